This design comes from an exercise in tuning for small area, a short achievable clock period and few clock cycles per item on the open sky130 flow, not from production work. Where RTL was checked, it was by simulation tests only, not by an equivalence proof against the original. Runs are listed by start time; runs that overlapped did not see each other's results, and the first one shown may already differ from the original design. Some runs may be left out. An edit can pass the tests and still lose a function that they never use. Only the layout flow was run in runs 2 to 7, 9 to 13 and 25; the RTL was not checked for function there. No activity file was given, so power comes from the tool's default toggle rates.

==> flow/design.v <==
module sha1_block (
    input wire clk,
    input wire rst,
    input wire start,
    input wire [159:0] context_in,
    input wire [511:0] block,
    output wire done,
    output wire [159:0] context_out);
reg [6:0] round;
reg [159:0] ctx;
wire [159:0] context_next;
assign done = round == 80;
wire [31:0] h0 = context_in[159:128];
wire [31:0] h1 = context_in[127:96];
wire [31:0] h2 = context_in[95:64];
wire [31:0] h3 = context_in[63:32];
wire [31:0] h4 = context_in[31:0];
wire [31:0] a = ctx[159:128];
wire [31:0] b = ctx[127:96];
wire [31:0] c = ctx[95:64];
wire [31:0] d = ctx[63:32];
wire [31:0] e = ctx[31:0];
wire [31:0] w;
wire [31:0] k = (round <= 19) ? 32'h5A827999 :
                (round <= 39) ? 32'h6ED9EBA1 :
                (round <= 59) ? 32'h8F1BBCDC :
                                32'hCA62C1D6;
reg [31:0] f;
wire [31:0] f_zero = ((h1 & h2) | (~h1 & h3));  
wire [31:0] f_next_20;
wire [31:0] f_next_40;
wire [31:0] f_next_60;
wire [31:0] f_next_80;
assign context_out = {h0+a, h1+b, h2+c, h3+d, h4+e};
w_machine w_machine (.clk(clk), .load(start), .block(block), .w(w));
sha1_round sha1_round (
    .context_in(ctx),
    .w(w), .k(k), .f(f),
    .context_out(context_next),
    .f_next_20(f_next_20),
    .f_next_40(f_next_40),
    .f_next_60(f_next_60),
    .f_next_80(f_next_80));
always @(posedge clk)
begin
    if (rst) begin
        round <= 81;  
    end else if (start) begin
        round <= 0;
        ctx <= context_in;
        f <= f_zero;
    end else begin
        if (round != 81)  
            round <= (round + 1) % 128;
        ctx <= context_next;
        if (round+1 <= 19)  
            f <= f_next_20;
        else if (round+1 <= 39)
            f <= f_next_40;
        else if (round+1 <= 59)
            f <= f_next_60;
        else
            f <= f_next_80;
    end
end
endmodule
module w_machine (
    input wire clk,
    input wire load,
    input wire [511:0] block,
    output wire [31:0] w);
reg [511:0] state;
assign w = state[511:480];
wire [31:0] w_im3 = state[95:64];
wire [31:0] w_im8 = state[255:224];
wire [31:0] w_im14 = state[447:416];
wire [31:0] w_im16 = state[511:480];
wire [31:0] w_temp = w_im3 ^ w_im8 ^ w_im14 ^ w_im16;
wire [31:0] w_next = {w_temp[30:0], w_temp[31]};
always @(posedge clk)
begin
    if (load)
        state <= block;
    else begin
        state <= {state[479:0], w_next};
    end
end
endmodule
module sha1_round (
    input wire [159:0] context_in,
    input wire [31:0] w,
    input wire [31:0] k,
    input wire [31:0] f,
    output wire [159:0] context_out,
    output wire [31:0] f_next_20,
    output wire [31:0] f_next_40,
    output wire [31:0] f_next_60,
    output wire [31:0] f_next_80);
wire [31:0] a_in = context_in[159:128];
wire [31:0] b_in = context_in[127:96];
wire [31:0] c_in = context_in[95:64];
wire [31:0] d_in = context_in[63:32];
wire [31:0] e_in = context_in[31:0];
wire [31:0] a_out = {a_in[26:0], a_in[31:27]} + f + e_in + k + w;
wire [31:0] b_out = a_in;
wire [31:0] c_out = {b_in[1:0],b_in[31:2]};
wire [31:0] d_out = c_in;
wire [31:0] e_out = d_in;
assign f_next_20 = ((b_out & c_out) | (~b_out & d_out));
assign f_next_40 = (b_out ^ c_out ^ d_out);
assign f_next_60 = ((b_out & c_out) | (b_out & d_out) | (c_out & d_out));
assign f_next_80 = (b_out ^ c_out ^ d_out);
assign context_out = {a_out, b_out, c_out, d_out, e_out};
endmodule
==> flow/run.sh <==
#!/bin/bash
# synth_recipe.tcl (not shown) runs the flow's synth.tcl, then flattens the netlist and writes it again
# the make line also repeats each setting of config.mk as NAME=value (left out here)
make -C /OpenROAD-flow-scripts/flow DESIGN_CONFIG=/design/flow/config.mk WORK_HOME=/design/flow/orfs CLKGATE_MAP_FILE= SYNTH_SCRIPT=/design/flow/synth_recipe.tcl finish
==> flow/config.mk <==
export PLATFORM = sky130hd
export DESIGN_NAME = sha1_block
export DESIGN_NICKNAME = sha1_block
export VERILOG_FILES = /design/flow/design.v
export SDC_FILE = /design/flow/constraint.sdc
export NUM_CORES = 4
export LEC_CHECK = 0
export CAP_MARGIN = 20
export CORE_MARGIN = 2
export CORE_UTILIZATION = 40
export PLACE_DENSITY = 0.6
export SLEW_MARGIN = 20
==> flow/constraint.sdc <==
create_clock -name core_clock -period 6.0 [get_ports {clk}]
set_input_delay 1.2000 -clock core_clock [delete_from_list [all_inputs] [get_ports {clk}]]
set_output_delay 1.2000 -clock core_clock [all_outputs]
set_load 0.01 [all_outputs]
==> results.sh, run 1 <==
export IMPL_status="complete, no violations"
export IMPL_report_final_setup_viol=0
export IMPL_max_cap_viol_count=0
export IMPL_worst_setup_sp_type="input pin"
export IMPL_worstPathMaxFanout=4
export IMPL_total_power_uw=24080
export IMPL_grt_setup_unrepaired="yes"
export IMPL_postSynthNetCount=4638
export IMPL_crit_required_ps=4800
export IMPL_area_of_the_multi_input_gates_mm2=0.02193
export IMPL_fillerInstances=8896
export IMPL_pin_count=836
export IMPL_worst_slew_pin_slew_ps=1062
export IMPL_hold_path_class="reg -> reg"
export IMPL_route_antenna_remaining_nets=0
export IMPL_register_bit_count_reported_by_yosys=711
export IMPL_fp_dieW_um=318.7
export IMPL_pwr_density_cell_mw_per_mm2=455.8
export IMPL_fin_hold_ws_ps=432.3
export IMPL_internal_power_uw=14620
export IMPL_number_of_search_and_repair_iterations_in_the_first_detailed_routing_pass=6
export IMPL_crit_start="context_in[70]"
export IMPL_worst_setup_path_endpoint="context_out[85]"
export IMPL_antenna_found_initial=63
export IMPL_post_route_util_pct=53.75
export IMPL_via_count_of_the_first_global_routing_pass=31210
export IMPL_mostFrequentLayoutCells="sky130_fd_sc_hd__clkdlybuf4s50_1 (831), sky130_fd_sc_hd__mux2_2 (582), sky130_fd_sc_hd__dfxtp_1 (519)"
export IMPL_cts_tree="built"
export IMPL_synth_area_mm2=0.03960
export IMPL_final_hold_violation_count=0
export IMPL_route_detailed_vias_per_inst=5.215
export IMPL_switching_share_pct=39.29
export IMPL_combPwrFrac_pct=52.5
export IMPL_placeableCoreArea_mm2=0.09828
export IMPL_portBuffers=835
export IMPL_numClockSinks=711
export IMPL_syn_area_per_cell_um2=10.87
export IMPL_std_cell_rows=115
export IMPL_die_h_um=318.7
export IMPL_die_area_mm2=0.1015
export IMPL_groute_usage_overall_pct=26.29
export IMPL_cts_buffer_depth=3
export IMPL_timing_critical_path_to_type="output port"
export IMPL_hold_buffers=0
export IMPL_final_sum_of_negative_setup_slack_ps=0
export IMPL_synth_yosys_seq_area_share_pct=40.79
export IMPL_synth_async_reset_ratio_pct=0
export IMPL_worst_r2r_path_depth=16
export IMPL_initial_core_util_pct=40.30
export IMPL_timing_worst_setup_path_type="in -> out"
export IMPL_wl_per_cell_um=23.18
export IMPL_post_route_fraction_of_the_period_consumed_by_the_critical_path_pct=98.70
export IMPL_reg2reg_slack_ps=540
export IMPL_dp_cells=5739
export IMPL_cts_max_level=3
export IMPL_time_the_worst_path_needs_with_i_o_delays_and_setup_ps=5922
export IMPL_synthesis_instances=3644
export IMPL_groute_layer_met1_usage_pct=31.75
export IMPL_drc=0
export IMPL_drt_iter0_drc=2223
export IMPL_met3_usage_in_global_routing_pct=7.218
export IMPL_arrival_time_of_the_worst_setup_path_ps=4720
export IMPL_regArea_mm2=0.01616
export IMPL_synth_edf_count=192
export IMPL_sequential_power_share_pct=26.5
export IMPL_gp_congestion=0.9554
export IMPL_final_setup_skew_ps=42.78
export IMPL_num_nets_final=5534
export IMPL_netlist_cell_type_count=73
export IMPL_crit_reg2reg_capture="ctx[156]"
export IMPL_area_growth_pct=33.37
export IMPL_wire_length_of_the_first_global_routing_pass_um=199400
export IMPL_largest_net_degree_at_the_start_of_global_routing=194
export IMPL_detailed_place_hpwl_um=110900
export IMPL_timing_max_slew_rel_slack_pct=29.20
export IMPL_worstReg2RegStart="round[0]"
export IMPL_commonest_non_fill_non_tap_cell_in_the_layout="sky130_fd_sc_hd__clkdlybuf4s50_1"
export IMPL_post_route_cells_drive_above_1_share_pct=18.78
export IMPL_path_clk_slew_ps=60
export IMPL_most_frequently_used_flop_master_after_synthesis="sky130_fd_sc_hd__dfxtp_1"
export IMPL_ir_worst_vdd_mv=0.3327
export IMPL_grt_met2_usage_pct=45.15
export IMPL_clock_fmax_ghz=0.1689
export IMPL_globalRouteOverflowTotal=0
export IMPL_cts_buffers=82
export IMPL_drv_slew=0
export IMPL_grt_busiest_layer="met2"
export IMPL_clock_root_buffer="sky130_fd_sc_hd__clkbuf_16"
export IMPL_worstSkewPairLatency_ps=660
export IMPL_instances_no_fill=5917
export IMPL_switchingPower_uw=9459
export IMPL_power_frac_clock_pct=21.0
export IMPL_wirelength_um=137200
export IMPL_leakage_power_figure_uw=0.02158
export IMPL_ys_warn_count=2
export IMPL_total_vias_in_the_final_route=30860
## per-layer routing
| metal | routed length [µm] | part of all wire (%) |
|---|---|---|
| met5 | 312 | 0.23 |
| met4 | 4550 | 3.3 |
| met3 | 10140 | 7.4 |
| met2 | 66140 | 48 |
| met1 | 56030 | 41 |
## sequential cells by signal (all words and copies together), names as in the netlist
register,flops
f,32
ctx,160
w_machine.state,512
round,7
## cells in the mapped netlist (all sizes together), types with 11 or more instances
master	n	area, µm²
nand2	201	757.0
a211oi	50	375.4
mux2	582	6554
fa	123	2462
ha	196	2452
mux2i	66	660.6
a31oi	18	112.6
buf	11	65.07
clkbuf	125	479.2
a21o	89	670.7
a21oi	187	935.9
o21bai	18	135.1
and2	28	177.7
edfxtp	192	5766
o31ai	17	141.4
o21a	36	270.3
nand3	41	205.2
nand4	17	106.4
a221oi	11	121.4
and3	19	118.9
nand2b	31	193.9
nor3	24	120.1
dfxtp	519	10390
nor2	106	397.9
inv	277	1040
o21ai	199	996.0
xor2	37	324.1
a211o	41	361.6
nor2b	24	150.1
xnor2	229	2006
or3	14	87.58
o211ai	28	210.2
## metrics by stage
stage | worst slack (ps) | cell area (µm²)
6_report | 78.25 | 52820
5_1_grt | -22.18 | 52800
4_1_cts | 18.87 | 52680
3_5_place_dp | -62.95 | 49930
3_3_place_gp | -51.51 | 49930
2_1_floorplan | 299.3 | 39600
## critical path, cell delays in order
cell	delay (ps)
sky130_fd_sc_hd__clkdlybuf4s50_1	580
sky130_fd_sc_hd__ha_1	320
sky130_fd_sc_hd__and4_1	230
sky130_fd_sc_hd__and3_1	200
sky130_fd_sc_hd__a221oi_2	410
sky130_fd_sc_hd__o21ai_1	180
sky130_fd_sc_hd__or3_1	450
sky130_fd_sc_hd__a31o_1	230
sky130_fd_sc_hd__a21oi_1	180
sky130_fd_sc_hd__xnor2_1	140
sky130_fd_sc_hd__clkdlybuf4s50_1	600
## final cells by class
type | instances | area share, %
flip-flops and latches | 711 | 30.59
multi-input cells | 2519 | 41.51
inverters | 277 | 1.978
repair buffers | 949 | 17.59
clock inverters | 29 | 0.6277
well taps | 1287 | 3.049
clock buffers | 121 | 4.548
diodes | 24 | 0.1137
## kinds of logic after synthesis
group / after synthesis / synth area share [%]
AO/OA/AOI/OAI: 748 / 12.15
XOR/XNOR: 266 / 5.883
adder cells (fa/ha/maj): 319 / 12.41
buffers and inverters: 414 / 4.025
flip-flops: 711 / 40.79
multiplexers: 648 / 18.22
AND/OR/NAND/NOR: 538 / 6.518
## how the worst min path moves through the flow
| stage | from | cells past startpoint | to | slack [ps] |
|---|---|---|---|---|
| floorplan | w_machine.state[479] | 1 | w_machine.state[511] | 430 |
| global placement | w_machine.state[317] | 1 | w_machine.state[349] | 440 |
| detailed placement | w_machine.state[343] | 1 | w_machine.state[375] | 440 |
| CTS | w_machine.state[300] | 1 | w_machine.state[332] | 430 |
| global route | w_machine.state[395] | 1 | w_machine.state[427] | 440 |
| finish | w_machine.state[300] | 1 | w_machine.state[332] | 430 |
## power by group through the flow
stage	Clock (µW)	Combinational, µW	Sequential [µW]
floorplan	0	8310	6220
global placement	0	12500	6450
detailed placement	0	12500	6470
CTS	5180	12600	6380
global route	5370	14000	6450
finish	5070	12600	6370
## what timing repair did
action	CTS	global route
endpoints found under the setup margin	2	20
setup buffers	1	3
pin swaps	1	7
gates resized for setup	1	15
Testbench counts, summed over its fixed seeds: cycles 41,984, blocks 512.
==> run 2: changes to the inputs <==
==> flow/design.v (replaced) <==
module sha1_block (
    input wire clk,
    input wire rst,
    input wire start,
    input wire [159:0] context_in,
    input wire [511:0] block,
    output wire done,
    output wire [159:0] context_out);
reg [31:0] a, b, c, d, e;
reg [511:0] win;         
reg [31:0] p;            
reg [31:0] q;            
reg [5:0] cnt;           
reg [1:0] ph;            
reg busy;
reg done_r;
assign done = done_r;
assign context_out = {a, b, c, d, e};
wire [31:0] h0 = context_in[159:128];
wire [31:0] h1 = context_in[127:96];
wire [31:0] h2 = context_in[95:64];
wire [31:0] h3 = context_in[63:32];
wire [31:0] h4 = context_in[31:0];
function [31:0] rotl5(input [31:0] x); rotl5 = {x[26:0], x[31:27]}; endfunction
function [31:0] rotr2(input [31:0] x); rotr2 = {x[1:0], x[31:2]}; endfunction
function [31:0] rotl1(input [31:0] x); rotl1 = {x[30:0], x[31]}; endfunction
function [31:0] kconst(input [1:0] g);
    case (g)
        2'd0: kconst = 32'h5A827999;
        2'd1: kconst = 32'h6ED9EBA1;
        2'd2: kconst = 32'h8F1BBCDC;
        default: kconst = 32'hCA62C1D6;
    endcase
endfunction
function [31:0] ffun(input [1:0] g, input [31:0] x, input [31:0] y, input [31:0] z);
    case (g)
        2'd0: ffun = (x & y) | (~x & z);
        2'd2: ffun = (x & y) | (x & z) | (y & z);
        default: ffun = x ^ y ^ z;
    endcase
endfunction
wire last = busy && (cnt == 6'd40);
wire pre_last = busy && (cnt == 6'd39);
wire [1:0] ph_n = start ? 2'd0 :
                  (cnt == 6'd10) ? 2'd1 :
                  (cnt == 6'd20) ? 2'd2 :
                  (cnt == 6'd30) ? 2'd3 : ph;
wire [31:0] x13 = win[95:64];
wire [31:0] x8  = win[255:224];
wire [31:0] x2  = win[447:416];
wire [31:0] x0  = win[511:480];
wire [31:0] x14 = win[63:32];
wire [31:0] x9  = win[223:192];
wire [31:0] x3  = win[415:384];
wire [31:0] x1  = win[479:448];
wire [31:0] ws0 = rotl1(x13 ^ x8 ^ x2 ^ x0);
wire [31:0] ws1 = rotl1(x14 ^ x9 ^ x3 ^ x1);
wire [2:0] bsel = start ? 3'd0 : cnt[2:0];
wire [63:0] bpair = block[511 - 64*bsel -: 64];
wire from_block = start || (cnt < 6'd8);
wire [31:0] wn0 = from_block ? bpair[63:32] : ws0;
wire [31:0] wn1 = from_block ? bpair[31:0] : ws1;
wire [31:0] fa = ffun(ph, b, c, d);
wire [31:0] a1 = rotl5(a) + fa + p;
wire [31:0] fb = ffun(ph, a, rotr2(b), c);
wire [31:0] s2 = fb + q;
wire [31:0] a2 = rotl5(a1) + s2;
wire [31:0] k_n = last ? 32'd0 : kconst(ph_n);
wire [31:0] p_n = (start ? h4 : c) + k_n + (last ? h4 : wn0);
wire [31:0] q_n = (start ? h3 : rotr2(b)) + k_n + (last ? h3 : wn1) +
                  (pre_last ? h0 : 32'd0);
always @(posedge clk) begin
    if (rst) begin
        busy <= 1'b0;
        done_r <= 1'b0;
    end else begin
        done_r <= last;
        if (start) busy <= 1'b1;
        else if (last) busy <= 1'b0;
    end
    if (start) cnt <= 6'd1;
    else cnt <= cnt + 6'd1;
    ph <= ph_n;
    win <= {win[447:0], wn0, wn1};
    p <= p_n;
    q <= q_n;
    if (start) begin
        a <= h0; b <= h1; c <= h2; d <= h3; e <= h4;
    end else begin
        a <= a2;
        b <= a1 + (last ? h1 : 32'd0);
        c <= rotr2(a) + (last ? h2 : 32'd0);
        d <= last ? q_n : rotr2(b);
        e <= last ? p_n : c;
    end
end
endmodule
==> results.sh, run 2 <==
export IMPL_status="finished with violations"
export IMPL_violatedChecks="negative setup slack"
export IMPL_critical_path_slowest_cell="sky130_fd_sc_hd__fa_2"
export IMPL_synthesis_instances=4752
export IMPL_critical_path_top_delay_family="compound AO/OA/AOI/OAI gates"
export IMPL_die_h_um=331.5
export IMPL_drv_slew=0
export IMPL_std_cell_rows=120
export IMPL_synth_area_mm2=0.04289
export IMPL_path_clk_slew_ps=70
export IMPL_area_growth_pct=51.40
export IMPL_placeableCoreArea_mm2=0.1068
export IMPL_numClockSinks=746
export IMPL_groute_layer_met1_usage_pct=44.23
export IMPL_syn_area_per_cell_um2=9.026
export IMPL_synth_async_reset_ratio_pct=0
export IMPL_critical_path_most_common_cell="sky130_fd_sc_hd__a21o_1"
export IMPL_most_frequently_used_flop_master_after_synthesis="sky130_fd_sc_hd__dfxtp_1"
export IMPL_timing_max_slew_rel_slack_pct=34.69
export IMPL_yosys_top_cells_area="sky130_fd_sc_hd__dfxtp_1 (35%), sky130_fd_sc_hd__fa_1 (10%), sky130_fd_sc_hd__xnor2_1 (6.0%)"
export IMPL_largest_net_degree_at_the_start_of_global_routing=93
export IMPL_final_sum_of_negative_setup_slack_ps=-9890
export IMPL_synth_compound_area_share_pct=15.57
export IMPL_synth_yosys_seq_area_share_pct=34.82
export IMPL_groute_usage_overall_pct=35.64
export IMPL_initial_core_util_pct=40.18
export IMPL_die_area_mm2=0.1099
export IMPL_simple_gate_fraction_of_synth_area_pct=13.24
export IMPL_route_detailed_vias_per_inst=5.265
export IMPL_fp_dieW_um=331.5
export IMPL_cts_max_level=3
export IMPL_timing_worst_setup_path_type="reg -> reg"
export IMPL_cts_buffer_depth=3
export IMPL_clock_fmax_ghz=0.1475
export IMPL_route_antenna_remaining_nets=0
export IMPL_synth_common_cells="sky130_fd_sc_hd__dfxtp_1 (746), sky130_fd_sc_hd__nand2_1 (652), sky130_fd_sc_hd__inv_1 (428)"
export IMPL_total_vias_in_the_final_route=41510
export IMPL_reg2reg_slack_ps=-780
export IMPL_synth_edf_count=0
export IMPL_largest_reg_flops=512
export IMPL_register_bit_count_reported_by_yosys=746
export IMPL_pin_count=836
export IMPL_time_the_worst_path_needs_with_i_o_delays_and_setup_ps=6780
export IMPL_mostFrequentLayoutCells="sky130_fd_sc_hd__buf_4 (844), sky130_fd_sc_hd__clkdlybuf4s50_1 (834), sky130_fd_sc_hd__dfxtp_1 (703)"
export IMPL_dominant_combinational_cell_family_by_area_after_synthesis="adder cells"
export IMPL_timing_critical_path_to_type="flop"
export IMPL_worstSkewPairLatency_ps=650
export IMPL_portBuffers=835
export IMPL_wirelength_um=203000
export IMPL_drc=0
export IMPL_worst_setup_sp_type="flop"
export IMPL_cts_buffers=79
export IMPL_fillerInstances=9231
export IMPL_post_route_fraction_of_the_period_consumed_by_the_critical_path_pct=113.0
export IMPL_commonest_non_fill_non_tap_cell_in_the_layout="sky130_fd_sc_hd__buf_4"
export IMPL_synth_most_common_cell="sky130_fd_sc_hd__dfxtp_1"
export IMPL_detailed_place_hpwl_um=168200
export IMPL_synth_top_area_share_pct=34.82
export IMPL_post_synth_top_area_cell="sky130_fd_sc_hd__dfxtp_1"
export IMPL_met3_usage_in_global_routing_pct=6.337
export IMPL_post_route_util_pct=60.83
export IMPL_crit_required_ps=6520
export IMPL_synthMuxAreaShare_pct=7.217
export IMPL_worstPathMaxFanout=4
export IMPL_ys_warn_count=1
export IMPL_crit_buf_inv=3
export IMPL_report_final_setup_viol=30
export IMPL_hold_buffers=0
export IMPL_grt_busiest_layer="met2"
export IMPL_via_count_of_the_first_global_routing_pass=41590
export IMPL_grt_met2_usage_pct=59.56
export IMPL_worst_slew_pin_slew_ps=969.4
export IMPL_gp_congestion=1.000
export IMPL_postSynthNetCount=5845
export IMPL_detailedPlace_worstSlack_ps=-1103
export IMPL_final_hold_violation_count=0
export IMPL_post_route_cells_drive_above_1_share_pct=24.66
export IMPL_layout_setup_ws_ps=-780.3
export IMPL_arrival_time_of_the_worst_setup_path_ps=7300
export IMPL_synth_xor_xnor_area_share_pct=7.412
export IMPL_max_cap_viol_count=0
export IMPL_max_flop_register="win"
export IMPL_drt_iter0_drc=3262
export IMPL_grt_setup_unrepaired="yes"
export IMPL_num_nets_final=7485
export IMPL_number_of_search_and_repair_iterations_in_the_first_detailed_routing_pass=6
export IMPL_hold_path_class="reg -> reg"
export IMPL_crit_path_max_incr_delay_ps=510
export IMPL_final_setup_skew_ps=43.76
export IMPL_globalRouteOverflowTotal=0
export IMPL_wl_per_cell_um=25.75
export IMPL_clock_root_buffer="sky130_fd_sc_hd__clkbuf_16"
export IMPL_wire_length_of_the_first_global_routing_pass_um=283500
export IMPL_antenna_found_initial=41
export IMPL_netlist_cell_type_count=100
export IMPL_fin_hold_ws_ps=290.4
export IMPL_adder_cell_fraction_of_synth_area_pct=16.08
export IMPL_cts_tree="built"
==> run 2: cell count changes after synthesis, moves of 36 or more <==
cell                       delta
sky130_fd_sc_hd__mux2i_1     +70
sky130_fd_sc_hd__edfxtp_1   -192
sky130_fd_sc_hd__mux2_2     -558
sky130_fd_sc_hd__nor2_1     +170
sky130_fd_sc_hd__dfxtp_1    +227
sky130_fd_sc_hd__o21ai_0    +190
sky130_fd_sc_hd__a21oi_1    +102
sky130_fd_sc_hd__xnor2_1     +65
sky130_fd_sc_hd__a21boi_0    +36
sky130_fd_sc_hd__fa_1        +99
sky130_fd_sc_hd__and3_1      +61
sky130_fd_sc_hd__inv_1      +151
sky130_fd_sc_hd__mux4_2      +64
sky130_fd_sc_hd__nand2_1    +452
==> run 2: logic make-up (layout without fill, tap and decap cells) <==
logic type,count (synthesis),after routing
AND/OR/NAND/NOR,1279,1279
AO/OA/AOI/OAI,1093,1093
flip-flops,746,746
buffers and inverters,631,2334
adder cells (fa/ha/maj),418,418
XOR/XNOR,359,359
multiplexers,226,226
other,0,26
==> run 2: final timing paths <==
kind,start,end,cells after the start
worst min-delay path,win[278],win[342],0
worst min register to register,win[278],win[342],0
worst max-delay path,d[6],a[24],30
worst max register to register,d[6],a[24],30
==> run 2: area by class of cell <==
class / count / area [µm²] / area share (%)
flip-flops and latches: 746 / 15050 / 23.18
clock inverters: 40 / 579.3 / 0.8921
multi-input cells: 3375 / 27620 / 42.53
diodes: 26 / 65.06 / 0.1002
repair buffers: 1760 / 16030 / 24.68
clock buffers: 104 / 2202 / 3.391
inverters: 430 / 1639 / 2.524
well taps: 1403 / 1755 / 2.703
==> run 2: repair_timing <==
item                                    CTS  global route
resized for setup                       179           305
hold endpoints to repair                  0             0
endpoints found under the setup margin   78            91
setup buffers                            31            71
pin swaps                               103           162
gates cloned                              2             3
==> run 2: stage by stage <==
stage | cells | instance area (µm²)
after CTS | 7790 | 63140
after global placement | 7619 | 59400
after global routing | 7878 | 64920
final | 7884 | 64940
after detailed placement | 7619 | 59400
after floorplan | 4752 | 43750
==> run 2: metal layers <==
layer	up-vias	wire (µm)
met5	-	101
met4	18	11480
met3	396	14100
met2	1723	95250
met1	20060	82070
li1	19310	-
Power of run 2 is left out: the tool's default activity adds up to more than one toggle a clock period on the data nets, which glitch-free logic cannot reach.
==> run 3: changes to the inputs <==
--- a/flow/config.mk
+++ b/flow/config.mk
@@ -7,6 +7,7 @@
 export LEC_CHECK = 0
 export CAP_MARGIN = 20
 export CORE_MARGIN = 2
-export CORE_UTILIZATION = 40
-export PLACE_DENSITY = 0.6
+export CORE_UTILIZATION = 50
+export PLACE_DENSITY = 0.65
+export SETUP_SLACK_MARGIN = 2.5
 export SLEW_MARGIN = 20
==> results.sh, run 3 <==
export IMPL_status="finished with violations"
export IMPL_violatedChecks="negative setup slack"
export IMPL_crit_path_max_incr_delay_ps=550
export IMPL_netlist_cell_type_count=100
export IMPL_hold_path_class="reg -> reg"
export IMPL_synth_most_common_cell="sky130_fd_sc_hd__dfxtp_1"
export IMPL_largest_net_degree_at_the_start_of_global_routing=143
export IMPL_synth_top_area_share_pct=34.82
export IMPL_layout_setup_ws_ps=-764.3
export IMPL_drv_slew=0
export IMPL_drc=0
export IMPL_pin_count=836
export IMPL_synthMuxAreaShare_pct=7.217
export IMPL_fp_dieW_um=296.9
export IMPL_commonest_non_fill_non_tap_cell_in_the_layout="sky130_fd_sc_hd__clkdlybuf4s50_1"
export IMPL_synth_xor_xnor_area_share_pct=7.412
export IMPL_detailed_place_hpwl_um=164000
export IMPL_synthesis_instances=4752
export IMPL_adder_cell_fraction_of_synth_area_pct=16.08
export IMPL_final_hold_violation_count=0
export IMPL_register_bit_count_reported_by_yosys=746
export IMPL_synth_common_cells="sky130_fd_sc_hd__dfxtp_1 (746), sky130_fd_sc_hd__nand2_1 (652), sky130_fd_sc_hd__inv_1 (428)"
export IMPL_clock_root_buffer="sky130_fd_sc_hd__clkbuf_16"
export IMPL_via_count_of_the_first_global_routing_pass=43360
export IMPL_initial_core_util_pct=50.38
export IMPL_largest_reg_flops=512
export IMPL_holdPathStages=0
export IMPL_portBuffers=835
export IMPL_timing_critical_path_to_type="flop"
export IMPL_synth_yosys_seq_area_share_pct=34.82
export IMPL_final_setup_skew_ps=25.99
export IMPL_source_of_the_worst_hold_timing_path="win[114]"
export IMPL_holdPathEnd="win[178]"
export IMPL_area_growth_pct=54.57
export IMPL_post_synth_top_area_cell="sky130_fd_sc_hd__dfxtp_1"
export IMPL_cts_buffer_depth=3
export IMPL_cts_buffers=76
export IMPL_route_antenna_remaining_nets=0
export IMPL_antenna_found_initial=57
export IMPL_clock_fmax_ghz=0.1478
export IMPL_timing_worst_setup_path_type="reg -> reg"
export IMPL_wl_per_cell_um=28.24
export IMPL_route_detailed_vias_per_inst=5.798
export IMPL_groute_usage_overall_pct=45.09
export IMPL_gp_congestion=1.070
export IMPL_synth_edf_count=0
export IMPL_max_flop_register="win"
export IMPL_post_route_fraction_of_the_period_consumed_by_the_critical_path_pct=112.7
export IMPL_critical_path_most_common_cell="sky130_fd_sc_hd__o21ai_2"
export IMPL_simple_gate_fraction_of_synth_area_pct=13.24
export IMPL_number_of_search_and_repair_iterations_in_the_first_detailed_routing_pass=8
export IMPL_total_vias_in_the_final_route=44390
export IMPL_num_nets_final=7494
export IMPL_hold_buffers=0
export IMPL_report_final_setup_viol=62
export IMPL_postSynthNetCount=5845
export IMPL_numClockSinks=746
export IMPL_max_cap_viol_count=0
export IMPL_syn_area_per_cell_um2=9.026
export IMPL_worst_r2r_path_depth=33
export IMPL_most_frequently_used_flop_master_after_synthesis="sky130_fd_sc_hd__dfxtp_1"
export IMPL_worstPathMaxFanout=2
export IMPL_crit_required_ps=6570
export IMPL_crit_buf_inv=6
export IMPL_critical_path_slowest_cell="sky130_fd_sc_hd__fa_2"
export IMPL_timing_max_slew_rel_slack_pct=35.35
export IMPL_synth_area_mm2=0.04289
export IMPL_critical_path_top_delay_family="compound AO/OA/AOI/OAI gates"
export IMPL_worstSkewPairLatency_ps=650
export IMPL_std_cell_rows=107
export IMPL_post_route_cells_drive_above_1_share_pct=27.30
export IMPL_die_area_mm2=0.08815
export IMPL_worst_setup_sp_type="flop"
export IMPL_die_h_um=296.9
export IMPL_synth_compound_area_share_pct=15.57
export IMPL_fin_hold_ws_ps=322.3
export IMPL_time_the_worst_path_needs_with_i_o_delays_and_setup_ps=6764
export IMPL_wirelength_um=216200
export IMPL_reg2reg_slack_ps=-760
export IMPL_grt_setup_unrepaired="yes"
export IMPL_mostFrequentLayoutCells="sky130_fd_sc_hd__clkdlybuf4s50_1 (834), sky130_fd_sc_hd__buf_4 (766), sky130_fd_sc_hd__dfxtp_1 (702)"
export IMPL_worstReg2RegStart="d[4]"
export IMPL_drt_iter0_drc=4576
export IMPL_crit_reg2reg_capture="a[31]"
export IMPL_synth_async_reset_ratio_pct=0
export IMPL_ys_warn_count=1
export IMPL_cts_tree="built"
export IMPL_path_clk_slew_ps=70
export IMPL_dominant_combinational_cell_family_by_area_after_synthesis="adder cells"
export IMPL_fillerInstances=5699
export IMPL_globalRouteOverflowTotal=0
export IMPL_arrival_time_of_the_worst_setup_path_ps=7330
export IMPL_wire_length_of_the_first_global_routing_pass_um=291000
export IMPL_yosys_top_cells_area="sky130_fd_sc_hd__dfxtp_1 (35%), sky130_fd_sc_hd__fa_1 (10%), sky130_fd_sc_hd__xnor2_1 (6.0%)"
export IMPL_worst_slew_pin_slew_ps=961.1
export IMPL_cts_max_level=3
export IMPL_placeableCoreArea_mm2=0.08515
[run 3: cell counts after synthesis]
Identical to the previous run, type by type.
[run 3: routing by layer]
| metal | vias up | wire length [µm] | share of wire, % | global-route usage, % |
|---|---|---|---|---|
| met5 | - | 131 | 0.061 | 0 |
| met4 | 18 | 20950 | 9.7 | 35.26 |
| met3 | 792 | 20460 | 9.5 | 8.887 |
| met2 | 2770 | 98340 | 45 | 72.40 |
| met1 | 21480 | 76320 | 35 | 53.04 |
| li1 | 19330 | - | - | - |
[run 3: final cells by class]
class / instances / area [µm²] / share of cell area (%)
Timing Repair Buffer: 1772 / 16430 / 24.78
Sequential cell: 746 / 15050 / 22.71
Clock buffer: 104 / 2181 / 3.289
Multi-Input combinational cell: 3375 / 28980 / 43.70
Antenna cell: 50 / 125.1 / 0.1887
Clock inverter: 35 / 464.2 / 0.7001
Inverter: 430 / 1644 / 2.480
Tap cell: 1144 / 1431 / 2.159
[run 3: what timing repair did]
action                                  4_1_cts  5_1_grt
gates resized for setup                     387      379
setup buffers                                78       88
gates cloned                                  4        3
endpoints found under the setup margin      217      219
pin swaps                                   177      225
[run 3: worst max path at each step]
stage | from | to | cells after the start
3_3_place_gp | start | p[31] | 26
3_5_place_dp | start | p[31] | 26
4_1_cts | d[5] | a[31] | 33
2_1_floorplan | start | q[31] | 27
6_report | d[4] | a[31] | 33
5_1_grt | d[4] | a[27] | 34
[run 3: cells by family (layout without fill, tap and decap cells)]
logic type | Yosys count | in the layout
AND/OR/NAND/NOR | 1279 | 1279
AO/OA/AOI/OAI | 1093 | 1093
flip-flops | 746 | 746
buffers and inverters | 631 | 2341
adder cells (fa/ha/maj) | 418 | 418
XOR/XNOR | 359 | 359
multiplexers | 226 | 226
other | 0 | 50
[run 3: stage by stage]
step / std cells / setup WS [ps] / area (µm²) / utilization (%) / setup TNS [ps]
floorplan: 4752 / -457.6 / 43910 / - / -3156
global placement: 7294 / -1010 / 58740 / 68.98 / -58620
detailed placement: 7294 / -1107 / 58740 / 68.98 / -67360
CTS: 7515 / -648.4 / 63790 / 74.92 / -7869
global route: 7649 / -1003 / 66280 / 77.85 / -25070
finish: 7656 / -764.3 / 66300 / 77.87 / -14310
[run 3: worst register-to-register path: cells and delay by family, from the launching register on]
| kind | cells | cell delay (ps) |
|---|---|---|
| muxes | 1 | 270 |
| AOI/OAI and AO/OA | 15 | 2600 |
| DFF | 1 | 330 |
| and+or+nand+nor | 3 | 330 |
| xor gates and xnor gates | 2 | 370 |
| adders and majority gates | 6 | 2200 |
| buffers and inverters | 6 | 560 |
Power of run 3 is left out for the same reason.
==> run 4: changes to the inputs <==
==> flow/design.v (replaced) <==
module sha1_block (
    input wire clk,
    input wire rst,
    input wire start,
    input wire [159:0] context_in,
    input wire [511:0] block,
    output wire done,
    output wire [159:0] context_out);
reg [31:0] a, b, c, d, e;
reg [511:0] win;         
reg [31:0] s;            
reg [31:0] pw;           
reg [6:0] cnt;           
reg [1:0] gk;            
reg [1:0] gf;            
reg busy;
reg pre_last;            
reg done_r;
assign done = done_r;
assign context_out = {a, b, c, d, e};
wire [31:0] h0 = context_in[159:128];
wire [31:0] h1 = context_in[127:96];
wire [31:0] h2 = context_in[95:64];
wire [31:0] h3 = context_in[63:32];
wire [31:0] h4 = context_in[31:0];
function [31:0] rotl5(input [31:0] x); rotl5 = {x[26:0], x[31:27]}; endfunction
function [31:0] rotr2(input [31:0] x); rotr2 = {x[1:0], x[31:2]}; endfunction
function [31:0] rotl2(input [31:0] x); rotl2 = {x[29:0], x[31:30]}; endfunction
function [31:0] rotl1(input [31:0] x); rotl1 = {x[30:0], x[31]}; endfunction
function [31:0] kconst(input [1:0] g);
    case (g)
        2'd0: kconst = 32'h5A827999;
        2'd1: kconst = 32'h6ED9EBA1;
        2'd2: kconst = 32'h8F1BBCDC;
        default: kconst = 32'hCA62C1D6;
    endcase
endfunction
function [31:0] ffun(input [1:0] g, input [31:0] x, input [31:0] y, input [31:0] z);
    case (g)
        2'd0: ffun = (x & y) | (~x & z);
        2'd2: ffun = (x & y) | (x & z) | (y & z);
        default: ffun = x ^ y ^ z;
    endcase
endfunction
wire q1 = busy && (cnt == 7'd1);
wire q2 = busy && (cnt == 7'd2);
wire last = busy && (cnt == 7'd82);        
wire [31:0] wx = rotl1(win[95:64] ^ win[255:224] ^ win[447:416] ^ win[511:480]);
wire [31:0] wb = block[511 - 32*cnt[3:0] -: 32];
wire [31:0] wn = start ? block[511:480] : (cnt < 7'd16) ? wb : wx;
wire [31:0] wq1 = win[31:0];                
wire [31:0] a_n = rotl5(a) + s;
wire [31:0] s_n = ffun(gf, a, rotr2(b), c) + pw;
wire [31:0] pw_n = c + kconst(gk) + wq1 + (pre_last ? h0 : 32'd0);
always @(posedge clk) begin
    if (rst) begin
        busy <= 1'b0;
        done_r <= 1'b0;
    end else begin
        done_r <= last;
        if (start) busy <= 1'b1;
        else if (last) busy <= 1'b0;
    end
    pre_last <= busy && !start && (cnt == 7'd79);
    if (start) cnt <= 7'd1;
    else cnt <= cnt + 7'd1;
    gf <= gk;
    if (start || cnt < 7'd20) gk <= 2'd0;
    else if (cnt < 7'd40) gk <= 2'd1;
    else if (cnt < 7'd60) gk <= 2'd2;
    else gk <= 2'd3;
    win <= {win[479:0], wn};
    s <= s_n;
    pw <= pw_n;
    if (start) begin
        a <= rotl2(h2);
        b <= rotl2(h3);
        c <= h4;
    end else begin
        a <= q1 ? h1 : q2 ? h0 : a_n;
        b <= last ? a + h1 : a;
        c <= last ? rotr2(b) + h2 : rotr2(b);
    end
    d <= last ? c + h3 : c;
    e <= last ? d + h4 : d;
end
endmodule
--- a/flow/config.mk
+++ b/flow/config.mk
@@ -9,5 +9,5 @@
 export CORE_MARGIN = 2
 export CORE_UTILIZATION = 50
 export PLACE_DENSITY = 0.65
-export SETUP_SLACK_MARGIN = 2.5
+export SETUP_SLACK_MARGIN = 3.0
 export SLEW_MARGIN = 20
==> results.sh, run 4 <==
export IMPL_status="complete, no violations"
export IMPL_wirelength_um=163200
export IMPL_wire_length_of_the_first_global_routing_pass_um=225500
export IMPL_worstSkewPairLatency_ps=660
export IMPL_ir_worst_vdd_mv=0.3661
export IMPL_groute_usage_overall_pct=40.46
export IMPL_leakage_power_figure_uw=0.02210
export IMPL_max_cap_viol_count=0
export IMPL_die_h_um=276.6
export IMPL_largest_reg_flops=512
export IMPL_report_final_setup_viol=0
export IMPL_clock_root_buffer="sky130_fd_sc_hd__clkbuf_16"
export IMPL_worst_slew_pin_slew_ps=1161
export IMPL_syn_area_per_cell_um2=9.997
export IMPL_commonest_non_fill_non_tap_cell_in_the_layout="sky130_fd_sc_hd__clkdlybuf4s50_1"
export IMPL_wl_met1_um=59030
export IMPL_clock_fmax_ghz=0.2391
export IMPL_pwr_density_cell_mw_per_mm2=468.0
export IMPL_final_sum_of_negative_setup_slack_ps=0
export IMPL_hold_path_class="reg -> reg"
export IMPL_synth_yosys_seq_area_share_pct=40.40
export IMPL_post_synth_top_area_cell="sky130_fd_sc_hd__dfxtp_1"
export IMPL_grt_setup_unrepaired="yes"
export IMPL_wl_per_cell_um=28.43
export IMPL_timing_critical_path_to_type="flop"
export IMPL_post_route_fraction_of_the_period_consumed_by_the_critical_path_pct=69.70
export IMPL_antenna_found_initial=52
export IMPL_number_of_search_and_repair_iterations_in_the_first_detailed_routing_pass=6
export IMPL_cts_tree="built"
export IMPL_synth_edf_count=0
export IMPL_worst_setup_sp_type="flop"
export IMPL_final_setup_skew_ps=32.26
export IMPL_area_growth_pct=43.78
export IMPL_ys_warn_count=1
export IMPL_post_route_cells_drive_above_1_share_pct=21.10
export IMPL_yosys_top_cells_area="sky130_fd_sc_hd__dfxtp_1 (40%), sky130_fd_sc_hd__ha_1 (8.0%), sky130_fd_sc_hd__mux4_2 (7.8%)"
export IMPL_timing_max_slew_rel_slack_pct=22.60
export IMPL_mostFrequentLayoutCells="sky130_fd_sc_hd__clkdlybuf4s50_1 (733), sky130_fd_sc_hd__dfxtp_1 (658), sky130_fd_sc_hd__nand2_1 (374)"
export IMPL_crit_start="gk[1]"
export IMPL_register_bit_count_reported_by_yosys=750
export IMPL_source_of_the_worst_hold_timing_path="win[270]"
export IMPL_netlist_cell_type_count=88
export IMPL_arrival_time_of_the_worst_setup_path_ps=4710
export IMPL_largest_net_degree_at_the_start_of_global_routing=103
export IMPL_time_the_worst_path_needs_with_i_o_delays_and_setup_ps=4182
export IMPL_max_flop_register="win"
export IMPL_initial_core_util_pct=50.69
export IMPL_route_detailed_vias_per_inst=5.910
export IMPL_globalRouteOverflowTotal=0
export IMPL_synth_top_area_share_pct=40.40
export IMPL_portBuffers=835
export IMPL_placeableCoreArea_mm2=0.07333
export IMPL_drv_slew=0
export IMPL_postSynthNetCount=4722
export IMPL_hold_buffers=0
export IMPL_synth_common_cells="sky130_fd_sc_hd__dfxtp_1 (750), sky130_fd_sc_hd__nand2_1 (387), sky130_fd_sc_hd__o21ai_0 (322)"
export IMPL_numClockSinks=750
export IMPL_crit_required_ps=6530
export IMPL_synth_most_common_cell="sky130_fd_sc_hd__dfxtp_1"
export IMPL_post_route_util_pct=72.88
export IMPL_fp_dieW_um=276.6
export IMPL_dr_wl_met2_um=74910
export IMPL_route_antenna_remaining_nets=0
export IMPL_timing_worst_setup_path_type="reg -> reg"
export IMPL_final_hold_violation_count=0
export IMPL_gp_congestion=1.016
export IMPL_pin_count=836
export IMPL_met3_length_um=14650
export IMPL_die_area_mm2=0.07653
export IMPL_cts_max_level=3
export IMPL_cts_buffers=77
export IMPL_synthesis_instances=3718
export IMPL_top_signal_layer_used="met5"
export IMPL_via_count_of_the_first_global_routing_pass=33270
export IMPL_worstPathMaxFanout=5
export IMPL_worstReg2RegStart="gk[1]"
export IMPL_most_frequently_used_flop_master_after_synthesis="sky130_fd_sc_hd__dfxtp_1"
export IMPL_detailed_place_hpwl_um=124700
export IMPL_total_vias_in_the_final_route=33930
export IMPL_synth_async_reset_ratio_pct=0
export IMPL_num_nets_final=5690
export IMPL_path_clk_slew_ps=70
export IMPL_fillerInstances=5385
export IMPL_drt_iter0_drc=2829
export IMPL_synth_area_mm2=0.03717
export IMPL_std_cell_rows=99
export IMPL_cts_buffer_depth=3
export IMPL_drc=0
==> run 4: path summary, 6_finish.rpt <==
| path | endpoint | slack [ps] | cells after the start |
|---|---|---|---|
| max | pw[28] | 1820 | 17 |
| min | win[302] | 310 | 0 |
| max reg2reg | pw[28] | 1820 | 17 |
| min reg2reg | win[302] | 310 | 0 |
==> run 4: worst max-delay path, stage by stage, from the launching register on <==
cell	delay, ps
sky130_fd_sc_hd__dfxtp_4	380
sky130_fd_sc_hd__buf_12	130
sky130_fd_sc_hd__ha_4	170
sky130_fd_sc_hd__nor2_4	130
sky130_fd_sc_hd__fa_1	460
sky130_fd_sc_hd__fa_1	530
sky130_fd_sc_hd__inv_1	60
sky130_fd_sc_hd__ha_1	270
sky130_fd_sc_hd__a21o_1	170
sky130_fd_sc_hd__a21oi_2	180
sky130_fd_sc_hd__nor2b_1	70
sky130_fd_sc_hd__o21a_1	200
sky130_fd_sc_hd__o2111ai_2	240
sky130_fd_sc_hd__a41oi_4	180
sky130_fd_sc_hd__o2111ai_4	360
sky130_fd_sc_hd__a21oi_4	120
sky130_fd_sc_hd__a221oi_2	270
sky130_fd_sc_hd__xnor2_1	100
==> run 4: cell families (layout without fill, tap and decap cells) <==
kind of cell	Yosys count	after routing	share of synthesized area (%)
AOI/OAI and AO/OA	980	981	16.47
xor gates and xnor gates	284	284	6.692
adders and majority gates	330	330	12.96
buffers and inverters	326	1351	3.346
DFF	750	750	40.40
muxes	213	213	10.06
other	0	37	0
and+or+nand+nor	835	836	10.07
==> run 4: metal layers <==
| metal | track usage (%) | up-vias |
|---|---|---|
| met5 | 0 | - |
| met1 | 46.13 | 16530 |
| met2 | 64.87 | 1655 |
| li1 | - | 15240 |
| met3 | 10.84 | 489 |
| met4 | 31.19 | 16 |
==> run 4: cell type report <==
class	count	area [µm²]	share of cell area (%)
inverter	177	674.4	1.262
tap	959	1200	2.245
clock inverter	32	364.1	0.6813
clock buffer	106	2227	4.168
antenna	37	92.59	0.1733
timing repair buffer	1036	9997	18.71
sequential	750	15220	28.48
multi-input combinational	2644	23670	44.29
==> run 4: power by group <==
| part | internal [µW] | leakage, µW | switching (µW) |
|---|---|---|---|
| Sequential | 6310 | 0.00633 | 1270 |
| Combinational | 6020 | 0.0145 | 6490 |
| Clock | 2740 | 0.00127 | 2170 |
| Total | 15100 | 0.0221 | 9940 |
==> run 4: what timing repair did <==
item / in CTS / in global routing
pin swaps: 152 / 124
gates cloned: 2 / 2
endpoints found under the setup margin: 294 / 161
setup buffers: 92 / 78
gates resized for setup: 450 / 257
==> run 4: through the flow <==
stage	cell area, µm²	setup WS (ps)	power, µW	std cells	hold WS, ps
6_report	53440	1818	25010	5741	309.2
4_1_cts	51930	1936	23920	5624	309.2
3_3_place_gp	47330	1193	17880	5392	309.8
2_1_floorplan	38080	2091	14280	3718	309.6
3_5_place_dp	47330	1154	17970	5392	312.1
5_1_grt	53430	1702	26200	5735	323.5
==> run 5: changes to the inputs <==
--- a/flow/config.mk
+++ b/flow/config.mk
@@ -9,5 +9,4 @@
 export CORE_MARGIN = 2
 export CORE_UTILIZATION = 50
 export PLACE_DENSITY = 0.65
-export SETUP_SLACK_MARGIN = 3.0
 export SLEW_MARGIN = 20
==> results.sh, run 5 <==
export IMPL_timing_worst_setup_path_type="reg -> reg"
export IMPL_largest_reg_flops=512
export IMPL_leakage_power_figure_uw=0.02062
export IMPL_hold_buffers=0
export IMPL_pin_count=836
export IMPL_cts_buffer_depth=3
export IMPL_crit_required_ps=6490
export IMPL_clock_fmax_ghz=0.1929
export IMPL_drc=0
export IMPL_layout_setup_ws_ps=814.6
export IMPL_most_frequently_used_flop_master_after_synthesis="sky130_fd_sc_hd__dfxtp_1"
export IMPL_worst_setup_sp_type="flop"
export IMPL_dp_cells=5394
export IMPL_cts_max_level=3
export IMPL_regArea_mm2=0.01502
export IMPL_num_nets_final=5517
export IMPL_placeableCoreArea_mm2=0.07333
export IMPL_arrival_time_of_the_worst_setup_path_ps=5680
export IMPL_post_route_cells_drive_above_1_share_pct=7.165
export IMPL_instances_no_fill=5541
export IMPL_synthesis_instances=3718
export IMPL_portBuffers=835
export IMPL_numClockSinks=750
export IMPL_wirelength_um=151300
export IMPL_clock_root_buffer="sky130_fd_sc_hd__clkbuf_16"
export IMPL_post_route_fraction_of_the_period_consumed_by_the_critical_path_pct=86.42
export IMPL_critical_path_slowest_cell="sky130_fd_sc_hd__o21ai_0"
export IMPL_grt_setup_unrepaired="no"
export IMPL_timing_critical_path_to_type="flop"
export IMPL_route_detailed_vias_per_inst=5.817
export IMPL_total_vias_in_the_final_route=32230
export IMPL_synth_yosys_seq_area_share_pct=40.40
export IMPL_postCtsResizedCells=0
export IMPL_cts_buffers=76
export IMPL_detailed_place_hpwl_um=123200
export IMPL_max_cap_viol_count=0
export IMPL_report_final_setup_viol=0
export IMPL_syn_area_per_cell_um2=9.997
export IMPL_ir_worst_vdd_mv=0.3255
export IMPL_globalRouteOverflowTotal=0
export IMPL_antenna_found_initial=37
export IMPL_final_hold_violation_count=0
export IMPL_final_setup_skew_ps=23.27
export IMPL_drt_iter0_drc=2950
export IMPL_post_route_util_pct=66.92
export IMPL_synth_async_reset_ratio_pct=0
export IMPL_number_of_search_and_repair_iterations_in_the_first_detailed_routing_pass=5
export IMPL_cts_post_setup_buffers_inserted=0
export IMPL_worstPathMaxFanout=6
export IMPL_worst_slew_pin_slew_ps=1046
export IMPL_via_count_of_the_first_global_routing_pass=31360
export IMPL_stdcell_area_mm2=0.04907
export IMPL_post_place_cell_area_mm2=0.04648
export IMPL_netlist_cell_type_count=88
export IMPL_std_cell_rows=99
export IMPL_wl_per_cell_um=27.31
export IMPL_crit_path_max_incr_delay_ps=650
export IMPL_worstSkewPairLatency_ps=620
export IMPL_synth_edf_count=0
export IMPL_drv_slew=0
export IMPL_commonest_non_fill_non_tap_cell_in_the_layout="sky130_fd_sc_hd__clkdlybuf4s50_1"
export IMPL_fp_dieW_um=276.6
export IMPL_gp_congestion=1.058
export IMPL_yosys_top_cells_area="sky130_fd_sc_hd__dfxtp_1 (40%), sky130_fd_sc_hd__ha_1 (8.0%), sky130_fd_sc_hd__mux4_2 (7.8%)"
export IMPL_cts_tree="built"
export IMPL_timing_max_slew_rel_slack_pct=29.51
export IMPL_fillerInstances=5902
export IMPL_crit_buf_inv=2
export IMPL_critical_path_cell_by_cell="inv_1 -> ha_1 -> o21ai_0 -> fa_1 -> inv_1 -> fa_1 -> ha_1 -> nor2b_1 -> o21a_1 -> o211ai_1 -> a21boi_0 -> o311ai_2 -> nor3_1 -> a21oi_1 -> o21bai_1 -> a21o_1 -> xor2_1"
export IMPL_final_sum_of_negative_setup_slack_ps=0
export IMPL_die_area_mm2=0.07653
export IMPL_die_h_um=276.6
export IMPL_wire_length_of_the_first_global_routing_pass_um=212900
export IMPL_max_flop_register="win"
export IMPL_critical_path_top_delay_family="compound AO/OA/AOI/OAI gates"
export IMPL_area_of_the_multi_input_gates_mm2=0.02098
export IMPL_detailedPlace_worstSlack_ps=871.2
export IMPL_synth_top_area_share_pct=40.40
export IMPL_postSynthNetCount=4722
export IMPL_pwr_density_cell_mw_per_mm2=460.0
export IMPL_post_synth_top_area_cell="sky130_fd_sc_hd__dfxtp_1"
export IMPL_synth_most_common_cell="sky130_fd_sc_hd__dfxtp_1"
export IMPL_path_clk_slew_ps=70
export IMPL_route_antenna_remaining_nets=0
export IMPL_time_the_worst_path_needs_with_i_o_delays_and_setup_ps=5185
export IMPL_synth_area_mm2=0.03717
export IMPL_register_bit_count_reported_by_yosys=750
export IMPL_initial_core_util_pct=50.69
export IMPL_synth_common_cells="sky130_fd_sc_hd__dfxtp_1 (750), sky130_fd_sc_hd__nand2_1 (387), sky130_fd_sc_hd__o21ai_0 (322)"
export IMPL_area_growth_pct=32.02
export IMPL_status="complete, no violations"
export IMPL_largest_net_degree_at_the_start_of_global_routing=100
export IMPL_mostFrequentLayoutCells="sky130_fd_sc_hd__clkdlybuf4s50_1 (834), sky130_fd_sc_hd__dfxtp_1 (747), sky130_fd_sc_hd__nand2_1 (386)"
export IMPL_ys_warn_count=1
export IMPL_groute_usage_overall_pct=38.29
export IMPL_hold_path_class="reg -> reg"
[run 5: cell counts after synthesis]
No cell type changed its count.
[run 5: kinds of logic (layout without fill, tap and decap cells)]
| group | after synthesis | count (layout) | share of synthesized area [%] |
|---|---|---|---|
| other | 0 | 18 | 0 |
| XOR/XNOR | 284 | 284 | 6.692 |
| buffers and inverters | 326 | 1172 | 3.346 |
| multiplexers | 213 | 213 | 10.06 |
| flip-flops | 750 | 750 | 40.40 |
| adder cells (fa/ha/maj) | 330 | 330 | 12.96 |
| AO/OA/AOI/OAI | 980 | 980 | 16.47 |
| AND/OR/NAND/NOR | 835 | 835 | 10.07 |
[run 5: layer usage]
metal	track usage, %	up-vias	wire (µm)
met2	61.10	1528	68950
met4	22.51	22	9633
met1	46.76	15470	58840
met3	10.07	376	13740
li1	-	14840	-
met5	0	-	147
[run 5: final cells by class]
type / count / area share (%)
clock buffer: 100 / 4.327
timing repair buffer: 866 / 17.56
tap: 959 / 2.445
clock inverter: 29 / 0.8567
sequential: 750 / 30.61
antenna: 18 / 0.09179
multi-input combinational: 2642 / 42.75
inverter: 177 / 1.354
[run 5: final timing paths]
path              slack, ps        to  cells past startpoint     start
setup / recovery        810    pw[29]                     17     gk[0]
hold / removal          320  win[179]                      0  win[147]
setup reg to reg        810    pw[29]                     17     gk[0]
hold reg to reg         320  win[179]                      0  win[147]
[run 5: through the flow]
step | hold WS, ps | power (µW)
2_1_floorplan | 309.6 | 13890
3_3_place_gp | 309.9 | 17340
5_1_grt | 324.3 | 23800
6_report | 321.6 | 22570
4_1_cts | 323.3 | 22420
3_5_place_dp | 312.1 | 17440
[run 5: report_power, final]
group / leakage, µW / internal, µW / switching [µW] / total, µW
Clock: 0.00124 / 2860 / 2070 / 4920
Combinational: 0.0131 / 4790 / 5400 / 10200
Sequential: 0.00631 / 6240 / 1220 / 7460
==> run 6: changes to the inputs <==
==> flow/design.v (replaced) <==
module sha1_block (
    input wire clk,
    input wire rst,
    input wire start,
    input wire [159:0] context_in,
    input wire [511:0] block,
    output wire done,
    output wire [159:0] context_out);
reg [31:0] a, b, c, d, e;
reg [511:0] win;         
reg [31:0] s;            
reg [31:0] pw;           
reg [6:0] cnt;           
reg [1:0] gk;            
reg [2:0] gf;            
reg busy;
reg f1, f2, f80, f81, f82;   
reg done_r;
assign done = done_r;
assign context_out = {a, b, c, pw, s};
wire [31:0] h0 = context_in[159:128];
wire [31:0] h1 = context_in[127:96];
wire [31:0] h2 = context_in[95:64];
wire [31:0] h3 = context_in[63:32];
wire [31:0] h4 = context_in[31:0];
function [31:0] rotl5(input [31:0] x); rotl5 = {x[26:0], x[31:27]}; endfunction
function [31:0] rotr2(input [31:0] x); rotr2 = {x[1:0], x[31:2]}; endfunction
function [31:0] rotl2(input [31:0] x); rotl2 = {x[29:0], x[31:30]}; endfunction
function [31:0] rotl1(input [31:0] x); rotl1 = {x[30:0], x[31]}; endfunction
function [31:0] kconst(input [1:0] g);
    case (g)
        2'd0: kconst = 32'h5A827999;
        2'd1: kconst = 32'h6ED9EBA1;
        2'd2: kconst = 32'h8F1BBCDC;
        default: kconst = 32'hCA62C1D6;
    endcase
endfunction
wire [31:0] wx = rotl1(win[95:64] ^ win[255:224] ^ win[447:416] ^ win[511:480]);
wire [31:0] wb = block[511 - 32*cnt[3:0] -: 32];
wire [31:0] wn = start ? block[511:480] : (cnt < 7'd16) ? wb : wx;
wire [31:0] wq1 = win[31:0];                
wire [31:0] x = a, y = rotr2(b), z = c;
wire [31:0] f = ({32{gf[0]}} & ((x & y) | (~x & z))) |
                ({32{gf[1]}} & (x ^ y ^ z)) |
                ({32{gf[2]}} & ((x & y) | (x & z) | (y & z)));
wire [31:0] a_n = rotl5(a) + s;
wire [31:0] s_n = f + pw;
wire [31:0] pw_w = f81 ? h4 : f82 ? h3 : wq1;
wire [31:0] pw_k = (f81 || f82) ? 32'd0 : kconst(gk);
wire [31:0] pw_n = c + pw_k + pw_w + (f80 ? h0 : 32'd0);
always @(posedge clk) begin
    if (rst) begin
        busy <= 1'b0;
        done_r <= 1'b0;
    end else begin
        done_r <= busy && f82;
        if (start) busy <= 1'b1;
        else if (f82) busy <= 1'b0;
    end
    if (start) cnt <= 7'd1;
    else cnt <= cnt + 7'd1;
    f1 <= start;
    f2 <= f1;
    f80 <= busy && !start && (cnt == 7'd79);
    f81 <= busy && !start && (cnt == 7'd80);
    f82 <= busy && !start && (cnt == 7'd81);
    if (start || cnt < 7'd20) gk <= 2'd0;
    else if (cnt < 7'd40) gk <= 2'd1;
    else if (cnt < 7'd60) gk <= 2'd2;
    else gk <= 2'd3;
    gf <= f81 ? 3'b000 :
          (gk == 2'd0) ? 3'b001 :
          (gk == 2'd2) ? 3'b100 : 3'b010;
    win <= {win[479:0], wn};
    s <= s_n;
    pw <= pw_n;
    if (start) begin
        a <= rotl2(h2);
        b <= rotl2(h3);
        c <= h4;
    end else begin
        a <= f1 ? h1 : f2 ? h0 : a_n;
        b <= f82 ? a + h1 : a;
        c <= f82 ? rotr2(b) + h2 : rotr2(b);
    end
    d <= c;
    e <= d;
end
endmodule
==> flow/flow/run.sh (new file) <==
#!/bin/bash
# The standard ORFS layout (standard.sh), except that the buffers ORFS puts on
# every input and output port are the smallest buffer cell instead of the
# resizer's default choice.
set -euo pipefail
bash standard.sh BUFFER_PORTS_ARGS="-buffer_cell sky130_fd_sc_hd__buf_1" finish > flow_make.log 2>&1
==> flow/standard.sh (new file) <==
#!/bin/bash
# synth_recipe.tcl (not shown) runs the flow's synth.tcl, then flattens the netlist and writes it again
# the make line also repeats each setting of config.mk as NAME=value (left out here)
make -C /OpenROAD-flow-scripts/flow DESIGN_CONFIG=/design/flow/config.mk WORK_HOME=/design/flow/orfs CLKGATE_MAP_FILE= SYNTH_SCRIPT=/design/flow/synth_recipe.tcl "${@:-finish}"
--- a/flow/config.mk
+++ b/flow/config.mk
@@ -9,4 +9,5 @@
 export CORE_MARGIN = 2
 export CORE_UTILIZATION = 50
 export PLACE_DENSITY = 0.65
+export SETUP_SLACK_MARGIN = 2.7
 export SLEW_MARGIN = 20
removed: flow/run.sh
==> results.sh, run 6 <==
export IMPL_status="complete, no violations"
export IMPL_synth_edf_count=0
export IMPL_arrival_time_of_the_worst_setup_path_ps=5070
export IMPL_ir_worst_vdd_mv=0.4065
export IMPL_wire_length_of_the_first_global_routing_pass_um=194900
export IMPL_yosys_top_cells_area="sky130_fd_sc_hd__dfxtp_1 (42%), sky130_fd_sc_hd__mux4_2 (8.8%), sky130_fd_sc_hd__ha_1 (6.4%)"
export IMPL_crit_required_ps=6500
export IMPL_route_detailed_vias_per_inst=5.957
export IMPL_pwr_density_cell_mw_per_mm2=473.6
export IMPL_max_cap_viol_count=0
export IMPL_cts_buffers=74
export IMPL_final_sum_of_negative_setup_slack_ps=0
export IMPL_antenna_found_initial=50
export IMPL_drv_slew=0
export IMPL_holdPathEnd="win[340]"
export IMPL_largest_reg_flops=512
export IMPL_mostFrequentLayoutCells="sky130_fd_sc_hd__buf_1 (827), sky130_fd_sc_hd__dfxtp_1 (640), sky130_fd_sc_hd__nand2_1 (283)"
export IMPL_std_cell_rows=93
export IMPL_gp_congestion=1.027
export IMPL_reg2reg_slack_ps=1470
export IMPL_groute_layer_met1_usage_pct=50.49
export IMPL_max_flop_register="win"
export IMPL_leakage_power_figure_uw=0.01712
export IMPL_largest_net_degree_at_the_start_of_global_routing=81
export IMPL_cts_buffer_depth=3
export IMPL_wl_per_cell_um=28.53
export IMPL_area_growth_pct=28.78
export IMPL_critical_path_slowest_cell="sky130_fd_sc_hd__fa_1"
export IMPL_portBuffers=835
export IMPL_internal_power_uw=12480
export IMPL_ys_warn_count=1
export IMPL_switchingPower_uw=7501
export IMPL_power_frac_clock_pct=25.3
export IMPL_cts_max_level=3
export IMPL_synthesis_instances=3123
export IMPL_grt_busiest_layer="met2"
export IMPL_crit_path_max_incr_delay_ps=490
export IMPL_wirelength_um=142500
export IMPL_combPwrFrac_pct=41.8
export IMPL_netlist_cell_type_count=76
export IMPL_critical_path_most_common_cell="sky130_fd_sc_hd__a21oi_2"
export IMPL_worstPathMaxFanout=3
export IMPL_grt_setup_unrepaired="yes"
export IMPL_drc=0
export IMPL_crit_buf_inv=2
export IMPL_globalRouteOverflowTotal=0
export IMPL_worstSkewPairLatency_ps=630
export IMPL_syn_area_per_cell_um2=10.49
export IMPL_timing_critical_path_to_type="flop"
export IMPL_timing_worst_setup_path_type="in -> reg"
export IMPL_clock_fmax_ghz=0.2189
export IMPL_worstReg2RegStart="gk[1]"
export IMPL_grt_met2_usage_pct=63.00
export IMPL_via_count_of_the_first_global_routing_pass=28610
export IMPL_cts_tree="built"
export IMPL_most_frequently_used_flop_master_after_synthesis="sky130_fd_sc_hd__dfxtp_1"
export IMPL_report_final_setup_viol=0
export IMPL_worst_slew_pin_slew_ps=1137
export IMPL_post_route_fraction_of_the_period_consumed_by_the_critical_path_pct=76.14
export IMPL_total_power_uw=19980
export IMPL_drt_iter0_drc=3413
export IMPL_synth_area_mm2=0.03276
export IMPL_hold_path_class="reg -> reg"
export IMPL_post_route_cells_drive_above_1_share_pct=16.44
export IMPL_num_nets_final=4991
export IMPL_timing_max_slew_rel_slack_pct=24.22
export IMPL_route_antenna_remaining_nets=0
export IMPL_time_the_worst_path_needs_with_i_o_delays_and_setup_ps=4569
export IMPL_clock_root_buffer="sky130_fd_sc_hd__clkbuf_16"
export IMPL_die_h_um=260.0
export IMPL_register_bit_count_reported_by_yosys=691
export IMPL_numClockSinks=691
export IMPL_switching_share_pct=37.54
export IMPL_critical_path_top_delay_family="compound AO/OA/AOI/OAI gates"
export IMPL_crit_reg2reg_capture="pw[19]"
export IMPL_total_vias_in_the_final_route=29740
export IMPL_initial_core_util_pct=50.73
export IMPL_synth_common_cells="sky130_fd_sc_hd__dfxtp_1 (691), sky130_fd_sc_hd__nand2_1 (287), sky130_fd_sc_hd__o21ai_0 (251)"
export IMPL_synth_most_common_cell="sky130_fd_sc_hd__dfxtp_1"
export IMPL_holdPathStages=0
export IMPL_synth_yosys_seq_area_share_pct=42.23
export IMPL_met3_usage_in_global_routing_pct=11.52
export IMPL_pin_count=836
export IMPL_fp_dieW_um=260.0
export IMPL_final_setup_skew_ps=37.47
export IMPL_placeableCoreArea_mm2=0.06458
export IMPL_sequential_power_share_pct=32.9
export IMPL_synth_async_reset_ratio_pct=0
export IMPL_worst_r2r_path_depth=18
export IMPL_critical_path_cell_by_cell="buf_1 -> mux2i_1 -> nor2_1 -> a21oi_2 -> fa_1 -> inv_1 -> fa_1 -> ha_4 -> fa_2 -> a21o_1 -> a21oi_2 -> o21bai_2 -> a2111oi_4 -> o21bai_2 -> a21o_1 -> a21oi_2 -> nor2b_2 -> o41ai_2 -> xnor2_1"
export IMPL_die_area_mm2=0.06758
export IMPL_hold_buffers=0
export IMPL_groute_usage_overall_pct=40.49
export IMPL_postSynthNetCount=4061
export IMPL_number_of_search_and_repair_iterations_in_the_first_detailed_routing_pass=6
export IMPL_path_clk_slew_ps=60
export IMPL_post_synth_top_area_cell="sky130_fd_sc_hd__dfxtp_1"
export IMPL_commonest_non_fill_non_tap_cell_in_the_layout="sky130_fd_sc_hd__buf_1"
export IMPL_worst_setup_sp_type="input pin"
export IMPL_final_hold_violation_count=0
export IMPL_source_of_the_worst_hold_timing_path="win[308]"
export IMPL_synth_top_area_share_pct=42.23
export IMPL_detailed_place_hpwl_um=108600
run 6: cell count changes in the layout (fill, tap and decap cells not counted), moves of 31 or more:
cell                              change
sky130_fd_sc_hd__a21oi_1             -85
sky130_fd_sc_hd__a21oi_2             +36
sky130_fd_sc_hd__a222oi_1            +32
sky130_fd_sc_hd__buf_1              +827
sky130_fd_sc_hd__buf_4               +70
sky130_fd_sc_hd__buf_6               +41
sky130_fd_sc_hd__clkdlybuf4s50_1    -834
sky130_fd_sc_hd__dfxtp_1            -107
sky130_fd_sc_hd__ha_1               -101
sky130_fd_sc_hd__nand2_1            -103
sky130_fd_sc_hd__nand3_1             -31
sky130_fd_sc_hd__nor2_1              -46
sky130_fd_sc_hd__o21ai_0             -93
sky130_fd_sc_hd__xor2_1              -35
run 6: repair_timing:
item / CTS / global route
pin swaps: 78 / 74
setup endpoints to repair: 107 / 83
hold endpoints to repair: 0 / 0
buffers inserted: 82 / 38
cloned: 3 / 0
gates resized for setup: 208 / 108
run 6: layer usage:
metal / routed length, µm / vias up / part of all wire [%]
met5: 138 / - / 0.097
met4: 9189 / 20 / 6.5
met3: 15670 / 443 / 11
met2: 63400 / 1925 / 45
met1: 54060 / 14320 / 38
li1: - / 13040 / -
run 6: kinds of logic (layout without fill, tap and decap cells):
family                     after synthesis  count (layout)  share of synthesized area [%]
AOI/OAI and AO/OA                      784             784                          15.15
DFF                                    691             691                          42.23
and+or+nand+nor                        606             606                          8.185
buffers and inverters                  293            1283                          3.369
adders and majority gates              264             264                          12.25
xor gates and xnor gates               243             243                          6.497
muxes                                  242             242                          12.32
other                                    0              25                              0
run 6: final cells by class:
cell class	count	area (µm²)
Clock inverter	41	645.6
Inverter	160	604.3
Antenna cell	25	62.56
Tap cell	855	1070
Multi-Input combinational cell	2139	19130
Clock buffer	95	2083
Sequential cell	691	13960
Timing Repair Buffer	987	4638
Fill cell	5388	22390
run 6: power by group through the flow:
stage | Combinational, µW | Clock [µW] | Sequential (µW)
floorplan | 4610 | 0 | 6300
global placement | 6640 | 0 | 6590
detailed placement | 6660 | 0 | 6590
CTS | 7610 | 5080 | 6510
global route | 8920 | 5280 | 6620
finish | 8360 | 5050 | 6580
run 6: through the flow:
step                instance area (µm²)  hold slack, ps  worst slack, ps  utilization (%)  std cells
floorplan                         33010           309.6             1272                -       3123
global placement                  37020           309.9            773.7            57.32       4709
detailed placement                37020           312.1            708.1            57.32       4709
CTS                               41350           304.6             1551            64.03       4930
global route                      42180           307.0             1327            65.32       4991
finish                            42190           296.4             1432            65.33       4993
run 6: worst max-delay path by stage:
| stage | start | end | slack [ps] | cells after the start |
|---|---|---|---|---|
| floorplan | context_in[33] | pw[31] | 1270 | 18 |
| global placement | context_in[33] | pw[31] | 770 | 19 |
| detailed placement | gk[0] | pw[31] | 710 | 18 |
| CTS | context_in[33] | pw[19] | 1550 | 19 |
| global route | context_in[33] | pw[19] | 1330 | 19 |
| finish | context_in[33] | pw[19] | 1430 | 19 |
run 6: worst register-to-register path, cell delays in order, from the launching register on:
cell                        delay (ps)
sky130_fd_sc_hd__dfxtp_2           350
sky130_fd_sc_hd__inv_1              90
sky130_fd_sc_hd__ha_1              250
sky130_fd_sc_hd__o21ai_4           230
sky130_fd_sc_hd__inv_1             100
sky130_fd_sc_hd__fa_1              420
sky130_fd_sc_hd__fa_1              510
sky130_fd_sc_hd__ha_4              190
sky130_fd_sc_hd__fa_2              390
sky130_fd_sc_hd__a21o_1            180
sky130_fd_sc_hd__a21oi_2           170
sky130_fd_sc_hd__o21bai_2          100
sky130_fd_sc_hd__a2111oi_4         350
sky130_fd_sc_hd__o21bai_2          140
sky130_fd_sc_hd__a21o_1            280
sky130_fd_sc_hd__a21oi_2           170
sky130_fd_sc_hd__nor2b_2            60
sky130_fd_sc_hd__o41ai_2           310
sky130_fd_sc_hd__xnor2_1           110
==> run 7: changes to the inputs <==
==> flow/design.v (replaced) <==
module sha1_block (
    input wire clk,
    input wire rst,
    input wire start,
    input wire [159:0] context_in,
    input wire [511:0] block,
    output wire done,
    output wire [159:0] context_out);
reg [31:0] a, b, c;
reg [31:0] s, u;
reg [511:0] win;         
reg [5:0] cnt;           
reg [2:0] gc;            
reg [2:0] gn;            
reg busy;
reg f39, f40;            
reg done_r;
assign done = done_r;
assign context_out = {a, b, c, u, s};
wire [31:0] h0 = context_in[159:128];
wire [31:0] h1 = context_in[127:96];
wire [31:0] h2 = context_in[95:64];
wire [31:0] h3 = context_in[63:32];
wire [31:0] h4 = context_in[31:0];
function [31:0] rotl5(input [31:0] x); rotl5 = {x[26:0], x[31:27]}; endfunction
function [31:0] rotr2(input [31:0] x); rotr2 = {x[1:0], x[31:2]}; endfunction
function [31:0] rotl1(input [31:0] x); rotl1 = {x[30:0], x[31]}; endfunction
function [31:0] kconst(input [2:0] g);
    case (g)
        3'd0: kconst = 32'h5A827999;
        3'd1: kconst = 32'h6ED9EBA1;
        3'd2: kconst = 32'h8F1BBCDC;
        3'd3: kconst = 32'hCA62C1D6;
        default: kconst = 32'd0;
    endcase
endfunction
function [31:0] ffun(input [2:0] g, input [31:0] x, input [31:0] y, input [31:0] z);
    case (g)
        3'd0: ffun = (x & y) | (~x & z);
        3'd1, 3'd3: ffun = x ^ y ^ z;
        3'd2: ffun = (x & y) | (x & z) | (y & z);
        default: ffun = 32'd0;
    endcase
endfunction
function [2:0] group(input [5:0] q);    
    group = (q <= 6'd10) ? 3'd0 : (q <= 6'd20) ? 3'd1 : (q <= 6'd30) ? 3'd2 :
            (q <= 6'd40) ? 3'd3 : 3'd4;
endfunction
wire [31:0] x0 = rotl1(win[95:64] ^ win[255:224] ^ win[447:416] ^ win[511:480]);
wire [31:0] x1 = rotl1(win[63:32] ^ win[223:192] ^ win[415:384] ^ win[479:448]);
wire [63:0] bp = block[511 - 64*cnt[2:0] -: 64];
wire [63:0] wnn = start ? block[511:448] : (cnt < 6'd8) ? bp : {x0, x1};
wire [31:0] w2 = wnn[63:32];
wire [31:0] w3 = wnn[31:0];
wire [31:0] a1 = rotl5(a) + s;
wire [31:0] s1 = ffun(gc, a, rotr2(b), c) + u;
wire [31:0] a2 = rotl5(a1) + s1;
wire [31:0] fx = start ? h1 : a1;
wire [31:0] fy = start ? h2 : rotr2(a);
wire [31:0] fz = start ? h3 : rotr2(b);
wire [31:0] kn = kconst(gn);
wire [31:0] v  = (start ? h4 : c) + kn + (f40 ? h4 : w2);
wire [31:0] s2 = ffun(gn, fx, fy, fz) + v;
wire [31:0] u2 = fz + kn + (f40 ? h3 : w3) + (f39 ? h0 : 32'd0);
always @(posedge clk) begin
    if (rst) begin
        busy <= 1'b0;
        done_r <= 1'b0;
    end else begin
        done_r <= busy && f40;
        if (start) busy <= 1'b1;
        else if (f40) busy <= 1'b0;
    end
    if (start) cnt <= 6'd1;
    else cnt <= cnt + 6'd1;
    f39 <= busy && !start && (cnt == 6'd38);
    f40 <= busy && !start && (cnt == 6'd39);
    gc <= gn;
    if (rst || !busy || start) gn <= 3'd0;    
    else gn <= group(cnt + 6'd2);
    win <= {win[447:0], wnn};
    s <= s2;
    u <= u2;
    if (start) begin
        a <= h0;
        b <= h1;
        c <= h2;
    end else begin
        a <= a2;
        b <= f40 ? a1 + h1 : a1;
        c <= f40 ? rotr2(a) + h2 : rotr2(a);
    end
end
endmodule
--- a/flow/config.mk
+++ b/flow/config.mk
@@ -9,5 +9,5 @@
 export CORE_MARGIN = 2
 export CORE_UTILIZATION = 50
 export PLACE_DENSITY = 0.65
-export SETUP_SLACK_MARGIN = 2.7
+export SETUP_SLACK_MARGIN = 1.0
 export SLEW_MARGIN = 20
==> results.sh, run 7 <==
export IMPL_status="finished with violations"
export IMPL_violatedChecks="negative setup slack"
export IMPL_holdPathEnd="win[447]"
export IMPL_path_clk_slew_ps=70
export IMPL_final_sum_of_negative_setup_slack_ps=-3130
export IMPL_synth_yosys_seq_area_share_pct=34.14
export IMPL_max_flop_register="win"
export IMPL_reg2reg_slack_ps=-390
export IMPL_synth_async_reset_ratio_pct=0
export IMPL_cts_tree="built"
export IMPL_most_frequently_used_flop_master_after_synthesis="sky130_fd_sc_hd__dfxtp_1"
export IMPL_synth_most_common_cell="sky130_fd_sc_hd__dfxtp_1"
export IMPL_mostFrequentLayoutCells="sky130_fd_sc_hd__buf_1 (834), sky130_fd_sc_hd__dfxtp_1 (667), sky130_fd_sc_hd__buf_4 (579)"
export IMPL_final_setup_skew_ps=37.81
export IMPL_dp_cells=6309
export IMPL_timing_critical_path_to_type="flop"
export IMPL_route_detailed_vias_per_inst=5.846
export IMPL_drc=0
export IMPL_number_of_search_and_repair_iterations_in_the_first_detailed_routing_pass=6
export IMPL_worst_r2r_path_depth=29
export IMPL_post_route_cells_drive_above_1_share_pct=24.13
export IMPL_clock_fmax_ghz=0.1565
export IMPL_report_final_setup_viol=14
export IMPL_worst_slew_pin_slew_ps=1340
export IMPL_largest_reg_flops=512
export IMPL_post_synth_top_area_cell="sky130_fd_sc_hd__dfxtp_1"
export IMPL_clock_root_buffer="sky130_fd_sc_hd__clkbuf_16"
export IMPL_portBuffers=835
export IMPL_synth_edf_count=0
export IMPL_worstReg2RegStart="s[1]"
export IMPL_crit_required_ps=6570
export IMPL_timing_max_slew_rel_slack_pct=10.45
export IMPL_arrival_time_of_the_worst_setup_path_ps=6960
export IMPL_final_hold_violation_count=0
export IMPL_register_bit_count_reported_by_yosys=688
export IMPL_syn_area_per_cell_um2=10.06
export IMPL_total_vias_in_the_final_route=38450
export IMPL_synth_common_cells="sky130_fd_sc_hd__dfxtp_1 (688), sky130_fd_sc_hd__inv_1 (290), sky130_fd_sc_hd__nor2_1 (241)"
export IMPL_pin_count=836
export IMPL_route_antenna_remaining_nets=0
export IMPL_worstPathMaxFanout=3
export IMPL_via_count_of_the_first_global_routing_pass=36990
export IMPL_crit_reg2reg_capture="s[30]"
export IMPL_die_h_um=288.0
export IMPL_initial_core_util_pct=50.32
export IMPL_holdPathStages=0
export IMPL_timing_worst_setup_path_type="reg -> reg"
export IMPL_max_cap_viol_count=0
export IMPL_groute_usage_overall_pct=43.10
export IMPL_hold_path_class="reg -> reg"
export IMPL_drt_iter0_drc=4265
export IMPL_wire_length_of_the_first_global_routing_pass_um=254300
export IMPL_yosys_top_cells_area="sky130_fd_sc_hd__dfxtp_1 (34%), sky130_fd_sc_hd__fa_1 (11%), sky130_fd_sc_hd__ha_1 (6.0%)"
export IMPL_critical_path_slowest_cell="sky130_fd_sc_hd__fa_2"
export IMPL_postSynthNetCount=5100
export IMPL_worst_setup_sp_type="flop"
export IMPL_layout_setup_ws_ps=-390.8
export IMPL_commonest_non_fill_non_tap_cell_in_the_layout="sky130_fd_sc_hd__buf_1"
export IMPL_grt_setup_unrepaired="yes"
export IMPL_netlist_cell_type_count=90
export IMPL_worstSkewPairLatency_ps=650
export IMPL_numClockSinks=688
export IMPL_cts_buffers=72
export IMPL_gp_congestion=1.061
export IMPL_crit_path_max_incr_delay_ps=540
export IMPL_die_area_mm2=0.08296
export IMPL_largest_net_degree_at_the_start_of_global_routing=65
export IMPL_synth_top_area_share_pct=34.14
export IMPL_placeableCoreArea_mm2=0.08016
export IMPL_antenna_found_initial=46
export IMPL_area_growth_pct=35.46
export IMPL_synthesis_instances=4009
export IMPL_time_the_worst_path_needs_with_i_o_delays_and_setup_ps=6391
export IMPL_wirelength_um=185200
export IMPL_std_cell_rows=104
export IMPL_fillerInstances=6594
export IMPL_detailed_place_hpwl_um=149700
export IMPL_ys_warn_count=1
export IMPL_cts_max_level=3
export IMPL_globalRouteOverflowTotal=0
export IMPL_cts_buffer_depth=3
export IMPL_synth_area_mm2=0.04034
export IMPL_critical_path_most_common_cell="sky130_fd_sc_hd__a21oi_2"
export IMPL_num_nets_final=6514
export IMPL_source_of_the_worst_hold_timing_path="win[383]"
export IMPL_wl_per_cell_um=28.16
export IMPL_fp_dieW_um=288.0
export IMPL_drv_slew=0
export IMPL_post_route_fraction_of_the_period_consumed_by_the_critical_path_pct=106.5
export IMPL_instances_no_fill=6578
==> run 7: cell types whose count changed after synthesis, moves of 63 or more <==
cell and change:
sky130_fd_sc_hd__a22o_1 +63, sky130_fd_sc_hd__fa_1 +126, sky130_fd_sc_hd__inv_1 +131, sky130_fd_sc_hd__mux2_2 +119
sky130_fd_sc_hd__mux4_2 -64, sky130_fd_sc_hd__nor2_1 +100, sky130_fd_sc_hd__o21ai_0 -96, sky130_fd_sc_hd__o32ai_1 +64
sky130_fd_sc_hd__xor2_1 +107
==> run 7: area by class of cell <==
class	instances	area [µm²]	share of cell area [%]
Antenna cell	35	87.58	0.1603
Clock buffer	87	1968	3.602
Clock inverter	47	698.2	1.278
Inverter	294	1115	2.040
Multi-Input combinational cell	2856	26760	48.98
Sequential cell	688	13820	25.29
Tap cell	1060	1326	2.427
Timing Repair Buffer	1511	8866	16.23
==> run 7: cell families (layout without fill, tap and decap cells) <==
family	Yosys count	count (layout)	synth area share (%)
compound gates	976	976	16.63
xor+xnor	372	372	8.167
fa+ha+maj	416	416	17.02
buf+inv	465	1939	4.389
flops	688	688	34.14
mux	361	361	11.35
other cells	0	35	0
simple gates	731	731	8.297
==> run 7: worst max-delay path, delay by kind of cell (launching register included) <==
kind	cells	cell delay (ps)
AO/OA/AOI/OAI	18	3020
flip-flops	1	350
XOR/XNOR	2	330
buffers and inverters	4	470
adder cells (fa/ha/maj)	5	2150
==> run 7: routing by layer <==
layer	vias to the layer above	GRT usage, %	wire length, µm
met3	523	12.68	21240
met4	26	27.25	12420
met2	2374	64.80	81080
met1	18530	54.18	70310
met5	-	0	175
li1	17010	-	-
==> run 7: repair_timing <==
action	4_1_cts	5_1_grt
hold buffers	0	0
resized for setup	240	163
setup endpoints to repair	72	85
pin swaps	120	124
gates cloned	2	0
setup buffers	52	46
==> run 7: worst max-delay path by stage <==
stage	start	endpoint	cells past startpoint
final	s[1]	s[30]	29
after global routing	a[27]	s[30]	29
after CTS	a[27]	s[31]	28
after detailed placement	start	s[31]	21
after global placement	start	s[31]	21
after floorplan	a[27]	s[31]	28
==> run 7: metrics by stage <==
stage	hold slack (ps)	setup WS, ps	instance area, µm²	utilization [%]
after floorplan	309.6	63.70	40870	-
after global placement	309.8	-515.1	49150	61.32
after detailed placement	312.1	-557.4	49150	61.32
after CTS	315.4	-315.1	53400	66.62
after global routing	317.4	-680.3	54600	68.12
final	312.5	-390.8	54640	68.17
Power of run 7 is not shown: the default activity estimate is doubtful for this run.
==> run 8: changes to the inputs <==
==> flow/design.v (replaced) <==
module sha1_block (
    input wire clk,
    input wire rst,
    input wire start,
    input wire [159:0] context_in,
    input wire [511:0] block,
    output wire done,
    output wire [159:0] context_out);
reg [31:0] a, b, c;       
reg [511:0] win;         
reg [31:0] s;            
reg [31:0] pw;           
reg [6:0] cnt;           
reg [1:0] gk;            
reg [2:0] gf;            
reg busy;
reg f1, f2, f81, f82, f83;   
reg done_r;
assign done = done_r;
assign context_out = {b, rotl2(c), pw, s, a};
wire [31:0] h0 = context_in[159:128];
wire [31:0] h1 = context_in[127:96];
wire [31:0] h2 = context_in[95:64];
wire [31:0] h3 = context_in[63:32];
wire [31:0] h4 = context_in[31:0];
function [31:0] rotl5(input [31:0] x); rotl5 = {x[26:0], x[31:27]}; endfunction
function [31:0] rotr2(input [31:0] x); rotr2 = {x[1:0], x[31:2]}; endfunction
function [31:0] rotl2(input [31:0] x); rotl2 = {x[29:0], x[31:30]}; endfunction
function [31:0] rotl1(input [31:0] x); rotl1 = {x[30:0], x[31]}; endfunction
function [31:0] kconst(input [1:0] g);
    case (g)
        2'd0: kconst = 32'h5A827999;
        2'd1: kconst = 32'h6ED9EBA1;
        2'd2: kconst = 32'h8F1BBCDC;
        default: kconst = 32'hCA62C1D6;
    endcase
endfunction
wire [31:0] wx = rotl1(win[95:64] ^ win[255:224] ^ win[447:416] ^ win[511:480]);
wire [31:0] wb = block[511 - 32*cnt[3:0] -: 32];
wire [31:0] wn = start ? block[511:480] : (cnt < 7'd16) ? wb : wx;
wire [31:0] wq1 = win[31:0];                
wire [31:0] x = a, y = rotr2(b), z = c;
wire [31:0] f = ({32{gf[0]}} & ((x & y) | (~x & z))) |
                ({32{gf[1]}} & (x ^ y ^ z)) |
                ({32{gf[2]}} & ((x & y) | (x & z) | (y & z)));
wire [31:0] a_n = rotl5(a) + s;
wire [31:0] s_n = f + pw;
wire [31:0] pw_w = (f81 || f82 || f83) ? 32'd0 : wq1;
wire [31:0] pw_k = f81 ? h4 : f82 ? h3 : f83 ? h2 : kconst(gk);
wire [31:0] pw_n = c + pw_k + pw_w;
always @(posedge clk) begin
    if (rst) begin
        busy <= 1'b0;
        done_r <= 1'b0;
    end else begin
        done_r <= busy && f83;
        if (start) busy <= 1'b1;
        else if (f83) busy <= 1'b0;
    end
    if (start) cnt <= 7'd1;
    else cnt <= cnt + 7'd1;
    f1 <= start;
    f2 <= f1;
    f81 <= busy && !start && (cnt == 7'd80);
    f82 <= busy && !start && (cnt == 7'd81);
    f83 <= busy && !start && (cnt == 7'd82);
    if (start || cnt < 7'd20) gk <= 2'd0;
    else if (cnt < 7'd40) gk <= 2'd1;
    else if (cnt < 7'd60) gk <= 2'd2;
    else gk <= 2'd3;
    gf <= (f81 || f82) ? 3'b000 :
          (gk == 2'd0) ? 3'b001 :
          (gk == 2'd2) ? 3'b100 : 3'b010;
    win <= {win[479:0], wn};
    s <= s_n;
    pw <= pw_n;
    if (start) begin
        a <= rotl2(h2);
        b <= rotl2(h3);
        c <= h4;
    end else begin
        a <= f1 ? h1 : f2 ? h0 : f83 ? s : a_n;
        b <= (f82 || f83) ? a + (f82 ? h1 : h0) : a;
        c <= rotr2(b);
    end
end
endmodule
--- a/flow/config.mk
+++ b/flow/config.mk
@@ -9,5 +9,5 @@
 export CORE_MARGIN = 2
 export CORE_UTILIZATION = 50
 export PLACE_DENSITY = 0.65
-export SETUP_SLACK_MARGIN = 1.0
+export SETUP_SLACK_MARGIN = 2.7
 export SLEW_MARGIN = 20
==> results.sh, run 8 <==
export IMPL_worst_r2r_path_depth=18
export IMPL_total_vias_in_the_final_route=28880
export IMPL_die_h_um=253.6
export IMPL_pwr_density_cell_mw_per_mm2=471.7
export IMPL_number_of_search_and_repair_iterations_in_the_first_detailed_routing_pass=9
export IMPL_synth_most_common_cell="sky130_fd_sc_hd__dfxtp_1"
export IMPL_detailed_place_hpwl_um=110800
export IMPL_post_synth_top_area_cell="sky130_fd_sc_hd__dfxtp_1"
export IMPL_leakage_power_figure_uw=0.01628
export IMPL_groute_usage_overall_pct=43.54
export IMPL_cts_max_level=3
export IMPL_cts_buffers=71
export IMPL_std_cell_rows=91
export IMPL_wl_per_cell_um=30.80
export IMPL_fin_hold_ws_ps=277.2
export IMPL_crit_required_ps=6520
export IMPL_placeableCoreArea_mm2=0.06160
export IMPL_dp_cells=4424
export IMPL_worstPathMaxFanout=3
export IMPL_initial_core_util_pct=50.57
export IMPL_route_detailed_vias_per_inst=6.093
export IMPL_synth_edf_count=0
export IMPL_syn_area_per_cell_um2=10.90
export IMPL_antenna_found_initial=51
export IMPL_synth_common_cells="sky130_fd_sc_hd__dfxtp_1 (691), sky130_fd_sc_hd__o21ai_0 (213), sky130_fd_sc_hd__nand2_1 (202)"
export IMPL_most_frequently_used_flop_master_after_synthesis="sky130_fd_sc_hd__dfxtp_1"
export IMPL_largest_reg_flops=512
export IMPL_synth_top_area_share_pct=44.41
export IMPL_wire_length_of_the_first_global_routing_pass_um=198100
export IMPL_arrival_time_of_the_worst_setup_path_ps=4770
export IMPL_time_the_worst_path_needs_with_i_o_delays_and_setup_ps=4246
export IMPL_postSynthNetCount=3733
export IMPL_synthesis_instances=2857
export IMPL_instances_no_fill=4739
export IMPL_via_count_of_the_first_global_routing_pass=28440
export IMPL_post_route_fraction_of_the_period_consumed_by_the_critical_path_pct=70.77
export IMPL_drc=0
export IMPL_path_clk_slew_ps=60
export IMPL_synth_async_reset_ratio_pct=0
export IMPL_grt_setup_unrepaired="yes"
export IMPL_timing_max_slew_rel_slack_pct=31.47
export IMPL_cts_tree="built"
export IMPL_commonest_non_fill_non_tap_cell_in_the_layout="sky130_fd_sc_hd__buf_1"
export IMPL_worst_slew_pin_slew_ps=1023
export IMPL_numClockSinks=691
export IMPL_pin_count=836
export IMPL_hold_path_class="reg -> reg"
export IMPL_clock_root_buffer="sky130_fd_sc_hd__clkbuf_16"
export IMPL_area_growth_pct=31.87
export IMPL_max_flop_register="win"
export IMPL_fp_dieW_um=253.6
export IMPL_die_area_mm2=0.06431
export IMPL_netlist_cell_type_count=78
export IMPL_clock_fmax_ghz=0.2355
export IMPL_ys_warn_count=1
export IMPL_globalRouteOverflowTotal=0
export IMPL_final_setup_skew_ps=61.13
export IMPL_route_antenna_remaining_nets=0
export IMPL_timing_worst_setup_path_type="reg -> reg"
export IMPL_status="complete, no violations"
export IMPL_wirelength_um=146000
export IMPL_portBuffers=835
export IMPL_cts_buffer_depth=3
export IMPL_synth_area_mm2=0.03115
export IMPL_synth_yosys_seq_area_share_pct=44.41
export IMPL_gp_congestion=1.108
export IMPL_hold_buffers=0
export IMPL_mostFrequentLayoutCells="sky130_fd_sc_hd__buf_1 (832), sky130_fd_sc_hd__dfxtp_1 (628), sky130_fd_sc_hd__nand2_1 (197)"
export IMPL_register_bit_count_reported_by_yosys=691
export IMPL_drt_iter0_drc=3514
export IMPL_holdPathStages=0
export IMPL_worst_setup_sp_type="flop"
export IMPL_max_cap_viol_count=0
export IMPL_final_sum_of_negative_setup_slack_ps=0
export IMPL_timing_critical_path_to_type="flop"
export IMPL_report_final_setup_viol=0
export IMPL_num_nets_final=4687
export IMPL_drv_slew=0
export IMPL_ir_worst_vdd_mv=0.2700
export IMPL_post_route_cells_drive_above_1_share_pct=22.43
export IMPL_yosys_top_cells_area="sky130_fd_sc_hd__dfxtp_1 (44%), sky130_fd_sc_hd__mux4_2 (9.3%), sky130_fd_sc_hd__ha_1 (5.4%)"
export IMPL_final_hold_violation_count=0
export IMPL_worstSkewPairLatency_ps=640
export IMPL_largest_net_degree_at_the_start_of_global_routing=74
run 8: cell types whose count changed after synthesis, moves of 52 or more:
| cell | delta |
|---|---|
| sky130_fd_sc_hd__a21oi_1 | -54 |
| sky130_fd_sc_hd__a221oi_1 | -56 |
| sky130_fd_sc_hd__a22o_1 | -64 |
| sky130_fd_sc_hd__a22oi_1 | +52 |
| sky130_fd_sc_hd__fa_1 | -154 |
| sky130_fd_sc_hd__ha_1 | -61 |
| sky130_fd_sc_hd__inv_1 | -187 |
| sky130_fd_sc_hd__mux2i_1 | -122 |
| sky130_fd_sc_hd__mux4_2 | +64 |
| sky130_fd_sc_hd__nor2_1 | -116 |
| sky130_fd_sc_hd__o21ai_0 | +58 |
| sky130_fd_sc_hd__o32ai_1 | -64 |
| sky130_fd_sc_hd__xor2_1 | -117 |
run 8: worst paths after layout:
kind,startpoint,end,slack (ps)
min,win[186],win[218],280
max,gk[0],pw[30],1750
min reg2reg,win[186],win[218],280
max reg2reg,gk[0],pw[30],1750
run 8: logic make-up (layout without fill, tap and decap cells):
logic type | Yosys count | count (layout) | share of synthesized area, %
simple gates | 499 | 499 | 7.375
flops | 691 | 691 | 44.41
compound gates | 725 | 725 | 14.89
xor+xnor | 214 | 214 | 6.017
fa+ha+maj | 202 | 202 | 9.720
buf+inv | 245 | 1254 | 2.976
mux | 281 | 281 | 14.61
other cells | 0 | 36 | 0
run 8: power breakdown:
part | switching (µW) | leakage (µW) | internal (µW) | total (µW)
combinational | 4490 | 0.00929 | 3570 | 8060
sequential | 1120 | 0.00583 | 5670 | 6790
clock | 1970 | 0.00117 | 2560 | 4540
total | 7580 | 0.0163 | 11800 | 19400
run 8: worst max-delay path, stage by stage (launching register included):
cell and delay [ps]:
sky130_fd_sc_hd__dfxtp_4 380, sky130_fd_sc_hd__inv_4 50, sky130_fd_sc_hd__ha_4 160, sky130_fd_sc_hd__nor3_4 250
sky130_fd_sc_hd__nor3_2 80, sky130_fd_sc_hd__a211oi_2 140, sky130_fd_sc_hd__a21oi_1 90, sky130_fd_sc_hd__fa_1 490
sky130_fd_sc_hd__ha_1 290, sky130_fd_sc_hd__a21o_1 160, sky130_fd_sc_hd__a21o_1 200, sky130_fd_sc_hd__a2111oi_4 400
sky130_fd_sc_hd__o211ai_1 220, sky130_fd_sc_hd__o2bb2ai_2 220, sky130_fd_sc_hd__a221oi_2 330, sky130_fd_sc_hd__o2bb2ai_2 190
sky130_fd_sc_hd__o221ai_1 160, sky130_fd_sc_hd__a21oi_1 180, sky130_fd_sc_hd__xnor2_1 130
run 8: area by class of cell:
class / count / area, µm²
well taps: 837 / 1047
multi-input cells: 1921 / 18090
clock inverters: 24 / 361.6
fillers: 4819 / 20520
inverters: 106 / 407.9
flip-flops and latches: 691 / 13990
diodes: 36 / 90.09
clock buffers: 104 / 2061
repair buffers: 1020 / 5029
run 8: what timing repair did:
action	CTS	global route
resized for setup	314	117
endpoints found under the setup margin	110	89
pin swaps	120	105
gates cloned	7	2
setup buffers	104	38
run 8: per-stage QoR:
stage                     area (µm²)  util (%)  setup slack (ps)  power, µW
after floorplan                31560         -              1875      10660
after global placement         35530     57.67              1088      13090
after detailed placement       35530     57.68              1064      13210
after CTS                      40170     65.21              1703      18610
after global routing           41050     66.65              1621      20020
final                          41080     66.69              1754      19380
run 8: metal layers:
layer / share of wire, % / up-vias / global-route usage (%)
met1: 38 / 14130 / 53.69
met3: 9.4 / 481 / 11.07
met2: 44 / 1975 / 66.94
met5: 0.16 / - / 1.236
li1: - / 12270 / -
met4: 8.2 / 24 / 29.89
Testbench counts for the RTL of run 8, summed over its fixed seeds: cycles 43,520, blocks 512.
==> run 9: changes to the inputs <==
==> flow/design.v (replaced) <==
module sha1_block (
    input wire clk,
    input wire rst,
    input wire start,
    input wire [159:0] context_in,
    input wire [511:0] block,
    output wire done,
    output wire [159:0] context_out);
reg [31:0] a, b, c;       
reg [511:0] win;         
reg [31:0] s;            
reg [31:0] pw;           
reg [31:0] yz;           
reg [6:0] cnt;           
reg [2:0] gk;            
reg [2:0] gf;            
reg busy;
reg f1, f2, f81, f82, f83;   
reg done_r;
assign done = done_r;
assign context_out = {b, rotl2(c), pw, s, a};
wire [31:0] h0 = context_in[159:128];
wire [31:0] h1 = context_in[127:96];
wire [31:0] h2 = context_in[95:64];
wire [31:0] h3 = context_in[63:32];
wire [31:0] h4 = context_in[31:0];
function [31:0] rotl5(input [31:0] x); rotl5 = {x[26:0], x[31:27]}; endfunction
function [31:0] rotr2(input [31:0] x); rotr2 = {x[1:0], x[31:2]}; endfunction
function [31:0] rotl2(input [31:0] x); rotl2 = {x[29:0], x[31:30]}; endfunction
function [31:0] rotl1(input [31:0] x); rotl1 = {x[30:0], x[31]}; endfunction
function [31:0] kconst(input [2:0] g);
    case (g)
        3'd0: kconst = 32'h5A827999;
        3'd1: kconst = 32'h6ED9EBA1;
        3'd2: kconst = 32'h8F1BBCDC;
        3'd3: kconst = 32'hCA62C1D6;
        default: kconst = 32'd0;
    endcase
endfunction
wire [31:0] wx = rotl1(win[95:64] ^ win[255:224] ^ win[447:416] ^ win[511:480]);
wire [31:0] wb = block[511 - 32*cnt[3:0] -: 32];
wire [31:0] wh = (cnt[1:0] == 2'd0) ? h4 : (cnt[1:0] == 2'd1) ? h3 : h2;
wire [31:0] wn = start ? block[511:480] : (cnt < 7'd16) ? wb : (cnt >= 7'd80) ? wh : wx;
wire [31:0] wq1 = win[31:0];                
wire [31:0] y = rotr2(b), z = c;
wire [31:0] fp = ({32{gf[0]}} & y) | ({32{gf[1]}} & ~yz) | ({32{gf[2]}} & (y | z));
wire [31:0] fq = ({32{gf[0]}} & z) | ({32{gf[1]}} & yz) | ({32{gf[2]}} & (y & z));
wire [31:0] f = (a & fp) | (~a & fq);      
wire [31:0] a_n = rotl5(a) + s;
wire [31:0] s_n = f + pw;
wire [31:0] pw_n = c + kconst(gk) + wq1;
wire [31:0] hb = ({32{f82}} & h1) | ({32{f83}} & h0);
always @(posedge clk) begin
    if (rst) begin
        busy <= 1'b0;
        done_r <= 1'b0;
    end else begin
        done_r <= busy && f83;
        if (start) busy <= 1'b1;
        else if (f83) busy <= 1'b0;
    end
    if (start) cnt <= 7'd1;
    else cnt <= cnt + 7'd1;
    f1 <= start;
    f2 <= f1;
    f81 <= busy && !start && (cnt == 7'd80);
    f82 <= busy && !start && (cnt == 7'd81);
    f83 <= busy && !start && (cnt == 7'd82);
    if (start || cnt < 7'd20) gk <= 3'd0;
    else if (cnt < 7'd40) gk <= 3'd1;
    else if (cnt < 7'd60) gk <= 3'd2;
    else if (cnt < 7'd80) gk <= 3'd3;
    else gk <= 3'd4;
    gf <= (f81 || f82) ? 3'b000 :
          (gk == 3'd0) ? 3'b001 :
          (gk == 3'd2) ? 3'b100 : 3'b010;
    win <= {win[479:0], wn};
    s <= s_n;
    pw <= pw_n;
    yz <= rotr2(a) ^ rotr2(b);
    if (start) begin
        a <= rotl2(h2);
        b <= rotl2(h3);
        c <= h4;
    end else begin
        a <= f1 ? h1 : f2 ? h0 : f83 ? s : a_n;
        b <= a + hb;
        c <= rotr2(b);
    end
end
endmodule
==> results.sh, run 9 <==
export IMPL_status="complete, no violations"
export IMPL_post_place_cell_area_mm2=0.03567
export IMPL_fillerInstances=5466
export IMPL_via_count_of_the_first_global_routing_pass=26400
export IMPL_initial_core_util_pct=50.32
export IMPL_post_route_fraction_of_the_period_consumed_by_the_critical_path_pct=61.90
export IMPL_groute_usage_overall_pct=40.94
export IMPL_timing_worst_setup_path_type="in -> reg"
export IMPL_route_detailed_vias_per_inst=5.847
export IMPL_synth_most_common_cell="sky130_fd_sc_hd__dfxtp_1"
export IMPL_numClockSinks=724
export IMPL_largest_net_degree_at_the_start_of_global_routing=73
export IMPL_yosys_top_cells_area="sky130_fd_sc_hd__dfxtp_1 (46%), sky130_fd_sc_hd__mux4_2 (6.8%), sky130_fd_sc_hd__ha_1 (5.1%)"
export IMPL_hold_buffers=0
export IMPL_post_synth_top_area_cell="sky130_fd_sc_hd__dfxtp_1"
export IMPL_std_cell_rows=92
export IMPL_ys_warn_count=1
export IMPL_grt_setup_unrepaired="yes"
export IMPL_synth_async_reset_ratio_pct=0
export IMPL_synthesis_instances=3033
export IMPL_num_nets_final=4761
export IMPL_leakage_power_figure_uw=0.01612
export IMPL_clock_fmax_ghz=0.2693
export IMPL_timing_critical_path_to_type="flop"
export IMPL_globalRouteOverflowTotal=0
export IMPL_placeableCoreArea_mm2=0.06285
export IMPL_synth_edf_count=0
export IMPL_most_frequently_used_flop_master_after_synthesis="sky130_fd_sc_hd__dfxtp_1"
export IMPL_cts_buffer_depth=3
export IMPL_gp_congestion=1.015
export IMPL_post_route_cells_drive_above_1_share_pct=14.75
export IMPL_die_area_mm2=0.06528
export IMPL_ir_worst_vdd_mv=0.3176
export IMPL_worstSkewPairLatency_ps=630
export IMPL_max_flop_register="win"
export IMPL_clock_root_buffer="sky130_fd_sc_hd__clkbuf_16"
export IMPL_worst_r2r_path_depth=18
export IMPL_wirelength_um=139500
export IMPL_worst_setup_sp_type="input pin"
export IMPL_dp_cells=4592
export IMPL_wl_per_cell_um=28.67
export IMPL_path_clk_slew_ps=60
export IMPL_synth_top_area_share_pct=45.83
export IMPL_detailedPlace_worstSlack_ps=1534
export IMPL_drv_slew=0
export IMPL_arrival_time_of_the_worst_setup_path_ps=4210
export IMPL_antenna_found_initial=60
export IMPL_largest_reg_flops=512
export IMPL_cts_max_level=3
export IMPL_report_final_setup_viol=0
export IMPL_fp_dieW_um=255.5
export IMPL_mostFrequentLayoutCells="sky130_fd_sc_hd__buf_1 (833), sky130_fd_sc_hd__dfxtp_1 (691), sky130_fd_sc_hd__nand2_1 (300)"
export IMPL_commonest_non_fill_non_tap_cell_in_the_layout="sky130_fd_sc_hd__buf_1"
export IMPL_netlist_cell_type_count=83
export IMPL_drc=0
export IMPL_die_h_um=255.5
export IMPL_route_antenna_remaining_nets=0
export IMPL_detailed_place_hpwl_um=109200
export IMPL_synth_common_cells="sky130_fd_sc_hd__dfxtp_1 (724), sky130_fd_sc_hd__nand2_1 (306), sky130_fd_sc_hd__o21ai_0 (247)"
export IMPL_worst_slew_pin_slew_ps=1138
export IMPL_synth_yosys_seq_area_share_pct=45.83
export IMPL_holdPathStages=0
export IMPL_cts_tree="built"
export IMPL_synth_area_mm2=0.03163
export IMPL_layout_setup_ws_ps=2286
export IMPL_drt_iter0_drc=2978
export IMPL_timing_max_slew_rel_slack_pct=23.84
export IMPL_register_bit_count_reported_by_yosys=724
export IMPL_time_the_worst_path_needs_with_i_o_delays_and_setup_ps=3714
export IMPL_pin_count=836
export IMPL_final_hold_violation_count=0
export IMPL_final_setup_skew_ps=17.99
export IMPL_pwr_density_cell_mw_per_mm2=452.6
export IMPL_crit_required_ps=6490
export IMPL_instances_no_fill=4867
export IMPL_stdcell_area_mm2=0.04019
export IMPL_worstPathMaxFanout=2
export IMPL_total_vias_in_the_final_route=28460
export IMPL_hold_path_class="reg -> reg"
export IMPL_cts_buffers=73
export IMPL_max_cap_viol_count=0
export IMPL_wire_length_of_the_first_global_routing_pass_um=191500
export IMPL_area_growth_pct=27.07
export IMPL_portBuffers=835
export IMPL_syn_area_per_cell_um2=10.43
export IMPL_postSynthNetCount=3870
export IMPL_number_of_search_and_repair_iterations_in_the_first_detailed_routing_pass=5
export IMPL_final_sum_of_negative_setup_slack_ps=0
==> run 9: repair_timing <==
item,in CTS,in global routing
gates resized for setup,128,132
setup endpoints to repair,95,83
gates cloned,1,0
pin swaps,58,96
setup buffers,50,52
==> run 9: through the flow <==
step / hold WS, ps / total power, µW / utilization [%]
after floorplan: 309.6 / 10550 / -
after global placement: 309.7 / 12640 / 56.74
after detailed placement: 312.1 / 12660 / 56.75
after CTS: 312.4 / 17640 / 62.15
after global routing: 326.3 / 18970 / 63.92
final: 319.9 / 18190 / 63.95
==> run 9: final cells by class <==
class,count,area [µm²],share of cell area (%)
clock inverter,24,305.3,0.7596
timing repair buffer,968,4358,10.84
multi-input combinational,2072,17300,43.03
inverter,85,329.1,0.8188
clock buffer,106,2155,5.361
sequential,724,14590,36.29
tap,846,1059,2.634
antenna,42,105.1,0.2615
==> run 9: routing by layer <==
layer	up-vias	share of wire (%)	global-route usage [%]
met5	-	0.098	0
met2	1580	43	60.67
met1	13760	39	52.51
met3	375	10	11.95
li1	12720	-	-
met4	22	7.4	25.73
==> run 9: cell families (layout without fill, tap and decap cells) <==
| kind of cell | count (synthesis) | count (layout) | synth area share (%) |
|---|---|---|---|
| AO/OA/AOI/OAI | 844 | 844 | 17.56 |
| other | 0 | 42 | 0 |
| multiplexers | 233 | 233 | 11.31 |
| AND/OR/NAND/NOR | 563 | 564 | 7.758 |
| flip-flops | 724 | 724 | 45.83 |
| buffers and inverters | 238 | 1183 | 2.880 |
| XOR/XNOR | 268 | 268 | 7.421 |
| adder cells (fa/ha/maj) | 163 | 163 | 7.247 |
==> run 9: critical path: stages <==
cell                       delay [ps]
sky130_fd_sc_hd__buf_6             90
sky130_fd_sc_hd__a22o_4           250
sky130_fd_sc_hd__ha_4             170
sky130_fd_sc_hd__fa_2             400
sky130_fd_sc_hd__a211oi_4         240
sky130_fd_sc_hd__o21bai_2         110
sky130_fd_sc_hd__a2111o_1         470
sky130_fd_sc_hd__a31o_1           240
sky130_fd_sc_hd__a21o_1           230
sky130_fd_sc_hd__a221oi_4         290
sky130_fd_sc_hd__o21bai_1         110
sky130_fd_sc_hd__a21oi_2          130
sky130_fd_sc_hd__xor2_1           180
sky130_fd_sc_hd__o21ai_1           80
==> run 9: power breakdown <==
part	switching (µW)	internal, µW
clock network	1950	2730
registers	1000	5900
logic	3690	2910
==> run 9: final timing paths <==
path | from | end | slack (ps)
worst min register to register | win[273] | win[305] | 320
worst max register to register | gk[2] | pw[17] | 2370
worst min-delay path | win[273] | win[305] | 320
worst max-delay path | context_in[128] | b[20] | 2290
==> run 10: changes to the inputs <==
--- a/flow/config.mk
+++ b/flow/config.mk
@@ -9,5 +9,5 @@
 export CORE_MARGIN = 2
 export CORE_UTILIZATION = 50
 export PLACE_DENSITY = 0.65
-export SETUP_SLACK_MARGIN = 2.7
+export SETUP_SLACK_MARGIN = 2.3
 export SLEW_MARGIN = 20
==> results.sh, run 10 <==
export IMPL_status="complete, no violations"
export IMPL_final_setup_skew_ps=23.00
export IMPL_gp_congestion=1.088
export IMPL_time_the_worst_path_needs_with_i_o_delays_and_setup_ps=3742
export IMPL_globalRouteOverflowTotal=0
export IMPL_critical_path_slowest_cell="sky130_fd_sc_hd__a2111o_1"
export IMPL_worstSkewPairLatency_ps=630
export IMPL_pwr_density_cell_mw_per_mm2=459.5
export IMPL_commonest_non_fill_non_tap_cell_in_the_layout="sky130_fd_sc_hd__buf_1"
export IMPL_largest_reg_flops=512
export IMPL_hold_path_class="reg -> reg"
export IMPL_groute_usage_overall_pct=40.93
export IMPL_syn_area_per_cell_um2=10.43
export IMPL_placeableCoreArea_mm2=0.06285
export IMPL_crit_path_max_incr_delay_ps=500
export IMPL_register_bit_count_reported_by_yosys=724
export IMPL_timing_max_slew_rel_slack_pct=21.18
export IMPL_via_count_of_the_first_global_routing_pass=26340
export IMPL_portBuffers=835
export IMPL_postSynthNetCount=3870
export IMPL_worst_slew_pin_slew_ps=1175
export IMPL_worstPathMaxFanout=3
export IMPL_die_h_um=255.5
export IMPL_synth_most_common_cell="sky130_fd_sc_hd__dfxtp_1"
export IMPL_die_area_mm2=0.06528
export IMPL_cts_tree="built"
export IMPL_reg2reg_slack_ps=2280
export IMPL_crit_required_ps=6500
export IMPL_route_detailed_vias_per_inst=5.897
export IMPL_largest_net_degree_at_the_start_of_global_routing=161
export IMPL_report_final_setup_viol=0
export IMPL_hold_buffers=0
export IMPL_clock_root_buffer="sky130_fd_sc_hd__clkbuf_16"
export IMPL_source_of_the_worst_hold_timing_path="win[189]"
export IMPL_max_cap_viol_count=0
export IMPL_area_growth_pct=22.63
export IMPL_antenna_found_initial=37
export IMPL_pin_count=836
export IMPL_ys_warn_count=1
export IMPL_post_route_fraction_of_the_period_consumed_by_the_critical_path_pct=62.37
export IMPL_synth_async_reset_ratio_pct=0
export IMPL_worstReg2RegStart="gk[2]"
export IMPL_synth_top_area_share_pct=45.83
export IMPL_grt_setup_unrepaired="yes"
export IMPL_total_vias_in_the_final_route=28180
export IMPL_crit_buf_inv=1
export IMPL_cts_max_level=3
export IMPL_drc=0
export IMPL_mostFrequentLayoutCells="sky130_fd_sc_hd__buf_1 (834), sky130_fd_sc_hd__dfxtp_1 (696), sky130_fd_sc_hd__nand2_1 (303)"
export IMPL_yosys_top_cells_area="sky130_fd_sc_hd__dfxtp_1 (46%), sky130_fd_sc_hd__mux4_2 (6.8%), sky130_fd_sc_hd__ha_1 (5.1%)"
export IMPL_detailed_place_hpwl_um=110300
export IMPL_synth_yosys_seq_area_share_pct=45.83
export IMPL_drt_iter0_drc=3236
export IMPL_initial_core_util_pct=50.32
export IMPL_route_antenna_remaining_nets=0
export IMPL_std_cell_rows=92
export IMPL_cts_buffer_depth=3
export IMPL_crit_cells=14
export IMPL_fillerInstances=5474
export IMPL_max_flop_register="win"
export IMPL_wirelength_um=139600
export IMPL_post_route_util_pct=61.71
export IMPL_wl_per_cell_um=29.22
export IMPL_timing_worst_setup_path_type="in -> reg"
export IMPL_crit_start="context_in[128]"
export IMPL_worst_r2r_path_depth=17
export IMPL_numClockSinks=724
export IMPL_netlist_cell_type_count=83
export IMPL_worst_setup_sp_type="input pin"
export IMPL_number_of_search_and_repair_iterations_in_the_first_detailed_routing_pass=6
export IMPL_synth_area_mm2=0.03163
export IMPL_leakage_power_figure_uw=0.01561
export IMPL_synth_common_cells="sky130_fd_sc_hd__dfxtp_1 (724), sky130_fd_sc_hd__nand2_1 (306), sky130_fd_sc_hd__o21ai_0 (247)"
export IMPL_most_frequently_used_flop_master_after_synthesis="sky130_fd_sc_hd__dfxtp_1"
export IMPL_worst_setup_path_endpoint="b[20]"
export IMPL_ir_worst_vdd_mv=0.3265
export IMPL_critical_path_top_delay_family="compound AO/OA/AOI/OAI gates"
export IMPL_synthesis_instances=3033
export IMPL_final_sum_of_negative_setup_slack_ps=0
export IMPL_crit_reg2reg_capture="pw[31]"
export IMPL_path_clk_slew_ps=60
export IMPL_synth_edf_count=0
export IMPL_fp_dieW_um=255.5
export IMPL_critical_path_cell_by_cell="buf_1 -> a22o_1 -> ha_2 -> fa_2 -> a211oi_4 -> o21bai_2 -> a2111o_1 -> a31o_1 -> a21o_4 -> a221oi_4 -> o21bai_1 -> a21oi_2 -> xor2_1 -> o21ai_1"
export IMPL_post_synth_top_area_cell="sky130_fd_sc_hd__dfxtp_1"
export IMPL_num_nets_final=4687
export IMPL_timing_critical_path_to_type="flop"
export IMPL_cts_buffers=72
export IMPL_wire_length_of_the_first_global_routing_pass_um=190800
export IMPL_final_hold_violation_count=0
export IMPL_drv_slew=0
export IMPL_post_route_cells_drive_above_1_share_pct=10.93
export IMPL_clock_fmax_ghz=0.2672
export IMPL_arrival_time_of_the_worst_setup_path_ps=4240
run 10: changes by cell type in the layout (fill, tap and decap cells not counted), moves of 7 or more:
cell                       before  now
sky130_fd_sc_hd__buf_6         18    2
sky130_fd_sc_hd__o21ai_1       21    5
sky130_fd_sc_hd__ha_1         105  122
sky130_fd_sc_hd__ha_4          20    4
sky130_fd_sc_hd__buf_4        105   54
sky130_fd_sc_hd__o21ai_0      222  243
sky130_fd_sc_hd__a21oi_2       22    7
sky130_fd_sc_hd__diode_2       42   25
sky130_fd_sc_hd__a211oi_1      42   49
sky130_fd_sc_hd__dfxtp_4       20   11
sky130_fd_sc_hd__a21oi_1      142  161
run 10: routing by layer:
metal  vias to the layer above  GRT usage, %  part of all wire (%)
met1                     13500         53.34                    40
met5                         -             0                 0.054
met2                      1764         59.28                    42
met3                       368         11.97                    11
li1                      12540             -                     -
met4                        12         26.43                   7.2
run 10: power by group:
part | switching [µW] | leakage, µW | internal (µW)
clock | 1950 | 0.00125 | 2860
combinational | 3470 | 0.00826 | 2570
sequential | 1070 | 0.00610 | 5900
run 10: what timing repair did:
item | 4_1_cts | 5_1_grt
pin swaps | 8 | 31
setup endpoints to repair | 47 | 38
gates resized for setup | 45 | 62
buffers inserted | 5 | 26
gates cloned | 0 | 1
run 10: cell families after synthesis:
group / Yosys count / synth area share, %
flip-flops: 724 / 45.83
multiplexers: 233 / 11.31
AND/OR/NAND/NOR: 563 / 7.758
adder cells (fa/ha/maj): 163 / 7.247
buffers and inverters: 238 / 2.880
XOR/XNOR: 268 / 7.421
AO/OA/AOI/OAI: 844 / 17.56
run 10: area by class of cell:
class	instances	area, µm²	area share, %
antenna	25	62.56	0.1613
clock buffer	99	2056	5.300
clock inverter	33	488.0	1.258
inverter	85	329.1	0.8484
multi-input combinational	2072	16590	42.79
sequential	724	14560	37.53
tap	846	1059	2.729
timing repair buffer	895	3641	9.387
run 10: worst min-delay path by stage:
stage | slack [ps] | end | cells after the start
after floorplan | 310 | win[128] | 0
after global placement | 310 | win[156] | 0
after detailed placement | 310 | win[153] | 0
after CTS | 310 | win[385] | 0
after global routing | 320 | win[161] | 0
final | 310 | win[221] | 0
run 10: stage by stage:
stage	power, µW	hold slack [ps]	area [µm²]	setup slack (ps)	std cells
2_1_floorplan	10520	309.6	31630	2088	3033
3_3_place_gp	12650	309.7	35550	1482	4589
3_5_place_dp	12680	312.1	35550	1473	4589
4_1_cts	17540	313.4	38260	2155	4726
5_1_grt	18560	322.3	38780	2118	4775
6_report	17820	312.9	38790	2258	4779
==> run 11: changes to the inputs <==
--- a/flow/config.mk
+++ b/flow/config.mk
@@ -9,5 +9,5 @@
 export CORE_MARGIN = 2
 export CORE_UTILIZATION = 50
 export PLACE_DENSITY = 0.65
-export SETUP_SLACK_MARGIN = 2.3
+export SETUP_SLACK_MARGIN = 3.1
 export SLEW_MARGIN = 20
==> results.sh, run 11 <==
export IMPL_status="complete, no violations"
export IMPL_initial_core_util_pct=50.32
export IMPL_total_vias_in_the_final_route=28890
export IMPL_std_cell_rows=92
export IMPL_cts_tree="built"
export IMPL_wirelength_um=142900
export IMPL_cts_buffers=73
export IMPL_worstPathMaxFanout=2
export IMPL_yosys_top_cells_area="sky130_fd_sc_hd__dfxtp_1 (46%), sky130_fd_sc_hd__mux4_2 (6.8%), sky130_fd_sc_hd__ha_1 (5.1%)"
export IMPL_synth_area_mm2=0.03163
export IMPL_detailed_place_hpwl_um=109400
export IMPL_wire_length_of_the_first_global_routing_pass_um=195800
export IMPL_regArea_mm2=0.01460
export IMPL_synth_top_area_share_pct=45.83
export IMPL_route_detailed_vias_per_inst=5.909
export IMPL_numClockSinks=724
export IMPL_wl_per_cell_um=29.23
export IMPL_drv_slew=0
export IMPL_mostFrequentLayoutCells="sky130_fd_sc_hd__buf_1 (832), sky130_fd_sc_hd__dfxtp_1 (685), sky130_fd_sc_hd__nand2_1 (297)"
export IMPL_commonest_non_fill_non_tap_cell_in_the_layout="sky130_fd_sc_hd__buf_1"
export IMPL_worst_slew_pin_slew_ps=1232
export IMPL_crit_required_ps=6500
export IMPL_area_growth_pct=29.59
export IMPL_via_count_of_the_first_global_routing_pass=27000
export IMPL_fp_dieW_um=255.5
export IMPL_drt_iter0_drc=3325
export IMPL_portBuffers=835
export IMPL_path_clk_slew_ps=60
export IMPL_max_flop_register="win"
export IMPL_largest_net_degree_at_the_start_of_global_routing=74
export IMPL_post_synth_top_area_cell="sky130_fd_sc_hd__dfxtp_1"
export IMPL_ir_worst_vdd_mv=0.3060
export IMPL_report_final_setup_viol=0
export IMPL_timing_critical_path_to_type="flop"
export IMPL_arrival_time_of_the_worst_setup_path_ps=4220
export IMPL_synth_edf_count=0
export IMPL_time_the_worst_path_needs_with_i_o_delays_and_setup_ps=3722
export IMPL_max_cap_viol_count=0
export IMPL_post_route_fraction_of_the_period_consumed_by_the_critical_path_pct=62.03
export IMPL_pwr_density_cell_mw_per_mm2=453.9
export IMPL_route_antenna_remaining_nets=0
export IMPL_die_h_um=255.5
export IMPL_groute_usage_overall_pct=41.96
export IMPL_postSynthNetCount=3870
export IMPL_post_route_util_pct=65.21
export IMPL_final_hold_violation_count=0
export IMPL_final_setup_skew_ps=26.76
export IMPL_placeableCoreArea_mm2=0.06285
export IMPL_hold_path_class="reg -> reg"
export IMPL_num_nets_final=4785
export IMPL_die_area_mm2=0.06528
export IMPL_final_sum_of_negative_setup_slack_ps=0
export IMPL_instances_no_fill=4889
export IMPL_register_bit_count_reported_by_yosys=724
export IMPL_drc=0
export IMPL_hold_buffers=0
export IMPL_synth_most_common_cell="sky130_fd_sc_hd__dfxtp_1"
export IMPL_timing_max_slew_rel_slack_pct=17.60
export IMPL_largest_reg_flops=512
export IMPL_worst_setup_sp_type="input pin"
export IMPL_globalRouteOverflowTotal=0
export IMPL_gp_congestion=1.049
export IMPL_netlist_cell_type_count=83
export IMPL_worstSkewPairLatency_ps=620
export IMPL_antenna_found_initial=53
export IMPL_area_of_the_multi_input_gates_mm2=0.01769
export IMPL_clock_fmax_ghz=0.2687
export IMPL_fillerInstances=5201
export IMPL_leakage_power_figure_uw=0.01634
export IMPL_number_of_search_and_repair_iterations_in_the_first_detailed_routing_pass=6
export IMPL_syn_area_per_cell_um2=10.43
export IMPL_cts_max_level=3
export IMPL_synth_common_cells="sky130_fd_sc_hd__dfxtp_1 (724), sky130_fd_sc_hd__nand2_1 (306), sky130_fd_sc_hd__o21ai_0 (247)"
export IMPL_fin_hold_ws_ps=311.8
export IMPL_timing_worst_setup_path_type="in -> reg"
export IMPL_ys_warn_count=1
export IMPL_post_route_cells_drive_above_1_share_pct=17.02
export IMPL_clock_root_buffer="sky130_fd_sc_hd__clkbuf_16"
export IMPL_most_frequently_used_flop_master_after_synthesis="sky130_fd_sc_hd__dfxtp_1"
export IMPL_dp_cells=4591
export IMPL_cts_buffer_depth=3
export IMPL_synth_async_reset_ratio_pct=0
export IMPL_synthesis_instances=3033
export IMPL_synth_yosys_seq_area_share_pct=45.83
export IMPL_pin_count=836
export IMPL_grt_setup_unrepaired="yes"
==> run 11: cell counts after synthesis <==
Identical to the previous run, type by type.
==> run 11: timing repair <==
item,CTS,global route
pin swaps,81,98
setup endpoints to repair,116,110
setup buffers,64,59
resized for setup,193,149
cloned,4,1
==> run 11: path summary, 6_finish.rpt <==
check             end  cells past startpoint  slack (ps)       startpoint
max reg2reg    pw[30]                     18        2420            gk[2]
max             b[20]                     14        2280  context_in[128]
min          win[428]                      0         310         win[396]
min reg2reg  win[428]                      0         310         win[396]
==> run 11: metrics by stage <==
step	cell area (µm²)	setup slack, ps	total power [µW]
2_1_floorplan	31930	2089	10620
3_3_place_gp	35780	1571	12660
3_5_place_dp	35780	1566	12700
4_1_cts	39820	2332	17960
5_1_grt	40960	2180	19390
6_report	40990	2278	18600
==> run 11: final cells by class <==
cell class | instances | area share [%]
antenna | 37 | 0.2259
multi-input combinational | 2074 | 43.17
tap | 846 | 2.583
inverter | 85 | 0.8029
clock inverter | 37 | 1.096
sequential | 724 | 35.62
clock buffer | 96 | 5.116
timing repair buffer | 990 | 11.39
==> run 11: power by group <==
part	internal (µW)	switching, µW	leakage, µW
Clock	2800	2000	0.00123
Sequential	5900	1030	0.00610
Combinational	3080	3790	0.00900
Total	11800	6820	0.0163
==> run 11: critical path, cell delays in order <==
cell	delay [ps]
sky130_fd_sc_hd__buf_6	90
sky130_fd_sc_hd__a22o_1	210
sky130_fd_sc_hd__ha_2	190
sky130_fd_sc_hd__fa_2	360
sky130_fd_sc_hd__a211oi_2	290
sky130_fd_sc_hd__o21bai_2	90
sky130_fd_sc_hd__a2111o_1	450
sky130_fd_sc_hd__a31o_1	250
sky130_fd_sc_hd__a21o_1	220
sky130_fd_sc_hd__a221oi_4	310
sky130_fd_sc_hd__o21bai_1	130
sky130_fd_sc_hd__a21oi_2	140
sky130_fd_sc_hd__xor2_1	200
sky130_fd_sc_hd__o21ai_1	70
==> run 11: kinds of logic (layout without fill, tap and decap cells) <==
group	after synthesis	in the layout	synth area share (%)
XOR/XNOR	268	270	7.421
flip-flops	724	724	45.83
multiplexers	233	233	11.31
adder cells (fa/ha/maj)	163	163	7.247
buffers and inverters	238	1208	2.880
AO/OA/AOI/OAI	844	844	17.56
AND/OR/NAND/NOR	563	564	7.758
other	0	37	0
==> run 11: per-layer routing <==
metal  global-route usage (%)  wire [µm]  share of wire [%]
met2                    60.75      60000                 42
met1                    54.11      55700                 39
met3                    13.57      16350                 11
met4                    26.48      10660                7.5
met5                        0        170               0.12
==> run 12: changes to the inputs <==
--- a/flow/config.mk
+++ b/flow/config.mk
@@ -8,6 +8,8 @@
 export CAP_MARGIN = 20
 export CORE_MARGIN = 2
 export CORE_UTILIZATION = 50
+export CTS_BUF_LIST = sky130_fd_sc_hd__clkbuf_4 sky130_fd_sc_hd__clkbuf_8
+export CTS_CLUSTER_SIZE = 30
 export PLACE_DENSITY = 0.65
-export SETUP_SLACK_MARGIN = 3.1
+export SETUP_SLACK_MARGIN = 2.3
 export SLEW_MARGIN = 20
==> results.sh, run 12 <==
export IMPL_netlist_cell_type_count=83
export IMPL_post_synth_top_area_cell="sky130_fd_sc_hd__dfxtp_1"
export IMPL_worst_slew_pin_slew_ps=1204
export IMPL_drt_iter0_drc=3194
export IMPL_placeableCoreArea_mm2=0.06285
export IMPL_synth_most_common_cell="sky130_fd_sc_hd__dfxtp_1"
export IMPL_std_cell_rows=92
export IMPL_synth_yosys_seq_area_share_pct=45.83
export IMPL_route_detailed_vias_per_inst=5.842
export IMPL_synth_area_mm2=0.03163
export IMPL_number_of_search_and_repair_iterations_in_the_first_detailed_routing_pass=5
export IMPL_die_h_um=255.5
export IMPL_portBuffers=835
export IMPL_globalRouteOverflowTotal=0
export IMPL_cts_buffer_depth=3
export IMPL_synth_common_cells="sky130_fd_sc_hd__dfxtp_1 (724), sky130_fd_sc_hd__nand2_1 (306), sky130_fd_sc_hd__o21ai_0 (247)"
export IMPL_critical_path_slowest_cell="sky130_fd_sc_hd__dfxtp_1"
export IMPL_worst_setup_sp_type="flop"
export IMPL_via_count_of_the_first_global_routing_pass=26560
export IMPL_cts_max_level=3
export IMPL_final_hold_violation_count=0
export IMPL_num_nets_final=4718
export IMPL_ir_worst_vdd_mv=0.2417
export IMPL_final_setup_skew_ps=41.53
export IMPL_initial_core_util_pct=50.32
export IMPL_critical_path_top_delay_family="compound AO/OA/AOI/OAI gates"
export IMPL_wl_per_cell_um=28.85
export IMPL_report_final_setup_viol=0
export IMPL_total_vias_in_the_final_route=28280
export IMPL_critical_path_most_common_cell="sky130_fd_sc_hd__nand2_1"
export IMPL_crit_buf_inv=1
export IMPL_leakage_power_figure_uw=0.01561
export IMPL_arrival_time_of_the_worst_setup_path_ps=4350
export IMPL_time_the_worst_path_needs_with_i_o_delays_and_setup_ps=3746
export IMPL_postSynthNetCount=3870
export IMPL_largest_net_degree_at_the_start_of_global_routing=161
export IMPL_register_bit_count_reported_by_yosys=724
export IMPL_gp_congestion=1.088
export IMPL_synthesis_instances=3033
export IMPL_crit_path_max_incr_delay_ps=710
export IMPL_wirelength_um=139700
export IMPL_grt_setup_unrepaired="yes"
export IMPL_cts_buffers=108
export IMPL_numClockSinks=724
export IMPL_syn_area_per_cell_um2=10.43
export IMPL_hold_buffers=0
export IMPL_mostFrequentLayoutCells="sky130_fd_sc_hd__buf_1 (834), sky130_fd_sc_hd__dfxtp_1 (699), sky130_fd_sc_hd__nand2_1 (303)"
export IMPL_largest_reg_flops=512
export IMPL_timing_worst_setup_path_type="reg -> reg"
export IMPL_clock_root_buffer="sky130_fd_sc_hd__clkbuf_8"
export IMPL_route_antenna_remaining_nets=0
export IMPL_antenna_found_initial=43
export IMPL_final_sum_of_negative_setup_slack_ps=0
export IMPL_pin_count=836
export IMPL_hold_path_class="reg -> reg"
export IMPL_groute_usage_overall_pct=40.92
export IMPL_drv_slew=0
export IMPL_area_growth_pct=22.07
export IMPL_fillerInstances=5542
export IMPL_pwr_density_cell_mw_per_mm2=449.3
export IMPL_worstPathMaxFanout=8
export IMPL_clock_fmax_ghz=0.2670
export IMPL_synth_async_reset_ratio_pct=0
export IMPL_commonest_non_fill_non_tap_cell_in_the_layout="sky130_fd_sc_hd__buf_1"
export IMPL_total_power_uw=17350
export IMPL_yosys_top_cells_area="sky130_fd_sc_hd__dfxtp_1 (46%), sky130_fd_sc_hd__mux4_2 (6.8%), sky130_fd_sc_hd__ha_1 (5.1%)"
export IMPL_max_flop_register="win"
export IMPL_status="complete, no violations"
export IMPL_die_area_mm2=0.06528
export IMPL_timing_max_slew_rel_slack_pct=19.28
export IMPL_wire_length_of_the_first_global_routing_pass_um=191200
export IMPL_most_frequently_used_flop_master_after_synthesis="sky130_fd_sc_hd__dfxtp_1"
export IMPL_synth_top_area_share_pct=45.83
export IMPL_post_route_cells_drive_above_1_share_pct=12.54
export IMPL_timing_critical_path_to_type="flop"
export IMPL_critical_path_cell_by_cell="inv_1 -> o21ai_0 -> nand2_1 -> o21ai_0 -> nand2_1 -> ha_1 -> nand2_1 -> o21bai_1 -> o41ai_4 -> o21ai_2 -> o31ai_2 -> o21a_1 -> a21oi_1 -> a41oi_1 -> and2b_1 -> xnor2_1"
export IMPL_fp_dieW_um=255.5
export IMPL_detailed_place_hpwl_um=110300
export IMPL_crit_required_ps=6610
export IMPL_max_cap_viol_count=0
export IMPL_synth_edf_count=0
export IMPL_cts_tree="built"
export IMPL_post_route_fraction_of_the_period_consumed_by_the_critical_path_pct=62.43
export IMPL_worstSkewPairLatency_ps=740
export IMPL_path_clk_slew_ps=70
export IMPL_ys_warn_count=1
export IMPL_drc=0
run 12: cell types whose count changed in the layout (fill, tap and decap cells not counted), sizes merged:
cell,delta
diode,-6
xor2,-2
nor2b,-1
buf,-99
clkbuf,+73
bufinv,-4
inv,-1
clkinvlp,-7
clkinv,-1
run 12: cell families after synthesis:
family,Yosys count,synth area share [%]
AO/OA/AOI/OAI,844,17.56
flip-flops,724,45.83
AND/OR/NAND/NOR,563,7.758
XOR/XNOR,268,7.421
buffers and inverters,238,2.880
multiplexers,233,11.31
adder cells (fa/ha/maj),163,7.247
run 12: worst reg2reg max path: cells and delay by family, from the launching register on:
family / cells / cell delay [ps]
DFF: 1 / 710
adders and majority gates: 1 / 380
and+or+nand+nor: 4 / 460
buffers and inverters: 1 / 80
AOI/OAI and AO/OA: 9 / 1890
xor gates and xnor gates: 1 / 110
run 12: power by group:
group	switching, µW	internal, µW
clock network	1940	2410
logic	3460	2570
registers	1070	5900
run 12: final timing paths:
path / from / end / slack [ps] / cells past startpoint
max reg2reg: a[5] / s[29] / 2250 / 16
max: a[5] / s[29] / 2250 / 16
min reg2reg: win[464] / win[496] / 300 / 0
min: win[464] / win[496] / 300 / 0
run 12: area by class of cell:
| class | instances | area (µm²) | area share (%) |
|---|---|---|---|
| diodes | 31 | 77.57 | 0.2009 |
| clock buffers | 169 | 2151 | 5.571 |
| clock inverters | 24 | 235.2 | 0.6093 |
| inverters | 85 | 329.1 | 0.8523 |
| multi-input cells | 2071 | 16580 | 42.94 |
| flip-flops and latches | 724 | 14560 | 37.70 |
| well taps | 846 | 1059 | 2.742 |
| repair buffers | 891 | 3625 | 9.388 |
run 12: repair_timing:
| action | 4_1_cts | 5_1_grt |
|---|---|---|
| pin swaps | 9 | 38 |
| resized for setup | 48 | 58 |
| setup endpoints to repair | 44 | 38 |
| buffers inserted | 3 | 24 |
run 12: per-stage QoR:
stage | cells | hold WS [ps] | instance area, µm² | utilization (%) | worst slack (ps)
final | 4841 | 303.6 | 38610 | 61.43 | 2254
after global placement | 4589 | 309.7 | 35550 | 56.57 | 1482
after CTS | 4785 | 312.2 | 38110 | 60.63 | 2188
after detailed placement | 4589 | 312.1 | 35550 | 56.57 | 1473
after global routing | 4836 | 319.0 | 38600 | 61.41 | 2098
after floorplan | 3033 | 309.6 | 31630 | - | 2088
run 12: metal layers:
metal / vias up / share of wire [%] / track usage [%]
li1: 12620 / - / -
met3: 358 / 11 / 12.00
met5: - / 0.064 / 0
met4: 14 / 7.8 / 27.58
met1: 13520 / 40 / 53.66
met2: 1772 / 41 / 58.33
==> run 13: changes to the inputs <==
==> flow/config.mk (replaced) <==
export PLATFORM = sky130hd
export DESIGN_NAME = sha1_block
export DESIGN_NICKNAME = sha1_block
export VERILOG_FILES = /design/flow/design.v
export SDC_FILE = /design/flow/constraint.sdc
export NUM_CORES = 4
export LEC_CHECK = 0
export CAP_MARGIN = 20
export CORE_MARGIN = 2
export CORE_UTILIZATION = 65
export PLACE_DENSITY = 0.75
export SETUP_SLACK_MARGIN = 2.3
export SLEW_MARGIN = 20
==> results.sh, run 13 <==
export IMPL_ys_warn_count=1
export IMPL_die_h_um=224.6
export IMPL_synth_top_area_share_pct=45.83
export IMPL_failed_stage="I/O pin placement"
export IMPL_status="did not finish"
export IMPL_register_bit_count_reported_by_yosys=724
export IMPL_synth_area_mm2=0.03163
export IMPL_synth_most_common_cell="sky130_fd_sc_hd__dfxtp_1"
export IMPL_syn_area_per_cell_um2=10.43
export IMPL_postSynthNetCount=3870
export IMPL_yosys_top_cells_area="sky130_fd_sc_hd__dfxtp_1 (46%), sky130_fd_sc_hd__mux4_2 (6.8%), sky130_fd_sc_hd__ha_1 (5.1%)"
export IMPL_synth_yosys_seq_area_share_pct=45.83
export IMPL_synth_async_reset_ratio_pct=0
export IMPL_tool_error="[ERROR PPL-0024] Number of IO pins (836) exceeds maximum number of available positions (806). Increase the die perimeter from 898.34um to 1136.96um."
export IMPL_fp_dieW_um=224.6
export IMPL_synth_common_cells="sky130_fd_sc_hd__dfxtp_1 (724), sky130_fd_sc_hd__nand2_1 (306), sky130_fd_sc_hd__o21ai_0 (247)"
export IMPL_synthesis_instances=3033
export IMPL_most_frequently_used_flop_master_after_synthesis="sky130_fd_sc_hd__dfxtp_1"
export IMPL_initial_core_util_pct=66.10
export IMPL_post_synth_top_area_cell="sky130_fd_sc_hd__dfxtp_1"
export IMPL_std_cell_rows=80
export IMPL_synth_edf_count=0
export IMPL_netlist_cell_type_count=83
## run 13: cell counts after synthesis
No cell type changed its count.
## run 13: cell families after synthesis
family                   Yosys count  synth area share (%)
flip-flops                       724                 45.83
AO/OA/AOI/OAI                    844                 17.56
XOR/XNOR                         268                 7.421
adder cells (fa/ha/maj)          163                 7.247
AND/OR/NAND/NOR                  563                 7.758
multiplexers                     233                 11.31
buffers and inverters            238                 2.880
==> run 14: changes to the inputs <==
--- a/flow/design.v
+++ b/flow/design.v
@@ -12,7 +12,7 @@
 reg [31:0] pw;           
 reg [31:0] yz;           
 reg [6:0] cnt;           
-reg [2:0] gk;            
+reg [3:0] gk;            
 reg [2:0] gf;            
 reg busy;
 reg f1, f2, f81, f82, f83;   
@@ -28,14 +28,9 @@
 function [31:0] rotr2(input [31:0] x); rotr2 = {x[1:0], x[31:2]}; endfunction
 function [31:0] rotl2(input [31:0] x); rotl2 = {x[29:0], x[31:30]}; endfunction
 function [31:0] rotl1(input [31:0] x); rotl1 = {x[30:0], x[31]}; endfunction
-function [31:0] kconst(input [2:0] g);
-    case (g)
-        3'd0: kconst = 32'h5A827999;
-        3'd1: kconst = 32'h6ED9EBA1;
-        3'd2: kconst = 32'h8F1BBCDC;
-        3'd3: kconst = 32'hCA62C1D6;
-        default: kconst = 32'd0;
-    endcase
+function [31:0] kconst(input [3:0] g);
+    kconst = ({32{g[0]}} & 32'h5A827999) | ({32{g[1]}} & 32'h6ED9EBA1) |
+             ({32{g[2]}} & 32'h8F1BBCDC) | ({32{g[3]}} & 32'hCA62C1D6);
 endfunction
 wire [31:0] wx = rotl1(win[95:64] ^ win[255:224] ^ win[447:416] ^ win[511:480]);
 wire [31:0] wb = block[511 - 32*cnt[3:0] -: 32];
@@ -49,7 +44,7 @@
 wire [31:0] a_n = rotl5(a) + s;
 wire [31:0] s_n = f + pw;
 wire [31:0] pw_n = c + kconst(gk) + wq1;
-wire [31:0] hb = ({32{f82}} & h1) | ({32{f83}} & h0);
+wire [31:0] hb = {32{f82 | f83}} & yz;
 always @(posedge clk) begin
     if (rst) begin
         busy <= 1'b0;
@@ -66,18 +61,16 @@
     f81 <= busy && !start && (cnt == 7'd80);
     f82 <= busy && !start && (cnt == 7'd81);
     f83 <= busy && !start && (cnt == 7'd82);
-    if (start || cnt < 7'd20) gk <= 3'd0;
-    else if (cnt < 7'd40) gk <= 3'd1;
-    else if (cnt < 7'd60) gk <= 3'd2;
-    else if (cnt < 7'd80) gk <= 3'd3;
-    else gk <= 3'd4;
-    gf <= (f81 || f82) ? 3'b000 :
-          (gk == 3'd0) ? 3'b001 :
-          (gk == 3'd2) ? 3'b100 : 3'b010;
+    if (start || cnt < 7'd20) gk <= 4'b0001;
+    else if (cnt < 7'd40) gk <= 4'b0010;
+    else if (cnt < 7'd60) gk <= 4'b0100;
+    else if (cnt < 7'd80) gk <= 4'b1000;
+    else gk <= 4'b0000;
+    gf <= (f81 || f82) ? 3'b000 : {gk[2], gk[1] | gk[3], gk[0]};
     win <= {win[479:0], wn};
     s <= s_n;
     pw <= pw_n;
-    yz <= rotr2(a) ^ rotr2(b);
+    yz <= f81 ? h1 : f82 ? h0 : rotr2(a) ^ rotr2(b);
     if (start) begin
         a <= rotl2(h2);
         b <= rotl2(h3);
--- a/flow/config.mk
+++ b/flow/config.mk
@@ -7,7 +7,7 @@
 export LEC_CHECK = 0
 export CAP_MARGIN = 20
 export CORE_MARGIN = 2
-export CORE_UTILIZATION = 65
-export PLACE_DENSITY = 0.75
+export CORE_UTILIZATION = 50
+export PLACE_DENSITY = 0.65
 export SETUP_SLACK_MARGIN = 2.3
 export SLEW_MARGIN = 20
==> results.sh, run 14 <==
export IMPL_status="complete, no violations"
export IMPL_wirelength_um=140400
export IMPL_hold_path_class="reg -> reg"
export IMPL_cts_buffer_depth=3
export IMPL_route_antenna_remaining_nets=0
export IMPL_synth_async_reset_ratio_pct=0
export IMPL_path_clk_slew_ps=60
export IMPL_initial_core_util_pct=50.67
export IMPL_synth_top_area_share_pct=45.24
export IMPL_crit_path_max_incr_delay_ps=640
export IMPL_synth_yosys_seq_area_share_pct=45.24
export IMPL_max_cap_viol_count=0
export IMPL_synthesis_instances=3168
export IMPL_pwr_density_cell_mw_per_mm2=459.7
export IMPL_number_of_search_and_repair_iterations_in_the_first_detailed_routing_pass=6
export IMPL_globalRouteOverflowTotal=0
export IMPL_leakage_power_figure_uw=0.01559
export IMPL_synth_common_cells="sky130_fd_sc_hd__dfxtp_1 (725), sky130_fd_sc_hd__nand2_1 (336), sky130_fd_sc_hd__o21ai_0 (279)"
export IMPL_worstPathMaxFanout=8
export IMPL_critical_path_cell_by_cell="ha_2 -> a211oi_2 -> nor2_1 -> o41ai_4 -> buf_4 -> or4_1 -> o211ai_4 -> o21a_1 -> a221o_2 -> a21o_1 -> a211o_1 -> a22o_1"
export IMPL_post_route_fraction_of_the_period_consumed_by_the_critical_path_pct=60.31
export IMPL_cts_tree="built"
export IMPL_worstSkewPairLatency_ps=640
export IMPL_synth_edf_count=0
export IMPL_postSynthNetCount=4005
export IMPL_drc=0
export IMPL_numClockSinks=725
export IMPL_largest_reg_flops=512
export IMPL_critical_path_slowest_cell="sky130_fd_sc_hd__dfxtp_1"
export IMPL_worst_setup_sp_type="flop"
export IMPL_pin_count=836
export IMPL_total_vias_in_the_final_route=28610
export IMPL_antenna_found_initial=32
export IMPL_largest_net_degree_at_the_start_of_global_routing=69
export IMPL_wire_length_of_the_first_global_routing_pass_um=194000
export IMPL_timing_critical_path_to_type="flop"
export IMPL_std_cell_rows=92
export IMPL_detailed_place_hpwl_um=111700
export IMPL_most_frequently_used_flop_master_after_synthesis="sky130_fd_sc_hd__dfxtp_1"
export IMPL_gp_congestion=1.022
export IMPL_die_area_mm2=0.06621
export IMPL_synth_most_common_cell="sky130_fd_sc_hd__dfxtp_1"
export IMPL_yosys_top_cells_area="sky130_fd_sc_hd__dfxtp_1 (45%), sky130_fd_sc_hd__mux4_2 (6.7%), sky130_fd_sc_hd__xnor2_1 (5.4%)"
export IMPL_post_synth_top_area_cell="sky130_fd_sc_hd__dfxtp_1"
export IMPL_route_detailed_vias_per_inst=5.844
export IMPL_register_bit_count_reported_by_yosys=725
export IMPL_grt_setup_unrepaired="no"
export IMPL_max_flop_register="win"
export IMPL_clock_fmax_ghz=0.2764
export IMPL_fin_hold_ws_ps=307.1
export IMPL_final_setup_skew_ps=43.62
export IMPL_wl_per_cell_um=28.69
export IMPL_final_hold_violation_count=0
export IMPL_die_h_um=257.3
export IMPL_final_sum_of_negative_setup_slack_ps=0
export IMPL_timing_worst_setup_path_type="reg -> reg"
export IMPL_synth_area_mm2=0.03208
export IMPL_ir_worst_vdd_mv=0.2831
export IMPL_drv_slew=0
export IMPL_post_route_cells_drive_above_1_share_pct=9.362
export IMPL_report_final_setup_viol=0
export IMPL_layout_setup_ws_ps=2381
export IMPL_num_nets_final=4810
export IMPL_fp_dieW_um=257.3
export IMPL_groute_usage_overall_pct=41.00
export IMPL_cts_max_level=3
export IMPL_detailedPlace_worstSlack_ps=1764
export IMPL_ys_warn_count=1
export IMPL_area_growth_pct=21.59
export IMPL_worst_slew_pin_slew_ps=1154
export IMPL_timing_max_slew_rel_slack_pct=22.91
export IMPL_placeableCoreArea_mm2=0.06331
export IMPL_mostFrequentLayoutCells="sky130_fd_sc_hd__buf_1 (834), sky130_fd_sc_hd__dfxtp_1 (704), sky130_fd_sc_hd__nand2_1 (336)"
export IMPL_time_the_worst_path_needs_with_i_o_delays_and_setup_ps=3619
export IMPL_portBuffers=835
export IMPL_crit_required_ps=6520
export IMPL_syn_area_per_cell_um2=10.13
export IMPL_hold_buffers=0
export IMPL_arrival_time_of_the_worst_setup_path_ps=4130
export IMPL_clock_root_buffer="sky130_fd_sc_hd__clkbuf_16"
export IMPL_cts_buffers=72
export IMPL_netlist_cell_type_count=75
export IMPL_drt_iter0_drc=3071
export IMPL_commonest_non_fill_non_tap_cell_in_the_layout="sky130_fd_sc_hd__buf_1"
export IMPL_via_count_of_the_first_global_routing_pass=27120
==> run 14: cell count changes after synthesis, sizes merged, moves of 19 or more <==
| cell | delta |
|---|---|
| nand2 | +30 |
| nor2 | +43 |
| xnor2 | +33 |
| xor2 | -31 |
| a22o | -29 |
| nor2b | +33 |
| o21ai | +27 |
| a21oi | +19 |
==> run 14: layer usage <==
metal | wire length, µm | global-route usage (%)
met1 | 54670 | 51.50
met2 | 59940 | 61.39
met4 | 11350 | 26.41
met5 | 28 | 0
met3 | 14450 | 12.25
==> run 14: final timing paths <==
path                            startpoint  endpoint  slack, ps  depth (start not counted)
worst max-delay path                  a[7]     b[29]       2380                         12
worst min-delay path               win[32]   win[64]        310                          0
worst max register to register        a[7]     b[29]       2380                         12
worst min register to register     win[32]   win[64]        310                          0
==> run 14: stage by stage <==
stage | utilization (%) | instances | instance area, µm² | power [µW]
floorplan | - | 3168 | 32080 | 10700
global placement | 56.96 | 4729 | 36060 | 12930
detailed placement | 56.96 | 4729 | 36060 | 12930
CTS | 61.09 | 4862 | 38680 | 17730
global route | 61.61 | 4894 | 39010 | 18730
finish | 61.61 | 4895 | 39010 | 17930
==> run 14: logic make-up after synthesis <==
group	Yosys count	synth area share, %
AOI/OAI and AO/OA	857	16.84
xor gates and xnor gates	270	7.371
adders and majority gates	162	7.114
buffers and inverters	233	2.730
DFF	725	45.24
muxes	237	11.29
and+or+nand+nor	684	9.422
==> run 14: power by group <==
part	internal [µW]	switching [µW]
clock network	2750	1990
logic	2650	3500
registers	5910	1140
==> run 14: area by class of cell <==
type / count / area (µm²)
Fill cell: 5663 / 24300
Clock inverter: 32 / 447.9
Antenna cell: 22 / 55.05
Sequential cell: 725 / 14550
Tap cell: 846 / 1059
Timing Repair Buffer: 884 / 3613
Multi-Input combinational cell: 2212 / 16970
Clock buffer: 96 / 2023
Inverter: 78 / 292.8
==> run 14: critical path, delay by kind of cell, from the launching register on <==
family | cells | cell delay, ps
and+or+nand+nor | 2 | 290
buffers and inverters | 1 | 200
adders and majority gates | 1 | 420
DFF | 1 | 640
AOI/OAI and AO/OA | 8 | 1960
==> run 14: timing repair <==
action	CTS	global route
gates resized for setup	22	51
pin swaps	7	17
buffers inserted	3	9
endpoints found under the setup margin	38	44
gates cloned	2	1
Testbench counts for the RTL of run 14, summed over its fixed seeds: cycles 43,520, blocks 512.
==> run 15: changes to the inputs <==
--- a/flow/config.mk
+++ b/flow/config.mk
@@ -9,5 +9,5 @@
 export CORE_MARGIN = 2
 export CORE_UTILIZATION = 50
 export PLACE_DENSITY = 0.65
-export SETUP_SLACK_MARGIN = 2.3
+export SETUP_SLACK_MARGIN = 2.6
 export SLEW_MARGIN = 20
==> results.sh, run 15 <==
export IMPL_reg2reg_slack_ps=2460
export IMPL_synth_edf_count=0
export IMPL_synth_most_common_cell="sky130_fd_sc_hd__dfxtp_1"
export IMPL_layout_setup_ws_ps=2463
export IMPL_register_bit_count_reported_by_yosys=725
export IMPL_path_clk_slew_ps=60
export IMPL_wirelength_um=143000
export IMPL_gp_congestion=1.034
export IMPL_drv_slew=0
export IMPL_num_nets_final=4870
export IMPL_sequential_power_share_pct=38.7
export IMPL_initial_core_util_pct=50.67
export IMPL_largest_net_degree_at_the_start_of_global_routing=73
export IMPL_synth_top_area_share_pct=45.24
export IMPL_fillerInstances=5516
export IMPL_die_h_um=257.3
export IMPL_number_of_search_and_repair_iterations_in_the_first_detailed_routing_pass=5
export IMPL_grt_setup_unrepaired="yes"
export IMPL_final_sum_of_negative_setup_slack_ps=0
export IMPL_status="complete, no violations"
export IMPL_worst_slew_pin_slew_ps=1180
export IMPL_route_detailed_vias_per_inst=5.894
export IMPL_report_final_setup_viol=0
export IMPL_portBuffers=835
export IMPL_arrival_time_of_the_worst_setup_path_ps=4060
export IMPL_drc=0
export IMPL_pwr_density_cell_mw_per_mm2=453.2
export IMPL_final_hold_violation_count=0
export IMPL_cts_max_level=3
export IMPL_pin_count=836
export IMPL_synthesis_instances=3168
export IMPL_synth_async_reset_ratio_pct=0
export IMPL_numClockSinks=725
export IMPL_groute_usage_overall_pct=41.31
export IMPL_post_synth_top_area_cell="sky130_fd_sc_hd__dfxtp_1"
export IMPL_hold_buffers=0
export IMPL_final_setup_skew_ps=19.16
export IMPL_cts_buffer_depth=3
export IMPL_postSynthNetCount=4005
export IMPL_cts_tree="built"
export IMPL_synth_common_cells="sky130_fd_sc_hd__dfxtp_1 (725), sky130_fd_sc_hd__nand2_1 (336), sky130_fd_sc_hd__o21ai_0 (279)"
export IMPL_die_area_mm2=0.06621
export IMPL_max_flop_register="win"
export IMPL_power_frac_clock_pct=25.9
export IMPL_crit_start="f82"
export IMPL_hold_path_class="reg -> reg"
export IMPL_commonest_non_fill_non_tap_cell_in_the_layout="sky130_fd_sc_hd__buf_1"
export IMPL_drt_iter0_drc=3190
export IMPL_switching_share_pct=37.17
export IMPL_largest_reg_flops=512
export IMPL_synth_area_mm2=0.03208
export IMPL_timing_max_slew_rel_slack_pct=20.85
export IMPL_clock_root_buffer="sky130_fd_sc_hd__clkbuf_16"
export IMPL_post_route_fraction_of_the_period_consumed_by_the_critical_path_pct=58.95
export IMPL_via_count_of_the_first_global_routing_pass=27370
export IMPL_wire_length_of_the_first_global_routing_pass_um=195000
export IMPL_yosys_top_cells_area="sky130_fd_sc_hd__dfxtp_1 (45%), sky130_fd_sc_hd__mux4_2 (6.7%), sky130_fd_sc_hd__xnor2_1 (5.4%)"
export IMPL_route_antenna_remaining_nets=0
export IMPL_syn_area_per_cell_um2=10.13
export IMPL_crit_required_ps=6520
export IMPL_globalRouteOverflowTotal=0
export IMPL_combPwrFrac_pct=35.4
export IMPL_placeableCoreArea_mm2=0.06331
export IMPL_worst_setup_path_endpoint="b[29]"
export IMPL_internal_power_uw=11400
export IMPL_detailedPlace_worstSlack_ps=1924
export IMPL_most_frequently_used_flop_master_after_synthesis="sky130_fd_sc_hd__dfxtp_1"
export IMPL_total_vias_in_the_final_route=29180
export IMPL_detailed_place_hpwl_um=112000
export IMPL_ir_worst_vdd_mv=0.2581
export IMPL_netlist_cell_type_count=75
export IMPL_ys_warn_count=1
export IMPL_worst_r2r_path_depth=17
export IMPL_clock_fmax_ghz=0.2827
export IMPL_leakage_power_figure_uw=0.01597
export IMPL_std_cell_rows=92
export IMPL_timing_critical_path_to_type="flop"
export IMPL_crit_reg2reg_capture="b[29]"
export IMPL_time_the_worst_path_needs_with_i_o_delays_and_setup_ps=3537
export IMPL_worstSkewPairLatency_ps=630
export IMPL_post_route_util_pct=63.22
export IMPL_synth_yosys_seq_area_share_pct=45.24
export IMPL_mostFrequentLayoutCells="sky130_fd_sc_hd__buf_1 (834), sky130_fd_sc_hd__dfxtp_1 (694), sky130_fd_sc_hd__nand2_1 (334)"
export IMPL_switchingPower_uw=6742
export IMPL_worstReg2RegStart="f82"
export IMPL_worst_setup_sp_type="flop"
export IMPL_wl_per_cell_um=28.89
export IMPL_fp_dieW_um=257.3
export IMPL_post_route_cells_drive_above_1_share_pct=12.41
export IMPL_max_cap_viol_count=0
export IMPL_worstPathMaxFanout=4
export IMPL_area_growth_pct=24.75
export IMPL_antenna_found_initial=33
export IMPL_timing_worst_setup_path_type="reg -> reg"
export IMPL_cts_buffers=73
## run 15: changes by cell type in the layout (fill, tap and decap cells not counted), moves of 6 or more
| cell | delta |
|---|---|
| sky130_fd_sc_hd__a211oi_1 | -6 |
| sky130_fd_sc_hd__ha_4 | +9 |
| sky130_fd_sc_hd__a21oi_2 | +7 |
| sky130_fd_sc_hd__a211oi_2 | +6 |
| sky130_fd_sc_hd__buf_4 | +45 |
| sky130_fd_sc_hd__dfxtp_2 | +6 |
| sky130_fd_sc_hd__a21oi_1 | -8 |
| sky130_fd_sc_hd__o21ai_1 | +7 |
| sky130_fd_sc_hd__ha_2 | +6 |
| sky130_fd_sc_hd__ha_1 | -15 |
| sky130_fd_sc_hd__o21ai_0 | -11 |
| sky130_fd_sc_hd__dfxtp_1 | -10 |
## run 15: logic make-up (layout without fill, tap and decap cells)
kind of cell	Yosys count	after routing	share of synthesized area (%)
XOR/XNOR	270	271	7.371
multiplexers	237	237	11.29
flip-flops	725	725	45.24
other	0	19	0
AO/OA/AOI/OAI	857	857	16.84
buffers and inverters	233	1150	2.730
adder cells (fa/ha/maj)	162	162	7.114
AND/OR/NAND/NOR	684	684	9.422
## run 15: layout make-up
cell class	count	area (µm²)	share of cell area [%]
Multi-Input combinational cell	2211	17350	43.36
Timing Repair Buffer	944	4272	10.67
Clock buffer	95	1979	4.946
Inverter	78	292.8	0.7315
Antenna cell	19	47.55	0.1188
Sequential cell	725	14580	36.42
Tap cell	846	1059	2.645
Clock inverter	33	444.2	1.110
## run 15: what timing repair did
| action | 4_1_cts | 5_1_grt |
|---|---|---|
| pin swaps | 53 | 56 |
| endpoints found under the hold margin | 0 | 0 |
| buffers inserted | 38 | 27 |
| gates cloned | 7 | 0 |
| gates resized for setup | 67 | 102 |
| setup endpoints to repair | 47 | 60 |
## run 15: through the flow
step           area [µm²]  std cells  power [µW]  hold WS (ps)
2_1_floorplan       32150       3168       10720         309.6
3_3_place_gp        36120       4732       12940         309.8
3_5_place_dp        36120       4732       12950         312.1
4_1_cts             39350       4905       17750         321.1
5_1_grt             40020       4948       18910         327.1
6_report            40020       4951       18140         317.8
## run 15: worst min path at each step
stage	startpoint	end	slack, ps	cells after the start
final	win[282]	win[314]	320	0
after CTS	win[303]	win[335]	320	0
after detailed placement	win[115]	win[147]	310	0
after global routing	win[282]	win[314]	330	0
after floorplan	win[96]	win[128]	310	0
after global placement	win[298]	win[330]	310	0
## run 15: power by group through the flow
stage | clock network (µW) | logic (µW) | registers, µW
2_1_floorplan | 0 | 4090 | 6630
3_3_place_gp | 0 | 5910 | 7040
3_5_place_dp | 0 | 5920 | 7040
4_1_cts | 4720 | 6070 | 6950
5_1_grt | 4940 | 6920 | 7050
6_report | 4700 | 6410 | 7020
## run 15: critical path: stages (launching register included)
cell                       delay [ps]
sky130_fd_sc_hd__dfxtp_4          360
sky130_fd_sc_hd__nor2_4           130
sky130_fd_sc_hd__buf_6            130
sky130_fd_sc_hd__buf_12           110
sky130_fd_sc_hd__buf_16           110
sky130_fd_sc_hd__nor2b_1           50
sky130_fd_sc_hd__ha_1             370
sky130_fd_sc_hd__o21ai_2          100
sky130_fd_sc_hd__nor2_1            70
sky130_fd_sc_hd__o41ai_2          320
sky130_fd_sc_hd__buf_4            200
sky130_fd_sc_hd__or4_4            130
sky130_fd_sc_hd__o211ai_4         120
sky130_fd_sc_hd__o21a_1           260
sky130_fd_sc_hd__a221o_2          380
sky130_fd_sc_hd__a21o_1           170
sky130_fd_sc_hd__a211o_1          250
sky130_fd_sc_hd__a22o_1           180
## run 15: routing by layer
layer	up-vias	wire [µm]	global-route usage, %	share of wire (%)
li1	13020	-	-	-
met1	14020	54870	51.73	38
met3	351	15130	11.92	11
met2	1768	62840	62.77	44
met4	14	10010	25.53	7.0
met5	-	178	1.096	0.12
==> run 16: changes to the inputs <==
--- a/flow/config.mk
+++ b/flow/config.mk
@@ -8,6 +8,7 @@
 export CAP_MARGIN = 20
 export CORE_MARGIN = 2
 export CORE_UTILIZATION = 50
+export CTS_BUF_LIST = sky130_fd_sc_hd__clkbuf_8
 export PLACE_DENSITY = 0.65
-export SETUP_SLACK_MARGIN = 2.6
+export SETUP_SLACK_MARGIN = 2.3
 export SLEW_MARGIN = 20
==> results.sh, run 16 <==
export IMPL_pin_count=836
export IMPL_globalRouteOverflowTotal=0
export IMPL_dp_cells=4729
export IMPL_numClockSinks=725
export IMPL_arrival_time_of_the_worst_setup_path_ps=4310
export IMPL_antenna_found_initial=30
export IMPL_die_h_um=257.3
export IMPL_synth_compound_area_share_pct=16.84
export IMPL_ir_worst_vdd_mv=0.2833
export IMPL_wl_per_cell_um=28.30
export IMPL_crit_required_ps=6620
export IMPL_largest_net_degree_at_the_start_of_global_routing=69
export IMPL_die_area_mm2=0.06621
export IMPL_instances_no_fill=4957
export IMPL_final_setup_skew_ps=43.29
export IMPL_ys_warn_count=1
export IMPL_gp_congestion=1.022
export IMPL_netlist_cell_type_count=75
export IMPL_most_frequently_used_flop_master_after_synthesis="sky130_fd_sc_hd__dfxtp_1"
export IMPL_worstSkewPairLatency_ps=750
export IMPL_via_count_of_the_first_global_routing_pass=27220
export IMPL_drt_iter0_drc=3100
export IMPL_worst_setup_sp_type="flop"
export IMPL_largest_reg_flops=512
export IMPL_wirelength_um=140300
export IMPL_synth_edf_count=0
export IMPL_report_final_setup_viol=0
export IMPL_crit_buf_inv=1
export IMPL_groute_usage_overall_pct=40.94
export IMPL_post_synth_top_area_cell="sky130_fd_sc_hd__dfxtp_1"
export IMPL_path_clk_slew_ps=60
export IMPL_time_the_worst_path_needs_with_i_o_delays_and_setup_ps=3698
export IMPL_initial_core_util_pct=50.67
export IMPL_dominant_combinational_cell_family_by_area_after_synthesis="compound AO/OA/AOI/OAI gates"
export IMPL_cts_max_level=3
export IMPL_max_cap_viol_count=0
export IMPL_critical_path_cell_by_cell="ha_2 -> a211oi_2 -> nor2_1 -> o41ai_4 -> buf_4 -> or4_1 -> o211ai_2 -> o21a_1 -> a221o_2 -> a21o_1 -> a211o_1 -> a22o_1"
export IMPL_synth_async_reset_ratio_pct=0
export IMPL_total_vias_in_the_final_route=28900
export IMPL_status="complete, no violations"
export IMPL_final_hold_violation_count=0
export IMPL_worstReg2RegStart="a[7]"
export IMPL_timing_worst_setup_path_type="reg -> reg"
export IMPL_placeableCoreArea_mm2=0.06331
export IMPL_synth_common_cells="sky130_fd_sc_hd__dfxtp_1 (725), sky130_fd_sc_hd__nand2_1 (336), sky130_fd_sc_hd__o21ai_0 (279)"
export IMPL_worst_slew_pin_slew_ps=1215
export IMPL_clock_fmax_ghz=0.2704
export IMPL_pwr_density_cell_mw_per_mm2=452.6
export IMPL_synth_xor_xnor_area_share_pct=7.371
export IMPL_post_route_cells_drive_above_1_share_pct=10.24
export IMPL_synth_yosys_seq_area_share_pct=45.24
export IMPL_fillerInstances=5728
export IMPL_yosys_top_cells_area="sky130_fd_sc_hd__dfxtp_1 (45%), sky130_fd_sc_hd__mux4_2 (6.7%), sky130_fd_sc_hd__xnor2_1 (5.4%)"
export IMPL_cts_buffers=110
export IMPL_synth_area_mm2=0.03208
export IMPL_wire_length_of_the_first_global_routing_pass_um=193800
export IMPL_area_growth_pct=21.17
export IMPL_adder_cell_fraction_of_synth_area_pct=7.114
export IMPL_syn_area_per_cell_um2=10.13
export IMPL_clock_root_buffer="sky130_fd_sc_hd__clkbuf_8"
export IMPL_route_detailed_vias_per_inst=5.829
export IMPL_leakage_power_figure_uw=0.01573
export IMPL_number_of_search_and_repair_iterations_in_the_first_detailed_routing_pass=5
export IMPL_postSynthNetCount=4005
export IMPL_crit_path_max_incr_delay_ps=660
export IMPL_critical_path_top_delay_family="compound AO/OA/AOI/OAI gates"
export IMPL_synthMuxAreaShare_pct=11.29
export IMPL_std_cell_rows=92
export IMPL_cts_buffer_depth=3
export IMPL_crit_start="a[7]"
export IMPL_synth_most_common_cell="sky130_fd_sc_hd__dfxtp_1"
export IMPL_register_bit_count_reported_by_yosys=725
export IMPL_stdcell_area_mm2=0.03887
export IMPL_timing_critical_path_to_type="flop"
export IMPL_synthesis_instances=3168
export IMPL_post_route_fraction_of_the_period_consumed_by_the_critical_path_pct=61.63
export IMPL_detailed_place_hpwl_um=111700
export IMPL_synth_top_area_share_pct=45.24
export IMPL_drc=0
export IMPL_detailedPlace_worstSlack_ps=1764
export IMPL_final_sum_of_negative_setup_slack_ps=0
export IMPL_route_antenna_remaining_nets=0
export IMPL_critical_path_slowest_cell="sky130_fd_sc_hd__dfxtp_1"
export IMPL_grt_setup_unrepaired="yes"
export IMPL_layout_setup_ws_ps=2302
export IMPL_source_of_the_worst_hold_timing_path="win[156]"
export IMPL_max_flop_register="win"
export IMPL_mostFrequentLayoutCells="sky130_fd_sc_hd__buf_1 (834), sky130_fd_sc_hd__dfxtp_1 (703), sky130_fd_sc_hd__nand2_1 (336)"
export IMPL_worstPathMaxFanout=8
export IMPL_post_place_cell_area_mm2=0.03606
export IMPL_cts_tree="built"
export IMPL_portBuffers=835
export IMPL_simple_gate_fraction_of_synth_area_pct=9.422
export IMPL_hold_path_class="reg -> reg"
export IMPL_drv_slew=0
export IMPL_fp_dieW_um=257.3
export IMPL_timing_max_slew_rel_slack_pct=18.51
export IMPL_commonest_non_fill_non_tap_cell_in_the_layout="sky130_fd_sc_hd__buf_1"
export IMPL_num_nets_final=4848
## run 16: changes by cell type in the layout (fill, tap and decap cells not counted), sizes merged
cell / previous run / this run
diode: 19 / 20
clkinv: 11 / 19
nor2b: 49 / 50
clkinvlp: 6 / 0
clkbuf: 96 / 134
bufbuf: 4 / 0
inv: 86 / 109
buf: 939 / 882
bufinv: 8 / 10
## run 16: worst reg2reg max path: stages, from the launching register on
cell	delay [ps]
sky130_fd_sc_hd__dfxtp_1	660
sky130_fd_sc_hd__ha_2	430
sky130_fd_sc_hd__a211oi_2	260
sky130_fd_sc_hd__nor2_1	120
sky130_fd_sc_hd__o41ai_4	280
sky130_fd_sc_hd__buf_4	200
sky130_fd_sc_hd__or4_1	150
sky130_fd_sc_hd__o211ai_2	170
sky130_fd_sc_hd__o21a_1	270
sky130_fd_sc_hd__a221o_2	400
sky130_fd_sc_hd__a21o_1	200
sky130_fd_sc_hd__a211o_1	280
sky130_fd_sc_hd__a22o_1	170
## run 16: final timing paths
| check | endpoint | slack [ps] | cells past startpoint |
|---|---|---|---|
| worst min-delay path | win[188] | 290 | 0 |
| worst max-delay path | b[29] | 2300 | 12 |
| worst max register to register | b[29] | 2300 | 12 |
| worst min register to register | win[188] | 290 | 0 |
## run 16: timing repair
action / 4_1_cts / 5_1_grt
cloned: 2 / 1
pin swaps: 6 / 15
setup endpoints to repair: 35 / 41
hold buffers: 0 / 0
buffers inserted: 3 / 10
resized for setup: 24 / 39
## run 16: logic make-up after synthesis
kind of cell	Yosys count
adder cells (fa/ha/maj)	162
multiplexers	237
buffers and inverters	233
AND/OR/NAND/NOR	684
XOR/XNOR	270
flip-flops	725
AO/OA/AOI/OAI	857
## run 16: metal layers
layer,global-route usage [%],wire (µm)
met4,24.81,9931
met1,52.01,54570
met5,0,54
met2,62.09,61120
met3,11.25,14580
## run 16: where the power goes
| group | switching (µW) | total [µW] | internal, µW |
|---|---|---|---|
| Clock | 1980 | 4410 | 2430 |
| Sequential | 1140 | 7050 | 5910 |
| Combinational | 3490 | 6140 | 2650 |
| Total | 6600 | 17600 | 11000 |
## run 16: area by class of cell
class	count	area [µm²]	area share, %
Multi-Input combinational cell	2212	16930	43.55
Tap cell	846	1059	2.723
Timing Repair Buffer	884	3613	9.295
Clock buffer	132	1817	4.673
Sequential cell	725	14550	37.42
Antenna cell	20	50.05	0.1287
Clock inverter	60	564.3	1.452
Inverter	78	292.8	0.7532
## run 16: stage by stage
step / power, µW / utilization (%) / hold WS, ps
5_1_grt: 18410 / 61.39 / 315.1
3_3_place_gp: 12930 / 56.96 / 309.5
3_5_place_dp: 12930 / 56.96 / 312.1
2_1_floorplan: 10700 / - / 309.6
4_1_cts: 17400 / 60.96 / 294.5
6_report: 17590 / 61.40 / 294.4
==> run 17: changes to the inputs <==
--- a/flow/design.v
+++ b/flow/design.v
@@ -33,9 +33,14 @@
              ({32{g[2]}} & 32'h8F1BBCDC) | ({32{g[3]}} & 32'hCA62C1D6);
 endfunction
 wire [31:0] wx = rotl1(win[95:64] ^ win[255:224] ^ win[447:416] ^ win[511:480]);
-wire [31:0] wb = block[511 - 32*cnt[3:0] -: 32];
-wire [31:0] wh = (cnt[1:0] == 2'd0) ? h4 : (cnt[1:0] == 2'd1) ? h3 : h2;
-wire [31:0] wn = start ? block[511:480] : (cnt < 7'd16) ? wb : (cnt >= 7'd80) ? wh : wx;
+reg [31:0] wn;
+integer i;
+always @* begin
+    wn = {32{cnt >= 7'd16 && cnt < 7'd80}} & wx;
+    for (i = 0; i < 16; i = i + 1)
+        wn = wn | ({32{cnt == i}} & block[511 - 32*i -: 32]);
+    wn = wn | ({32{cnt == 7'd80}} & h4) | ({32{cnt == 7'd81}} & h3) | ({32{cnt == 7'd82}} & h2);
+end
 wire [31:0] wq1 = win[31:0];                
 wire [31:0] y = rotr2(b), z = c;
 wire [31:0] fp = ({32{gf[0]}} & y) | ({32{gf[1]}} & ~yz) | ({32{gf[2]}} & (y | z));
@@ -54,14 +59,14 @@
         if (start) busy <= 1'b1;
         else if (f83) busy <= 1'b0;
     end
-    if (start) cnt <= 7'd1;
+    if (rst || !(busy || start)) cnt <= 7'd0;
     else cnt <= cnt + 7'd1;
     f1 <= start;
     f2 <= f1;
-    f81 <= busy && !start && (cnt == 7'd80);
-    f82 <= busy && !start && (cnt == 7'd81);
-    f83 <= busy && !start && (cnt == 7'd82);
-    if (start || cnt < 7'd20) gk <= 4'b0001;
+    f81 <= busy && (cnt == 7'd80);
+    f82 <= busy && (cnt == 7'd81);
+    f83 <= busy && (cnt == 7'd82);
+    if (cnt < 7'd20) gk <= 4'b0001;
     else if (cnt < 7'd40) gk <= 4'b0010;
     else if (cnt < 7'd60) gk <= 4'b0100;
     else if (cnt < 7'd80) gk <= 4'b1000;
@@ -76,7 +81,8 @@
         b <= rotl2(h3);
         c <= h4;
     end else begin
-        a <= f1 ? h1 : f2 ? h0 : f83 ? s : a_n;
+        a <= ({32{f1}} & h1) | ({32{f2}} & h0) | ({32{f83}} & s) |
+             ({32{!(f1 | f2 | f83)}} & a_n);
         b <= a + hb;
         c <= rotr2(b);
     end
--- a/flow/config.mk
+++ b/flow/config.mk
@@ -8,7 +8,6 @@
 export CAP_MARGIN = 20
 export CORE_MARGIN = 2
 export CORE_UTILIZATION = 50
-export CTS_BUF_LIST = sky130_fd_sc_hd__clkbuf_8
 export PLACE_DENSITY = 0.65
 export SETUP_SLACK_MARGIN = 2.3
 export SLEW_MARGIN = 20
==> results.sh, run 17 <==
export IMPL_status="complete, no violations"
export IMPL_fp_dieW_um=250.8
export IMPL_portBuffers=835
export IMPL_wl_per_cell_um=29.27
export IMPL_largest_net_degree_at_the_start_of_global_routing=80
export IMPL_number_of_search_and_repair_iterations_in_the_first_detailed_routing_pass=8
export IMPL_worstSkewPairLatency_ps=630
export IMPL_layout_setup_ws_ps=2396
export IMPL_netlist_cell_type_count=78
export IMPL_pwr_density_cell_mw_per_mm2=450.0
export IMPL_clock_fmax_ghz=0.2775
export IMPL_crit_required_ps=6540
export IMPL_worstPathMaxFanout=5
export IMPL_synthesis_instances=3054
export IMPL_report_final_setup_viol=0
export IMPL_die_h_um=250.8
export IMPL_fillerInstances=5427
export IMPL_worst_setup_sp_type="flop"
export IMPL_cts_max_level=3
export IMPL_commonest_non_fill_non_tap_cell_in_the_layout="sky130_fd_sc_hd__buf_1"
export IMPL_timing_worst_setup_path_type="reg -> reg"
export IMPL_timing_critical_path_to_type="flop"
export IMPL_cts_tree="built"
export IMPL_total_power_uw=16730
export IMPL_worst_slew_pin_slew_ps=1072
export IMPL_synth_yosys_seq_area_share_pct=47.65
export IMPL_antenna_found_initial=36
export IMPL_globalRouteOverflowTotal=0
export IMPL_max_flop_register="win"
export IMPL_drc=0
export IMPL_final_setup_skew_ps=39.83
export IMPL_total_vias_in_the_final_route=29120
export IMPL_drt_iter0_drc=4033
export IMPL_post_synth_top_area_cell="sky130_fd_sc_hd__dfxtp_1"
export IMPL_mostFrequentLayoutCells="sky130_fd_sc_hd__buf_1 (834), sky130_fd_sc_hd__dfxtp_1 (713), sky130_fd_sc_hd__nand2_1 (223)"
export IMPL_largest_reg_flops=512
export IMPL_crit_path_max_incr_delay_ps=580
export IMPL_std_cell_rows=90
export IMPL_cts_buffers=72
export IMPL_register_bit_count_reported_by_yosys=725
export IMPL_critical_path_slowest_cell="sky130_fd_sc_hd__fa_1"
export IMPL_grt_setup_unrepaired="yes"
export IMPL_synth_common_cells="sky130_fd_sc_hd__dfxtp_1 (725), sky130_fd_sc_hd__nand2_1 (223), sky130_fd_sc_hd__xnor2_1 (194)"
export IMPL_drv_slew=0
export IMPL_time_the_worst_path_needs_with_i_o_delays_and_setup_ps=3604
export IMPL_hold_path_class="reg -> reg"
export IMPL_postSynthNetCount=3891
export IMPL_final_hold_violation_count=0
export IMPL_wire_length_of_the_first_global_routing_pass_um=188600
export IMPL_stdcell_area_mm2=0.03717
export IMPL_leakage_power_figure_uw=0.01463
export IMPL_ys_warn_count=1
export IMPL_post_route_fraction_of_the_period_consumed_by_the_critical_path_pct=60.06
export IMPL_syn_area_per_cell_um2=9.974
export IMPL_via_count_of_the_first_global_routing_pass=26870
export IMPL_final_sum_of_negative_setup_slack_ps=0
export IMPL_synth_most_common_cell="sky130_fd_sc_hd__dfxtp_1"
export IMPL_synth_top_area_share_pct=47.65
export IMPL_path_clk_slew_ps=70
export IMPL_num_nets_final=4712
export IMPL_max_cap_viol_count=0
export IMPL_wirelength_um=138500
export IMPL_synth_area_mm2=0.03046
export IMPL_groute_usage_overall_pct=42.08
export IMPL_placeableCoreArea_mm2=0.06025
export IMPL_critical_path_cell_by_cell="inv_1 -> fa_1 -> inv_1 -> ha_1 -> a21o_1 -> a21oi_2 -> o21bai_1 -> a2111o_1 -> and2_1 -> a21o_1 -> o21a_1 -> o21a_1 -> o311ai_1"
export IMPL_post_route_cells_drive_above_1_share_pct=6.867
export IMPL_route_antenna_remaining_nets=0
export IMPL_dp_cells=4576
export IMPL_cts_buffer_depth=3
export IMPL_initial_core_util_pct=50.56
export IMPL_yosys_top_cells_area="sky130_fd_sc_hd__dfxtp_1 (48%), sky130_fd_sc_hd__xnor2_1 (5.6%), sky130_fd_sc_hd__ha_1 (5.3%)"
export IMPL_clock_root_buffer="sky130_fd_sc_hd__clkbuf_16"
export IMPL_pin_count=836
export IMPL_die_area_mm2=0.06291
export IMPL_detailed_place_hpwl_um=108400
export IMPL_most_frequently_used_flop_master_after_synthesis="sky130_fd_sc_hd__dfxtp_1"
export IMPL_synth_edf_count=0
export IMPL_arrival_time_of_the_worst_setup_path_ps=4140
export IMPL_synth_async_reset_ratio_pct=0
export IMPL_ir_worst_vdd_mv=0.2668
export IMPL_timing_max_slew_rel_slack_pct=28.56
export IMPL_gp_congestion=1.020
export IMPL_instances_no_fill=4733
export IMPL_numClockSinks=725
export IMPL_post_place_cell_area_mm2=0.03451
export IMPL_area_growth_pct=22.04
export IMPL_detailedPlace_worstSlack_ps=1964
export IMPL_route_detailed_vias_per_inst=6.152
==> run 17: cell types whose count changed in the layout (fill, tap and decap cells not counted), sizes merged, moves of 37 or more <==
cell	before	now
a221oi	3	134
o21ai	283	169
nand2	336	223
mux2i	103	3
mux4	96	0
a22o	2	97
o211ai	85	19
nand4	7	44
==> run 17: layout make-up <==
type	count	area, µm²	area share, %
clock inverter	29	362.8	0.9761
inverter	137	514.2	1.383
clock buffer	102	2095	5.634
sequential	725	14540	39.12
tap	782	978.4	2.632
multi-input combinational	2058	15130	40.70
antenna	19	47.55	0.1279
timing repair buffer	881	3505	9.428
==> run 17: final timing paths <==
| kind | start | end | slack [ps] | depth (start not counted) |
|---|---|---|---|---|
| worst max register to register | c[2] | pw[28] | 2400 | 13 |
| worst max-delay path | c[2] | pw[28] | 2400 | 13 |
| worst min-delay path | win[478] | win[510] | 300 | 0 |
| worst min register to register | win[478] | win[510] | 300 | 0 |
==> run 17: repair_timing <==
action | in CTS | in global routing
endpoints found under the hold margin | 0 | 0
setup endpoints to repair | 14 | 30
resized for setup | 8 | 24
pin swaps | 1 | 6
hold buffers | 0 | 0
buffers inserted | 2 | 5
==> run 17: critical path: cells and delay by family (launching register included) <==
family | cells | cell delay, ps
fa+ha+maj | 2 | 850
flops | 1 | 430
compound gates | 8 | 1870
buf+inv | 2 | 160
simple gates | 1 | 180
==> run 17: cells by family (layout without fill, tap and decap cells) <==
logic type / after synthesis / after routing / synth area share (%)
XOR/XNOR: 262 / 262 / 7.534
buffers and inverters: 271 / 1149 / 3.426
AO/OA/AOI/OAI: 923 / 923 / 21.70
flip-flops: 725 / 725 / 47.65
multiplexers: 45 / 45 / 1.651
other: 0 / 19 / 0
AND/OR/NAND/NOR: 666 / 666 / 10.54
adder cells (fa/ha/maj): 162 / 162 / 7.493
==> run 17: per-layer routing <==
metal  global-route usage, %  vias to the layer above  wire, µm
li1                        -                    12770         -
met1                   57.76                    13910     57230
met2                   60.60                     2066     57170
met3                   13.38                      359     17710
met4                   18.34                       20      6256
met5                  0.7722                        -       175
==> run 17: through the flow <==
| stage | util, % | hold WS [ps] |
|---|---|---|
| final | 61.70 | 301.2 |
| after global routing | 61.67 | 310.1 |
| after CTS | 61.41 | 300.4 |
| after detailed placement | 57.28 | 312.1 |
| after global placement | 57.28 | 309.5 |
| after floorplan | - | 309.6 |
==> run 17: power by group <==
part           switching [µW]  total, µW  internal (µW)
clock network            1980       4630           2650
registers                1110       6930           5820
logic                    2980       5170           2190
total                    6070      16700          10700
Testbench counts for the RTL of run 17, summed over its fixed seeds: cycles 43,520, blocks 512.
==> run 18: changes to the inputs <==
--- a/flow/config.mk
+++ b/flow/config.mk
@@ -9,5 +9,5 @@
 export CORE_MARGIN = 2
 export CORE_UTILIZATION = 50
 export PLACE_DENSITY = 0.65
-export SETUP_SLACK_MARGIN = 2.3
+export SETUP_SLACK_MARGIN = 1.9
 export SLEW_MARGIN = 20
==> results.sh, run 18 <==
export IMPL_synth_async_reset_ratio_pct=0
export IMPL_worstReg2RegStart="gk[2]"
export IMPL_pwr_density_cell_mw_per_mm2=450.8
export IMPL_synthesis_instances=3054
export IMPL_synth_area_mm2=0.03046
export IMPL_largest_net_degree_at_the_start_of_global_routing=80
export IMPL_detailed_place_hpwl_um=108400
export IMPL_status="complete, no violations"
export IMPL_ir_worst_vdd_mv=0.2673
export IMPL_clock_fmax_ghz=0.2577
export IMPL_synth_common_cells="sky130_fd_sc_hd__dfxtp_1 (725), sky130_fd_sc_hd__nand2_1 (223), sky130_fd_sc_hd__xnor2_1 (194)"
export IMPL_grt_busiest_layer="met2"
export IMPL_final_setup_skew_ps=40.92
export IMPL_crit_start="gk[2]"
export IMPL_clock_root_buffer="sky130_fd_sc_hd__clkbuf_16"
export IMPL_crit_reg2reg_capture="pw[28]"
export IMPL_wl_per_cell_um=29.19
export IMPL_wire_length_of_the_first_global_routing_pass_um=188500
export IMPL_route_detailed_vias_per_inst=6.179
export IMPL_report_final_setup_viol=0
export IMPL_postSynthNetCount=3891
export IMPL_combPwrFrac_pct=30.8
export IMPL_switchingPower_uw=6046
export IMPL_switching_share_pct=36.24
export IMPL_worstSkewPairLatency_ps=640
export IMPL_worstPathMaxFanout=10
export IMPL_wirelength_um=137900
export IMPL_cts_post_setup_buffers_inserted=0
export IMPL_post_synth_top_area_cell="sky130_fd_sc_hd__dfxtp_1"
export IMPL_cts_buffer_depth=3
export IMPL_total_vias_in_the_final_route=29180
export IMPL_worst_setup_sp_type="flop"
export IMPL_post_route_cells_drive_above_1_share_pct=6.293
export IMPL_num_nets_final=4705
export IMPL_cts_max_level=3
export IMPL_drc=0
export IMPL_netlist_cell_type_count=78
export IMPL_pin_count=836
export IMPL_met3_usage_in_global_routing_pct=13.13
export IMPL_die_area_mm2=0.06291
export IMPL_crit_required_ps=6530
export IMPL_portBuffers=835
export IMPL_commonest_non_fill_non_tap_cell_in_the_layout="sky130_fd_sc_hd__buf_1"
export IMPL_fp_dieW_um=250.8
export IMPL_worst_setup_path_endpoint="pw[28]"
export IMPL_final_hold_violation_count=0
export IMPL_numClockSinks=725
export IMPL_time_the_worst_path_needs_with_i_o_delays_and_setup_ps=3881
export IMPL_globalRouteOverflowTotal=0
export IMPL_largest_reg_flops=512
export IMPL_final_sum_of_negative_setup_slack_ps=0
export IMPL_synth_top_area_share_pct=47.65
export IMPL_placeableCoreArea_mm2=0.06025
export IMPL_std_cell_rows=90
export IMPL_hold_path_class="reg -> reg"
export IMPL_groute_layer_met1_usage_pct=57.91
export IMPL_grt_met2_usage_pct=60.49
export IMPL_max_cap_viol_count=0
export IMPL_sequential_power_share_pct=41.5
export IMPL_antenna_found_initial=35
export IMPL_initial_core_util_pct=50.56
export IMPL_cts_buffers=72
export IMPL_area_growth_pct=21.51
export IMPL_most_frequently_used_flop_master_after_synthesis="sky130_fd_sc_hd__dfxtp_1"
export IMPL_grt_setup_unrepaired="no"
export IMPL_timing_max_slew_rel_slack_pct=30.66
export IMPL_ys_warn_count=1
export IMPL_worst_r2r_path_depth=13
export IMPL_internal_power_uw=10640
export IMPL_max_flop_register="win"
export IMPL_gp_congestion=1.020
export IMPL_path_clk_slew_ps=60
export IMPL_timing_critical_path_to_type="flop"
export IMPL_syn_area_per_cell_um2=9.974
export IMPL_timing_worst_setup_path_type="reg -> reg"
export IMPL_drt_iter0_drc=4050
export IMPL_register_bit_count_reported_by_yosys=725
export IMPL_cts_tree="built"
export IMPL_leakage_power_figure_uw=0.01457
export IMPL_post_route_fraction_of_the_period_consumed_by_the_critical_path_pct=64.68
export IMPL_drv_slew=0
export IMPL_route_antenna_remaining_nets=0
export IMPL_die_h_um=250.8
export IMPL_yosys_top_cells_area="sky130_fd_sc_hd__dfxtp_1 (48%), sky130_fd_sc_hd__xnor2_1 (5.6%), sky130_fd_sc_hd__ha_1 (5.3%)"
export IMPL_synth_most_common_cell="sky130_fd_sc_hd__dfxtp_1"
export IMPL_groute_usage_overall_pct=42.06
export IMPL_number_of_search_and_repair_iterations_in_the_first_detailed_routing_pass=9
export IMPL_worst_slew_pin_slew_ps=1040
export IMPL_arrival_time_of_the_worst_setup_path_ps=4410
export IMPL_synth_yosys_seq_area_share_pct=47.65
export IMPL_power_frac_clock_pct=27.7
export IMPL_mostFrequentLayoutCells="sky130_fd_sc_hd__buf_1 (834), sky130_fd_sc_hd__dfxtp_1 (721), sky130_fd_sc_hd__nand2_1 (223)"
export IMPL_via_count_of_the_first_global_routing_pass=26850
export IMPL_reg2reg_slack_ps=2120
export IMPL_synth_edf_count=0
export IMPL_post_route_util_pct=61.43
==> run 18: layer usage <==
layer,share of wire (%),up-vias
li1,-,12750
met1,41,13980
met2,41,2104
met3,13,327
met4,4.5,20
met5,0.13,-
==> run 18: stage by stage <==
| stage | hold slack, ps | worst slack (ps) | instance area [µm²] | cells | power, µW |
|---|---|---|---|---|---|
| 2_1_floorplan | 309.6 | 2551 | 30460 | 3054 | 9946 |
| 4_1_cts | 300.4 | 1975 | 36960 | 4707 | 16530 |
| 5_1_grt | 310.1 | 1904 | 37000 | 4718 | 17370 |
| 3_5_place_dp | 312.1 | 1964 | 34510 | 4576 | 11890 |
| 3_3_place_gp | 309.5 | 1987 | 34510 | 4576 | 11930 |
| 6_report | 302.2 | 2119 | 37010 | 4723 | 16680 |
==> run 18: worst min path at each step <==
| stage | startpoint | to | slack (ps) | cells after the start |
|---|---|---|---|---|
| 2_1_floorplan | win[96] | win[128] | 310 | 0 |
| 3_3_place_gp | win[449] | win[481] | 310 | 0 |
| 3_5_place_dp | win[148] | win[180] | 310 | 0 |
| 4_1_cts | win[478] | win[510] | 300 | 0 |
| 5_1_grt | win[130] | win[162] | 310 | 0 |
| 6_report | win[382] | win[414] | 300 | 0 |
==> run 18: layout make-up <==
type                       count  area [µm²]
antenna                       16       40.04
clock buffer                 102        2095
clock inverter                29       362.8
fill                        5441       23230
inverter                     137       514.2
multi-input combinational   2058       15070
sequential                   725       14520
tap                          782       978.4
timing repair buffer         874        3431
==> run 18: worst max-delay path, stage by stage, from the launching register on <==
cell,delay (ps)
sky130_fd_sc_hd__dfxtp_1,640
sky130_fd_sc_hd__nor2_1,200
sky130_fd_sc_hd__fa_1,560
sky130_fd_sc_hd__inv_1,60
sky130_fd_sc_hd__ha_1,270
sky130_fd_sc_hd__a21o_1,170
sky130_fd_sc_hd__a21oi_1,240
sky130_fd_sc_hd__o21bai_1,160
sky130_fd_sc_hd__a2111o_1,440
sky130_fd_sc_hd__and2_1,180
sky130_fd_sc_hd__a21o_1,240
sky130_fd_sc_hd__o21a_1,230
sky130_fd_sc_hd__o21a_1,190
sky130_fd_sc_hd__o311ai_1,240
==> run 18: power by group through the flow <==
stage | combinational [µW] | sequential [µW] | clock [µW]
3_5_place_dp | 4970 | 6930 | 0
2_1_floorplan | 3430 | 6510 | 0
5_1_grt | 5590 | 6940 | 4840
3_3_place_gp | 4990 | 6940 | 0
4_1_cts | 5030 | 6850 | 4650
6_report | 5140 | 6930 | 4620
==> run 18: repair_timing <==
action,CTS,global route
hold buffers,0,0
hold endpoints to repair,0,0
resized for setup,0,2
endpoints found under the setup margin,0,5
==> run 18: cells by family (layout without fill, tap and decap cells) <==
kind of cell               after synthesis  count (layout)  share of synthesized area [%]
buffers and inverters                  271            1142                          3.426
muxes                                   45              45                          1.651
other                                    0              16                              0
adders and majority gates              162             162                          7.493
and+or+nand+nor                        666             666                          10.54
AOI/OAI and AO/OA                      923             923                          21.70
xor gates and xnor gates               262             262                          7.534
DFF                                    725             725                          47.65
==> run 19: changes to the inputs <==
--- a/flow/config.mk
+++ b/flow/config.mk
@@ -9,5 +9,5 @@
 export CORE_MARGIN = 2
 export CORE_UTILIZATION = 50
 export PLACE_DENSITY = 0.65
-export SETUP_SLACK_MARGIN = 1.9
+export SETUP_SLACK_MARGIN = 2.6
 export SLEW_MARGIN = 20
==> results.sh, run 19 <==
export IMPL_status="complete, no violations"
export IMPL_synth_area_mm2=0.03046
export IMPL_timing_max_slew_rel_slack_pct=13.22
export IMPL_register_bit_count_reported_by_yosys=725
export IMPL_wirelength_um=140100
export IMPL_synth_yosys_seq_area_share_pct=47.65
export IMPL_final_hold_violation_count=0
export IMPL_globalRouteOverflowTotal=0
export IMPL_dp_cells=4572
export IMPL_met3_usage_in_global_routing_pct=12.89
export IMPL_post_route_fraction_of_the_period_consumed_by_the_critical_path_pct=56.54
export IMPL_std_cell_rows=90
export IMPL_cts_buffer_depth=3
export IMPL_instances_no_fill=4785
export IMPL_fin_hold_ws_ps=310.3
export IMPL_crit_path_max_incr_delay_ps=630
export IMPL_netlist_cell_type_count=78
export IMPL_route_antenna_remaining_nets=0
export IMPL_synth_common_cells="sky130_fd_sc_hd__dfxtp_1 (725), sky130_fd_sc_hd__nand2_1 (223), sky130_fd_sc_hd__xnor2_1 (194)"
export IMPL_numClockSinks=725
export IMPL_worstPathMaxFanout=8
export IMPL_ys_warn_count=1
export IMPL_largest_net_degree_at_the_start_of_global_routing=75
export IMPL_postSynthNetCount=3891
export IMPL_antenna_found_initial=31
export IMPL_drv_slew=0
export IMPL_die_area_mm2=0.06291
export IMPL_pin_count=836
export IMPL_max_flop_register="win"
export IMPL_worst_setup_sp_type="flop"
export IMPL_groute_layer_met1_usage_pct=57.89
export IMPL_grt_setup_unrepaired="yes"
export IMPL_crit_required_ps=6470
export IMPL_yosys_top_cells_area="sky130_fd_sc_hd__dfxtp_1 (48%), sky130_fd_sc_hd__xnor2_1 (5.6%), sky130_fd_sc_hd__ha_1 (5.3%)"
export IMPL_mostFrequentLayoutCells="sky130_fd_sc_hd__buf_1 (834), sky130_fd_sc_hd__dfxtp_1 (698), sky130_fd_sc_hd__nand2_1 (223)"
export IMPL_synth_async_reset_ratio_pct=0
export IMPL_via_count_of_the_first_global_routing_pass=27010
export IMPL_largest_reg_flops=512
export IMPL_cts_max_level=3
export IMPL_worstSkewPairLatency_ps=630
export IMPL_hold_path_class="reg -> reg"
export IMPL_switchingPower_uw=6157
export IMPL_grt_busiest_layer="met2"
export IMPL_final_sum_of_negative_setup_slack_ps=0
export IMPL_max_cap_viol_count=0
export IMPL_gp_congestion=1.046
export IMPL_wl_per_cell_um=29.27
export IMPL_synth_most_common_cell="sky130_fd_sc_hd__dfxtp_1"
export IMPL_path_clk_slew_ps=70
export IMPL_critical_path_slowest_cell="sky130_fd_sc_hd__dfxtp_1"
export IMPL_leakage_power_figure_uw=0.01500
export IMPL_ir_worst_vdd_mv=0.2899
export IMPL_cts_tree="built"
export IMPL_total_power_uw=17050
export IMPL_pwr_density_cell_mw_per_mm2=447.7
export IMPL_timing_worst_setup_path_type="reg -> reg"
export IMPL_drt_iter0_drc=4174
export IMPL_wire_length_of_the_first_global_routing_pass_um=189600
export IMPL_worst_slew_pin_slew_ps=1300
export IMPL_hold_buffers=0
export IMPL_time_the_worst_path_needs_with_i_o_delays_and_setup_ps=3392
export IMPL_post_route_util_pct=63.21
export IMPL_groute_usage_overall_pct=42.19
export IMPL_area_growth_pct=25.02
export IMPL_arrival_time_of_the_worst_setup_path_ps=3860
export IMPL_switching_share_pct=36.12
export IMPL_post_route_cells_drive_above_1_share_pct=9.674
export IMPL_final_setup_skew_ps=25.02
export IMPL_power_frac_clock_pct=27.9
export IMPL_commonest_non_fill_non_tap_cell_in_the_layout="sky130_fd_sc_hd__buf_1"
export IMPL_sequential_power_share_pct=40.6
export IMPL_detailed_place_hpwl_um=106700
export IMPL_combPwrFrac_pct=31.5
export IMPL_initial_core_util_pct=50.56
export IMPL_clock_fmax_ghz=0.2948
export IMPL_internal_power_uw=10890
export IMPL_critical_path_cell_by_cell="a21oi_1 -> o31ai_1 -> ha_1 -> o21ai_0 -> o21ai_1 -> a211o_1 -> a211o_1 -> a41o_1 -> o21ai_4 -> o21ai_4 -> nand4_1 -> o211ai_1"
export IMPL_clock_root_buffer="sky130_fd_sc_hd__clkbuf_16"
export IMPL_most_frequently_used_flop_master_after_synthesis="sky130_fd_sc_hd__dfxtp_1"
export IMPL_die_h_um=250.8
export IMPL_fp_dieW_um=250.8
export IMPL_synthesis_instances=3054
export IMPL_num_nets_final=4770
export IMPL_placeableCoreArea_mm2=0.06025
export IMPL_grt_met2_usage_pct=60.83
export IMPL_drc=0
export IMPL_total_vias_in_the_final_route=29670
export IMPL_number_of_search_and_repair_iterations_in_the_first_detailed_routing_pass=9
export IMPL_report_final_setup_viol=0
export IMPL_syn_area_per_cell_um2=9.974
export IMPL_cts_buffers=72
export IMPL_portBuffers=835
export IMPL_timing_critical_path_to_type="flop"
export IMPL_post_synth_top_area_cell="sky130_fd_sc_hd__dfxtp_1"
export IMPL_synth_top_area_share_pct=47.65
export IMPL_route_detailed_vias_per_inst=6.200
export IMPL_synth_edf_count=0
-- run 19: path summary, 6_finish.rpt --
path                               start       end  slack (ps)  depth (start not counted)
worst max-delay path                a[3]     s[30]        2610                         12
worst max register to register      a[3]     s[30]        2610                         12
worst min-delay path            win[136]  win[168]         310                          0
worst min register to register  win[136]  win[168]         310                          0
-- run 19: critical path: cells and delay by family, from the launching register on --
| kind | cells | cell delay [ps] |
|---|---|---|
| adders and majority gates | 1 | 320 |
| and+or+nand+nor | 1 | 90 |
| DFF | 1 | 630 |
| AOI/OAI and AO/OA | 10 | 2190 |
-- run 19: area by class of cell --
type | instances | area (µm²)
well taps | 782 | 978.4
repair buffers | 937 | 4068
fillers | 5293 | 22160
clock buffers | 98 | 2073
flip-flops and latches | 725 | 14580
multi-input cells | 2060 | 15400
clock inverters | 33 | 435.4
inverters | 137 | 514.2
diodes | 13 | 32.53
-- run 19: per-layer routing --
metal / wire length [µm] / vias to the layer above
li1: - / 12890
met1: 56920 / 14110
met2: 57630 / 2224
met3: 18050 / 426
met4: 7324 / 20
met5: 130 / -
-- run 19: per-stage QoR --
step | setup slack (ps) | area (µm²)
2_1_floorplan | 2633 | 30470
3_3_place_gp | 2098 | 34480
3_5_place_dp | 2038 | 34480
4_1_cts | 2552 | 37460
5_1_grt | 2464 | 38080
6_report | 2608 | 38080
-- run 19: cells by family (layout without fill, tap and decap cells) --
group / after synthesis / in the layout / share of synthesized area, %
flops: 725 / 725 / 47.65
buf+inv: 271 / 1205 / 3.426
simple gates: 666 / 668 / 10.54
other cells: 0 / 13 / 0
compound gates: 923 / 923 / 21.70
xor+xnor: 262 / 262 / 7.534
fa+ha+maj: 162 / 162 / 7.493
mux: 45 / 45 / 1.651
-- run 19: power groups by stage --
stage / sequential [µW] / combinational, µW / clock [µW]
final: 6920 / 5370 / 4750
after global routing: 6940 / 5810 / 4970
after CTS: 6840 / 5100 / 4770
after detailed placement: 6920 / 4970 / 0
after global placement: 6940 / 4980 / 0
after floorplan: 6510 / 3440 / 0
-- run 19: timing repair --
action / 4_1_cts / 5_1_grt
pin swaps: 21 / 51
setup buffers: 28 / 36
cloned: 1 / 4
gates resized for setup: 62 / 56
setup endpoints to repair: 60 / 43
==> run 20: changes to the inputs <==
--- a/flow/config.mk
+++ b/flow/config.mk
@@ -9,5 +9,5 @@
 export CORE_MARGIN = 2
 export CORE_UTILIZATION = 50
 export PLACE_DENSITY = 0.65
-export SETUP_SLACK_MARGIN = 2.6
+export SETUP_SLACK_MARGIN = 2.9
 export SLEW_MARGIN = 20
==> results.sh, run 20 <==
export IMPL_status="complete, no violations"
export IMPL_max_cap_viol_count=0
export IMPL_synth_area_mm2=0.03046
export IMPL_dp_cells=4575
export IMPL_reg2reg_slack_ps=2650
export IMPL_globalRouteOverflowTotal=0
export IMPL_worst_setup_sp_type="flop"
export IMPL_num_nets_final=4864
export IMPL_synth_edf_count=0
export IMPL_portBuffers=835
export IMPL_hold_buffers=0
export IMPL_ys_warn_count=1
export IMPL_fp_dieW_um=250.8
export IMPL_antenna_found_initial=35
export IMPL_worstReg2RegStart="gk[3]"
export IMPL_cts_max_level=3
export IMPL_fillerInstances=5076
export IMPL_power_frac_clock_pct=26.7
export IMPL_post_route_fraction_of_the_period_consumed_by_the_critical_path_pct=55.80
export IMPL_number_of_search_and_repair_iterations_in_the_first_detailed_routing_pass=8
export IMPL_pin_count=836
export IMPL_cts_buffers=75
export IMPL_detailed_place_hpwl_um=108900
export IMPL_clock_fmax_ghz=0.2987
export IMPL_synth_top_area_share_pct=47.65
export IMPL_combPwrFrac_pct=33.3
export IMPL_wirelength_um=144700
export IMPL_switching_share_pct=36.50
export IMPL_final_setup_skew_ps=28.18
export IMPL_instances_no_fill=4884
export IMPL_final_sum_of_negative_setup_slack_ps=0
export IMPL_arrival_time_of_the_worst_setup_path_ps=3890
export IMPL_drt_iter0_drc=4350
export IMPL_crit_reg2reg_capture="pw[28]"
export IMPL_timing_critical_path_to_type="flop"
export IMPL_route_detailed_vias_per_inst=6.199
export IMPL_die_area_mm2=0.06291
export IMPL_worst_setup_path_endpoint="pw[28]"
export IMPL_synth_common_cells="sky130_fd_sc_hd__dfxtp_1 (725), sky130_fd_sc_hd__nand2_1 (223), sky130_fd_sc_hd__xnor2_1 (194)"
export IMPL_cts_tree="built"
export IMPL_most_frequently_used_flop_master_after_synthesis="sky130_fd_sc_hd__dfxtp_1"
export IMPL_worstSkewPairLatency_ps=640
export IMPL_timing_worst_setup_path_type="reg -> reg"
export IMPL_route_antenna_remaining_nets=0
export IMPL_die_h_um=250.8
export IMPL_syn_area_per_cell_um2=9.974
export IMPL_total_vias_in_the_final_route=30280
export IMPL_via_count_of_the_first_global_routing_pass=27900
export IMPL_gp_congestion=1.047
export IMPL_path_clk_slew_ps=70
export IMPL_wire_length_of_the_first_global_routing_pass_um=195300
export IMPL_internal_power_uw=11050
export IMPL_switchingPower_uw=6352
export IMPL_crit_start="gk[3]"
export IMPL_crit_required_ps=6540
export IMPL_report_final_setup_viol=0
export IMPL_clock_root_buffer="sky130_fd_sc_hd__clkbuf_16"
export IMPL_numClockSinks=725
export IMPL_cts_buffer_depth=3
export IMPL_time_the_worst_path_needs_with_i_o_delays_and_setup_ps=3348
export IMPL_grt_setup_unrepaired="yes"
export IMPL_ir_worst_vdd_mv=0.2906
export IMPL_placeableCoreArea_mm2=0.06025
export IMPL_drc=0
export IMPL_hold_path_class="reg -> reg"
export IMPL_timing_max_slew_rel_slack_pct=28.38
export IMPL_pwr_density_cell_mw_per_mm2=440.8
export IMPL_netlist_cell_type_count=78
export IMPL_mostFrequentLayoutCells="sky130_fd_sc_hd__buf_1 (834), sky130_fd_sc_hd__dfxtp_1 (690), sky130_fd_sc_hd__nand2_1 (218)"
export IMPL_commonest_non_fill_non_tap_cell_in_the_layout="sky130_fd_sc_hd__buf_1"
export IMPL_area_growth_pct=29.61
export IMPL_register_bit_count_reported_by_yosys=725
export IMPL_leakage_power_figure_uw=0.01556
export IMPL_post_route_cells_drive_above_1_share_pct=14.21
export IMPL_groute_usage_overall_pct=43.60
export IMPL_drv_slew=0
export IMPL_max_flop_register="win"
export IMPL_synth_yosys_seq_area_share_pct=47.65
export IMPL_sequential_power_share_pct=39.9
export IMPL_worst_r2r_path_depth=13
export IMPL_wl_per_cell_um=29.63
export IMPL_worst_slew_pin_slew_ps=1074
export IMPL_postSynthNetCount=3891
export IMPL_synth_most_common_cell="sky130_fd_sc_hd__dfxtp_1"
export IMPL_worstPathMaxFanout=6
export IMPL_post_synth_top_area_cell="sky130_fd_sc_hd__dfxtp_1"
export IMPL_synth_async_reset_ratio_pct=0
export IMPL_initial_core_util_pct=50.56
export IMPL_std_cell_rows=90
export IMPL_largest_net_degree_at_the_start_of_global_routing=70
export IMPL_synthesis_instances=3054
export IMPL_yosys_top_cells_area="sky130_fd_sc_hd__dfxtp_1 (48%), sky130_fd_sc_hd__xnor2_1 (5.6%), sky130_fd_sc_hd__ha_1 (5.3%)"
export IMPL_largest_reg_flops=512
export IMPL_final_hold_violation_count=0
run 20: stage by stage:
step                utilization, %  worst slack, ps  hold slack (ps)  power (µW)  instance area (µm²)
finish                       65.53             2652            313.3       17400                39480
global placement             57.44             2200            309.7       11930                34610
detailed placement           57.44             2141            312.1       11890                34610
floorplan                        -             2828            309.6        9966                30630
global route                 65.49             2479            312.6       18090                39450
CTS                          63.75             2674            313.5       16870                38410
run 20: routing by layer:
| layer | wire length, µm | vias to the layer above | GRT usage, % | share of wire (%) |
|---|---|---|---|---|
| met5 | 101 | - | 0.7722 | 0.070 |
| met4 | 8316 | 16 | 19.88 | 5.7 |
| met3 | 19970 | 480 | 15.26 | 14 |
| met2 | 59310 | 2257 | 63.01 | 41 |
| met1 | 56990 | 14450 | 58.38 | 39 |
| li1 | - | 13070 | - | - |
run 20: area by class of cell:
class | instances | area [µm²] | share of cell area [%]
diodes | 20 | 50.05 | 0.1268
inverters | 137 | 514.2 | 1.303
repair buffers | 1025 | 4780 | 12.11
multi-input cells | 2063 | 16090 | 40.76
clock buffers | 105 | 2130 | 5.394
clock inverters | 27 | 350.3 | 0.8874
well taps | 782 | 978.4 | 2.478
flip-flops and latches | 725 | 14590 | 36.94
run 20: how the worst min path moves through the flow:
| stage | from | to | depth (start not counted) |
|---|---|---|---|
| after global routing | win[46] | win[78] | 0 |
| after CTS | win[344] | win[376] | 0 |
| after global placement | win[373] | win[405] | 0 |
| after detailed placement | win[103] | win[135] | 0 |
| after floorplan | win[96] | win[128] | 0 |
| final | win[46] | win[78] | 0 |
run 20: power groups by stage:
stage,Sequential (µW),Combinational (µW),Clock (µW)
6_report,6950,5800,4650
3_3_place_gp,6930,4990,0
5_1_grt,6960,6260,4880
3_5_place_dp,6920,4970,0
2_1_floorplan,6510,3450,0
4_1_cts,6860,5340,4670
run 20: logic make-up after synthesis:
kind of cell | after synthesis | share of synthesized area (%)
DFF | 725 | 47.65
buffers and inverters | 271 | 3.426
AOI/OAI and AO/OA | 923 | 21.70
muxes | 45 | 1.651
and+or+nand+nor | 666 | 10.54
xor gates and xnor gates | 262 | 7.534
adders and majority gates | 162 | 7.493
run 20: critical path, cell delays in order (launching register included):
cell and delay (ps):
sky130_fd_sc_hd__dfxtp_4 430, sky130_fd_sc_hd__nor2_4 60, sky130_fd_sc_hd__fa_1 510, sky130_fd_sc_hd__inv_1 50
sky130_fd_sc_hd__ha_1 260, sky130_fd_sc_hd__a21o_1 170, sky130_fd_sc_hd__a21oi_2 190, sky130_fd_sc_hd__o21bai_2 110
sky130_fd_sc_hd__a2111o_1 390, sky130_fd_sc_hd__and2_4 170, sky130_fd_sc_hd__a21o_4 240, sky130_fd_sc_hd__o21a_1 230
sky130_fd_sc_hd__o21a_1 200, sky130_fd_sc_hd__o311ai_1 220
run 20: timing repair:
item                       4_1_cts  5_1_grt
buffers inserted                97       51
setup endpoints to repair       82       80
gates cloned                     6        3
gates resized for setup        118      124
pin swaps                       84       90
==> run 21: changes to the inputs <==
--- a/flow/config.mk
+++ b/flow/config.mk
@@ -7,7 +7,9 @@
 export LEC_CHECK = 0
 export CAP_MARGIN = 20
 export CORE_MARGIN = 2
-export CORE_UTILIZATION = 50
-export PLACE_DENSITY = 0.65
-export SETUP_SLACK_MARGIN = 2.9
+export CORE_UTILIZATION = 55
+export CTS_CLUSTER_DIAMETER = 80
+export CTS_CLUSTER_SIZE = 30
+export PLACE_DENSITY = 0.7
+export SETUP_SLACK_MARGIN = 2.6
 export SLEW_MARGIN = 20
==> results.sh, run 21 <==
export IMPL_status="complete, no violations"
export IMPL_yosys_top_cells_area="sky130_fd_sc_hd__dfxtp_1 (48%), sky130_fd_sc_hd__xnor2_1 (5.6%), sky130_fd_sc_hd__ha_1 (5.3%)"
export IMPL_pin_count=836
export IMPL_antenna_found_initial=42
export IMPL_instances_no_fill=4651
export IMPL_wire_length_of_the_first_global_routing_pass_um=198400
export IMPL_report_final_setup_viol=0
export IMPL_ir_worst_vdd_mv=0.2628
export IMPL_cts_buffer_depth=3
export IMPL_timing_worst_setup_path_type="reg -> reg"
export IMPL_register_bit_count_reported_by_yosys=725
export IMPL_cts_max_level=2
export IMPL_synthesis_instances=3054
export IMPL_final_sum_of_negative_setup_slack_ps=0
export IMPL_regArea_mm2=0.01459
export IMPL_cts_tree="built"
export IMPL_grt_setup_unrepaired="yes"
export IMPL_worstPathMaxFanout=14
export IMPL_wirelength_um=147400
export IMPL_most_frequently_used_flop_master_after_synthesis="sky130_fd_sc_hd__dfxtp_1"
export IMPL_detailed_place_hpwl_um=112100
export IMPL_final_hold_violation_count=0
export IMPL_die_area_mm2=0.05728
export IMPL_total_power_uw=15500
export IMPL_largest_net_degree_at_the_start_of_global_routing=77
export IMPL_critical_path_cell_by_cell="o21ai_1 -> nand2_1 -> o21ai_0 -> nand2_1 -> ha_1 -> fa_2 -> a211oi_2 -> o21ai_1 -> a211o_1 -> a211o_1 -> a41o_1 -> o21ai_4 -> o21ai_4 -> o311ai_2"
export IMPL_netlist_cell_type_count=78
export IMPL_drc=0
export IMPL_via_count_of_the_first_global_routing_pass=28570
export IMPL_crit_path_max_incr_delay_ps=420
export IMPL_numClockSinks=725
export IMPL_route_antenna_remaining_nets=0
export IMPL_post_route_util_pct=67.09
export IMPL_arrival_time_of_the_worst_setup_path_ps=3970
export IMPL_largest_reg_flops=512
export IMPL_gp_congestion=1.129
export IMPL_time_the_worst_path_needs_with_i_o_delays_and_setup_ps=3495
export IMPL_synth_common_cells="sky130_fd_sc_hd__dfxtp_1 (725), sky130_fd_sc_hd__nand2_1 (223), sky130_fd_sc_hd__xnor2_1 (194)"
export IMPL_clock_fmax_ghz=0.2861
export IMPL_worstSkewPairLatency_ps=600
export IMPL_max_cap_viol_count=0
export IMPL_num_nets_final=4746
export IMPL_die_h_um=239.3
export IMPL_std_cell_rows=86
export IMPL_fillerInstances=4327
export IMPL_portBuffers=835
export IMPL_dp_cells=4497
export IMPL_critical_path_slowest_cell="sky130_fd_sc_hd__dfxtp_4"
export IMPL_hold_path_class="reg -> reg"
export IMPL_route_detailed_vias_per_inst=6.598
export IMPL_cts_buffers=35
export IMPL_synth_most_common_cell="sky130_fd_sc_hd__dfxtp_1"
export IMPL_synth_top_area_share_pct=47.65
export IMPL_post_route_fraction_of_the_period_consumed_by_the_critical_path_pct=58.25
export IMPL_clock_root_buffer="sky130_fd_sc_hd__clkbuf_16"
export IMPL_worst_slew_pin_slew_ps=1127
export IMPL_groute_usage_overall_pct=48.82
export IMPL_total_vias_in_the_final_route=30690
export IMPL_synth_yosys_seq_area_share_pct=47.65
export IMPL_commonest_non_fill_non_tap_cell_in_the_layout="sky130_fd_sc_hd__buf_1"
export IMPL_mostFrequentLayoutCells="sky130_fd_sc_hd__buf_1 (834), sky130_fd_sc_hd__dfxtp_1 (689), sky130_fd_sc_hd__nand2_1 (222)"
export IMPL_globalRouteOverflowTotal=0
export IMPL_postSynthNetCount=3891
export IMPL_ys_warn_count=1
export IMPL_post_route_cells_drive_above_1_share_pct=8.926
export IMPL_synth_async_reset_ratio_pct=0
export IMPL_fp_dieW_um=239.3
export IMPL_post_synth_top_area_cell="sky130_fd_sc_hd__dfxtp_1"
export IMPL_path_clk_slew_ps=100
export IMPL_area_growth_pct=20.87
export IMPL_placeableCoreArea_mm2=0.05488
export IMPL_wl_per_cell_um=31.69
export IMPL_synth_edf_count=0
export IMPL_drt_iter0_drc=4351
export IMPL_initial_core_util_pct=55.50
export IMPL_final_setup_skew_ps=21.43
export IMPL_area_of_the_multi_input_gates_mm2=0.01551
export IMPL_synth_area_mm2=0.03046
export IMPL_timing_max_slew_rel_slack_pct=24.86
export IMPL_number_of_search_and_repair_iterations_in_the_first_detailed_routing_pass=14
export IMPL_syn_area_per_cell_um2=9.974
export IMPL_worst_setup_sp_type="flop"
export IMPL_pwr_density_cell_mw_per_mm2=421.1
export IMPL_max_flop_register="win"
export IMPL_timing_critical_path_to_type="flop"
export IMPL_fin_hold_ws_ps=322.4
export IMPL_crit_required_ps=6470
export IMPL_drv_slew=0
export IMPL_leakage_power_figure_uw=0.01437
run 21: logic make-up after synthesis:
group / after synthesis / share of synthesized area, %
flip-flops: 725 / 47.65
XOR/XNOR: 262 / 7.534
AND/OR/NAND/NOR: 666 / 10.54
multiplexers: 45 / 1.651
AO/OA/AOI/OAI: 923 / 21.70
adder cells (fa/ha/maj): 162 / 7.493
buffers and inverters: 271 / 3.426
run 21: worst max-delay path: cells and delay by family (launching register included):
family | cells | cell delay (ps)
compound gates | 10 | 2190
fa+ha+maj | 2 | 620
flops | 1 | 420
simple gates | 2 | 140
run 21: report_power, final:
part	internal, µW	total, µW	switching (µW)
clock	1180	2850	1670
sequential	5820	7000	1190
combinational	2390	5650	3260
run 21: path summary, 6_finish.rpt:
check	from	end	slack, ps	cells after the start
hold / removal	win[54]	win[86]	320	0
hold reg to reg	win[54]	win[86]	320	0
setup / recovery	gf[2]	s[28]	2500	14
setup reg to reg	gf[2]	s[28]	2500	14
run 21: final cells by class:
class | instances | share of cell area [%]
clock inverter | 13 | 0.5132
clock buffer | 36 | 2.416
tap | 704 | 2.393
timing repair buffer | 951 | 11.35
sequential | 725 | 39.63
inverter | 137 | 1.397
multi-input combinational | 2059 | 42.13
antenna | 26 | 0.1767
run 21: through the flow:
stage               instance area (µm²)  setup slack [ps]
floorplan                         30470              2633
global placement                  34400              2159
detailed placement                34400              2065
CTS                               35860              2520
global route                      36790              2383
finish                            36820              2505
run 21: repair_timing:
item                                    4_1_cts  5_1_grt
buffers inserted                             24       51
pin swaps                                    18       56
hold buffers                                  0        0
resized for setup                            52       99
gates cloned                                  1        3
endpoints found under the setup margin       50       54
run 21: routing by layer:
metal / part of all wire [%] / track usage (%) / routed length [µm] / up-vias
li1: - / - / - / 12790
met2: 40 / 68.38 / 59000 / 2770
met4: 7.3 / 28.05 / 10700 / 40
met3: 16 / 23.41 / 23940 / 686
met5: 0.22 / 1.212 / 323 / -
met1: 36 / 60.87 / 53430 / 14410
==> run 22: changes to the inputs <==
--- a/flow/config.mk
+++ b/flow/config.mk
@@ -7,9 +7,9 @@
 export LEC_CHECK = 0
 export CAP_MARGIN = 20
 export CORE_MARGIN = 2
-export CORE_UTILIZATION = 55
+export CORE_UTILIZATION = 50
 export CTS_CLUSTER_DIAMETER = 80
 export CTS_CLUSTER_SIZE = 30
-export PLACE_DENSITY = 0.7
-export SETUP_SLACK_MARGIN = 2.6
+export PLACE_DENSITY = 0.65
+export SETUP_SLACK_MARGIN = 2.75
 export SLEW_MARGIN = 20
==> results.sh, run 22 <==
export IMPL_largest_reg_flops=512
export IMPL_cts_buffers=37
export IMPL_fp_dieW_um=250.8
export IMPL_grt_met2_usage_pct=60.49
export IMPL_synth_top_area_share_pct=47.65
export IMPL_commonest_non_fill_non_tap_cell_in_the_layout="sky130_fd_sc_hd__buf_1"
export IMPL_wire_length_of_the_first_global_routing_pass_um=191300
export IMPL_portBuffers=835
export IMPL_time_the_worst_path_needs_with_i_o_delays_and_setup_ps=3401
export IMPL_drt_iter0_drc=4237
export IMPL_clock_fmax_ghz=0.2940
export IMPL_leakage_power_figure_uw=0.01455
export IMPL_std_cell_rows=90
export IMPL_route_antenna_remaining_nets=0
export IMPL_grt_busiest_layer="met2"
export IMPL_worstSkewPairLatency_ps=610
export IMPL_timing_worst_setup_path_type="reg -> reg"
export IMPL_status="complete, no violations"
export IMPL_synthesis_instances=3054
export IMPL_met3_usage_in_global_routing_pct=12.33
export IMPL_ys_warn_count=1
export IMPL_detailed_place_hpwl_um=108600
export IMPL_post_route_cells_drive_above_1_share_pct=10.45
export IMPL_area_growth_pct=22.91
export IMPL_synth_area_mm2=0.03046
export IMPL_numClockSinks=725
export IMPL_synth_yosys_seq_area_share_pct=47.65
export IMPL_groute_usage_overall_pct=42.31
export IMPL_worstPathMaxFanout=6
export IMPL_mostFrequentLayoutCells="sky130_fd_sc_hd__buf_1 (834), sky130_fd_sc_hd__dfxtp_1 (690), sky130_fd_sc_hd__nand2_1 (222)"
export IMPL_path_clk_slew_ps=110
export IMPL_globalRouteOverflowTotal=0
export IMPL_total_vias_in_the_final_route=29530
export IMPL_route_detailed_vias_per_inst=6.225
export IMPL_cts_max_level=2
export IMPL_ir_worst_vdd_mv=0.3328
export IMPL_crit_required_ps=6500
export IMPL_cts_tree="built"
export IMPL_wl_per_cell_um=29.31
export IMPL_timing_critical_path_to_type="flop"
export IMPL_synth_edf_count=0
export IMPL_drv_slew=0
export IMPL_groute_layer_met1_usage_pct=58.93
export IMPL_worst_setup_sp_type="flop"
export IMPL_drc=0
export IMPL_timing_max_slew_rel_slack_pct=13.25
export IMPL_antenna_found_initial=30
export IMPL_crit_start="gk[2]"
export IMPL_wirelength_um=139100
export IMPL_die_h_um=250.8
export IMPL_clock_root_buffer="sky130_fd_sc_hd__clkbuf_16"
export IMPL_initial_core_util_pct=50.56
export IMPL_worst_slew_pin_slew_ps=1291
export IMPL_register_bit_count_reported_by_yosys=725
export IMPL_stdcell_area_mm2=0.03744
export IMPL_most_frequently_used_flop_master_after_synthesis="sky130_fd_sc_hd__dfxtp_1"
export IMPL_cts_buffer_depth=3
export IMPL_syn_area_per_cell_um2=9.974
export IMPL_crit_reg2reg_capture="pw[28]"
export IMPL_worst_setup_path_endpoint="pw[28]"
export IMPL_netlist_cell_type_count=78
export IMPL_synth_async_reset_ratio_pct=0
export IMPL_post_route_fraction_of_the_period_consumed_by_the_critical_path_pct=56.69
export IMPL_num_nets_final=4762
export IMPL_via_count_of_the_first_global_routing_pass=27110
export IMPL_max_flop_register="win"
export IMPL_final_sum_of_negative_setup_slack_ps=0
export IMPL_hold_path_class="reg -> reg"
export IMPL_total_power_uw=15660
export IMPL_final_setup_skew_ps=36.22
export IMPL_final_hold_violation_count=0
export IMPL_largest_net_degree_at_the_start_of_global_routing=75
export IMPL_yosys_top_cells_area="sky130_fd_sc_hd__dfxtp_1 (48%), sky130_fd_sc_hd__xnor2_1 (5.6%), sky130_fd_sc_hd__ha_1 (5.3%)"
export IMPL_reg2reg_slack_ps=2600
export IMPL_max_cap_viol_count=0
export IMPL_post_synth_top_area_cell="sky130_fd_sc_hd__dfxtp_1"
export IMPL_synth_most_common_cell="sky130_fd_sc_hd__dfxtp_1"
export IMPL_report_final_setup_viol=0
export IMPL_pwr_density_cell_mw_per_mm2=418.2
export IMPL_post_place_cell_area_mm2=0.03452
export IMPL_worst_r2r_path_depth=13
export IMPL_gp_congestion=1.028
export IMPL_synth_common_cells="sky130_fd_sc_hd__dfxtp_1 (725), sky130_fd_sc_hd__nand2_1 (223), sky130_fd_sc_hd__xnor2_1 (194)"
export IMPL_pin_count=836
export IMPL_die_area_mm2=0.06291
export IMPL_number_of_search_and_repair_iterations_in_the_first_detailed_routing_pass=9
export IMPL_arrival_time_of_the_worst_setup_path_ps=3900
export IMPL_placeableCoreArea_mm2=0.06025
export IMPL_grt_setup_unrepaired="yes"
export IMPL_postSynthNetCount=3891
export IMPL_worstReg2RegStart="gk[2]"
[run 22: changes by cell type in the layout (fill, tap and decap cells not counted), sizes merged]
cell,delta
diode,-6
clkinvlp,+1
buf,+17
clkbuf,-2
clkinv,+5
[run 22: timing repair]
item / 4_1_cts / 5_1_grt
buffers inserted: 51 / 41
setup endpoints to repair: 74 / 56
gates cloned: 3 / 0
pin swaps: 44 / 83
resized for setup: 95 / 116
hold buffers: 0 / 0
[run 22: metal layers]
metal / up-vias / routed length [µm]
met5: - / 171
met4: 12 / 6773
met3: 395 / 18450
met2: 2185 / 57160
met1: 14120 / 56500
li1: 12820 / -
[run 22: worst min path at each step]
stage,startpoint,to,slack [ps],depth (start not counted)
global placement,win[459],win[491],310,0
CTS,win[118],win[150],320,0
finish,win[118],win[150],320,0
global route,win[130],win[162],330,0
detailed placement,win[148],win[180],310,0
floorplan,win[96],win[128],310,0
[run 22: stage by stage]
step | setup slack (ps) | utilization, % | std cells | hold WS, ps
after floorplan | 2723 | - | 3054 | 309.6
after global placement | 2080 | 57.29 | 4573 | 309.7
after detailed placement | 2007 | 57.29 | 4573 | 312.1
after CTS | 2578 | 60.70 | 4683 | 323.6
final | 2599 | 62.14 | 4744 | 321.1
after global routing | 2550 | 62.11 | 4736 | 330.8
[run 22: area by class of cell]
class                   count  area (µm²)
fillers                  5338       22810
diodes                     20       50.05
clock inverters            19       335.3
repair buffers            965        4299
multi-input cells        2059       15750
inverters                 137       514.2
flip-flops and latches    725       14590
clock buffers              37       925.9
well taps                 782       978.4
[run 22: power by group]
part / total [µW] / switching (µW) / leakage (µW) / internal [µW]
Clock: 3020 / 1740 / 0.000598 / 1280
Combinational: 5720 / 3190 / 0.00783 / 2530
Sequential: 6920 / 1110 / 0.00611 / 5810
Total: 15700 / 6040 / 0.0145 / 9620
[run 22: worst max-delay path, stage by stage (launching register included)]
cell,delay [ps]
sky130_fd_sc_hd__dfxtp_4,430
sky130_fd_sc_hd__nor2_4,70
sky130_fd_sc_hd__fa_1,590
sky130_fd_sc_hd__inv_1,60
sky130_fd_sc_hd__ha_1,260
sky130_fd_sc_hd__a21o_1,170
sky130_fd_sc_hd__a21oi_2,170
sky130_fd_sc_hd__o21bai_2,100
sky130_fd_sc_hd__a2111o_1,380
sky130_fd_sc_hd__and2_4,160
sky130_fd_sc_hd__a21o_4,220
sky130_fd_sc_hd__o21a_1,200
sky130_fd_sc_hd__o21a_1,200
sky130_fd_sc_hd__o311ai_1,290
[run 22: kinds of logic (layout without fill, tap and decap cells)]
kind of cell               Yosys count  in the layout  share of synthesized area, %
AOI/OAI and AO/OA                  923            923                         21.70
xor gates and xnor gates           262            262                         7.534
adders and majority gates          162            162                         7.493
buffers and inverters              271           1158                         3.426
DFF                                725            725                         47.65
muxes                               45             45                         1.651
other                                0             20                             0
and+or+nand+nor                    666            667                         10.54
==> run 23: changes to the inputs <==
--- a/flow/config.mk
+++ b/flow/config.mk
@@ -11,5 +11,5 @@
 export CTS_CLUSTER_DIAMETER = 80
 export CTS_CLUSTER_SIZE = 30
 export PLACE_DENSITY = 0.65
-export SETUP_SLACK_MARGIN = 2.75
+export SETUP_SLACK_MARGIN = 2.6
 export SLEW_MARGIN = 20
==> results.sh, run 23 <==
export IMPL_globalRouteOverflowTotal=0
export IMPL_sequential_power_share_pct=45.7
export IMPL_largest_reg_flops=512
export IMPL_crit_reg2reg_capture="a[31]"
export IMPL_switchingPower_uw=5810
export IMPL_die_area_mm2=0.06291
export IMPL_worstReg2RegStart="a[28]"
export IMPL_timing_worst_setup_path_type="reg -> reg"
export IMPL_worst_slew_pin_slew_ps=1071
export IMPL_placeableCoreArea_mm2=0.06025
export IMPL_hold_path_class="reg -> reg"
export IMPL_commonest_non_fill_non_tap_cell_in_the_layout="sky130_fd_sc_hd__buf_1"
export IMPL_clock_root_buffer="sky130_fd_sc_hd__clkbuf_16"
export IMPL_register_bit_count_reported_by_yosys=725
export IMPL_stdcell_area_mm2=0.03667
export IMPL_syn_area_per_cell_um2=9.974
export IMPL_timing_max_slew_rel_slack_pct=28.41
export IMPL_source_of_the_worst_hold_timing_path="win[58]"
export IMPL_synth_yosys_seq_area_share_pct=47.65
export IMPL_pin_count=836
export IMPL_drc=0
export IMPL_die_h_um=250.8
export IMPL_crit_required_ps=6530
export IMPL_post_place_cell_area_mm2=0.03448
export IMPL_synth_common_cells="sky130_fd_sc_hd__dfxtp_1 (725), sky130_fd_sc_hd__nand2_1 (223), sky130_fd_sc_hd__xnor2_1 (194)"
export IMPL_switching_share_pct=38.37
export IMPL_critical_path_cell_by_cell="ha_1 -> a211oi_1 -> o21a_1 -> o21ai_1 -> o21ai_1 -> o21ai_1 -> a221o_1 -> a21oi_1 -> a31oi_1 -> a21oi_1"
export IMPL_clock_fmax_ghz=0.2934
export IMPL_drv_slew=0
export IMPL_synth_most_common_cell="sky130_fd_sc_hd__dfxtp_1"
export IMPL_synthesis_instances=3054
export IMPL_antenna_found_initial=31
export IMPL_area_growth_pct=20.38
export IMPL_leakage_power_figure_uw=0.01429
export IMPL_wl_per_cell_um=29.30
export IMPL_wirelength_um=137700
export IMPL_groute_usage_overall_pct=41.60
export IMPL_worstPathMaxFanout=9
export IMPL_postSynthNetCount=3891
export IMPL_largest_net_degree_at_the_start_of_global_routing=75
export IMPL_arrival_time_of_the_worst_setup_path_ps=3940
export IMPL_via_count_of_the_first_global_routing_pass=26380
export IMPL_fin_hold_ws_ps=322.3
export IMPL_dp_cells=4572
export IMPL_initial_core_util_pct=50.56
export IMPL_std_cell_rows=90
export IMPL_final_setup_skew_ps=22.09
export IMPL_total_vias_in_the_final_route=29290
export IMPL_cts_tree="built"
export IMPL_time_the_worst_path_needs_with_i_o_delays_and_setup_ps=3408
export IMPL_report_final_setup_viol=0
export IMPL_worst_r2r_path_depth=10
export IMPL_numClockSinks=725
export IMPL_netlist_cell_type_count=78
export IMPL_synth_async_reset_ratio_pct=0
export IMPL_synth_area_mm2=0.03046
export IMPL_number_of_search_and_repair_iterations_in_the_first_detailed_routing_pass=9
export IMPL_cts_max_level=2
export IMPL_drt_iter0_drc=4377
export IMPL_cts_buffers=35
export IMPL_path_clk_slew_ps=100
export IMPL_route_detailed_vias_per_inst=6.233
export IMPL_yosys_top_cells_area="sky130_fd_sc_hd__dfxtp_1 (48%), sky130_fd_sc_hd__xnor2_1 (5.6%), sky130_fd_sc_hd__ha_1 (5.3%)"
export IMPL_grt_setup_unrepaired="yes"
export IMPL_reg2reg_slack_ps=2590
export IMPL_worst_setup_sp_type="flop"
export IMPL_fp_dieW_um=250.8
export IMPL_combPwrFrac_pct=35.7
export IMPL_portBuffers=835
export IMPL_post_synth_top_area_cell="sky130_fd_sc_hd__dfxtp_1"
export IMPL_post_route_cells_drive_above_1_share_pct=8.397
export IMPL_holdPathStages=0
export IMPL_instances_no_fill=4700
export IMPL_wire_length_of_the_first_global_routing_pass_um=187000
export IMPL_status="complete, no violations"
export IMPL_worstSkewPairLatency_ps=600
export IMPL_cts_buffer_depth=3
export IMPL_timing_critical_path_to_type="flop"
export IMPL_post_route_fraction_of_the_period_consumed_by_the_critical_path_pct=56.81
export IMPL_power_frac_clock_pct=18.6
export IMPL_final_sum_of_negative_setup_slack_ps=0
export IMPL_max_cap_viol_count=0
export IMPL_most_frequently_used_flop_master_after_synthesis="sky130_fd_sc_hd__dfxtp_1"
export IMPL_crit_path_max_incr_delay_ps=630
export IMPL_ir_worst_vdd_mv=0.2520
export IMPL_internal_power_uw=9331
export IMPL_holdPathEnd="win[90]"
export IMPL_pwr_density_cell_mw_per_mm2=412.9
export IMPL_critical_path_slowest_cell="sky130_fd_sc_hd__dfxtp_2"
export IMPL_synth_top_area_share_pct=47.65
export IMPL_detailed_place_hpwl_um=106700
export IMPL_route_antenna_remaining_nets=0
export IMPL_num_nets_final=4730
export IMPL_synth_edf_count=0
export IMPL_total_power_uw=15140
export IMPL_ys_warn_count=1
export IMPL_max_flop_register="win"
export IMPL_critical_path_most_common_cell="sky130_fd_sc_hd__o21ai_1"
export IMPL_final_hold_violation_count=0
export IMPL_mostFrequentLayoutCells="sky130_fd_sc_hd__buf_1 (834), sky130_fd_sc_hd__dfxtp_1 (696), sky130_fd_sc_hd__nand2_1 (223)"
export IMPL_gp_congestion=1.046
[run 23: worst max-delay path by stage]
stage | from | to | slack [ps]
6_report | a[28] | a[31] | 2590
2_1_floorplan | gk[2] | pw[29] | 2630
3_3_place_gp | gf[2] | s[28] | 2100
5_1_grt | gf[2] | s[29] | 2490
4_1_cts | gk[1] | pw[29] | 2530
3_5_place_dp | gf[2] | s[28] | 2040
[run 23: kinds of logic after synthesis]
logic type / after synthesis / share of synthesized area (%)
buffers and inverters: 271 / 3.426
adders and majority gates: 162 / 7.493
AOI/OAI and AO/OA: 923 / 21.70
DFF: 725 / 47.65
xor gates and xnor gates: 262 / 7.534
and+or+nand+nor: 666 / 10.54
muxes: 45 / 1.651
[run 23: worst max-delay path, delay by kind of cell, from the launching register on]
family	cells	cell delay [ps]
AO/OA/AOI/OAI	9	2370
adder cells (fa/ha/maj)	1	330
flip-flops	1	630
[run 23: power groups by stage]
stage          registers [µW]  clock network, µW  logic (µW)
6_report                 6920               2820        5410
5_1_grt                  6930               3030        5840
4_1_cts                  6830               2840        5090
3_5_place_dp             6920                  0        4970
3_3_place_gp             6940                  0        4980
2_1_floorplan            6510                  0        3440
[run 23: layer usage]
metal  vias to the layer above  GRT usage, %  part of all wire (%)
li1                      12760             -                     -
met1                     14070         58.38                    41
met2                      2070         60.28                    41
met3                       376         11.71                    13
met4                        18         16.63                   4.5
met5                         -             0                 0.084
[run 23: metrics by stage]
step	setup slack (ps)	util, %
CTS	2533	59.71
floorplan	2633	-
global route	2493	60.86
finish	2592	60.86
global placement	2098	57.23
detailed placement	2038	57.24
[run 23: timing repair]
item,4_1_cts,5_1_grt
setup buffers,26,37
setup endpoints to repair,60,45
cloned,1,2
gates resized for setup,50,86
pin swaps,12,51
hold buffers,0,0
[run 23: layout make-up]
class                           count  area (µm²)
Multi-Input combinational cell   2059       15470
Fill cell                        5437       23580
Antenna cell                       12       30.03
Tap cell                          782       978.4
Inverter                          137       514.2
Sequential cell                   725       14580
Clock inverter                     14       198.9
Timing Repair Buffer              935        3995
Clock buffer                       36       900.9
==> run 24: changes to the inputs <==
--- a/flow/config.mk
+++ b/flow/config.mk
@@ -5,6 +5,7 @@
 export SDC_FILE = /design/flow/constraint.sdc
 export NUM_CORES = 4
 export LEC_CHECK = 0
+export ABC_AREA = 1
 export CAP_MARGIN = 20
 export CORE_MARGIN = 2
 export CORE_UTILIZATION = 50
==> results.sh, run 24 <==
export IMPL_timing_max_slew_rel_slack_pct=21.57
export IMPL_internal_power_uw=9137
export IMPL_synthesis_instances=4526
export IMPL_post_route_cells_drive_above_1_share_pct=3.227
export IMPL_critical_path_cell_by_cell="inv_1 -> a21oi_1 -> a31oi_1 -> ha_1 -> nand2_1 -> inv_1 -> a21oi_2 -> o21ai_0 -> nand3_1 -> nand3_1 -> nand2_1"
export IMPL_mostFrequentLayoutCells="sky130_fd_sc_hd__nand2_1 (1,372), sky130_fd_sc_hd__buf_1 (834), sky130_fd_sc_hd__dfxtp_1 (718)"
export IMPL_status="complete, no violations"
export IMPL_fillerInstances=6570
export IMPL_worstSkewPairLatency_ps=640
export IMPL_std_cell_rows=95
export IMPL_synth_common_cells="sky130_fd_sc_hd__nand2_1 (1,372), sky130_fd_sc_hd__dfxtp_1 (725), sky130_fd_sc_hd__inv_1 (491)"
export IMPL_die_area_mm2=0.06932
export IMPL_path_clk_slew_ps=100
export IMPL_synth_yosys_seq_area_share_pct=43.17
export IMPL_largest_reg_flops=512
export IMPL_num_nets_final=6146
export IMPL_syn_area_per_cell_um2=7.428
export IMPL_post_route_fraction_of_the_period_consumed_by_the_critical_path_pct=56.63
export IMPL_final_setup_skew_ps=43.66
export IMPL_pin_count=836
export IMPL_placeableCoreArea_mm2=0.06692
export IMPL_synth_async_reset_ratio_pct=0
export IMPL_pwr_density_cell_mw_per_mm2=414.2
export IMPL_synth_top_area_share_pct=43.17
export IMPL_netlist_cell_type_count=51
export IMPL_crit_buf_inv=2
export IMPL_hold_path_class="reg -> reg"
export IMPL_yosys_top_cells_area="sky130_fd_sc_hd__dfxtp_1 (43%), sky130_fd_sc_hd__nand2_1 (15%), sky130_fd_sc_hd__inv_1 (5.5%)"
export IMPL_power_frac_clock_pct=20.4
export IMPL_switchingPower_uw=7065
export IMPL_crit_cells=11
export IMPL_max_flop_register="win"
export IMPL_sequential_power_share_pct=43.3
export IMPL_cts_max_level=2
export IMPL_area_growth_pct=16.36
export IMPL_synth_edf_count=0
export IMPL_register_bit_count_reported_by_yosys=725
export IMPL_report_final_setup_viol=0
export IMPL_max_cap_viol_count=0
export IMPL_die_h_um=263.3
export IMPL_route_antenna_remaining_nets=0
export IMPL_groute_usage_overall_pct=50.72
export IMPL_commonest_non_fill_non_tap_cell_in_the_layout="sky130_fd_sc_hd__nand2_1"
export IMPL_most_frequently_used_flop_master_after_synthesis="sky130_fd_sc_hd__dfxtp_1"
export IMPL_fp_dieW_um=263.3
export IMPL_route_detailed_vias_per_inst=6.010
export IMPL_postSynthNetCount=5363
export IMPL_synth_most_common_cell="sky130_fd_sc_hd__nand2_1"
export IMPL_via_count_of_the_first_global_routing_pass=32960
export IMPL_cts_buffer_depth=3
export IMPL_wl_per_cell_um=29.40
export IMPL_critical_path_top_delay_family="compound AO/OA/AOI/OAI gates"
export IMPL_detailedPlace_worstSlack_ps=2512
export IMPL_crit_required_ps=6500
export IMPL_leakage_power_figure_uw=0.01791
export IMPL_holdPathStages=0
export IMPL_detailed_place_hpwl_um=148200
export IMPL_wire_length_of_the_first_global_routing_pass_um=246000
export IMPL_drc=0
export IMPL_crit_path_max_incr_delay_ps=830
export IMPL_final_sum_of_negative_setup_slack_ps=0
export IMPL_numClockSinks=725
export IMPL_portBuffers=835
export IMPL_arrival_time_of_the_worst_setup_path_ps=3900
export IMPL_synth_area_mm2=0.03362
export IMPL_timing_worst_setup_path_type="reg -> reg"
export IMPL_layout_setup_ws_ps=2602
export IMPL_initial_core_util_pct=50.23
export IMPL_worst_r2r_path_depth=11
export IMPL_number_of_search_and_repair_iterations_in_the_first_detailed_routing_pass=10
export IMPL_hold_buffers=0
export IMPL_clock_root_buffer="sky130_fd_sc_hd__clkbuf_16"
export IMPL_cts_buffers=42
export IMPL_globalRouteOverflowTotal=0
export IMPL_wirelength_um=183300
export IMPL_grt_setup_unrepaired="yes"
export IMPL_largest_net_degree_at_the_start_of_global_routing=86
export IMPL_worstPathMaxFanout=6
export IMPL_combPwrFrac_pct=36.3
export IMPL_total_vias_in_the_final_route=37480
export IMPL_drt_iter0_drc=5784
export IMPL_clock_fmax_ghz=0.2943
export IMPL_worst_slew_pin_slew_ps=1164
export IMPL_gp_congestion=1.164
export IMPL_timing_critical_path_to_type="flop"
export IMPL_final_hold_violation_count=0
export IMPL_worst_setup_sp_type="flop"
export IMPL_antenna_found_initial=43
export IMPL_post_synth_top_area_cell="sky130_fd_sc_hd__dfxtp_1"
export IMPL_switching_share_pct=43.60
export IMPL_time_the_worst_path_needs_with_i_o_delays_and_setup_ps=3398
export IMPL_drv_slew=0
export IMPL_ys_warn_count=1
export IMPL_cts_tree="built"
export IMPL_ir_worst_vdd_mv=0.2688
export IMPL_critical_path_slowest_cell="sky130_fd_sc_hd__dfxtp_1"
run 24: changes by cell type in the layout (fill, tap and decap cells not counted), sizes merged, moves of 81 or more:
| cell | previous run | this run |
|---|---|---|
| xnor2 | 194 | 73 |
| a221oi | 134 | 44 |
| a21oi | 155 | 314 |
| nor2 | 158 | 339 |
| nand2 | 223 | 1375 |
| a22o | 97 | 16 |
| inv | 146 | 524 |
| nand3 | 21 | 249 |
run 24: layout make-up:
| cell class | instances | area, µm² | area share, % |
|---|---|---|---|
| Tap cell | 873 | 1092 | 2.792 |
| Clock inverter | 22 | 336.6 | 0.8604 |
| Clock buffer | 43 | 1076 | 2.751 |
| Inverter | 509 | 1911 | 4.884 |
| Sequential cell | 725 | 14530 | 37.14 |
| Multi-Input combinational cell | 3163 | 16670 | 42.61 |
| Antenna cell | 33 | 82.58 | 0.2111 |
| Timing Repair Buffer | 868 | 3422 | 8.748 |
run 24: final timing paths:
path,startpoint,to,slack [ps]
hold / removal,win[96],win[128],320
setup reg to reg,a[4],s[29],2600
setup / recovery,a[4],s[29],2600
hold reg to reg,win[96],win[128],320
run 24: timing repair:
item,4_1_cts,5_1_grt
gates resized for setup,2,18
endpoints found under the setup margin,10,28
setup buffers,0,1
run 24: power groups by stage:
stage	registers, µW	logic (µW)	clock network (µW)
2_1_floorplan	6380	3560	0
3_3_place_gp	6940	5580	0
3_5_place_dp	6930	5590	0
4_1_cts	6840	5630	3290
5_1_grt	6940	6340	3470
6_report	7010	5880	3310
run 24: cell families (layout without fill, tap and decap cells):
kind of cell | Yosys count | count (layout) | share of synthesized area, %
AO/OA/AOI/OAI | 711 | 711 | 12.41
AND/OR/NAND/NOR | 2141 | 2141 | 26.29
XOR/XNOR | 149 | 149 | 3.882
adder cells (fa/ha/maj) | 162 | 162 | 6.789
buffers and inverters | 638 | 1442 | 7.455
other | 0 | 33 | 0
flip-flops | 725 | 725 | 43.17
run 24: stage by stage:
| step | utilization, % | hold slack, ps | instance area (µm²) | cells | total power, µW |
|---|---|---|---|---|---|
| 6_report | 58.45 | 324.6 | 39120 | 6236 | 16200 |
| 5_1_grt | 58.37 | 325.7 | 39060 | 6213 | 16750 |
| 4_1_cts | 58.22 | 316.1 | 38960 | 6202 | 15770 |
| 3_5_place_dp | 56.10 | 312.1 | 37540 | 6137 | 12530 |
| 3_3_place_gp | 56.10 | 309.6 | 37540 | 6137 | 12520 |
| 2_1_floorplan | - | 309.6 | 33620 | 4526 | 9939 |
run 24: metal layers:
metal | routed length [µm] | track usage (%) | part of all wire, %
met1 | 66870 | 62.25 | 36
met2 | 69190 | 67.17 | 38
met3 | 30850 | 27.12 | 17
met4 | 15940 | 35.31 | 8.7
met5 | 494 | 1.317 | 0.27
==> run 25: changes to the inputs <==
--- a/flow/design.v
+++ b/flow/design.v
@@ -49,7 +49,8 @@
 wire [31:0] a_n = rotl5(a) + s;
 wire [31:0] s_n = f + pw;
 wire [31:0] pw_n = c + kconst(gk) + wq1;
-wire [31:0] hb = {32{f82 | f83}} & yz;
+wire [31:0] ba = {32{!start}} & a;
+wire [31:0] hb = start ? rotl2(h3) : {32{f82 | f83}} & yz;
 always @(posedge clk) begin
     if (rst) begin
         busy <= 1'b0;
@@ -76,15 +77,9 @@
     s <= s_n;
     pw <= pw_n;
     yz <= f81 ? h1 : f82 ? h0 : rotr2(a) ^ rotr2(b);
-    if (start) begin
-        a <= rotl2(h2);
-        b <= rotl2(h3);
-        c <= h4;
-    end else begin
-        a <= ({32{f1}} & h1) | ({32{f2}} & h0) | ({32{f83}} & s) |
-             ({32{!(f1 | f2 | f83)}} & a_n);
-        b <= a + hb;
-        c <= rotr2(b);
-    end
+    b <= ba + hb;
+    a <= ({32{start}} & rotl2(h2)) | ({32{f1}} & h1) | ({32{f2}} & h0) |
+         ({32{f83}} & s) | ({32{!(start | f1 | f2 | f83)}} & a_n);
+    c <= start ? h4 : rotr2(b);
 end
 endmodule
--- a/flow/config.mk
+++ b/flow/config.mk
@@ -5,7 +5,6 @@
 export SDC_FILE = /design/flow/constraint.sdc
 export NUM_CORES = 4
 export LEC_CHECK = 0
-export ABC_AREA = 1
 export CAP_MARGIN = 20
 export CORE_MARGIN = 2
 export CORE_UTILIZATION = 50
==> results.sh, run 25 <==
export IMPL_wl_per_cell_um=31.58
export IMPL_switching_share_pct=38.72
export IMPL_wire_length_of_the_first_global_routing_pass_um=194200
export IMPL_total_vias_in_the_final_route=29710
export IMPL_antenna_found_initial=38
export IMPL_internal_power_uw=9999
export IMPL_ys_warn_count=1
export IMPL_synthesis_instances=2937
export IMPL_arrival_time_of_the_worst_setup_path_ps=4480
export IMPL_mostFrequentLayoutCells="sky130_fd_sc_hd__buf_1 (834), sky130_fd_sc_hd__dfxtp_1 (704), sky130_fd_sc_hd__xnor2_1 (201)"
export IMPL_placeableCoreArea_mm2=0.05891
export IMPL_fin_hold_ws_ps=311.0
export IMPL_pin_count=836
export IMPL_final_sum_of_negative_setup_slack_ps=0
export IMPL_power_frac_clock_pct=18.2
export IMPL_drc=0
export IMPL_final_hold_violation_count=0
export IMPL_sequential_power_share_pct=43.3
export IMPL_total_power_uw=16320
export IMPL_crit_required_ps=6530
export IMPL_ir_worst_vdd_mv=0.2681
export IMPL_largest_net_degree_at_the_start_of_global_routing=63
export IMPL_worstPathMaxFanout=7
export IMPL_path_clk_slew_ps=100
export IMPL_most_frequently_used_flop_master_after_synthesis="sky130_fd_sc_hd__dfxtp_1"
export IMPL_drt_iter0_drc=3958
export IMPL_final_setup_skew_ps=30.69
export IMPL_hold_path_class="reg -> reg"
export IMPL_netlist_cell_type_count=64
export IMPL_time_the_worst_path_needs_with_i_o_delays_and_setup_ps=3946
export IMPL_cts_buffer_depth=3
export IMPL_register_bit_count_reported_by_yosys=725
export IMPL_post_route_fraction_of_the_period_consumed_by_the_critical_path_pct=65.77
export IMPL_timing_max_slew_rel_slack_pct=23.58
export IMPL_route_detailed_vias_per_inst=6.412
export IMPL_synth_area_mm2=0.02979
export IMPL_commonest_non_fill_non_tap_cell_in_the_layout="sky130_fd_sc_hd__buf_1"
export IMPL_drv_slew=0
export IMPL_post_place_cell_area_mm2=0.03409
export IMPL_portBuffers=835
export IMPL_worst_setup_sp_type="flop"
export IMPL_clock_root_buffer="sky130_fd_sc_hd__clkbuf_16"
export IMPL_wirelength_um=146300
export IMPL_synth_common_cells="sky130_fd_sc_hd__dfxtp_1 (725), sky130_fd_sc_hd__xnor2_1 (201), sky130_fd_sc_hd__a21oi_1 (186)"
export IMPL_gp_congestion=1.060
export IMPL_fp_dieW_um=248.1
export IMPL_max_cap_viol_count=0
export IMPL_globalRouteOverflowTotal=0
export IMPL_synth_edf_count=0
export IMPL_die_h_um=248.1
export IMPL_status="complete, no violations"
export IMPL_leakage_power_figure_uw=0.01432
export IMPL_area_growth_pct=24.66
export IMPL_worst_slew_pin_slew_ps=1144
export IMPL_cts_max_level=2
export IMPL_hold_buffers=0
export IMPL_initial_core_util_pct=50.56
export IMPL_max_flop_register="win"
export IMPL_yosys_top_cells_area="sky130_fd_sc_hd__dfxtp_1 (49%), sky130_fd_sc_hd__xnor2_1 (5.9%), sky130_fd_sc_hd__ha_1 (5.4%)"
export IMPL_std_cell_rows=89
export IMPL_syn_area_per_cell_um2=10.14
export IMPL_grt_setup_unrepaired="yes"
export IMPL_die_area_mm2=0.06154
export IMPL_largest_reg_flops=512
export IMPL_postSynthNetCount=3774
export IMPL_combPwrFrac_pct=38.5
export IMPL_numClockSinks=725
export IMPL_cts_buffers=38
export IMPL_synth_async_reset_ratio_pct=0
export IMPL_cts_tree="built"
export IMPL_synth_top_area_share_pct=48.73
export IMPL_groute_usage_overall_pct=44.78
export IMPL_worstSkewPairLatency_ps=610
export IMPL_synth_yosys_seq_area_share_pct=48.73
export IMPL_switchingPower_uw=6317
export IMPL_route_antenna_remaining_nets=0
export IMPL_via_count_of_the_first_global_routing_pass=27480
export IMPL_detailed_place_hpwl_um=111600
export IMPL_stdcell_area_mm2=0.03713
export IMPL_timing_worst_setup_path_type="reg -> reg"
export IMPL_post_synth_top_area_cell="sky130_fd_sc_hd__dfxtp_1"
export IMPL_timing_critical_path_to_type="flop"
export IMPL_post_route_cells_drive_above_1_share_pct=11.03
export IMPL_clock_fmax_ghz=0.2534
export IMPL_pwr_density_cell_mw_per_mm2=439.4
export IMPL_synth_most_common_cell="sky130_fd_sc_hd__dfxtp_1"
export IMPL_num_nets_final=4656
export IMPL_number_of_search_and_repair_iterations_in_the_first_detailed_routing_pass=10
export IMPL_report_final_setup_viol=0
-- run 25: what timing repair did --
item                                    CTS  global route
gates cloned                              8             4
endpoints found under the setup margin   55            40
resized for setup                        98            77
buffers inserted                         57            36
pin swaps                                46            61
-- run 25: worst max-delay path, cell delays in order, from the launching register on --
cell	delay [ps]
sky130_fd_sc_hd__dfxtp_4	410
sky130_fd_sc_hd__or2_4	260
sky130_fd_sc_hd__fa_2	360
sky130_fd_sc_hd__ha_4	170
sky130_fd_sc_hd__inv_2	50
sky130_fd_sc_hd__fa_2	240
sky130_fd_sc_hd__nor2b_4	50
sky130_fd_sc_hd__o31a_1	260
sky130_fd_sc_hd__o311a_1	330
sky130_fd_sc_hd__a2111o_1	410
sky130_fd_sc_hd__a311o_1	340
sky130_fd_sc_hd__a22o_4	300
sky130_fd_sc_hd__a21oi_4	140
sky130_fd_sc_hd__o21ai_2	100
sky130_fd_sc_hd__o41ai_2	280
sky130_fd_sc_hd__xnor2_1	160
-- run 25: worst paths after layout --
path	slack, ps	to	start	cells after the start
max reg2reg	2050	pw[31]	gk[0]	15
min	310	win[295]	win[263]	0
max	2050	pw[31]	gk[0]	15
min reg2reg	310	win[295]	win[263]	0
-- run 25: metal layers --
layer / vias to the layer above / track usage [%] / part of all wire, %
li1: 12510 / - / -
met4: 22 / 23.74 / 6.0
met1: 14300 / 57.47 / 38
met3: 551 / 18.20 / 14
met5: - / 1.510 / 0.15
met2: 2328 / 64.09 / 42
-- run 25: per-stage QoR --
stage	setup WS, ps	utilization, %	cells
5_1_grt	1987	63.00	4625
6_report	2054	63.03	4633
3_3_place_gp	1330	57.86	4447
3_5_place_dp	1258	57.86	4447
2_1_floorplan	1909	-	2937
4_1_cts	2108	61.79	4568
-- run 25: logic make-up (layout without fill, tap and decap cells) --
group	after synthesis	in the layout	share of synthesized area, %
compound gates	984	984	23.24
flops	725	725	48.73
simple gates	538	539	8.821
buf+inv	253	1150	3.188
xor+xnor	242	242	7.116
fa+ha+maj	162	162	7.662
mux	33	33	1.248
other cells	0	25	0
-- run 25: area by class of cell --
cell class / count / area (µm²)
clock inverter: 13 / 196.4
sequential: 725 / 14570
fill: 4954 / 21780
tap: 773 / 967.2
inverter: 117 / 441.7
timing repair buffer: 977 / 4563
clock buffer: 43 / 999.7
multi-input combinational: 1960 / 15330
antenna: 25 / 62.56
-- run 25: power by group through the flow --
stage          registers (µW)  logic [µW]  clock network (µW)
3_5_place_dp             7050        5360                   0
6_report                 7070        6270                2980
4_1_cts                  6970        5760                2970
3_3_place_gp             7050        5310                   0
5_1_grt                  7080        6740                3140
2_1_floorplan            6610        3610                   0
==> run 26: changes to the inputs <==
--- a/flow/design.v
+++ b/flow/design.v
@@ -28,6 +28,28 @@
 function [31:0] rotr2(input [31:0] x); rotr2 = {x[1:0], x[31:2]}; endfunction
 function [31:0] rotl2(input [31:0] x); rotl2 = {x[29:0], x[31:30]}; endfunction
 function [31:0] rotl1(input [31:0] x); rotl1 = {x[30:0], x[31]}; endfunction
+function [31:0] sk_add(input [31:0] x, input [31:0] y);
+    reg [31:0] g, p;
+    integer i, l;
+    begin
+        g = x & y;
+        p = x ^ y;
+        for (l = 0; l < 5; l = l + 1)
+            for (i = 31; i >= 0; i = i - 1)
+                if (((i >> l) & 1) == 1) begin
+                    g[i] = g[i] | (p[i] & g[((i >> l) << l) - 1]);
+                    p[i] = p[i] & p[((i >> l) << l) - 1];
+                end
+        sk_add = x ^ y ^ {g[30:0], 1'b0};
+    end
+endfunction
+function [31:0] sk_add3(input [31:0] x, input [31:0] y, input [31:0] z);
+    reg [31:0] m;
+    begin
+        m = (x & y) | (x & z) | (y & z);
+        sk_add3 = sk_add(x ^ y ^ z, {m[30:0], 1'b0});
+    end
+endfunction
 function [31:0] kconst(input [3:0] g);
     kconst = ({32{g[0]}} & 32'h5A827999) | ({32{g[1]}} & 32'h6ED9EBA1) |
              ({32{g[2]}} & 32'h8F1BBCDC) | ({32{g[3]}} & 32'hCA62C1D6);
@@ -46,11 +68,10 @@
 wire [31:0] fp = ({32{gf[0]}} & y) | ({32{gf[1]}} & ~yz) | ({32{gf[2]}} & (y | z));
 wire [31:0] fq = ({32{gf[0]}} & z) | ({32{gf[1]}} & yz) | ({32{gf[2]}} & (y & z));
 wire [31:0] f = (a & fp) | (~a & fq);      
-wire [31:0] a_n = rotl5(a) + s;
-wire [31:0] s_n = f + pw;
-wire [31:0] pw_n = c + kconst(gk) + wq1;
-wire [31:0] ba = {32{!start}} & a;
-wire [31:0] hb = start ? rotl2(h3) : {32{f82 | f83}} & yz;
+wire [31:0] a_n = sk_add(rotl5(a), s);
+wire [31:0] s_n = sk_add(f, pw);
+wire [31:0] pw_n = sk_add3(c, kconst(gk), wq1);
+wire [31:0] hb = {32{f82 | f83}} & yz;
 always @(posedge clk) begin
     if (rst) begin
         busy <= 1'b0;
@@ -77,9 +98,15 @@
     s <= s_n;
     pw <= pw_n;
     yz <= f81 ? h1 : f82 ? h0 : rotr2(a) ^ rotr2(b);
-    b <= ba + hb;
-    a <= ({32{start}} & rotl2(h2)) | ({32{f1}} & h1) | ({32{f2}} & h0) |
-         ({32{f83}} & s) | ({32{!(start | f1 | f2 | f83)}} & a_n);
-    c <= start ? h4 : rotr2(b);
+    if (start) begin
+        a <= rotl2(h2);
+        b <= rotl2(h3);
+        c <= h4;
+    end else begin
+        a <= ({32{f1}} & h1) | ({32{f2}} & h0) | ({32{f83}} & s) |
+             ({32{!(f1 | f2 | f83)}} & a_n);
+        b <= sk_add(a, hb);
+        c <= rotr2(b);
+    end
 end
 endmodule
--- a/flow/config.mk
+++ b/flow/config.mk
@@ -11,5 +11,5 @@
 export CTS_CLUSTER_DIAMETER = 80
 export CTS_CLUSTER_SIZE = 30
 export PLACE_DENSITY = 0.65
-export SETUP_SLACK_MARGIN = 2.6
+export SETUP_SLACK_MARGIN = 2.4
 export SLEW_MARGIN = 20
==> results.sh, run 26 <==
export IMPL_synth_compound_area_share_pct=19.53
export IMPL_std_cell_rows=88
export IMPL_max_cap_viol_count=0
export IMPL_portBuffers=835
export IMPL_crit_path_max_incr_delay_ps=370
export IMPL_cts_buffer_depth=3
export IMPL_synthMuxAreaShare_pct=1.654
export IMPL_worst_slew_pin_slew_ps=1052
export IMPL_pin_count=836
export IMPL_sequential_power_share_pct=48.2
export IMPL_total_vias_in_the_final_route=27860
export IMPL_numClockSinks=725
export IMPL_die_area_mm2=0.06021
export IMPL_num_nets_final=4442
export IMPL_synth_area_mm2=0.02913
export IMPL_critical_path_slowest_cell="sky130_fd_sc_hd__o21ai_1"
export IMPL_antenna_found_initial=46
export IMPL_route_antenna_remaining_nets=0
export IMPL_drc=0
export IMPL_ys_warn_count=1
export IMPL_area_growth_pct=19.11
export IMPL_gp_congestion=1.093
export IMPL_combPwrFrac_pct=31.2
export IMPL_grt_setup_unrepaired="yes"
export IMPL_post_route_fraction_of_the_period_consumed_by_the_critical_path_pct=58.82
export IMPL_arrival_time_of_the_worst_setup_path_ps=4020
export IMPL_wirelength_um=145400
export IMPL_worstPathMaxFanout=15
export IMPL_hold_buffers=0
export IMPL_drt_iter0_drc=3833
export IMPL_die_h_um=245.4
export IMPL_final_hold_violation_count=0
export IMPL_number_of_search_and_repair_iterations_in_the_first_detailed_routing_pass=10
export IMPL_initial_core_util_pct=50.49
export IMPL_post_route_util_pct=60.14
export IMPL_route_detailed_vias_per_inst=6.328
export IMPL_synth_edf_count=0
export IMPL_synth_yosys_seq_area_share_pct=49.82
export IMPL_dominant_combinational_cell_family_by_area_after_synthesis="compound AO/OA/AOI/OAI gates"
export IMPL_detailed_place_hpwl_um=114700
export IMPL_critical_path_top_delay_family="compound AO/OA/AOI/OAI gates"
export IMPL_synth_top_area_share_pct=49.82
export IMPL_via_count_of_the_first_global_routing_pass=26370
export IMPL_register_bit_count_reported_by_yosys=725
export IMPL_timing_worst_setup_path_type="reg -> reg"
export IMPL_hold_path_class="reg -> reg"
export IMPL_synth_xor_xnor_area_share_pct=7.637
export IMPL_crit_required_ps=6490
export IMPL_placeableCoreArea_mm2=0.05770
export IMPL_final_sum_of_negative_setup_slack_ps=0
export IMPL_path_clk_slew_ps=110
export IMPL_clock_root_buffer="sky130_fd_sc_hd__clkbuf_16"
export IMPL_switching_share_pct=37.28
export IMPL_max_flop_register="win"
export IMPL_largest_net_degree_at_the_start_of_global_routing=71
export IMPL_post_synth_top_area_cell="sky130_fd_sc_hd__dfxtp_1"
export IMPL_critical_path_cell_by_cell="nor2_2 -> buf_4 -> nor2b_1 -> ha_1 -> inv_1 -> fa_1 -> nor2b_1 -> o21a_1 -> o21ai_0 -> buf_4 -> a211oi_2 -> buf_4 -> o21ai_1 -> a211oi_2 -> o21a_1 -> o21a_1 -> o31ai_1"
export IMPL_commonest_non_fill_non_tap_cell_in_the_layout="sky130_fd_sc_hd__buf_1"
export IMPL_report_final_setup_viol=0
export IMPL_mostFrequentLayoutCells="sky130_fd_sc_hd__buf_1 (834), sky130_fd_sc_hd__dfxtp_1 (713), sky130_fd_sc_hd__xnor2_1 (188)"
export IMPL_power_frac_clock_pct=20.6
export IMPL_clock_fmax_ghz=0.2834
export IMPL_drv_slew=0
export IMPL_synth_async_reset_ratio_pct=0
export IMPL_synthesis_instances=2800
export IMPL_wire_length_of_the_first_global_routing_pass_um=194900
export IMPL_globalRouteOverflowTotal=0
export IMPL_crit_buf_inv=4
export IMPL_simple_gate_fraction_of_synth_area_pct=9.054
export IMPL_yosys_top_cells_area="sky130_fd_sc_hd__dfxtp_1 (50%), sky130_fd_sc_hd__xnor2_1 (5.7%), sky130_fd_sc_hd__ha_1 (5.4%)"
export IMPL_groute_usage_overall_pct=46.31
export IMPL_worstSkewPairLatency_ps=620
export IMPL_internal_power_uw=8962
export IMPL_pwr_density_cell_mw_per_mm2=411.8
export IMPL_cts_buffers=38
export IMPL_synth_common_cells="sky130_fd_sc_hd__dfxtp_1 (725), sky130_fd_sc_hd__xnor2_1 (188), sky130_fd_sc_hd__nand2_1 (163)"
export IMPL_wl_per_cell_um=33.03
export IMPL_synth_most_common_cell="sky130_fd_sc_hd__dfxtp_1"
export IMPL_postSynthNetCount=3649
export IMPL_cts_max_level=2
export IMPL_leakage_power_figure_uw=0.01360
export IMPL_final_setup_skew_ps=42.15
export IMPL_switchingPower_uw=5326
export IMPL_ir_worst_vdd_mv=0.2769
export IMPL_most_frequently_used_flop_master_after_synthesis="sky130_fd_sc_hd__dfxtp_1"
export IMPL_status="complete, no violations"
export IMPL_fp_dieW_um=245.4
export IMPL_syn_area_per_cell_um2=10.40
export IMPL_post_route_cells_drive_above_1_share_pct=6.345
export IMPL_time_the_worst_path_needs_with_i_o_delays_and_setup_ps=3529
export IMPL_timing_critical_path_to_type="flop"
export IMPL_cts_tree="built"
export IMPL_largest_reg_flops=512
export IMPL_netlist_cell_type_count=62
export IMPL_worst_setup_sp_type="flop"
export IMPL_adder_cell_fraction_of_synth_area_pct=8.736
export IMPL_timing_max_slew_rel_slack_pct=29.89
run 26: cell count changes after synthesis, moves of 15 or more:
cell,before,now
sky130_fd_sc_hd__o21ai_0,172,126
sky130_fd_sc_hd__nor2b_1,79,57
sky130_fd_sc_hd__nand2_1,120,163
sky130_fd_sc_hd__a222oi_1,0,35
sky130_fd_sc_hd__xor2_1,41,66
sky130_fd_sc_hd__fa_1,34,49
sky130_fd_sc_hd__a21oi_1,186,115
sky130_fd_sc_hd__inv_1,117,134
sky130_fd_sc_hd__a31oi_1,40,12
sky130_fd_sc_hd__a22o_1,151,97
sky130_fd_sc_hd__o31ai_1,4,27
sky130_fd_sc_hd__a221oi_1,163,131
sky130_fd_sc_hd__a22oi_1,83,65
sky130_fd_sc_hd__buf_2,0,15
run 26: metal layers:
layer	part of all wire (%)	wire length, µm	GRT usage [%]	vias up
met5	0.12	174	0	-
met4	6.0	8711	24.21	26
met3	14	20000	15.64	466
met2	43	62340	69.31	2234
met1	37	54190	59.24	13450
li1	-	-	-	11680
run 26: layout make-up:
cell class / instances / area (µm²)
diodes: 29 / 72.57
repair inverters: 1 / 7.507
inverters: 134 / 506.7
well taps: 765 / 957.2
flip-flops and latches: 725 / 14540
fillers: 5119 / 23000
multi-input cells: 1804 / 13840
repair buffers: 889 / 3588
clock buffers: 40 / 979.7
clock inverters: 16 / 205.2
run 26: worst paths after layout:
kind / from / to / slack [ps] / cells after the start
setup / recovery: f83 / b[28] / 2470 / 17
hold / removal: win[52] / win[84] / 290 / 0
setup reg to reg: f83 / b[28] / 2470 / 17
hold reg to reg: win[52] / win[84] / 290 / 0
run 26: power by group through the flow:
stage | clock network [µW] | logic [µW] | registers [µW]
after detailed placement | 0 | 4250 | 6900
after global placement | 0 | 4150 | 6890
final | 2950 | 4450 | 6890
after floorplan | 0 | 2740 | 6480
after global routing | 3120 | 4790 | 6900
after CTS | 2950 | 4300 | 6820
run 26: cell families (layout without fill, tap and decap cells):
| group | after synthesis | in the layout |
|---|---|---|
| AOI/OAI and AO/OA | 782 | 782 |
| xor gates and xnor gates | 254 | 254 |
| adders and majority gates | 174 | 174 |
| buffers and inverters | 271 | 1080 |
| DFF | 725 | 725 |
| muxes | 43 | 43 |
| other | 0 | 29 |
| and+or+nand+nor | 551 | 551 |
run 26: stage by stage:
step | setup WS (ps) | power, µW | hold slack (ps) | instances | area (µm²)
after floorplan | 2631 | 9228 | 309.6 | 2800 | 29130
after global placement | 1890 | 11040 | 309.6 | 4304 | 33150
after detailed placement | 1820 | 11150 | 312.1 | 4304 | 33150
after CTS | 2384 | 14060 | 298.5 | 4364 | 34410
after global routing | 2314 | 14800 | 300.8 | 4392 | 34670
final | 2471 | 14290 | 294.4 | 4403 | 34700
run 26: worst reg2reg max path: cells and delay by family (launching register included):
family	cells	cell delay, ps
AO/OA/AOI/OAI	8	1630
buffers and inverters	4	730
adder cells (fa/ha/maj)	2	440
flip-flops	1	340
AND/OR/NAND/NOR	3	290
run 26: what timing repair did:
| item | CTS | global route |
|---|---|---|
| setup endpoints to repair | 44 | 34 |
| gates resized for setup | 16 | 37 |
| gates cloned | 1 | 1 |
| pin swaps | 3 | 10 |
| setup buffers | 3 | 9 |
Testbench counts for the RTL of run 26, summed over its fixed seeds: cycles 43,520, blocks 512.
==> run 27: changes to the inputs <==
--- a/flow/config.mk
+++ b/flow/config.mk
@@ -11,5 +11,5 @@
 export CTS_CLUSTER_DIAMETER = 80
 export CTS_CLUSTER_SIZE = 30
 export PLACE_DENSITY = 0.65
-export SETUP_SLACK_MARGIN = 2.4
+export SETUP_SLACK_MARGIN = 2.6
 export SLEW_MARGIN = 20
==> results.sh, run 27 <==
export IMPL_wire_length_of_the_first_global_routing_pass_um=195500
export IMPL_worstPathMaxFanout=5
export IMPL_std_cell_rows=88
export IMPL_cts_tree="built"
export IMPL_postSynthNetCount=3649
export IMPL_arrival_time_of_the_worst_setup_path_ps=3940
export IMPL_crit_required_ps=6560
export IMPL_timing_critical_path_to_type="flop"
export IMPL_wl_per_cell_um=33.20
export IMPL_drc=0
export IMPL_timing_worst_setup_path_type="reg -> reg"
export IMPL_fp_dieW_um=245.4
export IMPL_number_of_search_and_repair_iterations_in_the_first_detailed_routing_pass=7
export IMPL_synthesis_instances=2800
export IMPL_largest_reg_flops=512
export IMPL_hold_path_class="reg -> reg"
export IMPL_synth_top_area_share_pct=49.82
export IMPL_fin_hold_ws_ps=295.0
export IMPL_final_setup_skew_ps=39.29
export IMPL_final_sum_of_negative_setup_slack_ps=0
export IMPL_initial_core_util_pct=50.49
export IMPL_groute_usage_overall_pct=46.47
export IMPL_synth_async_reset_ratio_pct=0
export IMPL_commonest_non_fill_non_tap_cell_in_the_layout="sky130_fd_sc_hd__buf_1"
export IMPL_detailedPlace_worstSlack_ps=1820
export IMPL_mostFrequentLayoutCells="sky130_fd_sc_hd__buf_1 (834), sky130_fd_sc_hd__dfxtp_1 (708), sky130_fd_sc_hd__xnor2_1 (188)"
export IMPL_synth_yosys_seq_area_share_pct=49.82
export IMPL_worst_setup_sp_type="flop"
export IMPL_route_detailed_vias_per_inst=6.345
export IMPL_antenna_found_initial=50
export IMPL_gp_congestion=1.093
export IMPL_max_cap_viol_count=0
export IMPL_ys_warn_count=1
export IMPL_placeableCoreArea_mm2=0.05770
export IMPL_num_nets_final=4464
export IMPL_pin_count=836
export IMPL_cts_buffer_depth=3
export IMPL_ir_worst_vdd_mv=0.2736
export IMPL_clock_root_buffer="sky130_fd_sc_hd__clkbuf_16"
export IMPL_synth_edf_count=0
export IMPL_detailed_place_hpwl_um=114700
export IMPL_largest_net_degree_at_the_start_of_global_routing=71
export IMPL_worst_slew_pin_slew_ps=1270
export IMPL_max_flop_register="win"
export IMPL_die_h_um=245.4
export IMPL_synth_common_cells="sky130_fd_sc_hd__dfxtp_1 (725), sky130_fd_sc_hd__xnor2_1 (188), sky130_fd_sc_hd__nand2_1 (163)"
export IMPL_post_synth_top_area_cell="sky130_fd_sc_hd__dfxtp_1"
export IMPL_drv_slew=0
export IMPL_netlist_cell_type_count=62
export IMPL_status="complete, no violations"
export IMPL_wirelength_um=146800
export IMPL_clock_fmax_ghz=0.2962
export IMPL_cts_max_level=2
export IMPL_globalRouteOverflowTotal=0
export IMPL_drt_iter0_drc=3684
export IMPL_final_hold_violation_count=0
export IMPL_syn_area_per_cell_um2=10.40
export IMPL_register_bit_count_reported_by_yosys=725
export IMPL_grt_setup_unrepaired="yes"
export IMPL_layout_setup_ws_ps=2624
export IMPL_path_clk_slew_ps=120
export IMPL_leakage_power_figure_uw=0.01377
export IMPL_die_area_mm2=0.06021
export IMPL_cts_buffers=38
export IMPL_post_route_cells_drive_above_1_share_pct=7.877
export IMPL_portBuffers=835
export IMPL_pwr_density_cell_mw_per_mm2=411.1
export IMPL_yosys_top_cells_area="sky130_fd_sc_hd__dfxtp_1 (50%), sky130_fd_sc_hd__xnor2_1 (5.7%), sky130_fd_sc_hd__ha_1 (5.4%)"
export IMPL_worstSkewPairLatency_ps=620
export IMPL_post_route_fraction_of_the_period_consumed_by_the_critical_path_pct=56.26
export IMPL_synth_area_mm2=0.02913
export IMPL_synth_most_common_cell="sky130_fd_sc_hd__dfxtp_1"
export IMPL_area_growth_pct=20.57
export IMPL_via_count_of_the_first_global_routing_pass=26470
export IMPL_report_final_setup_viol=0
export IMPL_route_antenna_remaining_nets=0
export IMPL_most_frequently_used_flop_master_after_synthesis="sky130_fd_sc_hd__dfxtp_1"
export IMPL_timing_max_slew_rel_slack_pct=15.35
export IMPL_time_the_worst_path_needs_with_i_o_delays_and_setup_ps=3376
export IMPL_numClockSinks=725
export IMPL_total_vias_in_the_final_route=28060
## run 27: metal layers
metal	global-route usage, %	wire length (µm)
met5	0	281
met2	69.05	63010
met3	16.11	20170
met1	59.08	54080
met4	25.61	9278
## run 27: path summary, 6_finish.rpt
check | cells past startpoint | slack, ps | start | end
worst max-delay path | 14 | 2620 | gk[0] | pw[28]
worst min-delay path | 0 | 300 | win[52] | win[84]
worst max register to register | 14 | 2620 | gk[0] | pw[28]
worst min register to register | 0 | 300 | win[52] | win[84]
## run 27: where the power goes
group,leakage [µW],internal (µW),switching (µW)
Combinational,0.00708,1970,2630
Sequential,0.00611,5790,1100
Clock,0.000580,1280,1670
## run 27: area by class of cell
cell class / instances / area (µm²)
diodes: 27 / 67.56
repair buffers: 910 / 3796
well taps: 765 / 957.2
fillers: 5074 / 22570
inverters: 134 / 506.7
clock inverters: 16 / 205.2
clock buffers: 40 / 979.7
flip-flops and latches: 725 / 14550
repair inverters: 1 / 7.507
multi-input cells: 1805 / 14050
## run 27: stage by stage
step | area [µm²] | util, % | power [µW] | cells
after floorplan | 29130 | - | 9228 | 2800
after global placement | 33150 | 57.45 | 11040 | 4304
after detailed placement | 33150 | 57.45 | 11150 | 4304
after CTS | 34650 | 60.06 | 14100 | 4377
after global routing | 35100 | 60.83 | 14950 | 4414
final | 35120 | 60.87 | 14440 | 4423
## run 27: timing repair
item                                    4_1_cts  5_1_grt
endpoints found under the setup margin       62       55
gates cloned                                  2        2
buffers inserted                             15       17
hold buffers                                  0        0
pin swaps                                    15       38
endpoints found under the hold margin         0        0
resized for setup                            51       56
## run 27: logic make-up after synthesis
logic type      Yosys count  synth area share, %
mux                      43                1.654
xor+xnor                254                7.637
fa+ha+maj               174                8.736
compound gates          782                19.53
buf+inv                 271                3.569
simple gates            551                9.054
flops                   725                49.82
## run 27: worst max-delay path, stage by stage, from the launching register on
cell and delay (ps):
sky130_fd_sc_hd__dfxtp_4 430, sky130_fd_sc_hd__buf_12 110, sky130_fd_sc_hd__nor3_4 50, sky130_fd_sc_hd__fa_1 520
sky130_fd_sc_hd__inv_2 60, sky130_fd_sc_hd__ha_4 160, sky130_fd_sc_hd__or4_4 520, sky130_fd_sc_hd__a21o_1 200
sky130_fd_sc_hd__a32o_2 290, sky130_fd_sc_hd__o41ai_4 270, sky130_fd_sc_hd__buf_4 180, sky130_fd_sc_hd__nand2_4 50
sky130_fd_sc_hd__o21a_1 230, sky130_fd_sc_hd__nor2_2 130, sky130_fd_sc_hd__xnor2_1 120
==> run 28: changes to the inputs <==
--- a/flow/config.mk
+++ b/flow/config.mk
@@ -11,5 +11,5 @@
 export CTS_CLUSTER_DIAMETER = 80
 export CTS_CLUSTER_SIZE = 30
 export PLACE_DENSITY = 0.65
-export SETUP_SLACK_MARGIN = 2.6
+export SETUP_SLACK_MARGIN = 2.8
 export SLEW_MARGIN = 20
==> results.sh, run 28 <==
export IMPL_fin_hold_ws_ps=296.6
export IMPL_cts_max_level=2
export IMPL_crit_start="gk[1]"
export IMPL_post_route_util_pct=62.28
export IMPL_drc=0
export IMPL_worstSkewPairLatency_ps=630
export IMPL_total_vias_in_the_final_route=28470
export IMPL_area_growth_pct=23.34
export IMPL_num_nets_final=4507
export IMPL_post_route_cells_drive_above_1_share_pct=10.62
export IMPL_internal_power_uw=9180
export IMPL_initial_core_util_pct=50.49
export IMPL_reg2reg_slack_ps=2650
export IMPL_arrival_time_of_the_worst_setup_path_ps=3890
export IMPL_cts_tree="built"
export IMPL_max_flop_register="win"
export IMPL_drt_iter0_drc=3957
export IMPL_worstReg2RegStart="gk[1]"
export IMPL_largest_net_degree_at_the_start_of_global_routing=78
export IMPL_report_final_setup_viol=0
export IMPL_critical_path_cell_by_cell="or2_4 -> buf_4 -> inv_1 -> fa_1 -> inv_2 -> ha_4 -> nand4_1 -> nor4_1 -> a32o_2 -> o41ai_4 -> nand3_2 -> a31o_4 -> a21oi_2 -> xnor2_1"
export IMPL_clock_fmax_ghz=0.2982
export IMPL_fillerInstances=4812
export IMPL_most_frequently_used_flop_master_after_synthesis="sky130_fd_sc_hd__dfxtp_1"
export IMPL_numClockSinks=725
export IMPL_post_route_fraction_of_the_period_consumed_by_the_critical_path_pct=55.89
export IMPL_switching_share_pct=38.15
export IMPL_crit_buf_inv=3
export IMPL_total_power_uw=14840
export IMPL_commonest_non_fill_non_tap_cell_in_the_layout="sky130_fd_sc_hd__buf_1"
export IMPL_worst_setup_path_endpoint="pw[31]"
export IMPL_cts_buffer_depth=3
export IMPL_die_area_mm2=0.06021
export IMPL_route_antenna_remaining_nets=0
export IMPL_status="complete, no violations"
export IMPL_path_clk_slew_ps=120
export IMPL_pin_count=836
export IMPL_leakage_power_figure_uw=0.01410
export IMPL_switchingPower_uw=5663
export IMPL_synthesis_instances=2800
export IMPL_register_bit_count_reported_by_yosys=725
export IMPL_netlist_cell_type_count=62
export IMPL_synth_async_reset_ratio_pct=0
export IMPL_worst_r2r_path_depth=14
export IMPL_groute_usage_overall_pct=47.75
export IMPL_fp_dieW_um=245.4
export IMPL_wirelength_um=152000
export IMPL_sequential_power_share_pct=46.7
export IMPL_final_setup_skew_ps=51.21
export IMPL_critical_path_slowest_cell="sky130_fd_sc_hd__fa_1"
export IMPL_synth_top_area_share_pct=49.82
export IMPL_crit_cells=14
export IMPL_antenna_found_initial=55
export IMPL_cts_buffers=38
export IMPL_post_synth_top_area_cell="sky130_fd_sc_hd__dfxtp_1"
export IMPL_drv_slew=0
export IMPL_synth_common_cells="sky130_fd_sc_hd__dfxtp_1 (725), sky130_fd_sc_hd__xnor2_1 (188), sky130_fd_sc_hd__nand2_1 (163)"
export IMPL_route_detailed_vias_per_inst=6.363
export IMPL_time_the_worst_path_needs_with_i_o_delays_and_setup_ps=3353
export IMPL_ir_worst_vdd_mv=0.3026
export IMPL_post_place_cell_area_mm2=0.03314
export IMPL_crit_reg2reg_capture="pw[31]"
export IMPL_worst_setup_sp_type="flop"
export IMPL_stdcell_area_mm2=0.03593
export IMPL_synth_yosys_seq_area_share_pct=49.82
export IMPL_wl_per_cell_um=33.98
export IMPL_die_h_um=245.4
export IMPL_mostFrequentLayoutCells="sky130_fd_sc_hd__buf_1 (834), sky130_fd_sc_hd__dfxtp_1 (695), sky130_fd_sc_hd__xnor2_1 (187)"
export IMPL_number_of_search_and_repair_iterations_in_the_first_detailed_routing_pass=8
export IMPL_final_sum_of_negative_setup_slack_ps=0
export IMPL_timing_critical_path_to_type="flop"
export IMPL_hold_path_class="reg -> reg"
export IMPL_pwr_density_cell_mw_per_mm2=413.1
export IMPL_via_count_of_the_first_global_routing_pass=26930
export IMPL_portBuffers=835
export IMPL_clock_root_buffer="sky130_fd_sc_hd__clkbuf_16"
export IMPL_critical_path_top_delay_family="compound AO/OA/AOI/OAI gates"
export IMPL_gp_congestion=1.069
export IMPL_max_cap_viol_count=0
export IMPL_synth_most_common_cell="sky130_fd_sc_hd__dfxtp_1"
export IMPL_timing_max_slew_rel_slack_pct=27.38
export IMPL_power_frac_clock_pct=20.3
export IMPL_globalRouteOverflowTotal=0
export IMPL_grt_setup_unrepaired="yes"
export IMPL_yosys_top_cells_area="sky130_fd_sc_hd__dfxtp_1 (50%), sky130_fd_sc_hd__xnor2_1 (5.7%), sky130_fd_sc_hd__ha_1 (5.4%)"
export IMPL_worstPathMaxFanout=7
export IMPL_crit_required_ps=6540
export IMPL_std_cell_rows=88
export IMPL_crit_path_max_incr_delay_ps=430
export IMPL_ys_warn_count=1
export IMPL_placeableCoreArea_mm2=0.05770
export IMPL_postSynthNetCount=3649
export IMPL_wire_length_of_the_first_global_routing_pass_um=200400
export IMPL_synth_edf_count=0
export IMPL_syn_area_per_cell_um2=10.40
export IMPL_synth_area_mm2=0.02913
export IMPL_detailed_place_hpwl_um=117600
export IMPL_combPwrFrac_pct=33.0
export IMPL_final_hold_violation_count=0
export IMPL_timing_worst_setup_path_type="reg -> reg"
export IMPL_largest_reg_flops=512
export IMPL_worst_slew_pin_slew_ps=1089
-- run 28: area by class of cell --
| cell class | count | area (µm²) | share of cell area [%] |
|---|---|---|---|
| tap | 765 | 957.2 | 2.664 |
| inverter | 134 | 505.5 | 1.407 |
| sequential | 725 | 14580 | 40.58 |
| timing repair buffer | 955 | 4243 | 11.81 |
| multi-input combinational | 1804 | 14340 | 39.91 |
| clock inverter | 14 | 216.5 | 0.6024 |
| antenna | 37 | 92.59 | 0.2577 |
| clock buffer | 41 | 993.5 | 2.765 |
-- run 28: routing by layer --
| layer | track usage [%] | routed length (µm) | vias up |
|---|---|---|---|
| met3 | 17.88 | 20730 | 577 |
| li1 | - | - | 11800 |
| met5 | 1.062 | 184 | - |
| met1 | 58.75 | 54950 | 13780 |
| met4 | 27.15 | 11200 | 26 |
| met2 | 71.77 | 64980 | 2284 |
-- run 28: cell families after synthesis --
family                   Yosys count  share of synthesized area (%)
multiplexers                      43                          1.654
AND/OR/NAND/NOR                  551                          9.054
AO/OA/AOI/OAI                    782                          19.53
flip-flops                       725                          49.82
XOR/XNOR                         254                          7.637
adder cells (fa/ha/maj)          174                          8.736
buffers and inverters            271                          3.569
-- run 28: per-stage QoR --
step | cells | setup WS [ps]
5_1_grt | 4465 | 2579
2_1_floorplan | 2800 | 2780
6_report | 4475 | 2647
3_3_place_gp | 4302 | 2008
3_5_place_dp | 4302 | 1950
4_1_cts | 4396 | 2599
-- run 28: how the worst min path moves through the flow --
stage / startpoint / endpoint / slack [ps] / cells past startpoint
after global routing: win[149] / win[181] / 310 / 0
after CTS: win[149] / win[181] / 300 / 0
after detailed placement: win[157] / win[189] / 310 / 0
after floorplan: win[96] / win[128] / 310 / 0
after global placement: win[35] / win[67] / 310 / 0
final: win[149] / win[181] / 300 / 0
-- run 28: timing repair --
item,in CTS,in global routing
setup buffers,37,39
pin swaps,43,62
cloned,2,3
resized for setup,94,106
setup endpoints to repair,81,73
hold buffers,0,0
-- run 28: power by group through the flow --
stage          registers (µW)  logic (µW)  clock network [µW]
6_report                 6930        4890                3020
3_5_place_dp             6900        4300                   0
2_1_floorplan            6480        2750                   0
3_3_place_gp             6890        4210                   0
5_1_grt                  6920        5220                3170
4_1_cts                  6820        4500                3000

## what the ideal ports hide
How much do the figures lean on ideal ports? The routed layouts below were timed once more, with nothing changed but the port constraints.
Step 1: set_driving_cell puts a clkbuf_16 on clk and a buf_2 on each other input, an assumption about the parent block.
Step 2 times the ports against the registers' clock, not the clock port: input delays grow and output delays shrink by t, the midpoint of the rising clock arrivals with the driver on.
Three values: ideal, step 1, step 2; two values: the first two.
run	shift t [ns]	slack for setup (ns)	hold slack, ns	worst setup path at the end
run 1	0.702	0.078 / 0.038 / 0.038	0.432 / 0.432 / 0.432	input to output
run 2	0.705	-0.780 / -0.780 / -0.780	0.290 / 0.290 / 0.290	register to register
run 3	0.689	-0.764 / -0.764 / -1.030	0.322 / 0.322 / 0.322	input to register
run 4	0.711	1.818 / 1.818 / 1.260	0.309 / 0.309 / 0.309	input to register
run 5	0.678	0.815 / 0.815 / 0.809	0.322 / 0.322 / 0.322	input to register
run 6	0.680	1.431 / 1.467 / 0.795	0.296 / 0.296 / 0.296	input to register
run 7	0.703	-0.391 / -0.391 / -0.595	0.312 / 0.312 / 0.312	input to register
run 8	0.670	1.754 / 1.754 / 1.118	0.277 / 0.277 / 0.277	input to register
run 9	0.684	2.286 / 2.315 / 1.631	0.320 / 0.320 / 0.320	input to register
run 10	0.681	2.258 / 2.276 / 1.620	0.313 / 0.313 / 0.313	input to register
run 11	0.680	2.278 / 2.318 / 1.638	0.312 / 0.312 / 0.312	input to register
run 12	0.786	2.254 / 2.254 / 1.586	0.304 / 0.304 / 0.304	input to register
run 14	0.683	2.381 / 2.381 / 2.381	0.307 / 0.307 / 0.307	register to register
run 15	0.685	2.463 / 2.463 / 2.375	0.318 / 0.318 / 0.318	input to register
run 16	0.784	2.302 / 2.302 / 2.302	0.294 / 0.294 / 0.294	register to register
run 17	0.678	2.396 / 2.396 / 2.396	0.301 / 0.301 / 0.301	register to register
run 18	0.679	2.119 / 2.119 / 2.119	0.302 / 0.302 / 0.302	register to register
run 19	0.677	2.608 / 2.608 / 2.608	0.310 / 0.310 / 0.310	register to register
run 20	0.693	2.652 / 2.652 / 2.652	0.313 / 0.313 / 0.313	register to register
run 21	0.657	2.505 / 2.505 / 2.505	0.322 / 0.322 / 0.322	register to register
run 22	0.659	2.599 / 2.599 / 2.599	0.321 / 0.321 / 0.321	register to register
run 23	0.666	2.592 / 2.592 / 2.592	0.322 / 0.322 / 0.322	register to register
run 24	0.688	2.602 / 2.602 / 2.602	0.325 / 0.325 / 0.325	register to register
run 25	0.655	2.054 / 2.054 / 1.807	0.311 / 0.311 / 0.311	input to register
run 26	0.663	2.471 / 2.471 / 2.471	0.294 / 0.294 / 0.294	register to register
run 27	0.667	2.624 / 2.624 / 2.624	0.295 / 0.295 / 0.295	register to register
run 28	0.666	2.647 / 2.647 / 2.647	0.297 / 0.297 / 0.297	register to register
For run 12, which loses most, drivers alone change the setup slack by 0.000 ns; drivers and shift together by -0.668 ns.
